From an optimization exercise on the open Yosys and OpenROAD flow, aimed at small area, a short achievable clock period and few clock cycles; shortcuts taken in it are not production practice. RTL that was checked went through simulation tests only; none was proved equivalent to the original. The runs stand in the order in which they began. Some may have run side by side, so a run need not build on the results above it, and the first need not be the original design. Some runs may be left out. An edit can pass the tests and still lose a function that they never use. No functional check of the RTL was part of runs 2 and 3. Power and IR drop assume default switching activity.

[flow/run.sh]
#!/bin/bash
# synth_recipe.tcl (not shown) runs the flow's synth.tcl, then flattens the netlist and writes it again
# the make line also repeats each setting of config.mk as NAME=value (left out here)
make -C /OpenROAD-flow-scripts/flow DESIGN_CONFIG=/design/flow/config.mk WORK_HOME=/design/flow/orfs CLKGATE_MAP_FILE= SYNTH_SCRIPT=/design/flow/synth_recipe.tcl finish
[flow/config.mk]
export PLATFORM = sky130hd
export DESIGN_NAME = y86_pipe
export DESIGN_NICKNAME = y86_pipe
export VERILOG_FILES = /design/flow/design.v
export SDC_FILE = /design/flow/constraint.sdc
export NUM_CORES = 4
export LEC_CHECK = 0
export CAP_MARGIN = 20
export CORE_MARGIN = 2
export CORE_UTILIZATION = 40
export PLACE_DENSITY = 0.6
export SLEW_MARGIN = 20
[flow/constraint.sdc]
create_clock -name core_clock -period 9.0 [get_ports {clk}]
set_input_delay 1.8000 -clock core_clock [delete_from_list [all_inputs] [get_ports {clk}]]
set_output_delay 1.8000 -clock core_clock [all_outputs]
set_load 0.01 [all_outputs]
[flow/design.v]
module F_pipe_reg(input clk_i,
	input rst_i,
	input F_stall_i,
	input F_bubble_i,
	input [63:0] f_predPC_i,
	output reg [63:0] F_predPC_o);
	always@ (posedge clk_i) begin
		if(rst_i | F_bubble_i) begin
			F_predPC_o <= 64'd0;
		end
		else if(~F_stall_i) begin
			F_predPC_o <= f_predPC_i;
		end
	end
endmodule
module select_pc(input wire [63:0] F_predPC_i,
	input wire [3:0] M_icode_i,
	input wire M_Cnd_i,
	input wire [63:0] M_valA_i,
	input wire [3:0] W_icode_i,
	input wire [63:0] W_valM_i,
	output reg [63:0] f_pc_o);
	always@ (*) begin
		if(M_icode_i == 4'h7 && !M_Cnd_i) begin
			f_pc_o = M_valA_i;
		end
		else if(W_icode_i == 4'h9) begin
			f_pc_o = W_valM_i;
		end
		else begin
			f_pc_o = F_predPC_i;
		end
	end
endmodule
module fetch (input wire [63:0] f_pc_i,
	input wire [79:0] nw_instr_i,
	output wire [3:0] f_icode_o,
	output wire [3:0] f_ifun_o,
	output wire [3:0] f_rA_o,
	output wire [3:0] f_rB_o,
	output wire [63:0] f_valC_o,
	output wire [63:0] f_valP_o,
	output wire [63:0] f_predPC_o,
	output wire [1:0] f_stat_o);
	wire [79:0] nw_instr = nw_instr_i;
	wire imem_error, instr_valid, valid_reg, valid_valc;
	wire [3:0] imem_icode = nw_instr[7:4];
	wire [3:0] imem_ifun = nw_instr[3:0];
	assign imem_error = (f_pc_i > 64'd1023);
	assign f_icode_o = imem_error ? 4'h1 : imem_icode;
	assign f_ifun_o = imem_error ? 4'h0 : imem_ifun;
	assign valid_reg = (f_icode_o == 4'h3) | (f_icode_o == 4'h4)
		| (f_icode_o == 4'h5) | (f_icode_o == 4'h6)| (f_icode_o == 4'h2)
		| (f_icode_o == 4'hA) | (f_icode_o == 4'hB);
	assign valid_valc = ((f_icode_o == 4'h3) | (f_icode_o == 4'h4)
		|(f_icode_o == 4'h5) | (f_icode_o == 4'h7) | (f_icode_o == 4'h8));
	assign f_rA_o = valid_reg ? nw_instr[15:12] : 4'hf;
	assign f_rB_o = valid_reg ? nw_instr[11:8] : 4'hf;
	assign f_valC_o = valid_reg ? nw_instr[79:16] : nw_instr[71:8];
	assign f_valP_o = f_pc_i + 64'd1 + {63'd0, valid_reg} + {60'd0, valid_valc, 3'd0};
	assign f_predPC_o = (f_icode_o == 4'h7 || f_icode_o == 4'h8) ? f_valC_o : f_valP_o;
	assign instr_valid = (f_icode_o <= 4'hb);
	assign f_stat_o = imem_error ? 2'd2 : (!instr_valid) ? 2'd3 : (f_icode_o == 4'h0) ? 2'd1 : 2'd0;
endmodule
module fetch_D_pipe_reg(input wire clk_i,
	input wire D_stall_i,
	input wire D_bubble_i,
	input wire [1:0] f_stat_i,
	input wire [63:0] f_pc_i,
	input wire [3:0] f_icode_i,
	input wire [3:0] f_ifun_i,
	input wire [3:0] f_rA_i,
	input wire [3:0] f_rB_i,
	input wire [63:0] f_valC_i,
	input wire [63:0] f_valP_i,
	output reg [1:0] D_stat_o,
	output reg [63:0] D_pc_o,
	output reg [3:0] D_icode_o,
	output reg [3:0] D_ifun_o,
	output reg [3:0] D_rA_o,
	output reg [3:0] D_rB_o,
	output reg [63:0] D_valC_o,
	output reg [63:0] D_valP_o);
	always@ (posedge clk_i) begin
		if(D_bubble_i) begin
			D_stat_o <= 2'd0;
			D_pc_o <= 64'd0;
			D_icode_o <= 4'h1;
			D_ifun_o <= 4'd0;
			D_rA_o <= 4'hf;
			D_rB_o <= 4'hf;
			D_valC_o <= 64'd0;
			D_valP_o <= 64'd0;
		end
		else if(~D_stall_i) begin
			D_stat_o <= f_stat_i;
			D_pc_o <= f_pc_i;
			D_icode_o <= f_icode_i;
			D_ifun_o <= f_ifun_i;
			D_rA_o <= f_rA_i;
			D_rB_o <= f_rB_i;
			D_valC_o <= f_valC_i;
			D_valP_o <= f_valP_i;
		end
	end
endmodule
module sel_fwd(input wire [3:0] D_icode_i,
	input wire [63:0] D_valP_i,
	input wire [3:0] d_srcA_i,
	input wire [3:0] e_dstE_i,
	input wire [63:0] e_valE_i,
	input wire [3:0] M_dstM_i,
	input wire [63:0] m_valM_i,
	input wire [3:0] M_dstE_i,
	input wire [63:0] M_valE_i,
	input wire [3:0] W_dstM_i,
	input wire [63:0] W_valM_i,
	input wire [3:0] W_dstE_i,
	input wire [63:0] W_valE_i,
	input wire [63:0] d_rvalA_i,
	output wire [63:0] fwdA_valA_o);
	assign fwdA_valA_o = ((D_icode_i == 4'h8 || D_icode_i == 4'h7)
		? D_valP_i : (d_srcA_i == 4'hf)
		? d_rvalA_i : (d_srcA_i == e_dstE_i)
		? e_valE_i : (d_srcA_i == M_dstM_i)
		? m_valM_i : (d_srcA_i == M_dstE_i)
		? M_valE_i : (d_srcA_i == W_dstM_i)
		? W_valM_i : (d_srcA_i == W_dstE_i)
		? W_valE_i : d_rvalA_i);
endmodule
module fwd(input wire [3:0] d_srcB_i,
	input wire [3:0] e_dstE_i,
	input wire [63:0] e_valE_i,
	input wire [3:0] M_dstM_i,
	input wire [63:0] m_valM_i,
	input wire [3:0] M_dstE_i,
	input wire [63:0] M_valE_i,
	input wire [3:0] W_dstM_i,
	input wire [63:0] W_valM_i,
	input wire [3:0] W_dstE_i,
	input wire [63:0] W_valE_i,
	input wire [63:0] d_rvalB_i,
	output wire [63:0] fwdB_valB_o);
	assign fwdB_valB_o = ((d_srcB_i == 4'hf)
		? d_rvalB_i : (d_srcB_i == e_dstE_i)
		? e_valE_i : (d_srcB_i == M_dstM_i)
		? m_valM_i : (d_srcB_i == M_dstE_i)
		? M_valE_i : (d_srcB_i == W_dstM_i)
		? W_valM_i : (d_srcB_i == W_dstE_i)
		? W_valE_i : d_rvalB_i);
endmodule
module access_register_file(input wire clk_i,
	input wire [3:0] D_icode_i,
	input wire [63:0] D_valP_i,
	input wire [3:0] e_dstE_i,
	input wire [63:0] e_valE_i,
	input wire [3:0] M_dstM_i,
	input wire [63:0] m_valM_i,
	input wire [3:0] M_dstE_i,
	input wire [63:0] M_valE_i,
	input wire [3:0] W_dstM_i,
	input wire [63:0] W_valM_i,
	input wire [3:0] W_dstE_i,
	input wire [63:0] W_valE_i,
	input wire [3:0] d_srcA_i,
	input wire [3:0] d_srcB_i,
	output wire [63:0] d_valA_o,
	output wire [63:0] d_valB_o);
	reg [63:0] reg_file [14:0];
	wire [63:0] d_rvalA;
	wire [63:0] d_rvalB;
	assign d_rvalA = (d_srcA_i == 4'hf) ? 64'd0 : reg_file[d_srcA_i];
	assign d_rvalB = (d_srcB_i == 4'hf) ? 64'd0 : reg_file[d_srcB_i];
	sel_fwd fwd_A(.D_icode_i(D_icode_i),
		.D_valP_i(D_valP_i),
		.d_srcA_i(d_srcA_i),
		.e_dstE_i(e_dstE_i),
		.e_valE_i(e_valE_i),
		.M_dstM_i(M_dstM_i),
		.m_valM_i(m_valM_i),
		.M_dstE_i(M_dstE_i),
		.M_valE_i(M_valE_i),
		.W_dstM_i(W_dstM_i),
		.W_valM_i(W_valM_i),
		.W_dstE_i(W_dstE_i),
		.W_valE_i(W_valE_i),
		.d_rvalA_i(d_rvalA),
		.fwdA_valA_o(d_valA_o));
	fwd fwd_B(.d_srcB_i(d_srcB_i),
		.e_dstE_i(e_dstE_i),
		.e_valE_i(e_valE_i),
		.M_dstM_i(M_dstM_i),
		.m_valM_i(m_valM_i),
		.M_dstE_i(M_dstE_i),
		.M_valE_i(M_valE_i),
		.W_dstM_i(W_dstM_i),
		.W_valM_i(W_valM_i),
		.W_dstE_i(W_dstE_i),
		.W_valE_i(W_valE_i),
		.d_rvalB_i(d_rvalB),
		.fwdB_valB_o(d_valB_o));
	always@ (posedge clk_i) begin
		if(W_dstE_i != 4'hf) begin
			reg_file[W_dstE_i] <= W_valE_i;
		end
		if(W_dstM_i != 4'hf) begin
			reg_file[W_dstM_i] <= W_valM_i;
		end
	end
endmodule
module decode(input wire clk_i,
	input wire [3:0] D_icode_i,
	input wire [3:0] D_rA_i,
	input wire [3:0] D_rB_i,
	input wire [63:0] D_valP_i,
	input wire [3:0] e_dstE_i,
	input wire [63:0] e_valE_i,
	input wire [3:0] M_dstM_i,
	input wire [63:0] m_valM_i,
	input wire [3:0] M_dstE_i,
	input wire [63:0] M_valE_i,
	input wire [3:0] W_dstM_i,
	input wire [63:0] W_valM_i,
	input wire [3:0] W_dstE_i,
	input wire [63:0] W_valE_i,
	output wire [63:0] d_valA_o,
	output wire [63:0] d_valB_o,
	output wire [3:0] d_dstE_o,
	output wire [3:0] d_dstM_o,
	output wire [3:0] d_srcA_o,
	output wire [3:0] d_srcB_o);
	assign d_srcA_o = (D_icode_i == 4'h2 || D_icode_i == 4'h4 || D_icode_i == 4'h6 || D_icode_i == 4'hA)
		 ? D_rA_i : (D_icode_i == 4'hB || D_icode_i == 4'h9)
		 ? 4'h4 : 4'hf;
	assign d_srcB_o = (D_icode_i == 4'h6 || D_icode_i == 4'h4 || D_icode_i == 4'h5)
		 ? D_rB_i : (D_icode_i == 4'h8 || D_icode_i == 4'hA || D_icode_i == 4'hB || D_icode_i == 4'h9)
		 ? 4'h4 : 4'hf;
	assign d_dstE_o = (D_icode_i == 4'h2 || D_icode_i == 4'h3 || D_icode_i == 4'h6)
		 ? D_rB_i : (D_icode_i == 4'hA || D_icode_i == 4'hB || D_icode_i == 4'h8 || D_icode_i == 4'h9)
		 ? 4'h4 : 4'hf;
	assign d_dstM_o = (D_icode_i == 4'h5 || D_icode_i == 4'hB) ? D_rA_i : 4'hf;
	access_register_file acc_reg_file(.clk_i(clk_i),
		.D_icode_i(D_icode_i),
		.D_valP_i(D_valP_i),
		.e_dstE_i(e_dstE_i),
		.e_valE_i(e_valE_i),
		.M_dstM_i(M_dstM_i),
		.m_valM_i(m_valM_i),
		.M_dstE_i(M_dstE_i),
		.M_valE_i(M_valE_i),
		.W_dstM_i(W_dstM_i),
		.W_valM_i(W_valM_i),
		.W_dstE_i(W_dstE_i),
		.W_valE_i(W_valE_i),
		.d_srcA_i(d_srcA_o),
		.d_srcB_i(d_srcB_o),
		.d_valA_o(d_valA_o),
		.d_valB_o(d_valB_o));
endmodule
module decode_E_pipe_reg(input wire clk_i,
	input wire E_stall_i,
	input wire E_bubble_i,
	input wire [1:0] d_stat_i,
	input wire [63:0] d_pc_i,
	input wire [3:0] d_icode_i,
	input wire [3:0] d_ifun_i,
	input wire [63:0] d_valC_i,
	input wire [63:0] d_valA_i,
	input wire [63:0] d_valB_i,
	input wire [3:0] d_dstE_i,
	input wire [3:0] d_dstM_i,
	input wire [3:0] d_srcA_i,
	input wire [3:0] d_srcB_i,
	output reg [1:0] E_stat_o,
	output reg [63:0] E_pc_o,
	output reg [3:0] E_icode_o,
	output reg [3:0] E_ifun_o,
	output reg [63:0] E_valC_o,
	output reg [63:0] E_valA_o,
	output reg [63:0] E_valB_o,
	output reg [3:0] E_dstE_o,
	output reg [3:0] E_dstM_o,
	output reg [3:0] E_srcA_o,
	output reg [3:0] E_srcB_o);
	always@ (posedge clk_i) begin
		if(E_bubble_i) begin
			E_stat_o <= 2'd0;
			E_pc_o <= 64'd0;
			E_icode_o <= 4'h1;
			E_ifun_o <= 4'd0;
			E_valC_o <= 64'd0;
			E_valA_o <= 64'd0;
			E_valB_o <= 64'd0;
			E_dstE_o <= 4'hf;
			E_dstM_o <= 4'hf;
			E_srcA_o <= 4'hf;
			E_srcB_o <= 4'hf;
		end
		else if(~E_stall_i) begin
			E_stat_o <= d_stat_i;
			E_pc_o <= d_pc_i;
			E_icode_o <= d_icode_i;
			E_ifun_o <= d_ifun_i;
			E_valC_o <= d_valC_i;
			E_valA_o <= d_valA_i;
			E_valB_o <= d_valB_i;
			E_dstE_o <= d_dstE_i;
			E_dstM_o <= d_dstM_i;
			E_srcA_o <= d_srcA_i;
			E_srcB_o <= d_srcB_i;
		end
	end
endmodule
module execute(input wire clk_i,
	input wire rst_i,
	input wire [3:0] E_icode_i,
	input wire [3:0] E_ifun_i,
	input wire [63:0] E_valA_i,
	input wire [63:0] E_valB_i,
	input wire [63:0] E_valC_i,
	input wire [3:0] E_dstE_i,
	input wire [1:0] m_stat_i,
	input wire [1:0] W_stat_i,
	output wire [63:0] e_valE_o,
	output wire [3:0] e_dstE_o,
	output wire e_Cnd_o);
	wire [63:0] aluA;
	wire [63:0] aluB;
	wire [3:0] alu_fun;
	wire [2:0] nw_cc;
	wire set_cc;
	reg [2:0] cc;
	wire zf = cc[2];
	wire sf = cc[1];
	wire of = cc[0];
	assign aluA = (E_icode_i == 4'h2 || E_icode_i == 4'h6)
		 ? E_valA_i : (E_icode_i == 4'h3 || E_icode_i == 4'h4 || E_icode_i == 4'h5)
		 ? E_valC_i : (E_icode_i == 4'h8 || E_icode_i == 4'hA)
		 ? -64'd8 : (E_icode_i == 4'h9 || E_icode_i == 4'hB) ? 64'd8 : 64'd0;
	assign aluB = (E_icode_i == 4'h4 || E_icode_i == 4'h5 || E_icode_i == 4'h6 || E_icode_i == 4'h8
		 || E_icode_i == 4'hA || E_icode_i == 4'h9 || E_icode_i == 4'hB)
		 ? E_valB_i : 64'd0;
	assign alu_fun = (E_icode_i == 4'h6) ? E_ifun_i : 4'h0;
	assign e_valE_o = (alu_fun == 4'h1)
		 ? (aluB - aluA) : (alu_fun == 4'h2)
		 ? (aluB & aluA) : (alu_fun == 4'h3)
		 ? (aluB ^ aluA) : (aluB + aluA);
	assign nw_cc = {(e_valE_o == 64'd0), e_valE_o[63],
		(alu_fun == 4'h0 && aluA[63] == aluB[63] && aluA[63] != e_valE_o[63]) ||
		(alu_fun == 4'h1 && aluA[63] != aluB[63] && aluB[63] != e_valE_o[63])};
	assign set_cc = (E_icode_i == 4'h6) && (m_stat_i == 2'd0) && (W_stat_i == 2'd0);
	always@ (posedge clk_i) begin
		if(rst_i) begin
			cc <= 3'b100;
		end
		else if(set_cc) begin
			cc <= nw_cc;
		end
	end
	assign e_Cnd_o =
		(E_ifun_i == 4'h0) |
		(E_ifun_i == 4'h1 & ((sf ^ of) | zf)) |
		(E_ifun_i == 4'h2 & (sf ^ of)) |
		(E_ifun_i == 4'h3 & zf) |
		(E_ifun_i == 4'h4 & ~zf) |
		(E_ifun_i == 4'h5 & ~(sf ^ of)) |
		(E_ifun_i == 4'h6 & (~(sf ^ of) & ~zf));
	assign e_dstE_o = (E_icode_i == 4'h2 && !e_Cnd_o) ? 4'hf : E_dstE_i;
endmodule
module execute_M_pipe_reg(input wire clk_i,
	input wire M_stall_i,
	input wire M_bubble_i,
	input wire [1:0] e_stat_i,
	input wire [63:0] e_pc_i,
	input wire [3:0] e_icode_i,
	input wire [3:0] e_ifun_i,
	input wire e_Cnd_i,
	input wire [63:0] e_valE_i,
	input wire [63:0] e_valA_i,
	input wire [3:0] e_dstE_i,
	input wire [3:0] e_dstM_i,
	output reg [1:0] M_stat_o,
	output reg [63:0] M_pc_o,
	output reg [3:0] M_icode_o,
	output reg [3:0] M_ifun_o,
	output reg M_Cnd_o,
	output reg [63:0] M_valE_o,
	output reg [63:0] M_valA_o,
	output reg [3:0] M_dstE_o,
	output reg [3:0] M_dstM_o);
	always@ (posedge clk_i) begin
		if(M_bubble_i) begin
			M_stat_o <= 2'd0;
			M_pc_o <= 64'd0;
			M_icode_o <= 4'h1;
			M_ifun_o <= 4'd0;
			M_Cnd_o <= 1'd0;
			M_valE_o <= 64'd0;
			M_valA_o <= 64'd0;
			M_dstE_o <= 4'hf;
			M_dstM_o <= 4'hf;
		end
		else if(~M_stall_i) begin
			M_stat_o <= e_stat_i;
			M_pc_o <= e_pc_i;
			M_icode_o <= e_icode_i;
			M_ifun_o <= e_ifun_i;
			M_Cnd_o <= e_Cnd_i;
			M_valE_o <= e_valE_i;
			M_valA_o <= e_valA_i;
			M_dstE_o <= e_dstE_i;
			M_dstM_o <= e_dstM_i;
		end
	end
endmodule
module memory_access(input wire clk_i,
	input wire [3:0] M_icode_i,
	input wire [63:0] M_valE_i,
	input wire [63:0] M_valA_i,
	input wire [1:0] M_stat_i,
	input wire [63:0] dmem_rdata_i,
	output wire [63:0] m_valM_o,
	output wire [1:0] m_stat_o,
	output wire [63:0] dmem_addr_o,
	output wire [63:0] dmem_wdata_o,
	output wire dmem_wen_o);
	reg r_en;
	reg w_en;
	reg [63:0] mem_addr;
	wire dmem_error;
	always@ (*) begin
		case (M_icode_i)
			4'h4, 4'hA, 4'h8: begin
				r_en = 1'b0;
				w_en = 1'b1;
				mem_addr = M_valE_i;
			end
			4'h5: begin
				r_en = 1'b1;
				w_en = 1'b0;
				mem_addr = M_valE_i;
			end
			4'hB, 4'h9: begin
				r_en = 1'b1;
				w_en = 1'b0;
				mem_addr = M_valA_i;
			end
			default: begin
				r_en = 1'b0;
				w_en = 1'b0;
				mem_addr = 64'd0;
			end
		endcase
	end
	assign dmem_error = (r_en | w_en) && (mem_addr > 64'd1016);
	assign m_stat_o = (dmem_error) ? 2'd2 : M_stat_i;
	assign dmem_addr_o = mem_addr;
	assign dmem_wdata_o = M_valA_i;
	assign dmem_wen_o = w_en & ~dmem_error;
	assign m_valM_o = r_en ? dmem_rdata_i : 64'd0;
endmodule
module memory_access_W_pipe_reg(input wire clk_i,
	input wire W_stall_i,
	input wire W_bubble_i,
	input wire [1:0] m_stat_i,
	input wire [63:0] m_pc_i,
	input wire [3:0] m_icode_i,
	input wire [63:0] M_valE_i,
	input wire [63:0] m_valM_i,
	input wire [3:0] M_dstE_i,
	input wire [3:0] M_dstM_i,
	output reg [1:0] W_stat_o,
	output reg [63:0] W_pc_o,
	output reg [3:0] W_icode_o,
	output reg [63:0] W_valE_o,
	output reg [63:0] W_valM_o,
	output reg [3:0] W_dstE_o,
	output reg [3:0] W_dstM_o);
	always@ (posedge clk_i) begin
		if(W_bubble_i) begin
			W_stat_o <= 2'd0;
			W_pc_o <= 64'h0;
			W_icode_o <= 4'h1;
			W_valE_o <= 64'h0;
			W_valM_o <= 64'h0;
			W_dstE_o <= 4'hf;
			W_dstM_o <= 4'hf;
		end
		else if(~W_stall_i) begin
			W_stat_o <= m_stat_i;
			W_pc_o <= m_pc_i;
			W_icode_o <= m_icode_i;
			W_valE_o <= M_valE_i;
			W_valM_o <= m_valM_i;
			W_dstE_o <= M_dstE_i;
			W_dstM_o <= M_dstM_i;
		end
	end
endmodule
module control(input wire rst_i,
	input wire [3:0] D_icode_i,
	input wire [3:0] d_srcA_i,
	input wire [3:0] d_srcB_i,
	input wire [3:0] E_icode_i,
	input wire [3:0] E_dstM_i,
	input wire e_Cnd_i,
	input wire [3:0] M_icode_i,
	input wire [1:0] m_stat_i,
	input wire [1:0] W_stat_i,
	output wire F_stall_o,
	output wire F_bubble_o,
	output wire D_bubble_o,
	output wire D_stall_o,
	output wire E_bubble_o,
	output wire E_stall_o,
	output wire M_bubble_o,
	output wire M_stall_o,
	output wire W_bubble_o,
	output wire W_stall_o);
	wire load_use = (E_icode_i == 4'h5 || E_icode_i == 4'hB) && (E_dstM_i == d_srcA_i || E_dstM_i == d_srcB_i);
	wire ret_in_flight = (D_icode_i == 4'h9 || E_icode_i == 4'h9 || M_icode_i == 4'h9);
	wire mispredict = (E_icode_i == 4'h7) && (~e_Cnd_i);
	assign F_bubble_o = rst_i;
	assign F_stall_o = load_use || ret_in_flight;
	assign D_stall_o = load_use;
	assign D_bubble_o = rst_i || mispredict || (~load_use && ret_in_flight);
	assign E_stall_o = 1'b0;
	assign E_bubble_o = rst_i || mispredict || load_use;
	assign M_stall_o = 1'b0;
	assign M_bubble_o = rst_i || (m_stat_i != 2'd0) || (W_stat_i != 2'd0);
	assign W_stall_o = (W_stat_i != 2'd0);
	assign W_bubble_o = rst_i;
endmodule
module y86_pipe(input wire clk,
	input wire rst,
	output wire [63:0] imem_addr,
	input wire [79:0] imem_data,
	output wire [63:0] dmem_addr,
	output wire [63:0] dmem_wdata,
	output wire dmem_wen,
	input wire [63:0] dmem_rdata,
	output wire [1:0] stat);
	wire F_stall;
	wire F_bubble;
	wire [63:0] F_predPC;
	wire [63:0] f_pc;
	wire [1:0] f_stat;
	wire [3:0] f_icode;
	wire [3:0] f_ifun;
	wire [3:0] f_rA;
	wire [3:0] f_rB;
	wire [63:0] f_valC;
	wire [63:0] f_valP;
	wire [63:0] f_predPC;
	wire D_stall;
	wire D_bubble;
	wire [1:0] D_stat;
	wire [63:0] D_pc;
	wire [3:0] D_icode;
	wire [3:0] D_ifun;
	wire [3:0] D_rA;
	wire [3:0] D_rB;
	wire [63:0] D_valC;
	wire [63:0] D_valP;
	wire [63:0] d_valA;
	wire [63:0] d_valB;
	wire [3:0] d_dstE;
	wire [3:0] d_dstM;
	wire [3:0] d_srcA;
	wire [3:0] d_srcB;
	wire E_stall;
	wire E_bubble;
	wire [1:0] E_stat;
	wire [63:0] E_pc;
	wire [3:0] E_icode;
	wire [3:0] E_ifun;
	wire [63:0] E_valC;
	wire [63:0] E_valA;
	wire [63:0] E_valB;
	wire [3:0] E_dstE;
	wire [3:0] E_dstM;
	wire [3:0] E_srcA;
	wire [3:0] E_srcB;
	wire [63:0] e_valE;
	wire [3:0] e_dstE;
	wire e_Cnd;
	wire M_stall;
	wire M_bubble;
	wire M_Cnd;
	wire [1:0] M_stat;
	wire [63:0] M_pc;
	wire [3:0] M_icode;
	wire [3:0] M_ifun;
	wire [63:0] M_valE;
	wire [63:0] M_valA;
	wire [3:0] M_dstE;
	wire [3:0] M_dstM;
	wire [63:0] m_valM;
	wire [1:0] m_stat;
	wire W_stall;
	wire W_bubble;
	wire [1:0] W_stat;
	wire [63:0] W_pc;
	wire [3:0] W_icode;
	wire [63:0] W_valE;
	wire [63:0] W_valM;
	wire [3:0] W_dstE;
	wire [3:0] W_dstM;
	F_pipe_reg F_stage(
		.clk_i(clk),
		.rst_i(rst),
		.F_stall_i(F_stall),
		.F_bubble_i(F_bubble),
		.f_predPC_i(f_predPC),
		.F_predPC_o(F_predPC)
	);
	select_pc select_stage(
		.F_predPC_i(F_predPC),
		.M_icode_i(M_icode),
		.M_Cnd_i(M_Cnd),
		.M_valA_i(M_valA),
		.W_icode_i(W_icode),
		.W_valM_i(W_valM),
		.f_pc_o(f_pc)
	);
	assign imem_addr = f_pc;
	fetch fetch_stage(
		.f_pc_i(f_pc),
		.nw_instr_i(imem_data),
		.f_icode_o(f_icode),
		.f_ifun_o(f_ifun),
		.f_rA_o(f_rA),
		.f_rB_o(f_rB),
		.f_valC_o(f_valC),
		.f_valP_o(f_valP),
		.f_predPC_o(f_predPC),
		.f_stat_o(f_stat)
	);
	fetch_D_pipe_reg f_D_stage(
		.clk_i(clk),
		.D_stall_i(D_stall),
		.D_bubble_i(D_bubble),
		.f_stat_i(f_stat),
		.f_pc_i(f_pc),
		.f_icode_i(f_icode),
		.f_ifun_i(f_ifun),
		.f_rA_i(f_rA),
		.f_rB_i(f_rB),
		.f_valC_i(f_valC),
		.f_valP_i(f_valP),
		.D_stat_o(D_stat),
		.D_pc_o(D_pc),
		.D_icode_o(D_icode),
		.D_ifun_o(D_ifun),
		.D_rA_o(D_rA),
		.D_rB_o(D_rB),
		.D_valC_o(D_valC),
		.D_valP_o(D_valP)
	);
	decode decode_stage(
		.clk_i(clk),
		.D_icode_i(D_icode),
		.D_rA_i(D_rA),
		.D_rB_i(D_rB),
		.D_valP_i(D_valP),
		.e_dstE_i(e_dstE),
		.e_valE_i(e_valE),
		.M_dstM_i(M_dstM),
		.m_valM_i(m_valM),
		.M_dstE_i(M_dstE),
		.M_valE_i(M_valE),
		.W_dstM_i(W_dstM),
		.W_valM_i(W_valM),
		.W_dstE_i(W_dstE),
		.W_valE_i(W_valE),
		.d_valA_o(d_valA),
		.d_valB_o(d_valB),
		.d_dstE_o(d_dstE),
		.d_dstM_o(d_dstM),
		.d_srcA_o(d_srcA),
		.d_srcB_o(d_srcB)
	);
	decode_E_pipe_reg d_E_stage(.clk_i(clk),
		.E_stall_i(E_stall),
		.E_bubble_i(E_bubble),
		.d_stat_i(D_stat),
		.d_pc_i(D_pc),
		.d_icode_i(D_icode),
		.d_ifun_i(D_ifun),
		.d_valC_i(D_valC),
		.d_valA_i(d_valA),
		.d_valB_i(d_valB),
		.d_dstE_i(d_dstE),
		.d_dstM_i(d_dstM),
		.d_srcA_i(d_srcA),
		.d_srcB_i(d_srcB),
		.E_stat_o(E_stat),
		.E_pc_o(E_pc),
		.E_icode_o(E_icode),
		.E_ifun_o(E_ifun),
		.E_valC_o(E_valC),
		.E_valA_o(E_valA),
		.E_valB_o(E_valB),
		.E_dstE_o(E_dstE),
		.E_dstM_o(E_dstM),
		.E_srcA_o(E_srcA),
		.E_srcB_o(E_srcB));
	execute execute_stage(.clk_i(clk),
		.rst_i(rst),
		.E_icode_i(E_icode),
		.E_ifun_i(E_ifun),
		.E_valA_i(E_valA),
		.E_valB_i(E_valB),
		.E_valC_i(E_valC),
		.E_dstE_i(E_dstE),
		.m_stat_i(m_stat),
		.W_stat_i(W_stat),
		.e_valE_o(e_valE),
		.e_dstE_o(e_dstE),
		.e_Cnd_o(e_Cnd));
	execute_M_pipe_reg e_M_stage(.clk_i(clk),
		.M_stall_i(M_stall),
		.M_bubble_i(M_bubble),
		.e_stat_i(E_stat),
		.e_pc_i(E_pc),
		.e_icode_i(E_icode),
		.e_ifun_i(E_ifun),
		.e_Cnd_i(e_Cnd),
		.e_valE_i(e_valE),
		.e_valA_i(E_valA),
		.e_dstE_i(e_dstE),
		.e_dstM_i(E_dstM),
		.M_stat_o(M_stat),
		.M_pc_o(M_pc),
		.M_icode_o(M_icode),
		.M_ifun_o(M_ifun),
		.M_Cnd_o(M_Cnd),
		.M_valE_o(M_valE),
		.M_valA_o(M_valA),
		.M_dstE_o(M_dstE),
		.M_dstM_o(M_dstM));
	memory_access memory_stage(.clk_i(clk),
		.M_icode_i(M_icode),
		.M_valE_i(M_valE),
		.M_valA_i(M_valA),
		.M_stat_i(M_stat),
		.dmem_rdata_i(dmem_rdata),
		.m_valM_o(m_valM),
		.m_stat_o(m_stat),
		.dmem_addr_o(dmem_addr),
		.dmem_wdata_o(dmem_wdata),
		.dmem_wen_o(dmem_wen));
	memory_access_W_pipe_reg m_W_stage(.clk_i(clk),
		.W_stall_i(W_stall),
		.W_bubble_i(W_bubble),
		.m_stat_i(m_stat),
		.m_pc_i(M_pc),
		.m_icode_i(M_icode),
		.M_valE_i(M_valE),
		.m_valM_i(m_valM),
		.M_dstE_i(M_dstE),
		.M_dstM_i(M_dstM),
		.W_stat_o(W_stat),
		.W_pc_o(W_pc),
		.W_icode_o(W_icode),
		.W_valE_o(W_valE),
		.W_valM_o(W_valM),
		.W_dstE_o(W_dstE),
		.W_dstM_o(W_dstM));
	control control_unit(.rst_i(rst),
		.D_icode_i(D_icode),
		.d_srcA_i(d_srcA),
		.d_srcB_i(d_srcB),
		.E_icode_i(E_icode),
		.E_dstM_i(E_dstM),
		.e_Cnd_i(e_Cnd),
		.M_icode_i(M_icode),
		.m_stat_i(m_stat),
		.W_stat_i(W_stat),
		.F_stall_o(F_stall),
		.F_bubble_o(F_bubble),
		.D_bubble_o(D_bubble),
		.D_stall_o(D_stall),
		.E_bubble_o(E_bubble),
		.E_stall_o(E_stall),
		.M_bubble_o(M_bubble),
		.M_stall_o(M_stall),
		.W_bubble_o(W_bubble),
		.W_stall_o(W_stall));
	assign stat = W_stat;
endmodule
==> results of run 1 <==
==> power groups by stage <==
stage	registers [mW]	clock network, mW	logic, mW
global route	9.59	8.45	8.93
detailed placement	9.69	0	8.25
finish	9.56	8.16	8.65
floorplan	9.24	0	5.13
CTS	9.53	8.16	8.28
global placement	9.68	0	8.19
==> layout make-up <==
type | count | share of cell area (%)
multi-input combinational | 8081 | 47.55
inverter | 181 | 0.5887
timing repair buffer | 661 | 5.312
clock buffer | 268 | 4.668
sequential | 1668 | 37.26
tap | 3384 | 3.669
clock inverter | 79 | 0.9085
antenna | 21 | 0.04553
==> through the flow <==
step	setup slack (ns)	power (mW)	std cells	cell area [sq um]	hold WS, ns
2_1_floorplan	3.249	14.37	11160	102700	0.4057
4_1_cts	0.7546	25.98	14320	115400	0.4390
5_1_grt	0.3519	26.97	14330	115400	0.4567
6_report	0.4225	26.37	14340	115400	0.4321
3_5_place_dp	1.104	17.94	13980	108900	0.4315
3_3_place_gp	1.205	17.88	13980	108900	0.4297
==> layout by cell type (no fill, tap or decap), drive strengths merged, types with 322 or more instances in the layout <==
cell type / instances
clkdlybuf4s50: 339
edfxtp: 960
nand2: 1577
a211oi: 369
a21oi: 597
dfxtp: 708
o21ai: 364
buf: 322
mux2: 975
nand3: 525
nor2: 938
==> worst max path at each step <==
stage / to / cells past startpoint
6_report: execute_stage.cc[2] / 21
3_5_place_dp: execute_stage.cc[2] / 21
3_3_place_gp: execute_stage.cc[2] / 21
4_1_cts: dmem_wen / 8
5_1_grt: dmem_wen / 8
2_1_floorplan: decode_stage.acc_reg_file.reg_file[13][0] / 3
==> worst max-delay path, stage by stage (launching register included) <==
cell and delay (ns):
dfxtp_1 0.57, nand2_1 0.20, mux2i_1 0.26, nor2b_1 0.46
nor2_4 0.25, buf_4 0.25, o21ai_0 0.43, ha_1 0.60
nand4_1 0.39, nor4_1 0.35, a32oi_1 0.31, a31oi_1 0.66
o21ai_0 0.28, buf_4 0.22, o21ai_0 0.51, a21boi_0 0.26
o211ai_1 0.23, nor4bb_1 1.04, nand3_1 0.45, nor4_1 0.44
nand4_1 0.18, nand2_1 0.10
==> cells in the mapped netlist (all sizes together), types with 213 or more instances <==
library cell,n
nand2,1577
clkbuf,1015
mux2,975
edfxtp,960
nor2,938
dfxtp,708
a21oi,597
nand3,525
a211oi,369
o21ai,364
a31oi,231
a221oi,215
buf,213
==> metal layers <==
layer	up-vias	wire length (um)	part of all wire, %	GRT usage, %
li1	40720	-	-	-
met1	48950	207600	39	52.12
met2	7483	229100	43	58.24
met3	1554	62150	12	9.201
met4	18	38540	7.2	24.33
met5	-	165	0.031	0.1644
==> cell families (layout without fill, tap and decap cells) <==
| kind of cell | count (synthesis) | in the layout | synth area share (%) |
|---|---|---|---|
| AND/OR/NAND/NOR | 3816 | 3816 | 16.54 |
| AO/OA/AOI/OAI | 2718 | 2718 | 18.21 |
| flip-flops | 1668 | 1668 | 41.86 |
| buffers and inverters | 1409 | 1189 | 5.354 |
| multiplexers | 1284 | 1284 | 15.30 |
| adder cells (fa/ha/maj) | 133 | 133 | 1.635 |
| XOR/XNOR | 130 | 130 | 1.108 |
| other | 0 | 21 | 0 |
==> impl_metrics.ini, run 1 <==
[die]
die-area_sq_um = 260900
core_area_sq_um = 256000
die_w_um = 510.7
floorplan.initialDensity_pct = 40.12
pin_count = 341
rows = 186
die_height_um = 510.7

[worst_setup_path]
worstSetupPathType = reg2reg
r2r_slack_ns = 0.42
worst_setup_path_end_kind = flip-flop
reg2reg_from = d_E_stage.E_icode_o[0]
critPathMaxFanout = 19
reg2reg_to = execute_stage.cc[2]
rr_worst_depth = 21
required_ns = 9.79
cp-start-kind = flip-flop
critPathLaunch = d_E_stage.E_icode_o[0]
arrival_ns = 9.37

[synthesis]
netlist_area_sq_um = 102700
syn-mean-instance-area_sq_um = 9.206
ys.warnings.count = 9
synth_cells = 11160
synth_edf_count = 960
ys_types = 104
synth.largest_area_cell = edfxtp_1
synth_seq_cells = 1668
synth_top_area_share_pct = 28.07
synth-main-ff-cell = edfxtp_1
yosys-top-cells-area = edfxtp_1, dfxtp_1, mux2_2, nand2_1, clkbuf_1
ys_seq_area_share_pct = 41.86
synthArstFlopShare_pct = 0

[pwr]
power_frac_clock_pct = 30.9
ir_worst_vdd_v = 0.0003535
p_int_mw = 16.00
combPwrFrac_pct = 32.8
p_leak_nw = 40.95
p_sw_share_pct = 39.33
power.density_nw_per_um2 = 228.5
p_sw_mw = 10.37
seqPwrFrac_pct = 36.3

[global_route]
grt_pass1_wl_um = 737100
antenna_found_initial = 44
overflow = 0
grt_max_degree = 188
track_usage_pct = 39.45
grt_pass1_vias = 92330

[layout]
largest_reg_flops = 960
largest-register = decode_stage.acc_reg_file.reg_file
multi_input_area_sq_um = 54870
layout-drive-gt1-share_pct = 17.13
syn2layout_area_growth_pct = 12.36
fill_cells = 24390
regArea_sq_um = 43000
post-route-util_pct = 45.08
final_nets = 11060

[placed_design]
numPortBuffers = 340
gp_congestion = 1.063
dp_hpwl_um = 367200

[timing]
fin_tns_setup_ns = 0
rsz0062_at_grt = no
max_freq_ghz = 0.1166
tightest_slew_ns = 1.275
finClkSkew_ns = 0.07177
setup_viol = 0
period_share_pct = 95.31
slew_headroom_pct = 14.23
slew_viol_final = 0
post-route-min-period_ns = 8.577
hold_violations = 0

[route]
drc = 0
totalWireLength_um = 537600
drtPass1Iterations = 7
via_per_inst = 6.883
post_drt_wl_per_cell_um = 37.48
num_vias = 98730
drtAntennaViolNets = 0
drt-initial-drc-count = 15750

[clocking]
clk_latency_ns = 0.90
tritoncts = built
clock-root-buffer = clkbuf_16
cts.path.max_buffers = 3
htree_levels = 4
cts_made_buffers = 187
cts_setup_buffers = 0
ctsHoldBuffers = 0
clkTransAtPathRegs_ns = 0.07
cts-resized-gates = 0
cts_sinks = 1668

[worst_hold_path]
hp-class = reg2reg
whs_path_depth = 1
hold_end = e_M_stage.M_stat_o[0]
hp-start = d_E_stage.E_stat_o[0]

[run_status]
status = finished clean

[flow_run]
max_cap_violations = 0
Testbench counts, summed over its fixed seeds: cycles 25,097.
==> inputs of run 2 (changes only) <==
==> flow/design.v (replaced) <==
module y86_pipe(input wire clk,
	input wire rst,
	output wire [63:0] imem_addr,
	input wire [79:0] imem_data,
	output wire [63:0] dmem_addr,
	output wire [63:0] dmem_wdata,
	output wire dmem_wen,
	input wire [63:0] dmem_rdata,
	output wire [1:0] stat);
	reg [9:0] pc;           
	reg pc_bad;             
	reg [2:0] cc;           
	reg [1:0] stop_stat;    
	reg [63:0] rf [0:14];
	reg [10:0] ras0, ras1;  
	reg e_v;                
	reg [1:0] e_fstat;      
	reg [1:0] e_alu;        
	reg [1:0] e_ofm;        
	reg e_setcc;
	reg e_cmov;
	reg [3:0] e_ifun;
	reg e_rd, e_wr;         
	reg e_aB;               
	reg e_ret;
	reg [3:0] e_wdst;       
	reg e_wM;
	reg e_rspE;             
	reg [63:0] e_opA, e_opB, e_data;
	wire [63:0] opAx = (e_alu == 2'd1) ? ~e_opA : e_opA;
	wire [63:0] sum = e_opB + opAx + {63'd0, e_alu == 2'd1};
	wire [63:0] valE = (e_alu == 2'd2) ? (e_opB & e_opA) :
		(e_alu == 2'd3) ? (e_opB ^ e_opA) : sum;
	wire zf = cc[2], sf = cc[1], of = cc[0];
	wire e_cnd =
		(e_ifun == 4'h0) |
		(e_ifun == 4'h1 & ((sf ^ of) | zf)) |
		(e_ifun == 4'h2 & (sf ^ of)) |
		(e_ifun == 4'h3 & zf) |
		(e_ifun == 4'h4 & ~zf) |
		(e_ifun == 4'h5 & ~(sf ^ of)) |
		(e_ifun == 4'h6 & (~(sf ^ of) & ~zf));
	wire [2:0] nw_cc = {valE == 64'd0, valE[63],
		(e_ofm == 2'd1 && e_opA[63] == e_opB[63] && sum[63] != e_opB[63]) ||
		(e_ofm == 2'd2 && e_opA[63] != e_opB[63] && sum[63] != e_opB[63])};
	wire [10:0] sum10 = {1'b0, e_opB[9:0]} + {1'b0, opAx[9:0]} + {10'd0, e_alu == 2'd1};
	wire [53:0] hx = e_opB[63:10] ^ opAx[63:10];
	wire [53:0] ho = e_opB[63:10] | opAx[63:10];
	wire hi_zero = (&(hx[53:1] ~^ ho[52:0])) & (hx[0] == sum10[10]);
	wire [9:0] maddr = e_aB ? e_opB[9:0] : sum10[9:0];
	wire hi_bad = e_aB ? (e_opB[63:10] != 54'd0) : ~hi_zero;
	wire merr = (e_rd | e_wr) & (hi_bad | (maddr[9:3] == 7'h7f && maddr[2:0] != 3'd0));
	wire [1:0] e_code = (e_fstat != 2'd0) ? e_fstat : merr ? 2'd2 : 2'd0;
	wire stopping = e_v & (e_code != 2'd0);
	assign dmem_addr = {54'd0, maddr};
	assign dmem_wdata = e_data;
	assign dmem_wen = e_v & e_wr & ~merr;
	assign stat = stop_stat | (e_v ? e_code : 2'd0);
	wire [63:0] w = e_wM ? dmem_rdata : valE;
	wire wen = e_v & (~e_cmov | e_cnd);
	wire [3:0] wdst = wen ? e_wdst : 4'hf;
	wire rspE = e_v & e_rspE;
	always @(posedge clk) begin
		if (wdst != 4'hf && wdst != 4'd4)
			rf[wdst] <= w;
		if (wdst == 4'd4)
			rf[4] <= w;
		else if (rspE)
			rf[4] <= valE;
	end
	always @(posedge clk) begin
		if (rst)
			cc <= 3'b100;
		else if (e_v & e_setcc)
			cc <= nw_cc;
	end
	wire [3:0] icode = imem_data[7:4];
	wire [3:0] ifun = imem_data[3:0];
	wire [3:0] rA = imem_data[15:12];
	wire [3:0] rB = imem_data[11:8];
	wire i_halt = icode == 4'h0;
	wire i_cmov = icode == 4'h2;
	wire i_irmov = icode == 4'h3;
	wire i_rmmov = icode == 4'h4;
	wire i_mrmov = icode == 4'h5;
	wire i_op = icode == 4'h6;
	wire i_jxx = icode == 4'h7;
	wire i_call = icode == 4'h8;
	wire i_ret = icode == 4'h9;
	wire i_push = icode == 4'hA;
	wire i_pop = icode == 4'hB;
	wire i_bad = icode > 4'hb;
	wire need_reg = i_cmov | i_irmov | i_rmmov | i_mrmov | i_op | i_push | i_pop;
	wire need_valC = i_irmov | i_rmmov | i_mrmov | i_jxx | i_call;
	wire [63:0] valC = need_reg ? imem_data[79:16] : imem_data[71:8];
	wire [10:0] valP = {1'b0, pc} + {7'd0, need_valC, 1'b0, need_reg, ~need_reg};
	wire [1:0] d_fstat = pc_bad ? 2'd2 : i_bad ? 2'd3 : i_halt ? 2'd1 : 2'd0;
	function [63:0] rdreg(input [3:0] r);
		case (r)
			4'd0: rdreg = rf[0];
			4'd1: rdreg = rf[1];
			4'd2: rdreg = rf[2];
			4'd3: rdreg = rf[3];
			4'd4: rdreg = rf[4];
			4'd5: rdreg = rf[5];
			4'd6: rdreg = rf[6];
			4'd7: rdreg = rf[7];
			4'd8: rdreg = rf[8];
			4'd9: rdreg = rf[9];
			4'd10: rdreg = rf[10];
			4'd11: rdreg = rf[11];
			4'd12: rdreg = rf[12];
			4'd13: rdreg = rf[13];
			4'd14: rdreg = rf[14];
			default: rdreg = 64'd0;
		endcase
	endfunction
	wire [63:0] rdA = (rA != 4'hf && rA == wdst) ? w : (rA == 4'd4 && rspE) ? valE : rdreg(rA);
	wire [63:0] rdB = (rB != 4'hf && rB == wdst) ? w : (rB == 4'd4 && rspE) ? valE : rdreg(rB);
	wire [63:0] rsp = (wdst == 4'd4) ? w : rspE ? valE : rf[4];
	wire [2:0] ccf = (e_v & e_setcc) ? nw_cc : cc;
	wire d_cnd =
		(ifun == 4'h0) |
		(ifun == 4'h1 & ((ccf[1] ^ ccf[0]) | ccf[2])) |
		(ifun == 4'h2 & (ccf[1] ^ ccf[0])) |
		(ifun == 4'h3 & ccf[2]) |
		(ifun == 4'h4 & ~ccf[2]) |
		(ifun == 4'h5 & ~(ccf[1] ^ ccf[0])) |
		(ifun == 4'h6 & (~(ccf[1] ^ ccf[0]) & ~ccf[2]));
	wire ok = ~pc_bad;
	wire stk = i_push | i_pop | i_call | i_ret;
	wire e_miss = e_v & e_ret & ((dmem_rdata[63:10] != 54'd0) | (dmem_rdata[9:0] != pc) | pc_bad);
	wire d_real = ~e_miss;
	always @(posedge clk) begin
		if (rst) begin
			pc <= 10'd0;
			pc_bad <= 1'b0;
		end else if (e_miss) begin
			pc <= dmem_rdata[9:0];
			pc_bad <= dmem_rdata[63:10] != 54'd0;
		end else if ((i_jxx & d_cnd) | i_call) begin
			pc <= valC[9:0];
			pc_bad <= valC[63:10] != 54'd0;
		end else if (i_ret) begin
			pc <= ras0[9:0];
			pc_bad <= ras0[10];
		end else begin
			pc <= valP[9:0];
			pc_bad <= valP[10];
		end
	end
	always @(posedge clk) begin
		if (d_real & ok & i_call) begin
			ras0 <= valP;
			ras1 <= ras0;
		end else if (d_real & ok & i_ret) begin
			ras0 <= ras1;
		end
	end
	always @(posedge clk) begin
		if (rst)
			stop_stat <= 2'd0;
		else
			stop_stat <= stat;
	end
	always @(posedge clk) begin
		e_v <= ~rst & ~stopping & (stop_stat == 2'd0) & d_real;
		e_fstat <= d_fstat;
		e_alu <= (ok & i_op & ifun == 4'd1) ? 2'd1 :
			(ok & i_op & ifun == 4'd2) ? 2'd2 :
			(ok & i_op & ifun == 4'd3) ? 2'd3 : 2'd0;
		e_ofm <= (ok & i_op & ifun == 4'd0) ? 2'd1 : (ok & i_op & ifun == 4'd1) ? 2'd2 : 2'd0;
		e_setcc <= ok & i_op;
		e_cmov <= i_cmov;
		e_ifun <= ifun;
		e_rd <= ok & (i_mrmov | i_pop | i_ret);
		e_wr <= ok & (i_rmmov | i_push | i_call);
		e_aB <= i_pop | i_ret;
		e_ret <= ok & i_ret;
		e_wdst <= ~ok ? 4'hf : (i_cmov | i_irmov | i_op) ? rB : (i_mrmov | i_pop) ? rA : 4'hf;
		e_wM <= i_mrmov | i_pop;
		e_rspE <= ok & stk;
		e_opA <= (i_cmov | i_op) ? rdA :
			(i_irmov | i_rmmov | i_mrmov) ? valC :
			(i_push | i_call) ? -64'd8 :
			(i_pop | i_ret) ? 64'd8 : 64'd0;
		e_opB <= (i_op | i_rmmov | i_mrmov) ? rdB : stk ? rsp : 64'd0;
		e_data <= i_call ? {53'd0, valP} : rdA;
	end
	assign imem_addr = {54'd0, pc};
endmodule
--- a/flow/config.mk
+++ b/flow/config.mk
@@ -5,8 +5,10 @@
 export SDC_FILE = /design/flow/constraint.sdc
 export NUM_CORES = 4
 export LEC_CHECK = 0
+export ABC_CLOCK_PERIOD_IN_PS = 4000
 export CAP_MARGIN = 20
 export CORE_MARGIN = 2
 export CORE_UTILIZATION = 40
 export PLACE_DENSITY = 0.6
+export SETUP_SLACK_MARGIN = 5
 export SLEW_MARGIN = 20
==> run 2 against run 1 <==
Net effect: clock-buffer cell count decreased by 115; power decreased by 37%; flip-flop and latch count down 455; synthesized cell count is 47% lower; critical path type is now reg2out; first-iteration DRC count decreased by 21%; non-clock buffer count up 286; sequential power shrank about 30%; cell count is 39% lower; still clean on timing, DRC and antenna.
==> impl_metrics.ini, run 2 <==
[run_status]
status = finished clean

[clocking]
tritoncts = built
cts.path.max_buffers = 3
clock-root-buffer = clkbuf_16
cts_sinks = 1213
htree_levels = 4
clk_latency_ns = 0.81
clkTransAtPathRegs_ns = 0.06
cts_made_buffers = 131
ctsHoldBuffers = 0

[synthesis]
netlist_area_sq_um = 64080
yosys-top-cells-area = edfxtp_1, a22oi_1, dfxtp_1, ha_1, o21ai_0
ys.warnings.count = 1
synthArstFlopShare_pct = 0
synth_seq_cells = 1213
synth_top_area_share_pct = 46.02
syn-mean-instance-area_sq_um = 10.81
synth-main-ff-cell = edfxtp_1
ys_types = 99
synth.most_common_cell = edfxtp_1
synth_edf_count = 982
synth_commonest_cells = edfxtp_1, a22oi_1, o21ai_0
ys_seq_area_share_pct = 53.24
synth_cells = 5929
synth.largest_area_cell = edfxtp_1

[worst_setup_path]
crit_chain = nand2b_4, buf_12, buf_4, xnor2_2, inv_1, ha_4, xnor2_2, nor4_1, nand4_1, nor4_4, a41oi_4, a21oi_4, o31ai_2, a21oi_1, inv_1, buf_6
critPathLaunch = e_alu[1]
arrival_ns = 4.55
crit_path_max_incr_delay_ns = 0.54
worst_setup_path_end_kind = primary output
r2r_slack_ns = 2.81
cp-start-kind = flip-flop
cp-endpoint = stat[1]
rr_worst_depth = 38
required_ns = 7.20
cpMaxStageDelayCell = nor4_4
worstSetupPathType = reg2out
worst-path-buf-inv = 5
worstSetupPathDepth = 16
critPathTopFamily = simple AND/OR/NAND/NOR gates
reg2reg_from = e_alu[1]
reg2reg_to = e_v
critPathMaxFanout = 10

[die]
rows = 146
die_height_um = 404.2
die_w_um = 404.2
die-area_sq_um = 163400
core_area_sq_um = 158700
pin_count = 341
floorplan.initialDensity_pct = 40.36

[layout]
syn2layout_area_growth_pct = 32.75
layout-drive-gt1-share_pct = 26.53
final_common_cell = edfxtp_1
largest-register = rf
layout.cells.non_filler = 8736
final_nets = 6881
fill_cells = 13420
largest_reg_flops = 960
most-common-layout-cells = edfxtp_1, a22oi_1, buf_4

[global_route]
grt_pass1_vias = 57900
grt_pass1_wl_um = 450800
antenna_found_initial = 21
overflow = 0
track_usage_pct = 39.11
grt_max_degree = 85

[pwr]
power.density_nw_per_um2 = 195.0
p_sw_share_pct = 31.81
combPwrFrac_pct = 26.8
power_frac_clock_pct = 33.0
ir_worst_vdd_v = 0.0002267
p_sw_mw = 5.278
p_leak_nw = 29.74
seqPwrFrac_pct = 40.3
p_int_mw = 11.31

[timing]
setup_viol = 0
tightest_slew_ns = 1.177
post-route-min-period_ns = 6.349
max_freq_ghz = 0.1575
fin_tns_setup_ns = 0
slew_headroom_pct = 19.31
slew_viol_final = 0
rsz0062_at_grt = yes
hold_violations = 0
finClkSkew_ns = 0.02222
period_share_pct = 70.54

[placed_design]
dp_hpwl_um = 203100
place_inst = 7952
gp_congestion = 1.066
numPortBuffers = 232

[route]
post_drt_wl_per_cell_um = 38.29
drt-initial-drc-count = 12370
via_per_inst = 7.116
totalWireLength_um = 334500
drtAntennaViolNets = 0
num_vias = 62170
drtPass1Iterations = 14
drc = 0

[flow_run]
max_cap_violations = 0

[worst_hold_path]
hp-class = reg2reg
-- run 2: changes by cell type in the layout (fill, tap and decap cells not counted), moves of 335 or more --
cell | previous run | this run
a22oi_1 | 79 | 660
nand3_1 | 524 | 175
nor2_1 | 917 | 271
dfxtp_1 | 707 | 226
mux2_2 | 974 | 25
nand2_1 | 1572 | 322
a21oi_1 | 586 | 160
a211oi_1 | 367 | 32
-- run 2: per-layer routing --
metal | part of all wire [%] | track usage [%]
met1 | 34 | 48.35
met2 | 41 | 55.65
met3 | 16 | 15.67
met4 | 8.5 | 27.00
met5 | 0.047 | 0
-- run 2: what timing repair did --
action / in CTS / in global routing
buffers inserted: 344 / 161
cloned: 24 / 7
setup endpoints to repair: 1852 / 1123
pin swaps: 196 / 190
resized for setup: 1058 / 481
-- run 2: final cells by class --
cell class	instances	area (sq um)	share of cell area, %
antenna	12	30.03	0.03530
timing repair buffer	947	10380	12.20
sequential	1213	34130	40.12
inverter	148	563.0	0.6619
clock inverter	82	842.1	0.9899
tap	2072	2592	3.048
multi-input combinational	4109	33120	38.94
clock buffer	153	3402	3.999
-- run 2: worst min-delay path by stage --
| stage | startpoint | to | slack (ns) | cells after the start |
|---|---|---|---|---|
| final | ras0[6] | ras1[6] | 0.46 | 0 |
| after global routing | ras0[6] | ras1[6] | 0.48 | 0 |
| after CTS | ras0[6] | ras1[6] | 0.45 | 0 |
| after detailed placement | ras0[7] | ras1[7] | 0.45 | 0 |
| after global placement | ras0[4] | ras1[4] | 0.44 | 0 |
| after floorplan | stop_stat[1] | stop_stat[1] | 0.42 | 2 |
-- run 2: power by group through the flow --
stage,combinational (mW),sequential [mW],clock [mW]
3_5_place_dp,2.88,6.77,0
6_report,4.44,6.68,5.47
3_3_place_gp,2.86,6.77,0
5_1_grt,4.53,6.68,5.67
2_1_floorplan,1.57,6.71,0
4_1_cts,3.74,6.66,5.46
-- run 2: through the flow --
stage / power, mW / cell area (sq um) / util (%) / setup WS [ns] / hold WS (ns)
detailed placement: 9.650 / 69500 / 43.78 / 1.555 / 0.4501
finish: 16.59 / 85060 / 53.59 / 2.651 / 0.4593
global route: 16.88 / 85050 / 53.58 / 2.660 / 0.4800
CTS: 15.86 / 81450 / 51.31 / 2.847 / 0.4549
global placement: 9.637 / 69490 / 43.78 / 1.526 / 0.4353
floorplan: 8.274 / 65230 / - / 4.121 / 0.4240
-- run 2: worst reg2reg max path: cells and delay by family, from the launching register on --
kind | cells | cell delay (ns)
AO/OA/AOI/OAI | 4 | 0.81
flip-flops | 1 | 0.36
adder cells (fa/ha/maj) | 1 | 0.36
buffers and inverters | 26 | 2.87
AND/OR/NAND/NOR | 5 | 1.37
XOR/XNOR | 2 | 0.32
-- run 2: cells by family after synthesis --
| family | Yosys count | share of synthesized area, % |
|---|---|---|
| AO/OA/AOI/OAI | 2113 | 23.18 |
| XOR/XNOR | 158 | 2.160 |
| adder cells (fa/ha/maj) | 185 | 3.636 |
| buffers and inverters | 721 | 4.925 |
| flip-flops | 1213 | 53.24 |
| multiplexers | 133 | 2.177 |
| other | 1 | 0.005852 |
| AND/OR/NAND/NOR | 1405 | 10.68 |
==> inputs of run 3 (changes only) <==
--- a/flow/design.v
+++ b/flow/design.v
@@ -21,7 +21,8 @@
 	reg e_cmov;
 	reg [3:0] e_ifun;
 	reg e_rd, e_wr;         
-	reg e_aB;               
+	reg [9:0] e_maddr;      
+	reg e_merr;             
 	reg e_ret;
 	reg [3:0] e_wdst;       
 	reg e_wM;
@@ -43,16 +44,10 @@
 	wire [2:0] nw_cc = {valE == 64'd0, valE[63],
 		(e_ofm == 2'd1 && e_opA[63] == e_opB[63] && sum[63] != e_opB[63]) ||
 		(e_ofm == 2'd2 && e_opA[63] != e_opB[63] && sum[63] != e_opB[63])};
-	wire [10:0] sum10 = {1'b0, e_opB[9:0]} + {1'b0, opAx[9:0]} + {10'd0, e_alu == 2'd1};
-	wire [53:0] hx = e_opB[63:10] ^ opAx[63:10];
-	wire [53:0] ho = e_opB[63:10] | opAx[63:10];
-	wire hi_zero = (&(hx[53:1] ~^ ho[52:0])) & (hx[0] == sum10[10]);
-	wire [9:0] maddr = e_aB ? e_opB[9:0] : sum10[9:0];
-	wire hi_bad = e_aB ? (e_opB[63:10] != 54'd0) : ~hi_zero;
-	wire merr = (e_rd | e_wr) & (hi_bad | (maddr[9:3] == 7'h7f && maddr[2:0] != 3'd0));
+	wire merr = e_merr;
 	wire [1:0] e_code = (e_fstat != 2'd0) ? e_fstat : merr ? 2'd2 : 2'd0;
 	wire stopping = e_v & (e_code != 2'd0);
-	assign dmem_addr = {54'd0, maddr};
+	assign dmem_addr = {54'd0, e_maddr};
 	assign dmem_wdata = e_data;
 	assign dmem_wen = e_v & e_wr & ~merr;
 	assign stat = stop_stat | (e_v ? e_code : 2'd0);
@@ -163,6 +158,14 @@
 		else
 			stop_stat <= stat;
 	end
+	wire [63:0] d_opB = (i_op | i_rmmov | i_mrmov) ? rdB : stk ? rsp : 64'd0;
+	wire [63:0] d_disp = (i_rmmov | i_mrmov) ? valC : (i_push | i_call) ? -64'd8 : 64'd0;
+	wire [10:0] sum10 = {1'b0, d_opB[9:0]} + {1'b0, d_disp[9:0]};
+	wire [53:0] hx = d_opB[63:10] ^ d_disp[63:10];
+	wire [53:0] ho = d_opB[63:10] | d_disp[63:10];
+	wire hi_zero = (&(hx[53:1] ~^ ho[52:0])) & (hx[0] == sum10[10]);
+	wire [9:0] d_maddr = sum10[9:0];
+	wire d_merr = ~hi_zero | (d_maddr[9:3] == 7'h7f && d_maddr[2:0] != 3'd0);
 	always @(posedge clk) begin
 		e_v <= ~rst & ~stopping & (stop_stat == 2'd0) & d_real;
 		e_fstat <= d_fstat;
@@ -175,7 +178,8 @@
 		e_ifun <= ifun;
 		e_rd <= ok & (i_mrmov | i_pop | i_ret);
 		e_wr <= ok & (i_rmmov | i_push | i_call);
-		e_aB <= i_pop | i_ret;
+		e_maddr <= d_maddr;
+		e_merr <= ok & (i_rmmov | i_mrmov | stk) & d_merr;
 		e_ret <= ok & i_ret;
 		e_wdst <= ~ok ? 4'hf : (i_cmov | i_irmov | i_op) ? rB : (i_mrmov | i_pop) ? rA : 4'hf;
 		e_wM <= i_mrmov | i_pop;
@@ -184,7 +188,7 @@
 			(i_irmov | i_rmmov | i_mrmov) ? valC :
 			(i_push | i_call) ? -64'd8 :
 			(i_pop | i_ret) ? 64'd8 : 64'd0;
-		e_opB <= (i_op | i_rmmov | i_mrmov) ? rdB : stk ? rsp : 64'd0;
+		e_opB <= d_opB;
 		e_data <= i_call ? {53'd0, valP} : rdA;
 	end
 	assign imem_addr = {54'd0, pc};
==> run 3 against run 2 <==
Net effect: final area rose by 6.8%; still clean on timing, DRC and antenna; via count increased by 6.9%; clock power is 2% higher; sequential share of layout area is 2.4 points lower; synthesized cell count rose by 1.6%; critical path depth up 10; register-to-register slack improved by 0.08 ns; power increased by 4.3%.
==> impl_metrics.ini, run 3 <==
[worst_setup_path]
crit_top_cell = nand4_1
cpMaxStageDelayCell = nand4_1
required_ns = 9.67
worst-path-buf-inv = 6
crit_path_max_incr_delay_ns = 0.52
reg2reg_from = e_alu[1]
arrival_ns = 6.79
critPathLaunch = e_alu[1]
worstSetupPathType = reg2reg
critPathTopFamily = simple AND/OR/NAND/NOR gates
worst_setup_path_end_kind = flip-flop
critPathMaxFanout = 8
cp-start-kind = flip-flop

[global_route]
grt_pass1_vias = 60900
overflow = 0
grt_pass1_wl_um = 475500
track_usage_pct = 40.37
grt_max_degree = 112
antenna_found_initial = 12

[layout]
largest-register = rf
final_common_cell = edfxtp_1
layout.cells.non_filler = 9253
syn2layout_area_growth_pct = 39.68
largest_reg_flops = 960
layout-drive-gt1-share_pct = 31.20
final_nets = 7334
most-common-layout-cells = edfxtp_1, a22oi_1, buf_4

[placed_design]
gp_congestion = 1.128
dp_slack_ns = 0.9947
place_inst = 8219
dp_hpwl_um = 213900
numPortBuffers = 232

[route]
totalWireLength_um = 363400
drc = 0
via_per_inst = 7.179
num_vias = 66430
drt-initial-drc-count = 14880
drtPass1Iterations = 22
post_drt_wl_per_cell_um = 39.27
drtAntennaViolNets = 0

[timing]
hold_violations = 0
rsz0062_at_grt = yes
slew_viol_final = 0
fin_tns_setup_ns = 0
max_freq_ghz = 0.1636
finClkSkew_ns = 0.03372
whs_ns = 0.4414
setup_viol = 0
period_share_pct = 67.94
slew_headroom_pct = 23.35
post-route-min-period_ns = 6.114
tightest_slew_ns = 1.150
fin_ws_ns = 2.886

[synthesis]
synth.most_common_cell = edfxtp_1
yosys-top-cells-area = edfxtp_1, dfxtp_1, a22oi_1, ha_1, a21oi_1
synthArstFlopShare_pct = 0
synth_commonest_cells = edfxtp_1, a22oi_1, nor2_1
syn-mean-instance-area_sq_um = 10.79
synth.largest_area_cell = edfxtp_1
ys_seq_area_share_pct = 52.74
synth_top_area_share_pct = 45.35
synth_cells = 6026
netlist_area_sq_um = 65030
synth-main-ff-cell = edfxtp_1
ys_types = 96
synth_seq_cells = 1222
synth_edf_count = 982
ys.warnings.count = 1

[die]
floorplan.initialDensity_pct = 40.41
rows = 147
die-area_sq_um = 165800
die_height_um = 407.2
pin_count = 341
die_w_um = 407.2
core_area_sq_um = 160900

[worst_hold_path]
hp-start = ras0[5]
hp-class = reg2reg

[pwr]
ir_worst_vdd_v = 0.0002190
finalPower_mw = 17.31
p_leak_nw = 32.56
power.density_nw_per_um2 = 190.6

[clocking]
clk_latency_ns = 0.81
cts_sinks = 1222
cts_made_buffers = 131
htree_levels = 4
cts.path.max_buffers = 3
clock-root-buffer = clkbuf_16
tritoncts = built
ctsHoldBuffers = 0
clkTransAtPathRegs_ns = 0.06

[flow_run]
max_cap_violations = 0

[run_status]
status = finished clean
run 3: cell types whose count changed after synthesis, moves of 66 or more:
cell      change
a21oi_1     +159
mux2i_1      +66
nor2_1      +125
o211ai_1     -80
o21ai_0     -177
o22ai_1      +77
run 3: worst reg2reg max path, cell delays in order (launching register included):
cell and delay, ns:
dfxtp_4 0.37, nand2b_4 0.21, buf_16 0.22, buf_16 0.20, xnor2_4 0.14, ha_4 0.31
nand4_1 0.24, buf_4 0.23, buf_6 0.13, nor2_4 0.08, a22oi_2 0.11, o211a_4 0.21
o211ai_1 0.34, xor2_1 0.22, mux2i_1 0.09, buf_4 0.18, mux2_4 0.34, clkinvlp_4 0.11
o21ai_2 0.06, o21a_4 0.26, ha_4 0.28, xor2_2 0.14, nand4_1 0.52, nor4_2 0.34
nand4_1 0.26, a311oi_2 0.31, a21oi_1 0.09
run 3: cell type report:
class / count / area, sq um
clock buffer: 165 / 3615
inverter: 119 / 478.0
tap: 2160 / 2703
sequential: 1222 / 34310
multi-input combinational: 4221 / 34670
timing repair buffer: 1289 / 14370
antenna: 7 / 17.52
fill: 12990 / 70100
clock inverter: 70 / 668.1
run 3: layer usage:
metal / vias up / global-route usage (%) / wire [um]
met5: - / 0 / 190
met3: 2076 / 16.14 / 60660
met4: 14 / 32.27 / 38400
li1: 25550 / - / -
met1: 31650 / 47.77 / 117100
met2: 7137 / 57.98 / 147100
run 3: worst paths after layout:
path	cells after the start	slack [ns]	endpoint
setup / recovery	26	2.89	e_merr
hold / removal	0	0.44	ras1[5]
setup reg to reg	26	2.89	e_merr
hold reg to reg	0	0.44	ras1[5]
run 3: what timing repair did:
item                                     CTS  global route
endpoints found under the setup margin  1318          1293
cloned                                    28            39
gates resized for setup                 1121           741
pin swaps                                195           254
setup buffers                            472           253
run 3: power by group:
part	leakage [nW]	internal (mW)	switching (mW)
sequential	10.9	6.55	0.165
clock	2.10	3.14	2.43
combinational	19.5	2.00	3.01
run 3: per-stage QoR:
| stage | util [%] | area [sq um] |
|---|---|---|
| after floorplan | - | 66130 |
| after global placement | 44.12 | 71000 |
| after detailed placement | 44.12 | 71000 |
| after CTS | 52.73 | 84860 |
| after global routing | 56.43 | 90820 |
| final | 56.44 | 90830 |
run 3: cell families after synthesis:
group / share of synthesized area, %
buf+inv: 4.745
simple gates: 10.33
other cells: 0.005767
flops: 52.74
fa+ha+maj: 3.975
compound gates: 22.75
mux: 3.005
xor+xnor: 2.446
==> inputs of run 4 (changes only) <==
==> flow/design.v (replaced) <==
module y86_pipe(input wire clk,
	input wire rst,
	output wire [63:0] imem_addr,
	input wire [79:0] imem_data,
	output wire [63:0] dmem_addr,
	output wire [63:0] dmem_wdata,
	output wire dmem_wen,
	input wire [63:0] dmem_rdata,
	output wire [1:0] stat);
	reg [9:0] pc;           
	reg pc_bad;             
	reg [2:0] cc;           
	reg [1:0] stop_stat;    
	reg [63:0] rf [0:14];
	reg [10:0] ras0, ras1;  
	reg a_v;                
	reg [1:0] a_fstat;      
	reg [9:0] a_pc;         
	reg a_pcbad;
	reg [1:0] a_alu;        
	reg a_ofm;              
	reg a_setcc;
	reg a_cmov;
	reg [3:0] a_ifun;
	reg a_jp;               
	reg [10:0] a_valP;      
	reg a_rd, a_wr;         
	reg a_aB;               
	reg a_ret;
	reg [3:0] a_wdst;       
	reg a_wM;
	reg a_rspE;             
	reg [1:0] a_sA, a_sB, a_sD;  
	reg [63:0] a_opA, a_opB, a_data;
	reg m_v;
	reg [1:0] m_fstat;
	reg m_merr;             
	reg m_rd, m_wr;
	reg m_ret;
	reg [9:0] m_addr;
	reg [3:0] m_wdst;
	reg m_wM;
	reg m_rspE;
	reg [63:0] m_valE, m_data;
	wire [1:0] m_code = (m_fstat != 2'd0) ? m_fstat : m_merr ? 2'd2 : 2'd0;
	wire stopping = m_v & (m_code != 2'd0);
	wire halted = stop_stat != 2'd0;
	assign dmem_addr = {54'd0, m_addr};
	assign dmem_wdata = m_data;
	assign dmem_wen = m_v & m_wr & ~m_merr;
	assign stat = stop_stat | (m_v ? m_code : 2'd0);
	wire [63:0] w = m_wM ? dmem_rdata : m_valE;
	wire [3:0] wdst = m_v ? m_wdst : 4'hf;
	wire rspE = m_v & m_rspE;
	always @(posedge clk) begin
		if (wdst != 4'hf && wdst != 4'd4)
			rf[wdst] <= w;
		if (wdst == 4'd4)
			rf[4] <= w;
		else if (rspE)
			rf[4] <= m_valE;
	end
	wire ret_miss = m_v & m_ret & ((dmem_rdata[63:10] != 54'd0) | (dmem_rdata[9:0] != a_pc) | a_pcbad);
	always @(posedge clk) begin
		if (rst)
			stop_stat <= 2'd0;
		else
			stop_stat <= stat;
	end
	wire [63:0] inv = {64{a_alu == 2'd1}};
	wire [63:0] opA = (a_sA == 2'd1) ? (m_valE ^ inv) : (a_sA == 2'd2) ? (dmem_rdata ^ inv) : a_opA;
	wire [63:0] opB = (a_sB == 2'd1) ? m_valE : (a_sB == 2'd2) ? dmem_rdata : a_opB;
	wire [63:0] data = (a_sD == 2'd1) ? m_valE : (a_sD == 2'd2) ? dmem_rdata : a_data;
	wire [64:0] sum_c = {opB, 1'b1} + {opA, a_alu == 2'd1};
	wire [63:0] sum = sum_c[64:1];
	wire [63:0] ax = opB ^ opA;
	wire [63:0] ao = opB | opA;
	wire [63:0] valE = (a_alu == 2'd2) ? (opB & opA) : (a_alu == 2'd3) ? ax : sum;
	wire sum_zero = (&(ax[63:1] ~^ ao[62:0])) & (ax[0] == (a_alu == 2'd1));
	wire alu_zero = (a_alu == 2'd2) ? ((opB & opA) == 64'd0) :
		(a_alu == 2'd3) ? (ax == 64'd0) : sum_zero;
	wire [2:0] nw_cc = {alu_zero, valE[63],
		a_ofm & (opA[63] == opB[63]) & (sum[63] != opB[63])};
	function cond(input [3:0] fn, input [2:0] c);
		cond = (fn == 4'h0) |
			(fn == 4'h1 & ((c[1] ^ c[0]) | c[2])) |
			(fn == 4'h2 & (c[1] ^ c[0])) |
			(fn == 4'h3 & c[2]) |
			(fn == 4'h4 & ~c[2]) |
			(fn == 4'h5 & ~(c[1] ^ c[0])) |
			(fn == 4'h6 & (~(c[1] ^ c[0]) & ~c[2]));
	endfunction
	wire a_cnd = cond(a_ifun, cc);
	wire [63:0] disp = a_aB ? 64'd0 : a_opA;
	wire [10:0] addr_c = {1'b0, opB[9:0]} + {1'b0, disp[9:0]};
	wire [53:0] hx = opB[63:10] ^ disp[63:10];
	wire [53:0] ho = opB[63:10] | disp[63:10];
	wire hi_zero = (&(hx[53:1] ~^ ho[52:0])) & (hx[0] == addr_c[10]);
	wire a_merr = ~hi_zero | (addr_c[9:3] == 7'h7f && addr_c[2:0] != 3'd0);
	wire jmis = a_v & a_jp & ~a_cnd;
	wire a_go = a_v & ~ret_miss & ~stopping & ~halted;
	always @(posedge clk) begin
		if (rst)
			cc <= 3'b100;
		else if (a_go & a_setcc)
			cc <= nw_cc;
	end
	always @(posedge clk) begin
		m_v <= ~rst & a_go;
		m_fstat <= a_fstat;
		m_merr <= (a_rd | a_wr) & a_merr;
		m_rd <= a_rd;
		m_wr <= a_wr;
		m_ret <= a_ret;
		m_addr <= addr_c[9:0];
		m_wdst <= (a_cmov & ~a_cnd) ? 4'hf : a_wdst;
		m_wM <= a_wM;
		m_rspE <= a_rspE;
		m_valE <= valE;
		m_data <= data;
	end
	wire [3:0] icode = imem_data[7:4];
	wire [3:0] ifun = imem_data[3:0];
	wire [3:0] rA = imem_data[15:12];
	wire [3:0] rB = imem_data[11:8];
	wire ok = ~pc_bad;
	wire i_halt = icode == 4'h0;
	wire i_cmov = icode == 4'h2;
	wire i_irmov = icode == 4'h3;
	wire i_rmmov = icode == 4'h4;
	wire i_mrmov = icode == 4'h5;
	wire i_op = icode == 4'h6;
	wire i_jxx = icode == 4'h7;
	wire i_call = icode == 4'h8;
	wire i_ret = icode == 4'h9;
	wire i_push = icode == 4'hA;
	wire i_pop = icode == 4'hB;
	wire i_bad = icode > 4'hb;
	wire stk = i_push | i_pop | i_call | i_ret;
	wire need_reg = i_cmov | i_irmov | i_rmmov | i_mrmov | i_op | i_push | i_pop;
	wire need_valC = i_irmov | i_rmmov | i_mrmov | i_jxx | i_call;
	wire [63:0] valC = need_reg ? imem_data[79:16] : imem_data[71:8];
	wire [10:0] valP = {1'b0, pc} + {7'd0, need_valC, 1'b0, need_reg, ~need_reg};
	wire [1:0] d_fstat = pc_bad ? 2'd2 : i_bad ? 2'd3 : i_halt ? 2'd1 : 2'd0;
	wire i_sub = i_op & (ifun == 4'd1);
	function [63:0] rdreg(input [3:0] r);
		case (r)
			4'd0: rdreg = rf[0];
			4'd1: rdreg = rf[1];
			4'd2: rdreg = rf[2];
			4'd3: rdreg = rf[3];
			4'd4: rdreg = rf[4];
			4'd5: rdreg = rf[5];
			4'd6: rdreg = rf[6];
			4'd7: rdreg = rf[7];
			4'd8: rdreg = rf[8];
			4'd9: rdreg = rf[9];
			4'd10: rdreg = rf[10];
			4'd11: rdreg = rf[11];
			4'd12: rdreg = rf[12];
			4'd13: rdreg = rf[13];
			4'd14: rdreg = rf[14];
			default: rdreg = 64'd0;
		endcase
	endfunction
	wire [3:0] a_wd = (a_v & ~(a_cmov & ~a_cnd)) ? a_wdst : 4'hf;
	wire a_rE = a_v & a_rspE;
	function [1:0] pend(input [3:0] r);
		pend = (r != 4'hf && r == a_wd) ? (a_wM ? 2'd2 : 2'd1) :
			(r == 4'd4 && a_rE) ? 2'd1 : 2'd0;
	endfunction
	wire [1:0] pA = pend(rA);
	wire [1:0] pB = pend(rB);
	wire [1:0] pS = pend(4'd4);
	wire [63:0] rdA = (rA != 4'hf && rA == wdst) ? w : (rA == 4'd4 && rspE) ? m_valE : rdreg(rA);
	wire [63:0] rdB = (rB != 4'hf && rB == wdst) ? w : (rB == 4'd4 && rspE) ? m_valE : rdreg(rB);
	wire [63:0] rsp = (wdst == 4'd4) ? w : rspE ? m_valE : rf[4];
	wire cc_busy = a_v & a_setcc;
	wire d_cnd = cond(ifun, cc);
	wire d_jp = i_jxx & cc_busy;
	wire d_take = i_call | (i_jxx & (cc_busy | d_cnd));
	wire d_go = ~jmis & ~ret_miss & ~stopping & ~halted;
	always @(posedge clk) begin
		if (rst) begin
			pc <= 10'd0;
			pc_bad <= 1'b0;
		end else if (ret_miss) begin
			pc <= dmem_rdata[9:0];
			pc_bad <= dmem_rdata[63:10] != 54'd0;
		end else if (jmis) begin
			pc <= a_valP[9:0];
			pc_bad <= a_valP[10];
		end else if (d_take) begin
			pc <= valC[9:0];
			pc_bad <= valC[63:10] != 54'd0;
		end else if (i_ret) begin
			pc <= ras0[9:0];
			pc_bad <= ras0[10];
		end else begin
			pc <= valP[9:0];
			pc_bad <= valP[10];
		end
	end
	always @(posedge clk) begin
		if (d_go & ok & i_call) begin
			ras0 <= valP;
			ras1 <= ras0;
		end else if (d_go & ok & i_ret) begin
			ras0 <= ras1;
		end
	end
	always @(posedge clk) begin
		a_v <= ~rst & d_go;
		a_fstat <= d_fstat;
		a_pc <= pc;
		a_pcbad <= pc_bad;
		a_alu <= (ok & i_op & ifun == 4'd1) ? 2'd1 :
			(ok & i_op & ifun == 4'd2) ? 2'd2 :
			(ok & i_op & ifun == 4'd3) ? 2'd3 : 2'd0;
		a_ofm <= ok & i_op & (ifun == 4'd0 || ifun == 4'd1);
		a_setcc <= ok & i_op;
		a_cmov <= i_cmov;
		a_ifun <= ifun;
		a_jp <= ok & d_jp;
		a_valP <= valP;
		a_rd <= ok & (i_mrmov | i_pop | i_ret);
		a_wr <= ok & (i_rmmov | i_push | i_call);
		a_aB <= i_pop | i_ret;
		a_ret <= ok & i_ret;
		a_wdst <= ~ok ? 4'hf : (i_cmov | i_irmov | i_op) ? rB : (i_mrmov | i_pop) ? rA : 4'hf;
		a_wM <= i_mrmov | i_pop;
		a_rspE <= ok & stk;
		a_sA <= (i_cmov | i_op) ? pA : 2'd0;
		a_sB <= (i_op | i_rmmov | i_mrmov) ? pB : stk ? pS : 2'd0;
		a_sD <= (i_rmmov | i_push) ? pA : 2'd0;
		a_opA <= i_sub ? ~rdA : (i_cmov | i_op) ? rdA :
			(i_irmov | i_rmmov | i_mrmov) ? valC :
			(i_push | i_call) ? -64'd8 :
			(i_pop | i_ret) ? 64'd8 : 64'd0;
		a_opB <= (i_op | i_rmmov | i_mrmov) ? rdB : stk ? rsp : 64'd0;
		a_data <= i_call ? {53'd0, valP} : rdA;
	end
	assign imem_addr = {54'd0, pc};
endmodule
--- a/flow/config.mk
+++ b/flow/config.mk
@@ -5,7 +5,7 @@
 export SDC_FILE = /design/flow/constraint.sdc
 export NUM_CORES = 4
 export LEC_CHECK = 0
-export ABC_CLOCK_PERIOD_IN_PS = 4000
+export ABC_CLOCK_PERIOD_IN_PS = 2500
 export CAP_MARGIN = 20
 export CORE_MARGIN = 2
 export CORE_UTILIZATION = 40
==> run 4 against run 3 <==
Net effect: register-to-register slack improved by 1.9 ns; still clean on timing, DRC and antenna; synthesized cell count rose by 18%; cell count grew 6.4%.
==> impl_metrics.ini, run 4 <==
[pwr]
power.density_nw_per_um2 = 208.0
p_leak_nw = 31.20
ir_worst_vdd_v = 0.0002220

[synthesis]
yosys-top-cells-area = edfxtp_1, dfxtp_1, a22oi_1, mux2i_1, ha_1
synth.largest_area_cell = edfxtp_1
synth_compound_area_share_pct = 21.76
synthXorXnorAreaFrac_pct = 3.701
ys.warnings.count = 1
synth_seq_cells = 1391
synth_edf_count = 982
synth_mux_area_share_pct = 5.113
synthSimpleGateAreaFrac_pct = 10.29
synth_fa_ha_area_share_pct = 3.299
syn-mean-instance-area_sq_um = 10.58
ys_types = 93
synth-main-ff-cell = edfxtp_1
synth.most_common_cell = edfxtp_1
synth_commonest_cells = edfxtp_1, clkbuf_1, a21oi_1
ys_seq_area_share_pct = 50.22
synth_top_family_by_area = compound AO/OA/AOI/OAI gates
synth_cells = 7089
netlist_area_sq_um = 75020
synth_top_area_share_pct = 39.31
synthArstFlopShare_pct = 0

[die]
rows = 158
die_w_um = 437.1
floorplan.initialDensity_pct = 40.37
die_height_um = 437.1
pin_count = 341
core_area_sq_um = 185800
die-area_sq_um = 191000

[route]
num_vias = 67990
drtAntennaViolNets = 0
post_drt_wl_per_cell_um = 38.05
via_per_inst = 6.907
drt-initial-drc-count = 12900
totalWireLength_um = 374600
drc = 0
drtPass1Iterations = 9

[placed_design]
dp_slack_ns = 2.097
dp_hpwl_um = 230900
place_inst = 9333
gp_congestion = 1.034
numPortBuffers = 232

[clocking]
cts_sinks = 1391
cts_made_buffers = 149
clock-root-buffer = clkbuf_16
clkTransAtPathRegs_ns = 0.07
cts.path.max_buffers = 3
htree_levels = 4
ctsHoldBuffers = 0
clk_latency_ns = 0.83
tritoncts = built

[timing]
max_freq_ghz = 0.2278
setup_viol = 0
post-route-min-period_ns = 4.389
slew_viol_final = 0
hold_violations = 0
finClkSkew_ns = 0.02621
fin_ws_ns = 4.611
period_share_pct = 48.77
rsz0062_at_grt = yes
tightest_slew_ns = 1.217
fin_tns_setup_ns = 0
slew_headroom_pct = 18.86

[worst_setup_path]
crit_chain = clkdlybuf4s50_1, nor3_4, nand3_2, a21oi_4, nand4_1, nor4_1, nand4_1, o221ai_2, a221oi_1
cpMaxStageDelayCell = nand4_1
crit_top_cell = nand4_1
arrival_ns = 5.07
crit_path_max_incr_delay_ns = 0.58
critPathMaxFanout = 3
required_ns = 9.68
worstSetupPathType = in2reg
worst_setup_path_end_kind = flip-flop
cp-start-kind = primary input

[global_route]
grt_max_degree = 129
grt_pass1_vias = 63320
grt_pass1_wl_um = 506300
overflow = 0
track_usage_pct = 37.55
antenna_found_initial = 25

[layout]
final_nets = 7567
syn2layout_area_growth_pct = 20.13
final_common_cell = edfxtp_1
largest_reg_flops = 960
most-common-layout-cells = edfxtp_1, a22oi_1, a21oi_1
largest-register = rf
layout-drive-gt1-share_pct = 16.78
layout.cells.non_filler = 9844

[flow_run]
max_cap_violations = 0

[run_status]
status = finished clean

[worst_hold_path]
hp-class = reg2reg
==> run 4: cell count changes after synthesis, moves of 79 or more <==
cell | before | now
nor2_1 | 472 | 302
dfxtp_1 | 240 | 409
a22oi_1 | 615 | 459
xnor2_1 | 115 | 263
a221oi_1 | 84 | 227
mux2i_1 | 148 | 282
clkbuf_1 | 394 | 525
inv_1 | 118 | 232
and3_1 | 26 | 115
a21o_1 | 35 | 114
==> run 4: cells by family (layout without fill, tap and decap cells) <==
| group | after synthesis | after routing |
|---|---|---|
| compound gates | 2318 | 2318 |
| flops | 1391 | 1391 |
| simple gates | 1498 | 1505 |
| mux | 372 | 372 |
| fa+ha+maj | 196 | 196 |
| buf+inv | 996 | 1139 |
| xor+xnor | 317 | 317 |
| other cells | 1 | 126 |
==> run 4: repair_timing <==
item,4_1_cts,5_1_grt
gates resized for setup,686,244
gates cloned,23,3
endpoints found under the setup margin,343,271
setup buffers,126,69
pin swaps,126,110
==> run 4: metrics by stage <==
step | power, mW | hold WS (ns) | util, % | cell area [sq um]
after floorplan | 9.925 | 0.3096 | - | 76030
after global placement | 11.64 | 0.3121 | 43.14 | 80160
final | 18.74 | 0.3269 | 48.50 | 90120
after global routing | 19.10 | 0.3389 | 48.48 | 90090
after detailed placement | 11.67 | 0.3121 | 43.15 | 80190
after CTS | 18.35 | 0.3308 | 47.77 | 88760
==> run 4: per-layer routing <==
layer	up-vias	wire, um	track usage [%]
met4	18	35720	29.25
li1	27440	-	-
met1	33010	129400	45.21
met5	-	126	0
met3	1581	54230	13.64
met2	5945	155100	54.32
==> run 4: critical path: cells and delay by family <==
family / cells / cell delay (ns)
AOI/OAI and AO/OA: 3 / 0.85
and+or+nand+nor: 5 / 1.85
buffers and inverters: 1 / 0.55
==> run 4: power breakdown <==
| part | switching, mW | internal [mW] |
|---|---|---|
| Clock | 2.78 | 3.70 |
| Combinational | 2.71 | 1.49 |
| Sequential | 0.585 | 7.46 |
| Total | 6.08 | 12.7 |
==> run 4: final timing paths <==
check                              startpoint         end  slack, ns  cells past startpoint
worst max register to register       a_alu[0]  m_valE[48]       4.81                     21
worst max-delay path            imem_data[60]      pc_bad       4.61                      9
worst min-delay path               a_fstat[1]  m_fstat[1]       0.33                      0
worst min register to register     a_fstat[1]  m_fstat[1]       0.33                      0
==> run 4: layout make-up <==
| class | instances | area [sq um] |
|---|---|---|
| diodes | 18 | 45.04 |
| clock buffers | 183 | 3949 |
| clock inverters | 89 | 1102 |
| fillers | 16620 | 95700 |
| inverters | 232 | 897.1 |
| multi-input cells | 4816 | 36840 |
| flip-flops and latches | 1391 | 37710 |
| well taps | 2480 | 3103 |
| repair buffers | 634 | 6464 |
| repair inverters | 1 | 16.27 |
Testbench counts for the RTL of run 4, summed over its fixed seeds: cycles 20,243.
==> inputs of run 5 (changes only) <==
--- a/flow/design.v
+++ b/flow/design.v
@@ -37,30 +37,51 @@
 	reg m_merr;             
 	reg m_rd, m_wr;
 	reg m_ret;
+	reg m_aB;               
 	reg [9:0] m_addr;
 	reg [3:0] m_wdst;
 	reg m_wM;
 	reg m_rspE;
-	reg [63:0] m_valE, m_data;
+	reg m_setcc;            
+	reg m_of;
+	reg [63:0] m_val;       
+	reg r_miss;             
+	reg [9:0] r_pc;         
+	reg r_bad;
+	wire mv = m_v & ~r_miss;
 	wire [1:0] m_code = (m_fstat != 2'd0) ? m_fstat : m_merr ? 2'd2 : 2'd0;
-	wire stopping = m_v & (m_code != 2'd0);
+	wire stopping = mv & (m_code != 2'd0);
 	wire halted = stop_stat != 2'd0;
 	assign dmem_addr = {54'd0, m_addr};
-	assign dmem_wdata = m_data;
-	assign dmem_wen = m_v & m_wr & ~m_merr;
-	assign stat = stop_stat | (m_v ? m_code : 2'd0);
-	wire [63:0] w = m_wM ? dmem_rdata : m_valE;
-	wire [3:0] wdst = m_v ? m_wdst : 4'hf;
-	wire rspE = m_v & m_rspE;
+	assign dmem_wdata = m_val;
+	assign dmem_wen = mv & m_wr & ~m_merr;
+	assign stat = stop_stat | (mv ? m_code : 2'd0);
+	wire [10:0] rsp_m = {1'b0, m_addr} + {7'd0, m_aB, 3'd0};
+	wire [63:0] m_valE = m_rspE ? {53'd0, rsp_m} : m_val;
+	wire [63:0] w = m_wM ? dmem_rdata : m_val;
+	wire [3:0] wdst = mv ? m_wdst : 4'hf;
+	wire rspE = mv & m_rspE;
+	wire [2:0] cc_now = (mv & m_setcc) ? {m_val == 64'd0, m_val[63], m_of} : cc;
+	always @(posedge clk) begin
+		if (rst)
+			cc <= 3'b100;
+		else
+			cc <= cc_now;
+	end
 	always @(posedge clk) begin
 		if (wdst != 4'hf && wdst != 4'd4)
 			rf[wdst] <= w;
 		if (wdst == 4'd4)
 			rf[4] <= w;
 		else if (rspE)
-			rf[4] <= m_valE;
-	end
-	wire ret_miss = m_v & m_ret & ((dmem_rdata[63:10] != 54'd0) | (dmem_rdata[9:0] != a_pc) | a_pcbad);
+			rf[4] <= {53'd0, rsp_m};
+	end
+	always @(posedge clk) begin
+		r_miss <= ~rst & mv & m_ret & ((dmem_rdata[63:10] != 54'd0) | (dmem_rdata[9:0] != a_pc) | a_pcbad);
+		r_pc <= dmem_rdata[9:0];
+		r_bad <= dmem_rdata[63:10] != 54'd0;
+	end
+	wire ret_miss = r_miss;
 	always @(posedge clk) begin
 		if (rst)
 			stop_stat <= 2'd0;
@@ -74,13 +95,8 @@
 	wire [64:0] sum_c = {opB, 1'b1} + {opA, a_alu == 2'd1};
 	wire [63:0] sum = sum_c[64:1];
 	wire [63:0] ax = opB ^ opA;
-	wire [63:0] ao = opB | opA;
 	wire [63:0] valE = (a_alu == 2'd2) ? (opB & opA) : (a_alu == 2'd3) ? ax : sum;
-	wire sum_zero = (&(ax[63:1] ~^ ao[62:0])) & (ax[0] == (a_alu == 2'd1));
-	wire alu_zero = (a_alu == 2'd2) ? ((opB & opA) == 64'd0) :
-		(a_alu == 2'd3) ? (ax == 64'd0) : sum_zero;
-	wire [2:0] nw_cc = {alu_zero, valE[63],
-		a_ofm & (opA[63] == opB[63]) & (sum[63] != opB[63])};
+	wire a_of = a_ofm & (opA[63] == opB[63]) & (sum[63] != opB[63]);
 	function cond(input [3:0] fn, input [2:0] c);
 		cond = (fn == 4'h0) |
 			(fn == 4'h1 & ((c[1] ^ c[0]) | c[2])) |
@@ -90,7 +106,7 @@
 			(fn == 4'h5 & ~(c[1] ^ c[0])) |
 			(fn == 4'h6 & (~(c[1] ^ c[0]) & ~c[2]));
 	endfunction
-	wire a_cnd = cond(a_ifun, cc);
+	wire a_cnd = cond(a_ifun, cc_now);
 	wire [63:0] disp = a_aB ? 64'd0 : a_opA;
 	wire [10:0] addr_c = {1'b0, opB[9:0]} + {1'b0, disp[9:0]};
 	wire [53:0] hx = opB[63:10] ^ disp[63:10];
@@ -100,24 +116,20 @@
 	wire jmis = a_v & a_jp & ~a_cnd;
 	wire a_go = a_v & ~ret_miss & ~stopping & ~halted;
 	always @(posedge clk) begin
-		if (rst)
-			cc <= 3'b100;
-		else if (a_go & a_setcc)
-			cc <= nw_cc;
-	end
-	always @(posedge clk) begin
 		m_v <= ~rst & a_go;
 		m_fstat <= a_fstat;
 		m_merr <= (a_rd | a_wr) & a_merr;
 		m_rd <= a_rd;
 		m_wr <= a_wr;
 		m_ret <= a_ret;
+		m_aB <= a_aB;
 		m_addr <= addr_c[9:0];
 		m_wdst <= (a_cmov & ~a_cnd) ? 4'hf : a_wdst;
 		m_wM <= a_wM;
 		m_rspE <= a_rspE;
-		m_valE <= valE;
-		m_data <= data;
+		m_setcc <= a_setcc;
+		m_of <= a_of;
+		m_val <= a_wr ? data : valE;
 	end
 	wire [3:0] icode = imem_data[7:4];
 	wire [3:0] ifun = imem_data[3:0];
@@ -142,7 +154,6 @@
 	wire [63:0] valC = need_reg ? imem_data[79:16] : imem_data[71:8];
 	wire [10:0] valP = {1'b0, pc} + {7'd0, need_valC, 1'b0, need_reg, ~need_reg};
 	wire [1:0] d_fstat = pc_bad ? 2'd2 : i_bad ? 2'd3 : i_halt ? 2'd1 : 2'd0;
-	wire i_sub = i_op & (ifun == 4'd1);
 	function [63:0] rdreg(input [3:0] r);
 		case (r)
 			4'd0: rdreg = rf[0];
@@ -172,11 +183,11 @@
 	wire [1:0] pA = pend(rA);
 	wire [1:0] pB = pend(rB);
 	wire [1:0] pS = pend(4'd4);
-	wire [63:0] rdA = (rA != 4'hf && rA == wdst) ? w : (rA == 4'd4 && rspE) ? m_valE : rdreg(rA);
-	wire [63:0] rdB = (rB != 4'hf && rB == wdst) ? w : (rB == 4'd4 && rspE) ? m_valE : rdreg(rB);
-	wire [63:0] rsp = (wdst == 4'd4) ? w : rspE ? m_valE : rf[4];
+	wire [63:0] rdA = (rA != 4'hf && rA == wdst) ? w : (rA == 4'd4 && rspE) ? {53'd0, rsp_m} : rdreg(rA);
+	wire [63:0] rdB = (rB != 4'hf && rB == wdst) ? w : (rB == 4'd4 && rspE) ? {53'd0, rsp_m} : rdreg(rB);
+	wire [63:0] rsp = (wdst == 4'd4) ? w : rspE ? {53'd0, rsp_m} : rf[4];
 	wire cc_busy = a_v & a_setcc;
-	wire d_cnd = cond(ifun, cc);
+	wire d_cnd = cond(ifun, cc_now);
 	wire d_jp = i_jxx & cc_busy;
 	wire d_take = i_call | (i_jxx & (cc_busy | d_cnd));
 	wire d_go = ~jmis & ~ret_miss & ~stopping & ~halted;
@@ -185,8 +196,8 @@
 			pc <= 10'd0;
 			pc_bad <= 1'b0;
 		end else if (ret_miss) begin
-			pc <= dmem_rdata[9:0];
-			pc_bad <= dmem_rdata[63:10] != 54'd0;
+			pc <= r_pc;
+			pc_bad <= r_bad;
 		end else if (jmis) begin
 			pc <= a_valP[9:0];
 			pc_bad <= a_valP[10];
@@ -233,7 +244,7 @@
 		a_sA <= (i_cmov | i_op) ? pA : 2'd0;
 		a_sB <= (i_op | i_rmmov | i_mrmov) ? pB : stk ? pS : 2'd0;
 		a_sD <= (i_rmmov | i_push) ? pA : 2'd0;
-		a_opA <= i_sub ? ~rdA : (i_cmov | i_op) ? rdA :
+		a_opA <= (i_op & ifun == 4'd1) ? ~rdA : (i_cmov | i_op) ? rdA :
 			(i_irmov | i_rmmov | i_mrmov) ? valC :
 			(i_push | i_call) ? -64'd8 :
 			(i_pop | i_ret) ? 64'd8 : 64'd0;
--- a/flow/config.mk
+++ b/flow/config.mk
@@ -5,10 +5,10 @@
 export SDC_FILE = /design/flow/constraint.sdc
 export NUM_CORES = 4
 export LEC_CHECK = 0
-export ABC_CLOCK_PERIOD_IN_PS = 2500
 export CAP_MARGIN = 20
 export CORE_MARGIN = 2
 export CORE_UTILIZATION = 40
 export PLACE_DENSITY = 0.6
 export SETUP_SLACK_MARGIN = 5
 export SLEW_MARGIN = 20
+export TNS_END_PERCENT = 10
==> run 5 against run 4 <==
Net effect: cell count decreased by 6.7%; critical path depth increased by 1; hold slack about the same; still clean on timing, DRC and antenna; flip-flop and latch count decreased by 49; final area decreased by 6.7%.
==> impl_metrics.ini, run 5 <==
[run_status]
status = finished clean

[synthesis]
synth_top_family_by_area = compound AO/OA/AOI/OAI gates
synth_cells = 6559
synth.largest_area_cell = edfxtp_1
yosys-top-cells-area = edfxtp_1, dfxtp_1, a22oi_1, mux2i_1, nor2_1
synth_top_area_share_pct = 41.73
synth_mux_area_share_pct = 4.816
synth_edf_count = 982
synth-main-ff-cell = edfxtp_1
ys_types = 100
synthSimpleGateAreaFrac_pct = 11.00
synth.most_common_cell = edfxtp_1
synthArstFlopShare_pct = 0
netlist_area_sq_um = 70670
synth_compound_area_share_pct = 21.88
synth_commonest_cells = edfxtp_1, a22oi_1, nor2_1
synthXorXnorAreaFrac_pct = 3.072
syn-mean-instance-area_sq_um = 10.77
ys_seq_area_share_pct = 51.93
ys.warnings.count = 1
synth_seq_cells = 1342
synth_fa_ha_area_share_pct = 2.422

[die]
die_w_um = 424.3
core_area_sq_um = 175900
die_height_um = 424.3
die-area_sq_um = 180000
floorplan.initialDensity_pct = 40.17
pin_count = 341
rows = 154

[layout]
syn2layout_area_growth_pct = 18.97
largest-register = rf
most-common-layout-cells = edfxtp_1, a22oi_1, nor2_1
largest_reg_flops = 960
regArea_sq_um = 36750
fill_cells = 15690
layout.cells.non_filler = 9184
final_common_cell = edfxtp_1
final_nets = 6997
multi_input_area_sq_um = 33570
layout-drive-gt1-share_pct = 15.64

[worst_setup_path]
worst_setup_path_end_kind = flip-flop
arrival_ns = 5.30
required_ns = 9.72
cp-start-kind = flip-flop
worst-path-buf-inv = 1
cpMaxStageDelayCell = nor4_1
critPathTopFamily = simple AND/OR/NAND/NOR gates
critPathMaxFanout = 11
crit_chain = nor4_1, nand4_1, nor4_1, a31oi_1, a2111oi_0, o21ai_0, o211ai_1, buf_4, mux2_2, o21ai_0
worstSetupPathType = reg2reg
crit_path_max_incr_delay_ns = 0.98

[timing]
slew_viol_final = 0
fin_tns_setup_ns = 0
max_freq_ghz = 0.2183
finClkSkew_ns = 0.02875
slew_headroom_pct = 13.21
whs_ns = 0.3271
setup_viol = 0
hold_violations = 0
period_share_pct = 50.90
post-route-min-period_ns = 4.581
rsz0062_at_grt = yes
tightest_slew_ns = 1.266

[placed_design]
gp_congestion = 1.053
place_inst = 8760
dp_hpwl_um = 217500
numPortBuffers = 232

[route]
via_per_inst = 6.983
drtAntennaViolNets = 0
drtPass1Iterations = 10
totalWireLength_um = 355100
drt-initial-drc-count = 12710
post_drt_wl_per_cell_um = 38.66
num_vias = 64130
drc = 0

[clocking]
cts_sinks = 1342
cts.path.max_buffers = 3
clkTransAtPathRegs_ns = 0.07
tritoncts = built
cts_made_buffers = 142
ctsHoldBuffers = 0
htree_levels = 4
clock-root-buffer = clkbuf_16
clk_latency_ns = 0.82

[global_route]
grt_pass1_wl_um = 480100
antenna_found_initial = 22
track_usage_pct = 37.84
grt_pass1_vias = 60070
grt_max_degree = 124
overflow = 0

[pwr]
power.density_nw_per_um2 = 207.4
ir_worst_vdd_v = 0.0002183
p_leak_nw = 28.41

[worst_hold_path]
hp-class = reg2reg

[flow_run]
max_cap_violations = 0
-- run 5: layout make-up --
class / instances / area share [%]
flip-flops and latches: 1342 / 43.71
multi-input cells: 4538 / 39.93
repair buffers: 533 / 6.533
clock buffers: 178 / 4.633
well taps: 2340 / 3.483
clock inverters: 80 / 0.8959
inverters: 156 / 0.7278
repair inverters: 3 / 0.04316
diodes: 14 / 0.04167
-- run 5: cell families after synthesis --
group | after synthesis
AO/OA/AOI/OAI | 2172
XOR/XNOR | 247
adder cells (fa/ha/maj) | 135
buffers and inverters | 796
flip-flops | 1342
multiplexers | 321
other | 1
AND/OR/NAND/NOR | 1545
-- run 5: worst paths after layout --
| kind | start | endpoint | slack (ns) | cells past startpoint |
|---|---|---|---|---|
| worst min register to register | a_fstat[0] | m_fstat[0] | 0.33 | 0 |
| worst max-delay path | m_val[35] | pc[9] | 4.42 | 10 |
| worst max register to register | m_val[35] | pc[9] | 4.42 | 10 |
| worst min-delay path | a_fstat[0] | m_fstat[0] | 0.33 | 0 |
-- run 5: repair_timing --
item	CTS	global route
pin swaps	104	55
setup endpoints to repair	416	342
buffers inserted	84	43
resized for setup	555	144
cloned	17	7
-- run 5: where the power goes --
group	leakage [nW]	internal, mW	switching [mW]
Clock	2.27	3.35	2.63
Sequential	11.9	7.22	0.477
Combinational	14.2	1.28	2.48
Total	28.4	11.9	5.58
-- run 5: through the flow --
step	total power, mW	cell area (sq um)	util, %	setup WS (ns)
final	17.44	84070	47.79	4.419
after global routing	17.79	84050	47.78	4.435
after CTS	17.13	82970	47.16	4.588
after detailed placement	11.03	75480	42.91	2.302
after global placement	11.01	75460	42.90	2.299
after floorplan	9.369	71100	-	3.992
-- run 5: layer usage --
layer  track usage (%)  share of wire, %
met1             47.14                35
met5                 0             0.014
met2             55.20                42
met3             12.53                14
met4             26.54               8.4
-- run 5: worst register-to-register path, stage by stage (launching register included) --
cell and delay [ns]:
dfxtp_1 0.42, nor4_1 0.98, nand4_1 0.60, nor4_1 0.64, a31oi_1 0.33, a2111oi_0 0.42
o21ai_0 0.16, o211ai_1 0.12, buf_4 0.27, mux2_2 0.38, o21ai_0 0.15
Testbench counts for the RTL of run 5, summed over its fixed seeds: cycles 20,243.
==> inputs of run 6 (changes only) <==
--- a/flow/design.v
+++ b/flow/design.v
@@ -37,9 +37,10 @@
 	reg m_merr;             
 	reg m_rd, m_wr;
 	reg m_ret;
-	reg m_aB;               
 	reg [9:0] m_addr;
-	reg [3:0] m_wdst;
+	reg [10:0] m_rsp;       
+	reg [14:0] m_fw;        
+	reg m_rs;               
 	reg m_wM;
 	reg m_rspE;
 	reg m_setcc;            
@@ -48,7 +49,7 @@
 	reg r_miss;             
 	reg [9:0] r_pc;         
 	reg r_bad;
-	wire mv = m_v & ~r_miss;
+	wire mv = m_v;
 	wire [1:0] m_code = (m_fstat != 2'd0) ? m_fstat : m_merr ? 2'd2 : 2'd0;
 	wire stopping = mv & (m_code != 2'd0);
 	wire halted = stop_stat != 2'd0;
@@ -56,11 +57,12 @@
 	assign dmem_wdata = m_val;
 	assign dmem_wen = mv & m_wr & ~m_merr;
 	assign stat = stop_stat | (mv ? m_code : 2'd0);
-	wire [10:0] rsp_m = {1'b0, m_addr} + {7'd0, m_aB, 3'd0};
+	wire [10:0] rsp_m = m_rsp;
 	wire [63:0] m_valE = m_rspE ? {53'd0, rsp_m} : m_val;
+	wire [14:0] fw = m_fw & {15{~r_miss}};
+	wire rs = m_rs & ~r_miss;
+	wire [14:0] m_mk = fw | {10'd0, rs, 4'd0};
 	wire [63:0] w = m_wM ? dmem_rdata : m_val;
-	wire [3:0] wdst = mv ? m_wdst : 4'hf;
-	wire rspE = mv & m_rspE;
 	wire [2:0] cc_now = (mv & m_setcc) ? {m_val == 64'd0, m_val[63], m_of} : cc;
 	always @(posedge clk) begin
 		if (rst)
@@ -68,16 +70,17 @@
 		else
 			cc <= cc_now;
 	end
-	always @(posedge clk) begin
-		if (wdst != 4'hf && wdst != 4'd4)
-			rf[wdst] <= w;
-		if (wdst == 4'd4)
-			rf[4] <= w;
-		else if (rspE)
-			rf[4] <= {53'd0, rsp_m};
-	end
-	always @(posedge clk) begin
-		r_miss <= ~rst & mv & m_ret & ((dmem_rdata[63:10] != 54'd0) | (dmem_rdata[9:0] != a_pc) | a_pcbad);
+	integer i;
+	always @(posedge clk) begin
+		for (i = 0; i < 15; i = i + 1)
+			if (fw[i])
+				rf[i] <= w;
+			else if (i == 4 && rs)
+				rf[i] <= {53'd0, rsp_m};
+	end
+	wire ret_bad = mv & m_ret & ((dmem_rdata[63:10] != 54'd0) | (dmem_rdata[9:0] != a_pc) | a_pcbad);
+	always @(posedge clk) begin
+		r_miss <= ~rst & ret_bad;
 		r_pc <= dmem_rdata[9:0];
 		r_bad <= dmem_rdata[63:10] != 54'd0;
 	end
@@ -116,15 +119,17 @@
 	wire jmis = a_v & a_jp & ~a_cnd;
 	wire a_go = a_v & ~ret_miss & ~stopping & ~halted;
 	always @(posedge clk) begin
-		m_v <= ~rst & a_go;
+		m_v <= ~rst & a_go & ~ret_bad;
 		m_fstat <= a_fstat;
 		m_merr <= (a_rd | a_wr) & a_merr;
 		m_rd <= a_rd;
 		m_wr <= a_wr;
 		m_ret <= a_ret;
-		m_aB <= a_aB;
 		m_addr <= addr_c[9:0];
-		m_wdst <= (a_cmov & ~a_cnd) ? 4'hf : a_wdst;
+		m_rsp <= {1'b0, addr_c[9:0]} + {7'd0, a_aB, 3'd0};
+		for (i = 0; i < 15; i = i + 1)
+			m_fw[i] <= ~rst & a_go & ~(a_cmov & ~a_cnd) & (a_wdst == i);
+		m_rs <= ~rst & a_go & a_rspE & ~(a_wdst == 4'd4 & ~(a_cmov & ~a_cnd));
 		m_wM <= a_wM;
 		m_rspE <= a_rspE;
 		m_setcc <= a_setcc;
@@ -152,28 +157,12 @@
 	wire need_reg = i_cmov | i_irmov | i_rmmov | i_mrmov | i_op | i_push | i_pop;
 	wire need_valC = i_irmov | i_rmmov | i_mrmov | i_jxx | i_call;
 	wire [63:0] valC = need_reg ? imem_data[79:16] : imem_data[71:8];
-	wire [10:0] valP = {1'b0, pc} + {7'd0, need_valC, 1'b0, need_reg, ~need_reg};
+	wire [10:0] pc1 = {1'b0, pc} + 11'd1;
+	wire [10:0] pc2 = {1'b0, pc} + 11'd2;
+	wire [10:0] pc9 = {1'b0, pc} + 11'd9;
+	wire [10:0] pc10 = {1'b0, pc} + 11'd10;
+	wire [10:0] valP = need_valC ? (need_reg ? pc10 : pc9) : (need_reg ? pc2 : pc1);
 	wire [1:0] d_fstat = pc_bad ? 2'd2 : i_bad ? 2'd3 : i_halt ? 2'd1 : 2'd0;
-	function [63:0] rdreg(input [3:0] r);
-		case (r)
-			4'd0: rdreg = rf[0];
-			4'd1: rdreg = rf[1];
-			4'd2: rdreg = rf[2];
-			4'd3: rdreg = rf[3];
-			4'd4: rdreg = rf[4];
-			4'd5: rdreg = rf[5];
-			4'd6: rdreg = rf[6];
-			4'd7: rdreg = rf[7];
-			4'd8: rdreg = rf[8];
-			4'd9: rdreg = rf[9];
-			4'd10: rdreg = rf[10];
-			4'd11: rdreg = rf[11];
-			4'd12: rdreg = rf[12];
-			4'd13: rdreg = rf[13];
-			4'd14: rdreg = rf[14];
-			default: rdreg = 64'd0;
-		endcase
-	endfunction
 	wire [3:0] a_wd = (a_v & ~(a_cmov & ~a_cnd)) ? a_wdst : 4'hf;
 	wire a_rE = a_v & a_rspE;
 	function [1:0] pend(input [3:0] r);
@@ -183,9 +172,21 @@
 	wire [1:0] pA = pend(rA);
 	wire [1:0] pB = pend(rB);
 	wire [1:0] pS = pend(4'd4);
-	wire [63:0] rdA = (rA != 4'hf && rA == wdst) ? w : (rA == 4'd4 && rspE) ? {53'd0, rsp_m} : rdreg(rA);
-	wire [63:0] rdB = (rB != 4'hf && rB == wdst) ? w : (rB == 4'd4 && rspE) ? {53'd0, rsp_m} : rdreg(rB);
-	wire [63:0] rsp = (wdst == 4'd4) ? w : rspE ? {53'd0, rsp_m} : rf[4];
+	function [63:0] rdreg(input [3:0] r);
+		reg [63:0] v;
+		integer k;
+		begin
+			v = 64'd0;
+			for (k = 0; k < 15; k = k + 1)
+				v = v | ({64{r == k && !m_mk[k]}} & rf[k]);
+			v = v | ({64{r != 4'hf && fw[r]}} & w);
+			v = v | ({64{r == 4'd4 && rs}} & {53'd0, rsp_m});
+			rdreg = v;
+		end
+	endfunction
+	wire [63:0] rdA = rdreg(rA);
+	wire [63:0] rdB = rdreg(rB);
+	wire [63:0] rsp = fw[4] ? w : rs ? {53'd0, rsp_m} : rf[4];
 	wire cc_busy = a_v & a_setcc;
 	wire d_cnd = cond(ifun, cc_now);
 	wire d_jp = i_jxx & cc_busy;
==> run 6 against run 5 <==
Net effect: utilization rose by 0.12 points; cell count decreased by 6.1%; power rose by 2.8%; non-clock buffer count is 25 lower; critical path type is now in2reg; highest routed layer unchanged; maximum frequency fell by 3.6%; die area fell by 3.5%; synthesized cell count down 6.8%; hold slack better by 0.0014 ns; still clean.
==> impl_metrics.ini, run 6 <==
[route]
via_per_inst = 7.034
drtAntennaViolNets = 0
drc = 0
totalWireLength_um = 336900
drtPass1Iterations = 10
drt-initial-drc-count = 12100
post_drt_wl_per_cell_um = 39.08
num_vias = 60640

[layout]
most-common-layout-cells = edfxtp_1, a22oi_1, dfxtp_1
final_nets = 6558
largest-register = rf
final_common_cell = edfxtp_1
syn2layout_area_growth_pct = 18.98
largest_reg_flops = 960
fill_cells = 15040
layout-drive-gt1-share_pct = 16.44

[pwr]
power.density_nw_per_um2 = 221.0
p_leak_nw = 27.33
ir_worst_vdd_v = 0.0002119
finalPower_mw = 17.92

[timing]
finClkSkew_ns = 0.03843
tightest_slew_ns = 1.263
fin_ws_ns = 4.248
slew_headroom_pct = 15.51
rsz0062_at_grt = yes
max_freq_ghz = 0.2105
post-route-min-period_ns = 4.752
hold_violations = 0
slew_viol_final = 0
setup_viol = 0
fin_tns_setup_ns = 0
period_share_pct = 52.79

[worst_setup_path]
reg2reg_to = a_sB[0]
critPathMaxFanout = 5
worst-path-buf-inv = 2
reg2reg_from = m_val[7]
crit_top_cell = nand4_1
rr_worst_depth = 9
r2r_slack_ns = 4.36
required_ns = 9.69
critPathLaunch = dmem_rdata[43]
crit_path_max_incr_delay_ns = 0.68
worst_setup_path_end_kind = flip-flop
arrival_ns = 5.44
cpMaxStageDelayCell = clkdlybuf4s50_1
cp-start-kind = primary input
worstSetupPathType = in2reg
crit_chain = clkdlybuf4s50_1, o221a_2, inv_1, ha_1, xor2_1, nand4_1, nor4_2, nand4_1, o32a_1, a31o_2
critPathTopFamily = simple AND/OR/NAND/NOR gates

[synthesis]
synth_commonest_cells = edfxtp_1, a22oi_1, dfxtp_1
synth-main-ff-cell = edfxtp_1
synth_compound_area_share_pct = 22.23
synth_top_area_share_pct = 40.44
synth_fa_ha_area_share_pct = 2.478
synthXorXnorAreaFrac_pct = 3.328
synth_mux_area_share_pct = 4.012
syn-mean-instance-area_sq_um = 11.15
synthSimpleGateAreaFrac_pct = 9.995
synthArstFlopShare_pct = 0
ys.warnings.count = 2
synth_seq_cells = 1361
synth.largest_area_cell = edfxtp_1
ys_types = 92
netlist_area_sq_um = 68170
synth_top_family_by_area = compound AO/OA/AOI/OAI gates
ys_seq_area_share_pct = 53.45
yosys-top-cells-area = edfxtp_1, dfxtp_1, a22oi_1, ha_1, clkbuf_1
synth_edf_count = 918
synth.most_common_cell = edfxtp_1
synth_cells = 6113

[clocking]
htree_levels = 4
clkTransAtPathRegs_ns = 0.06
cts.path.max_buffers = 3
clock-root-buffer = clkbuf_16
ctsHoldBuffers = 0
clk_latency_ns = 0.82
cts_made_buffers = 144
cts_sinks = 1361
tritoncts = built

[die]
pin_count = 341
die_height_um = 416.8
die-area_sq_um = 173700
rows = 151
floorplan.initialDensity_pct = 40.27
die_w_um = 416.8
core_area_sq_um = 169300

[worst_hold_path]
hp-class = reg2reg
whs_path_depth = 0
hp-start = a_fstat[0]
hold_end = m_fstat[0]

[placed_design]
gp_congestion = 1.040
dp_slack_ns = 1.861
numPortBuffers = 232
dp_hpwl_um = 199400

[global_route]
track_usage_pct = 37.16
grt_pass1_wl_um = 455200
overflow = 0
grt_pass1_vias = 56410
grt_max_degree = 66
antenna_found_initial = 18

[run_status]
status = finished clean

[flow_run]
max_cap_violations = 0
==> run 6: repair_timing <==
item	4_1_cts	5_1_grt
pin swaps	115	26
setup buffers	100	13
gates cloned	22	3
setup endpoints to repair	324	203
gates resized for setup	565	76
==> run 6: cell families (layout without fill, tap and decap cells) <==
family / after synthesis / count (layout)
flip-flops: 1361 / 1361
multiplexers: 256 / 256
AND/OR/NAND/NOR: 1387 / 1389
adder cells (fa/ha/maj): 134 / 134
AO/OA/AOI/OAI: 2015 / 2016
other: 1 / 112
XOR/XNOR: 259 / 259
buffers and inverters: 700 / 876
==> run 6: per-stage QoR <==
stage                     cell area (sq um)  util, %  hold WS [ns]  cells
after floorplan                       68660        -        0.3096   6220
after global placement                72750    42.97        0.3116   8212
after detailed placement              72810    43.01        0.3135   8213
after CTS                             80790    47.73        0.3254   8601
after global routing                  81100    47.91        0.3313   8618
final                                 81110    47.91        0.3285   8621
==> run 6: worst max path at each step <==
| stage | end | depth (start not counted) |
|---|---|---|
| floorplan | m_val[57] | 14 |
| global placement | m_val[55] | 14 |
| detailed placement | m_val[55] | 14 |
| CTS | a_opB[5] | 10 |
| global route | m_val[57] | 16 |
| finish | m_merr | 10 |
==> run 6: layer usage <==
metal / GRT usage [%] / vias up / wire length, um
li1: - / 24240 / -
met5: 0 / - / 85
met2: 54.05 / 5680 / 139800
met3: 12.56 / 1290 / 50390
met4: 23.82 / 14 / 26690
met1: 47.16 / 29420 / 120000
==> run 6: area by class of cell <==
| type | count | area [sq um] | share of cell area, % |
|---|---|---|---|
| flip-flops and latches | 1361 | 36460 | 44.95 |
| multi-input cells | 4162 | 31140 | 38.40 |
| repair buffers | 508 | 5400 | 6.658 |
| clock buffers | 183 | 3936 | 4.853 |
| well taps | 2218 | 2775 | 3.422 |
| clock inverters | 83 | 996.0 | 1.228 |
| inverters | 102 | 386.6 | 0.4767 |
| diodes | 4 | 10.01 | 0.01234 |
==> run 6: worst register-to-register path, stage by stage (launching register included) <==
cell and delay [ns]:
dfxtp_1 0.39, nor4_1 0.64, nand4_1 0.56, nor3_4 0.70, nand3_1 0.23, a211oi_2 0.75, o22ai_1 0.20, a22oi_1 0.33
mux2i_1 0.13, o32ai_1 0.48
==> run 6: power by group <==
group	internal [mW]	switching (mW)	leakage, nW
clock network	3.62	2.69	2.38
logic	1.30	2.51	13.0
registers	7.30	0.507	12.0
total	12.2	5.71	27.3
Testbench counts for the RTL of run 6, summed over its fixed seeds: cycles 20,243.
==> inputs of run 7 (changes only) <==
--- a/flow/config.mk
+++ b/flow/config.mk
@@ -7,8 +7,8 @@
 export LEC_CHECK = 0
 export CAP_MARGIN = 20
 export CORE_MARGIN = 2
-export CORE_UTILIZATION = 40
-export PLACE_DENSITY = 0.6
+export CORE_UTILIZATION = 55
+export PLACE_DENSITY = 0.7
 export SETUP_SLACK_MARGIN = 5
 export SLEW_MARGIN = 20
 export TNS_END_PERCENT = 10
==> run 7 against run 6 <==
Net effect: die area fell by 27%; via count rose by 1.3%; clock power fell by 4.4%; synthesized cell count did not move; combinational power fell by 3%; critical endpoint unchanged; highest routed layer unchanged.
==> impl_metrics.ini, run 7 <==
[die]
pin_count = 341
floorplan.initialDensity_pct = 55.28
die_height_um = 356.1
core_area_sq_um = 123300
rows = 129
die-area_sq_um = 126800
die_w_um = 356.1

[clocking]
htree_levels = 4
tritoncts = built
ctsHoldBuffers = 0
clock-root-buffer = clkbuf_16
clk_latency_ns = 0.82
cts_sinks = 1361
cts.path.max_buffers = 3
cts_made_buffers = 142
clkTransAtPathRegs_ns = 0.06

[timing]
setup_viol = 0
rsz0062_at_grt = yes
finClkSkew_ns = 0.05477
slew_headroom_pct = 18.22
post-route-min-period_ns = 4.802
tightest_slew_ns = 1.217
period_share_pct = 53.36
slew_viol_final = 0
hold_violations = 0
fin_tns_setup_ns = 0
max_freq_ghz = 0.2082

[synthesis]
synth.most_common_cell = edfxtp_1
syn-mean-instance-area_sq_um = 11.15
ys.warnings.count = 2
synth.largest_area_cell = edfxtp_1
netlist_area_sq_um = 68170
synth_top_family_by_area = compound AO/OA/AOI/OAI gates
synth_edf_count = 918
synthArstFlopShare_pct = 0
synth_seq_cells = 1361
synth-main-ff-cell = edfxtp_1
synth_top_area_share_pct = 40.44
synth_mux_area_share_pct = 4.012
ys_types = 92
yosys-top-cells-area = edfxtp_1, dfxtp_1, a22oi_1, ha_1, clkbuf_1
synth_commonest_cells = edfxtp_1, a22oi_1, dfxtp_1
synth_cells = 6113
synthXorXnorAreaFrac_pct = 3.328
synth_compound_area_share_pct = 22.23
synth_fa_ha_area_share_pct = 2.478
ys_seq_area_share_pct = 53.45
synthSimpleGateAreaFrac_pct = 9.995

[run_status]
status = finished clean

[pwr]
finalPower_mw = 17.53
power.density_nw_per_um2 = 221.8
p_leak_nw = 26.85
ir_worst_vdd_v = 0.0002001

[worst_setup_path]
cp-start-kind = primary input
required_ns = 9.69
worstSetupPathType = in2reg
cpMaxStageDelayCell = clkdlybuf4s50_1
rr_worst_depth = 20
crit_path_max_incr_delay_ns = 0.62
crit_chain = clkdlybuf4s50_1, o221a_2, inv_1, ha_1, xnor2_1, a2111oi_0, o2111ai_1, nor4_2, nand4_1, o32a_1, a31o_2
reg2reg_to = m_val[51]
r2r_slack_ns = 4.26
arrival_ns = 5.49
worst_setup_path_end_kind = flip-flop
critPathMaxFanout = 5
critPathLaunch = dmem_rdata[52]
cp-endpoint = m_merr
reg2reg_from = a_sA[1]

[layout]
final_common_cell = edfxtp_1
fill_cells = 9495
regArea_sq_um = 36460
final_nets = 6509
largest-register = rf
layout-drive-gt1-share_pct = 14.87
most-common-layout-cells = edfxtp_1, a22oi_1, dfxtp_1
multi_input_area_sq_um = 30730
largest_reg_flops = 960
syn2layout_area_growth_pct = 15.96

[global_route]
grt_max_degree = 70
track_usage_pct = 48.22
antenna_found_initial = 16
overflow = 0
grt_pass1_vias = 57100
grt_pass1_wl_um = 431500

[placed_design]
dp_hpwl_um = 192700
numPortBuffers = 232
gp_congestion = 1.088

[route]
post_drt_wl_per_cell_um = 39.56
totalWireLength_um = 316000
drt-initial-drc-count = 14130
drtPass1Iterations = 10
via_per_inst = 7.686
drtAntennaViolNets = 0
drc = 0
num_vias = 61410

[worst_hold_path]
whs_path_depth = 0
hp-class = reg2reg
hp-start = a_fstat[1]

[flow_run]
max_cap_violations = 0
==> run 7: cells by family after synthesis <==
group,after synthesis
multiplexers,256
adder cells (fa/ha/maj),134
XOR/XNOR,259
AND/OR/NAND/NOR,1387
flip-flops,1361
other,1
AO/OA/AOI/OAI,2015
buffers and inverters,700
==> run 7: routing by layer <==
metal	up-vias	wire length, um	track usage, %
li1	24110	-	-
met1	29340	107700	61.75
met2	6408	125000	65.67
met3	1526	59690	23.24
met4	18	23530	28.65
met5	-	119	0
==> run 7: how the worst min path moves through the flow <==
stage                 endpoint  slack (ns)
finish              m_fstat[1]        0.33
CTS                      m_ret        0.33
global route             m_ret        0.34
floorplan           m_fstat[0]        0.31
global placement         m_ret        0.31
detailed placement       m_ret        0.31
==> run 7: through the flow <==
| stage | std cells | hold WS (ns) | util (%) | instance area (sq um) | setup slack (ns) |
|---|---|---|---|---|---|
| 3_3_place_gp | 7626 | 0.3109 | 58.32 | 71920 | 2.151 |
| 2_1_floorplan | 6220 | 0.3096 | - | 68660 | 4.121 |
| 4_1_cts | 7953 | 0.3275 | 63.66 | 78500 | 4.240 |
| 5_1_grt | 7985 | 0.3387 | 64.10 | 79040 | 4.209 |
| 3_5_place_dp | 7627 | 0.3147 | 58.36 | 71960 | 2.170 |
| 6_report | 7989 | 0.3279 | 64.11 | 79050 | 4.198 |
==> run 7: worst max-delay path: cells and delay by family <==
kind / cells / cell delay (ns)
compound gates: 5 / 1.71
xor+xnor: 1 / 0.13
fa+ha+maj: 1 / 0.29
buf+inv: 2 / 0.68
simple gates: 2 / 0.86
==> run 7: power by group <==
part	leakage (nW)	switching, mW	internal [mW]
Sequential	12.0	0.532	7.30
Clock	2.31	2.60	3.42
Combinational	12.6	2.44	1.24
==> run 7: timing repair <==
action / 4_1_cts / 5_1_grt
setup buffers: 56 / 30
setup endpoints to repair: 327 / 276
gates cloned: 9 / 1
pin swaps: 69 / 49
resized for setup: 389 / 127
==> run 7: cell type report <==
type                       instances  share of cell area [%]
antenna                            5                 0.01583
multi-input combinational       4162                   38.88
timing repair buffer             461                   5.964
clock buffer                     192                   4.997
sequential                      1361                   46.12
inverter                         102                  0.4922
clock inverter                    69                  0.9480
tap                             1637                   2.591
==> inputs of run 8 (changes only) <==
--- a/flow/design.v
+++ b/flow/design.v
@@ -44,7 +44,7 @@
 	reg m_wM;
 	reg m_rspE;
 	reg m_setcc;            
-	reg m_of;
+	reg m_zf, m_of;
 	reg [63:0] m_val;       
 	reg r_miss;             
 	reg [9:0] r_pc;         
@@ -63,7 +63,7 @@
 	wire rs = m_rs & ~r_miss;
 	wire [14:0] m_mk = fw | {10'd0, rs, 4'd0};
 	wire [63:0] w = m_wM ? dmem_rdata : m_val;
-	wire [2:0] cc_now = (mv & m_setcc) ? {m_val == 64'd0, m_val[63], m_of} : cc;
+	wire [2:0] cc_now = (mv & m_setcc) ? {m_zf, m_val[63], m_of} : cc;
 	always @(posedge clk) begin
 		if (rst)
 			cc <= 3'b100;
@@ -100,6 +100,10 @@
 	wire [63:0] ax = opB ^ opA;
 	wire [63:0] valE = (a_alu == 2'd2) ? (opB & opA) : (a_alu == 2'd3) ? ax : sum;
 	wire a_of = a_ofm & (opA[63] == opB[63]) & (sum[63] != opB[63]);
+	wire [63:0] ao = opB | opA;
+	wire sum_zero = (&(ax[63:1] ~^ ao[62:0])) & (ax[0] == (a_alu == 2'd1));
+	wire [63:0] lres = a_alu[0] ? ax : (opB & opA);
+	wire a_zf = a_alu[1] ? (lres == 64'd0) : sum_zero;
 	function cond(input [3:0] fn, input [2:0] c);
 		cond = (fn == 4'h0) |
 			(fn == 4'h1 & ((c[1] ^ c[0]) | c[2])) |
@@ -134,6 +138,7 @@
 		m_rspE <= a_rspE;
 		m_setcc <= a_setcc;
 		m_of <= a_of;
+		m_zf <= a_zf;
 		m_val <= a_wr ? data : valE;
 	end
 	wire [3:0] icode = imem_data[7:4];
==> run 8 against run 7 <==
Net effect: combinational power grew 19%; still clean on timing, DRC and antenna; clock-buffer cell count increased by 4; global-route usage is 2.6 points higher; first-iteration DRC count increased by 3.5%; die area increased by 2.9%; power increased by 4.6%.
==> impl_metrics.ini, run 8 <==
[timing]
rsz0062_at_grt = yes
slew_headroom_pct = 16.19
finClkSkew_ns = 0.06979
period_share_pct = 51.56
hold_violations = 0
max_freq_ghz = 0.2155
post-route-min-period_ns = 4.641
tightest_slew_ns = 1.246
setup_viol = 0
slew_viol_final = 0
fin_tns_setup_ns = 0

[global_route]
overflow = 0
antenna_found_initial = 17
grt_pass1_wl_um = 464700
grt_pass1_vias = 59000
track_usage_pct = 50.80
grt_max_degree = 66

[route]
post_drt_wl_per_cell_um = 41.00
drtPass1Iterations = 10
via_per_inst = 7.680
drc = 0
drt-initial-drc-count = 14620
totalWireLength_um = 343800
drtAntennaViolNets = 0
num_vias = 64390

[layout]
layout.cells.non_filler = 8384
fill_cells = 9711
final_nets = 6936
layout-drive-gt1-share_pct = 17.57
multi_input_area_sq_um = 33240
largest_reg_flops = 960
syn2layout_area_growth_pct = 17.99
most-common-layout-cells = edfxtp_1, a22oi_1, dfxtp_1
largest-register = rf
regArea_sq_um = 36490
final_common_cell = edfxtp_1

[clocking]
htree_levels = 4
clock-root-buffer = clkbuf_16
tritoncts = built
clk_latency_ns = 0.83
ctsHoldBuffers = 0
cts_made_buffers = 143
cts.path.max_buffers = 3
clkTransAtPathRegs_ns = 0.06
cts_sinks = 1362

[synthesis]
netlist_area_sq_um = 70170
synth_cells = 6396
ys.warnings.count = 2
synthArstFlopShare_pct = 0
syn-mean-instance-area_sq_um = 10.97
ys_types = 85
ys_seq_area_share_pct = 51.95
synth-main-ff-cell = edfxtp_1
synth_top_area_share_pct = 39.29
synth_seq_cells = 1362
synth.most_common_cell = edfxtp_1
synth_edf_count = 918
synth.largest_area_cell = edfxtp_1
yosys-top-cells-area = edfxtp_1, dfxtp_1, a22oi_1, ha_1, xnor2_1
synth_commonest_cells = edfxtp_1, a22oi_1, dfxtp_1

[placed_design]
dp_hpwl_um = 216000
place_inst = 7924
numPortBuffers = 232
gp_congestion = 1.114

[die]
rows = 131
floorplan.initialDensity_pct = 55.24
die_height_um = 361.2
core_area_sq_um = 127000
die_w_um = 361.2
die-area_sq_um = 130500
pin_count = 341

[worst_setup_path]
critPathMaxFanout = 43
arrival_ns = 5.32
worstSetupPathType = in2reg
worst_setup_path_end_kind = flip-flop
required_ns = 9.68
cp-start-kind = primary input

[worst_hold_path]
hp-class = reg2reg

[pwr]
finalPower_mw = 18.34
ir_worst_vdd_v = 0.0002113
power.density_nw_per_um2 = 221.5
p_leak_nw = 28.83

[run_status]
status = finished clean

[flow_run]
max_cap_violations = 0
-- run 8: cell families (layout without fill, tap and decap cells) --
logic type,count (synthesis),count (layout),synth area share [%]
other,1,115,0.005344
AO/OA/AOI/OAI,2076,2076,22.12
buffers and inverters,819,1023,5.066
flip-flops,1362,1362,51.95
adder cells (fa/ha/maj),197,197,3.531
AND/OR/NAND/NOR,1403,1411,10.03
multiplexers,226,226,3.397
XOR/XNOR,312,312,3.894
-- run 8: cell type report --
cell class | instances | share of cell area (%)
Multi-Input combinational cell | 4330 | 40.15
Clock buffer | 196 | 4.745
Antenna cell | 7 | 0.02116
Inverter | 190 | 0.8795
Sequential cell | 1362 | 44.07
Timing Repair Buffer | 567 | 6.482
Tap cell | 1662 | 2.512
Clock inverter | 70 | 1.141
-- run 8: power breakdown --
| part | switching (mW) | internal, mW |
|---|---|---|
| clock network | 2.71 | 3.44 |
| registers | 0.505 | 7.30 |
| logic | 2.89 | 1.49 |
| total | 6.11 | 12.2 |
-- run 8: path summary, 6_finish.rpt --
| path | from | to | slack, ns | cells past startpoint |
|---|---|---|---|---|
| setup / recovery | imem_data[11] | a_opB[34] | 4.36 | 10 |
| hold / removal | a_fstat[1] | m_fstat[1] | 0.32 | 0 |
| setup reg to reg | r_miss | a_opB[44] | 4.50 | 11 |
| hold reg to reg | a_fstat[1] | m_fstat[1] | 0.32 | 0 |
-- run 8: critical path, stage by stage --
cell           delay, ns
dlygate4sd2_1       0.66
nand2_1             0.30
nor3_2              0.26
buf_4               0.47
buf_4               0.76
a22o_1              0.25
a221oi_1            0.06
nand4_1             0.15
a21oi_1             0.05
o21ai_0             0.37
-- run 8: metal layers --
layer / wire, um / part of all wire [%] / GRT usage (%) / vias up
li1: - / - / - / 25150
met1: 117300 / 34 / 65.48 / 30780
met2: 135200 / 39 / 68.81 / 6839
met4: 28110 / 8.2 / 33.30 / 24
met5: 586 / 0.17 / 2.368 / -
met3: 62620 / 18 / 22.05 / 1599
-- run 8: metrics by stage --
stage | hold WS [ns] | utilization (%) | setup slack (ns) | instance area (sq um)
6_report | 0.3168 | 65.18 | 4.359 | 82790
5_1_grt | 0.3358 | 65.16 | 4.483 | 82780
4_1_cts | 0.3238 | 64.65 | 4.634 | 82120
3_5_place_dp | 0.3121 | 58.15 | 2.424 | 73870
3_3_place_gp | 0.3109 | 58.14 | 2.441 | 73850
2_1_floorplan | 0.3096 | - | 4.367 | 70760
-- run 8: timing repair --
item                       CTS  global route
buffers inserted           135            38
setup endpoints to repair  311           264
cloned                      13             1
gates resized for setup    681           100
pin swaps                  130            43
Testbench counts for the RTL of run 8, summed over its fixed seeds: cycles 20,243.
==> inputs of run 9 (changes only) <==
==> flow/flow/run.sh (new file) <==
#!/bin/bash
# Layout flow: the standard layout (standard.sh, from synthesis to the
# routed layout, unchanged), except that the port buffers are
# sky130_fd_sc_hd__buf_4 cells. Left to itself the placement step buffers the
# ports with a delay cell (clkdlybuf4s50_1), which the timing repair may only
# swap for other delay cells, so every path from an input or to an output
# carries about half a nanosecond of needless delay.
set -euo pipefail
export BUFFER_PORTS_ARGS="-buffer_cell sky130_fd_sc_hd__buf_4"
bash standard.sh finish > standard_flow.log 2>&1
==> flow/standard.sh (new file) <==
#!/bin/bash
# synth_recipe.tcl (not shown) runs the flow's synth.tcl, then flattens the netlist and writes it again
# the make line also repeats each setting of config.mk as NAME=value (left out here)
make -C /OpenROAD-flow-scripts/flow DESIGN_CONFIG=/design/flow/config.mk WORK_HOME=/design/flow/orfs CLKGATE_MAP_FILE= SYNTH_SCRIPT=/design/flow/synth_recipe.tcl "${@:-finish}"
removed: flow/run.sh
==> run 9 against run 8 <==
Net effect: routed wire length down 5.5%; register-to-register slack better by 0.05 ns; sequential share of layout area up 0.89 points; flip-flop and latch count unchanged; die area unchanged; final area down 2.0%; synthesized cell count unchanged; area after synthesis unchanged.
==> impl_metrics.ini, run 9 <==
[synthesis]
synth.largest_area_cell = edfxtp_1
ys_types = 85
ys.warnings.count = 2
yosys-top-cells-area = edfxtp_1, dfxtp_1, a22oi_1, ha_1, xnor2_1
syn-mean-instance-area_sq_um = 10.97
synth_commonest_cells = edfxtp_1, a22oi_1, dfxtp_1
synthArstFlopShare_pct = 0
netlist_area_sq_um = 70170
ys_seq_area_share_pct = 51.95
synth_seq_cells = 1362
synth-main-ff-cell = edfxtp_1
synth_edf_count = 918
synth_top_area_share_pct = 39.29
synth_cells = 6396
synth.most_common_cell = edfxtp_1

[die]
die_height_um = 361.2
rows = 131
die_w_um = 361.2
pin_count = 341
die-area_sq_um = 130500
floorplan.initialDensity_pct = 55.24
core_area_sq_um = 127000

[route]
drtAntennaViolNets = 0
num_vias = 63210
drt-initial-drc-count = 15010
drc = 0
via_per_inst = 7.615
post_drt_wl_per_cell_um = 39.16
totalWireLength_um = 325000
drtPass1Iterations = 13

[global_route]
overflow = 0
grt_max_degree = 76
grt_pass1_wl_um = 442300
antenna_found_initial = 17
grt_pass1_vias = 58680
track_usage_pct = 47.80

[worst_setup_path]
crit_chain = buf_8, nor2b_4, buf_6, buf_12, nor4_2, buf_4, buf_4, a22oi_1, nand4_1, a211o_1, a21oi_1, a21oi_1
crit_path_max_incr_delay_ns = 0.69
critPathTopFamily = buffers and inverters
arrival_ns = 5.16
worst-path-buf-inv = 5
required_ns = 9.71
cpMaxStageDelayCell = buf_4
worst_setup_path_end_kind = flip-flop
worstSetupPathType = reg2reg
critPathMaxFanout = 38
r2r_slack_ns = 4.55
cp-start-kind = flip-flop

[clocking]
tritoncts = built
clk_latency_ns = 0.83
htree_levels = 4
clock-root-buffer = clkbuf_16
clkTransAtPathRegs_ns = 0.06
cts_made_buffers = 143
cts.path.max_buffers = 3
ctsHoldBuffers = 0
cts_sinks = 1362

[placed_design]
placed_area_sq_um = 73250
gp_congestion = 1.150
dp_hpwl_um = 203500
numPortBuffers = 232

[timing]
slew_headroom_pct = 11.27
fin_tns_setup_ns = 0
tightest_slew_ns = 1.320
slew_viol_final = 0
max_freq_ghz = 0.2249
setup_viol = 0
period_share_pct = 49.41
hold_violations = 0
rsz0062_at_grt = yes
post-route-min-period_ns = 4.447
finClkSkew_ns = 0.04892

[layout]
syn2layout_area_growth_pct = 15.64
largest_reg_flops = 960
most-common-layout-cells = edfxtp_1, a22oi_1, dfxtp_1
layout-drive-gt1-share_pct = 18.43
largest-register = rf
multi_input_area_sq_um = 32700
regArea_sq_um = 36480
final_nets = 6856
fin_area_sq_um = 81140
fill_cells = 9795
final_common_cell = edfxtp_1

[pwr]
power.density_nw_per_um2 = 221.7
ir_worst_vdd_v = 0.0001727
finalPower_mw = 17.99
p_leak_nw = 28.59

[worst_hold_path]
hp-class = reg2reg

[flow_run]
max_cap_violations = 0

[run_status]
status = finished clean
## run 9: report_power, final
group          total, mW  leakage, nW  internal [mW]  switching [mW]
combinational       4.13         14.3           1.36            2.77
clock               6.10         2.32           3.47            2.63
sequential          7.75         12.0           7.29           0.458
total               18.0         28.6           12.1            5.86
## run 9: worst register-to-register path: cells and delay by family (launching register included)
kind	cells	cell delay [ns]
compound gates	4	0.85
buf+inv	5	2.30
simple gates	3	0.67
flops	1	0.53
## run 9: through the flow
stage	instances	hold slack (ns)	utilization [%]	setup slack (ns)
3_5_place_dp	7920	0.3121	57.66	2.868
5_1_grt	8294	0.3359	63.87	4.498
4_1_cts	8258	0.3250	63.17	4.627
2_1_floorplan	6503	0.3096	-	4.367
6_report	8300	0.3258	63.88	4.553
3_3_place_gp	7920	0.3134	57.66	2.894
## run 9: path summary, 6_finish.rpt
kind	from	to	cells after the start
max	r_miss	a_opA[5]	12
min	a_ret	m_ret	0
max reg2reg	r_miss	a_opA[5]	12
min reg2reg	a_ret	m_ret	0
## run 9: cell type report
| cell class | instances | area share [%] |
|---|---|---|
| flip-flops and latches | 1362 | 44.96 |
| multi-input cells | 4327 | 40.30 |
| repair buffers | 490 | 5.394 |
| clock buffers | 191 | 4.833 |
| well taps | 1662 | 2.563 |
| clock inverters | 72 | 1.033 |
| inverters | 190 | 0.8974 |
| diodes | 6 | 0.01850 |
## run 9: kinds of logic (layout without fill, tap and decap cells)
group / after synthesis / in the layout / share of synthesized area, %
compound gates: 2076 / 2076 / 22.12
xor+xnor: 312 / 312 / 3.894
simple gates: 1403 / 1408 / 10.03
flops: 1362 / 1362 / 51.95
other cells: 1 / 114 / 0.005344
mux: 226 / 226 / 3.397
fa+ha+maj: 197 / 197 / 3.531
buf+inv: 819 / 943 / 5.066
## run 9: metal layers
layer	global-route usage, %	part of all wire, %	vias to the layer above
met2	65.46	40	6600
met5	0.8509	0.076	-
met4	32.59	8.7	14
met1	59.78	33	29880
met3	22.03	18	1694
li1	-	-	25020
## run 9: timing repair
item | CTS | global route
endpoints found under the setup margin | 241 | 206
gates resized for setup | 307 | 121
setup buffers | 69 | 31
cloned | 6 | 5
pin swaps | 83 | 33
==> inputs of run 10 (changes only) <==
--- a/flow/design.v
+++ b/flow/design.v
@@ -44,7 +44,7 @@
 	reg m_wM;
 	reg m_rspE;
 	reg m_setcc;            
-	reg m_zf, m_of;
+	reg m_of;
 	reg [63:0] m_val;       
 	reg r_miss;             
 	reg [9:0] r_pc;         
@@ -63,7 +63,7 @@
 	wire rs = m_rs & ~r_miss;
 	wire [14:0] m_mk = fw | {10'd0, rs, 4'd0};
 	wire [63:0] w = m_wM ? dmem_rdata : m_val;
-	wire [2:0] cc_now = (mv & m_setcc) ? {m_zf, m_val[63], m_of} : cc;
+	wire [2:0] cc_now = (mv & m_setcc) ? {m_val == 64'd0, m_val[63], m_of} : cc;
 	always @(posedge clk) begin
 		if (rst)
 			cc <= 3'b100;
@@ -100,10 +100,6 @@
 	wire [63:0] ax = opB ^ opA;
 	wire [63:0] valE = (a_alu == 2'd2) ? (opB & opA) : (a_alu == 2'd3) ? ax : sum;
 	wire a_of = a_ofm & (opA[63] == opB[63]) & (sum[63] != opB[63]);
-	wire [63:0] ao = opB | opA;
-	wire sum_zero = (&(ax[63:1] ~^ ao[62:0])) & (ax[0] == (a_alu == 2'd1));
-	wire [63:0] lres = a_alu[0] ? ax : (opB & opA);
-	wire a_zf = a_alu[1] ? (lres == 64'd0) : sum_zero;
 	function cond(input [3:0] fn, input [2:0] c);
 		cond = (fn == 4'h0) |
 			(fn == 4'h1 & ((c[1] ^ c[0]) | c[2])) |
@@ -138,7 +134,6 @@
 		m_rspE <= a_rspE;
 		m_setcc <= a_setcc;
 		m_of <= a_of;
-		m_zf <= a_zf;
 		m_val <= a_wr ? data : valE;
 	end
 	wire [3:0] icode = imem_data[7:4];
==> run 10 against run 9 <==
Net effect: still clean; utilization rose by 0.055 points; first-iteration DRC count fell by 8.5%; combinational power fell by 11%; non-clock buffer count fell by 13; hold slack improved by 0.0031 ns; critical path depth rose by 4.
==> impl_metrics.ini, run 10 <==
[synthesis]
netlist_area_sq_um = 68170
yosys-top-cells-area = edfxtp_1, dfxtp_1, a22oi_1, ha_1, clkbuf_1
ys_seq_area_share_pct = 53.45
synth-main-ff-cell = edfxtp_1
synth_cells = 6113
syn-mean-instance-area_sq_um = 11.15
synth_seq_cells = 1361
synth_top_area_share_pct = 40.44
synth.most_common_cell = edfxtp_1
ys_types = 92
ys.warnings.count = 2
synth_edf_count = 918
synth_commonest_cells = edfxtp_1, a22oi_1, dfxtp_1
synthArstFlopShare_pct = 0
synth.largest_area_cell = edfxtp_1

[route]
num_vias = 61420
drc = 0
post_drt_wl_per_cell_um = 38.63
totalWireLength_um = 309400
drtAntennaViolNets = 0
drtPass1Iterations = 12
drt-initial-drc-count = 13740
via_per_inst = 7.669

[global_route]
grt_pass1_wl_um = 420300
grt_max_degree = 66
antenna_found_initial = 10
grt_pass1_vias = 56680
overflow = 0
track_usage_pct = 46.65

[clocking]
cts_made_buffers = 143
ctsHoldBuffers = 0
tritoncts = built
clock-root-buffer = clkbuf_16
clk_latency_ns = 0.81
cts_sinks = 1361
htree_levels = 4
clkTransAtPathRegs_ns = 0.06
cts.path.max_buffers = 3

[layout]
multi_input_area_sq_um = 30770
fill_cells = 9538
largest_reg_flops = 960
regArea_sq_um = 36460
post-route-util_pct = 63.93
fin_area_sq_um = 78840
final_nets = 6526
final_common_cell = edfxtp_1
syn2layout_area_growth_pct = 15.65
largest-register = rf
layout-drive-gt1-share_pct = 18.15
most-common-layout-cells = edfxtp_1, a22oi_1, dfxtp_1

[timing]
slew_headroom_pct = 7.455
slew_viol_final = 0
period_share_pct = 52.26
whs_ns = 0.3289
post-route-min-period_ns = 4.703
fin_tns_setup_ns = 0
fin_ws_ns = 4.297
setup_viol = 0
hold_violations = 0
max_freq_ghz = 0.2126
finClkSkew_ns = 0.04855
tightest_slew_ns = 1.375
rsz0062_at_grt = yes

[worst_setup_path]
reg2reg_to = m_val[57]
crit_chain = buf_4, o221a_2, ha_2, nand2_4, nor4_4, o31ai_4, buf_12, a2111oi_4, buf_4, o2111ai_4, a2111oi_4, buf_4, o211ai_1, a21oi_2, mux2_4, a22oi_2
cp-start-kind = primary input
r2r_slack_ns = 4.31
critPathLaunch = dmem_rdata[12]
cpMaxStageDelayCell = ha_2
rr_worst_depth = 17
cp-endpoint = m_val[57]
worstSetupPathDepth = 16
required_ns = 9.71
crit_path_max_incr_delay_ns = 0.41
critPathTopFamily = compound AO/OA/AOI/OAI gates
worst_setup_path_end_kind = flip-flop
worst-path-buf-inv = 4
critPathMaxFanout = 5
worstSetupPathType = in2reg
arrival_ns = 5.42
crit_top_cell = buf_4
reg2reg_from = a_sA[1]

[worst_hold_path]
hp-start = a_fstat[0]
hp-class = reg2reg

[die]
pin_count = 341
floorplan.initialDensity_pct = 55.28
rows = 129
die-area_sq_um = 126800
die_height_um = 356.1
core_area_sq_um = 123300
die_w_um = 356.1

[placed_design]
placed_area_sq_um = 71370
numPortBuffers = 232
gp_congestion = 1.120
dp_hpwl_um = 186800
dp_slack_ns = 2.358

[run_status]
status = finished clean

[pwr]
power.density_nw_per_um2 = 222.9
p_leak_nw = 27.18
ir_worst_vdd_v = 0.0002110

[flow_run]
max_cap_violations = 0
==> run 10: cell types whose count changed after synthesis, sizes merged, moves of 29 or more <==
| cell | previous run | this run |
|---|---|---|
| a211oi | 135 | 195 |
| a22oi | 695 | 655 |
| ha | 194 | 131 |
| inv | 190 | 99 |
| nand3 | 139 | 168 |
| nand4 | 196 | 149 |
| nor2 | 262 | 332 |
| o21ai | 235 | 205 |
| o22ai | 44 | 13 |
| xnor2 | 224 | 161 |
==> run 10: cells by family (layout without fill, tap and decap cells) <==
logic type / after synthesis / in the layout / synth area share, %
muxes: 256 / 256 / 4.012
AOI/OAI and AO/OA: 2015 / 2015 / 22.23
and+or+nand+nor: 1387 / 1390 / 9.995
adders and majority gates: 134 / 134 / 2.478
buffers and inverters: 700 / 846 / 4.508
DFF: 1361 / 1361 / 53.45
other: 1 / 111 / 0.005501
xor gates and xnor gates: 259 / 259 / 3.328
==> run 10: power by group <==
part           switching [mW]  leakage [nW]  internal, mW
Sequential              0.512          12.0          7.30
Combinational            2.45          12.8          1.21
Clock                    2.60          2.36          3.50
==> run 10: area by class of cell <==
cell class,count,area share (%)
Clock buffer,204,5.263
Timing Repair Buffer,477,5.494
Inverter,102,0.4967
Tap cell,1637,2.598
Clock inverter,63,0.8634
Antenna cell,3,0.009522
Multi-Input combinational cell,4162,39.03
Sequential cell,1361,46.25
==> run 10: repair_timing <==
action,in CTS,in global routing
pin swaps,56,53
gates cloned,5,7
setup endpoints to repair,304,287
setup buffers,48,47
resized for setup,154,177
==> run 10: how the worst min path moves through the flow <==
stage            endpoint  slack (ns)  depth (start not counted)
2_1_floorplan  m_fstat[0]        0.31                          0
4_1_cts             m_ret        0.33                          0
6_report       m_fstat[0]        0.33                          0
5_1_grt             m_ret        0.33                          0
3_3_place_gp        m_ret        0.31                          0
3_5_place_dp        m_ret        0.31                          0
==> run 10: layer usage <==
layer	track usage, %	share of wire [%]
met1	60.24	33
met2	63.42	40
met3	20.87	19
met4	29.25	7.6
met5	0.6415	0.056
==> run 10: metrics by stage <==
step                      power [mW]  std cells
final                          17.57       8009
after global routing           17.86       8006
after CTS                      17.05       7950
after detailed placement       10.99       7630
after global placement         10.96       7629
after floorplan                9.441       6220
Testbench counts for the RTL of run 10, summed over its fixed seeds: cycles 20,243.
==> inputs of run 11 (changes only) <==
--- a/flow/design.v
+++ b/flow/design.v
@@ -44,7 +44,7 @@
 	reg m_wM;
 	reg m_rspE;
 	reg m_setcc;            
-	reg m_of;
+	reg m_zf, m_of;
 	reg [63:0] m_val;       
 	reg r_miss;             
 	reg [9:0] r_pc;         
@@ -61,9 +61,9 @@
 	wire [63:0] m_valE = m_rspE ? {53'd0, rsp_m} : m_val;
 	wire [14:0] fw = m_fw & {15{~r_miss}};
 	wire rs = m_rs & ~r_miss;
-	wire [14:0] m_mk = fw | {10'd0, rs, 4'd0};
+	wire [14:0] m_mk = m_fw | {10'd0, m_rs, 4'd0};
 	wire [63:0] w = m_wM ? dmem_rdata : m_val;
-	wire [2:0] cc_now = (mv & m_setcc) ? {m_val == 64'd0, m_val[63], m_of} : cc;
+	wire [2:0] cc_now = (mv & m_setcc) ? {m_zf, m_val[63], m_of} : cc;
 	always @(posedge clk) begin
 		if (rst)
 			cc <= 3'b100;
@@ -100,6 +100,10 @@
 	wire [63:0] ax = opB ^ opA;
 	wire [63:0] valE = (a_alu == 2'd2) ? (opB & opA) : (a_alu == 2'd3) ? ax : sum;
 	wire a_of = a_ofm & (opA[63] == opB[63]) & (sum[63] != opB[63]);
+	wire [63:0] ao = opB | opA;
+	wire sum_zero = (&(ax[63:1] ~^ ao[62:0])) & (ax[0] == (a_alu == 2'd1));
+	wire [63:0] lres = a_alu[0] ? ax : (opB & opA);
+	wire a_zf = a_alu[1] ? (lres == 64'd0) : sum_zero;
 	function cond(input [3:0] fn, input [2:0] c);
 		cond = (fn == 4'h0) |
 			(fn == 4'h1 & ((c[1] ^ c[0]) | c[2])) |
@@ -134,6 +138,7 @@
 		m_rspE <= a_rspE;
 		m_setcc <= a_setcc;
 		m_of <= a_of;
+		m_zf <= a_zf;
 		m_val <= a_wr ? data : valE;
 	end
 	wire [3:0] icode = imem_data[7:4];
@@ -179,14 +184,14 @@
 			v = 64'd0;
 			for (k = 0; k < 15; k = k + 1)
 				v = v | ({64{r == k && !m_mk[k]}} & rf[k]);
-			v = v | ({64{r != 4'hf && fw[r]}} & w);
-			v = v | ({64{r == 4'd4 && rs}} & {53'd0, rsp_m});
+			v = v | ({64{r != 4'hf && m_fw[r]}} & w);
+			v = v | ({64{r == 4'd4 && m_rs}} & {53'd0, rsp_m});
 			rdreg = v;
 		end
 	endfunction
 	wire [63:0] rdA = rdreg(rA);
 	wire [63:0] rdB = rdreg(rB);
-	wire [63:0] rsp = fw[4] ? w : rs ? {53'd0, rsp_m} : rf[4];
+	wire [63:0] rsp = m_fw[4] ? w : m_rs ? {53'd0, rsp_m} : rf[4];
 	wire cc_busy = a_v & a_setcc;
 	wire d_cnd = cond(ifun, cc_now);
 	wire d_jp = i_jxx & cc_busy;
==> run 11 against run 10 <==
Net effect: still clean; hold slack improved by 0.0067 ns; cell count rose by 4.5%; global-route usage rose by 4.5 points; non-clock buffer count is 15 higher; clock skew is 0.014 ns higher; first-iteration DRC count up 13%; setup slack gained 0.16 ns; via count grew 5.5%; die area grew 4.2%; routed wire length increased by 13%; critical path type unchanged; largest cell class unchanged.
==> impl_metrics.ini, run 11 <==
[placed_design]
dp_hpwl_um = 229100
placed_area_sq_um = 74520
gp_congestion = 1.137
place_inst = 8010
numPortBuffers = 232
dp_slack_ns = 2.816

[route]
totalWireLength_um = 348600
post_drt_wl_per_cell_um = 41.63
drt-initial-drc-count = 15480
drc = 0
num_vias = 64810
via_per_inst = 7.741
drtAntennaViolNets = 0
drtPass1Iterations = 13

[pwr]
power.density_nw_per_um2 = 217.9
p_leak_nw = 28.98
p_sw_mw = 5.848
power_frac_clock_pct = 34.4
finalPower_mw = 17.78
p_sw_share_pct = 32.90
ir_worst_vdd_v = 0.0002243
combPwrFrac_pct = 22.1
seqPwrFrac_pct = 43.4
p_int_mw = 11.93

[timing]
period_share_pct = 50.48
post-route-min-period_ns = 4.544
max_freq_ghz = 0.2201
fin_tns_setup_ns = 0
slew_viol_final = 0
whs_ns = 0.3356
rsz0062_at_grt = yes
finClkSkew_ns = 0.06239
fin_ws_ns = 4.456
slew_headroom_pct = 9.213
tightest_slew_ns = 1.324
setup_viol = 0
hold_violations = 0

[synthesis]
synth_cells = 6461
synth_seq_cells = 1362
synth_edf_count = 982
ys_seq_area_share_pct = 52.19
synthXorXnorAreaFrac_pct = 3.783
syn-mean-instance-area_sq_um = 11.00
synth_top_area_share_pct = 41.49
yosys-top-cells-area = edfxtp_1, dfxtp_1, a22oi_1, ha_1, mux2i_1
ys_types = 82
synth_commonest_cells = edfxtp_1, a22oi_1, clkbuf_1
synthSimpleGateAreaFrac_pct = 9.638
synth_fa_ha_area_share_pct = 3.485
synth_top_family_by_area = compound AO/OA/AOI/OAI gates
ys.warnings.count = 2
synth.largest_area_cell = edfxtp_1
synth_mux_area_share_pct = 3.632
netlist_area_sq_um = 71080
synth.most_common_cell = edfxtp_1
synth-main-ff-cell = edfxtp_1
synth_compound_area_share_pct = 21.99
synthArstFlopShare_pct = 0

[clocking]
htree_levels = 4
cts_made_buffers = 143
clk_latency_ns = 0.83
clkTransAtPathRegs_ns = 0.06
tritoncts = built
clock-root-buffer = clkbuf_16
cts.path.max_buffers = 3
cts_sinks = 1362

[die]
rows = 131
die-area_sq_um = 132100
pin_count = 341
die_w_um = 363.5
floorplan.initialDensity_pct = 55.60
die_height_um = 363.5
core_area_sq_um = 127800

[worst_setup_path]
critPathMaxFanout = 13
crit_path_max_incr_delay_ns = 0.87
required_ns = 9.75
arrival_ns = 5.29
r2r_slack_ns = 4.48
crit_top_cell = buf_4
worstSetupPathType = in2reg
cpMaxStageDelayCell = a222oi_1
worst_setup_path_end_kind = flip-flop
crit_chain = buf_4, xor2_1, o221a_2, ha_4, buf_4, or4_4, nor4_2, nand4b_1, a222oi_1, o221ai_1, o21ai_2, buf_4
cp-start-kind = primary input

[flow_run]
max_cap_violations = 0

[layout]
post-route-util_pct = 63.80
largest-register = rf
layout-drive-gt1-share_pct = 16.95
largest_reg_flops = 960
final_common_cell = edfxtp_1
fill_cells = 9861
layout.cells.non_filler = 8373
fin_area_sq_um = 81570
most-common-layout-cells = edfxtp_1, a22oi_1, buf_4
syn2layout_area_growth_pct = 14.77
final_nets = 6922

[worst_hold_path]
hp-class = reg2reg

[run_status]
status = finished clean

[global_route]
track_usage_pct = 51.13
overflow = 0
grt_max_degree = 70
antenna_found_initial = 18
grt_pass1_wl_um = 469800
grt_pass1_vias = 58730
run 11: cell types whose count changed after synthesis, moves of 54 or more:
cell / before / now
a22oi_1: 655 / 576
ha_1: 131 / 194
edfxtp_1: 918 / 982
mux2_2: 110 / 35
a21oi_1: 210 / 315
mux2i_1: 139 / 193
o22ai_1: 13 / 104
a221oi_1: 90 / 159
xor2_1: 98 / 193
dfxtp_1: 443 / 380
a211oi_1: 194 / 99
inv_1: 98 / 248
nor2b_1: 51 / 119
run 11: layout make-up:
cell class / count / area (sq um) / area share (%)
antenna: 10 / 25.02 / 0.03068
clock buffer: 179 / 3856 / 4.727
clock inverter: 87 / 994.7 / 1.219
inverter: 248 / 932.1 / 1.143
multi-input combinational: 4333 / 32440 / 39.77
sequential: 1362 / 37120 / 45.51
tap: 1662 / 2079 / 2.549
timing repair buffer: 492 / 4120 / 5.051
run 11: power by group through the flow:
stage / clock network, mW / registers (mW) / logic, mW
floorplan: 0 / 7.57 / 1.93
global route: 6.34 / 7.69 / 4.01
CTS: 6.08 / 7.65 / 3.62
global placement: 0 / 7.79 / 3.45
detailed placement: 0 / 7.78 / 3.47
finish: 6.12 / 7.72 / 3.94
run 11: worst max-delay path, delay by kind of cell:
family / cells / cell delay [ns]
xor+xnor: 1 / 0.17
buf+inv: 3 / 0.49
fa+ha+maj: 1 / 0.27
simple gates: 3 / 0.83
compound gates: 4 / 1.72
run 11: metal layers:
metal / routed length (um) / share of wire, % / vias up / global-route usage, %
met5: 340 / 0.098 / - / 0.5810
met4: 27350 / 7.8 / 20 / 26.84
met3: 63700 / 18 / 1618 / 24.35
met2: 138000 / 40 / 7165 / 71.20
met1: 119200 / 34 / 30730 / 65.66
li1: - / - / 25280 / -
run 11: repair_timing:
action                     4_1_cts  5_1_grt
setup endpoints to repair      157      209
hold buffers                     0        0
hold endpoints to repair         0        0
gates cloned                     1        3
pin swaps                       52       46
setup buffers                   55       28
gates resized for setup        191       98
run 11: cell families (layout without fill, tap and decap cells):
| logic type | count (synthesis) | in the layout |
|---|---|---|
| other | 1 | 118 |
| AO/OA/AOI/OAI | 2119 | 2119 |
| XOR/XNOR | 307 | 307 |
| buffers and inverters | 876 | 1006 |
| multiplexers | 241 | 241 |
| AND/OR/NAND/NOR | 1358 | 1361 |
| adder cells (fa/ha/maj) | 197 | 197 |
| flip-flops | 1362 | 1362 |
run 11: final timing paths:
check	from	end	cells past startpoint
worst min register to register	a_fstat[0]	m_fstat[0]	0
worst max-delay path	dmem_rdata[40]	m_zf	12
worst min-delay path	a_fstat[0]	m_fstat[0]	0
worst max register to register	a_sA[0]	m_zf	14
Testbench counts for the RTL of run 11, summed over its fixed seeds: cycles 20,243.

==> port drivers added, routing unchanged <==
The flow's constraints put no driver on any port. The routed layouts listed below were extracted and timed again, unchanged, in two steps. Step 1 sets driving cells, clkbuf_16 on the clock port and buf_2 on the other inputs (assumed; they add their load-dependent delay and slew). Step 2, shift: input delay + t, output delay - t, t = (earliest + latest rising clock arrival at the registers) / 2. This alone moves slack from input paths to output paths. a / b / c = no drivers / after step 1 / after step 2; a / b = the first two.
| run | t, ns | setup WS [ns] | worst slew at a driven data input, ns |
|---|---|---|---|
| run 1 | 0.967 | 0.423 / 0.341 / 0.423 | 0.14 |
| run 2 | 0.883 | 2.651 / 2.562 / 2.814 | 0.12 |
| run 3 | 0.872 | 2.886 / 2.886 / 2.647 | 0.15 |
| run 4 | 0.922 | 4.611 / 4.673 / 3.751 | 0.23 |
| run 5 | 0.887 | 4.419 / 4.419 / 3.636 | 0.18 |
| run 6 | 0.888 | 4.248 / 4.292 / 3.404 | 0.07 |
| run 7 | 0.879 | 4.198 / 4.252 / 3.373 | 0.18 |
| run 8 | 0.883 | 4.359 / 4.429 / 3.547 | 0.12 |
| run 9 | 0.875 | 4.553 / 4.553 / 3.719 | 0.11 |
| run 10 | 0.867 | 4.297 / 4.312 / 3.474 | 0.15 |
| run 11 | 0.871 | 4.456 / 4.483 / 3.638 | 0.10 |
After both steps setup and hold are still met in every run listed. The setup slack of run 4, which loses most, moves by +0.062 ns with the drivers and by -0.860 ns with both steps.
